Background: an optimization exercise with open tools, aiming at small area and a short achievable clock period. Do not read the settings as production practice. Where RTL was checked, it was by simulation tests only, not by an equivalence proof against the original. The runs stand in the order in which they began. Some may have run side by side, so a run need not build on the results above it, and the first need not be the original design. Not every run is shown, and edits may drop behaviour that the tests do not exercise. Only the layout flow was run in run 11; the RTL was not checked for function there. No activity file was given, so power comes from the tool's default toggle rates.

## flow/constraint.sdc

```tcl
create_clock -name core_clock -period 13.0 [get_ports {clk}]
set_input_delay 2.6000 -clock core_clock [delete_from_list [all_inputs] [get_ports {clk}]]
set_output_delay 2.6000 -clock core_clock [all_outputs]
set_load 0.01 [all_outputs]
```

## flow/design.v

```verilog
`timescale 1ns / 1ps
module MUX2T1_32(input[31:0]I0,
				 input[31:0]I1,
				 input s,
				 output[31:0]o
    );
    assign o = s ? I1 : I0;
endmodule
`timescale 1ns / 1ps
module MUX4T1_32(
    input [1:0]s,
    input [31:0]I0, I1, I2, I3,
    output [31:0]o
    );
    wire s0 = s == 2'b00;
    wire s1 = s == 2'b01;
    wire s2 = s == 2'b10;
    wire s3 = s == 2'b11;
    assign o =  {32{s0}} & I0 |
                {32{s1}} & I1 |
                {32{s2}} & I2 |
                {32{s3}} & I3 ;
endmodule
`timescale 1ns / 1ps
module REG32(
                    input clk,
					input rst,
					input CE,
					input [31:0]D,
					output reg[31:0]Q
					);
	always @(posedge clk or posedge rst)
		if (rst)  Q <= 32'h00000000;
		else if (CE) Q <= D;
endmodule
`timescale 1ns / 1ps
module add_32(    input [31:0] a,
				  input [31:0] b,
				  output [31:0]c
    );
    assign c=a+b;
endmodule
`timescale 1ns / 1ps
module cmp_32(  input [31:0] a,
                input [31:0] b,
                input [2:0] ctrl,
                output c
    );
    parameter cmp_EQ  = 3'b001;
    parameter cmp_NE  = 3'b010;
    parameter cmp_LT  = 3'b011;
    parameter cmp_LTU = 3'b100;
    parameter cmp_GE  = 3'b101;
    parameter cmp_GEU = 3'b110;
    wire res_EQ  = a == b;
    wire res_NE  = ~res_EQ;
    wire res_LT  = (a[31] & ~b[31]) || (~(a[31] ^ b[31]) && a < b);
    wire res_LTU = a < b;
    wire res_GE  = ~res_LT;
    wire res_GEU = ~res_LTU;
    wire EQ  = ctrl == cmp_EQ ;
    wire NE  = ctrl == cmp_NE ;
    wire LT  = ctrl == cmp_LT ;
    wire LTU = ctrl == cmp_LTU;
    wire GE  = ctrl == cmp_GE ;
    wire GEU = ctrl == cmp_GEU;
    assign c = (EQ & res_EQ) |
                (NE & res_NE) |
                (LT & res_LT) |
                (LTU & res_LTU)|
                (GE & res_GE) |
                (GEU & res_GEU);
endmodule
`timescale 1ns / 1ps
module ALU(
    input[31:0] A, B,
    input[3:0] Control,
    output[31:0] res,
    output zero, overflow
);
    parameter ALU_ADD  = 4'b0001;
    parameter ALU_SUB  = 4'b0010;
    parameter ALU_AND  = 4'b0011;
    parameter ALU_OR   = 4'b0100;
    parameter ALU_XOR  = 4'b0101;
    parameter ALU_SLL  = 4'b0110;
    parameter ALU_SRL  = 4'b0111;
    parameter ALU_SLT  = 4'b1000;
    parameter ALU_SLTU = 4'b1001;
    parameter ALU_SRA  = 4'b1010;
    parameter ALU_Ap4  = 4'b1011;
    parameter ALU_Bout = 4'b1100;
    wire[4:0] shamt = B[4:0];
    wire[32:0] res_subu = {1'b0,A} - {1'b0,B};
    wire[31:0] res_ADD  = A + B;
    wire[31:0] res_SUB  = A - B;
    wire[31:0] res_AND  = A & B;
    wire[31:0] res_OR   = A | B;
    wire[31:0] res_XOR  = A ^ B;
    wire[31:0] res_SLL  = A << shamt;
    wire[31:0] res_SRL  = A >> shamt;
    wire add_of = A[31] & B[31] & ~res_ADD[31] |  
                  ~A[31] & ~B[31] & res_ADD[31];  
    wire sub_of = ~A[31] & B[31] & res_SUB[31] |  
                  A[31] & ~B[31] & ~res_SUB[31];  
    wire[31:0] res_SLT  = {31'b0, res_SUB[31] ^ sub_of};
    wire[31:0] res_SLTU = {31'b0, res_subu[32]};
    wire[31:0] res_SRA  = {{32{A[31]}}, A} >> shamt;
    wire[31:0] res_Ap4  = A + 4;
    wire[31:0] res_Bout = B;
    wire ADD  = Control == ALU_ADD ;
    wire SUB  = Control == ALU_SUB ;
    wire AND  = Control == ALU_AND ;
    wire OR   = Control == ALU_OR  ;
    wire XOR  = Control == ALU_XOR ;
    wire SLL  = Control == ALU_SLL ;
    wire SRL  = Control == ALU_SRL ;
    wire SLT  = Control == ALU_SLT ;
    wire SLTU = Control == ALU_SLTU;
    wire SRA  = Control == ALU_SRA ;
    wire Ap4  = Control == ALU_Ap4 ;
    wire Bout = Control == ALU_Bout;
    assign zero = ~|res;
    assign overflow = (Control == ALU_ADD && add_of) |
                    (Control == ALU_SUB && sub_of);
    assign res = {32{ADD }} & res_ADD  |
                 {32{SUB }} & res_SUB  |
                 {32{AND }} & res_AND  |
                 {32{OR  }} & res_OR   |
                 {32{XOR }} & res_XOR  |
                 {32{SLL }} & res_SLL  |
                 {32{SRL }} & res_SRL  |
                 {32{SLT }} & res_SLT  |
                 {32{SLTU}} & res_SLTU |
                 {32{SRA }} & res_SRA  |
                 {32{Ap4 }} & res_Ap4  |
                 {32{Bout}} & res_Bout ;
endmodule
`timescale 1ns / 1ps
module CtrlUnit(
    input[31:0] inst,
    input cmp_res,
    output Branch, ALUSrc_A, ALUSrc_B, DatatoReg, RegWrite, mem_w,
        MIO, rs1use, rs2use,
    output [1:0] hazard_optype,
    output [2:0] ImmSel, cmp_ctrl,
    output [3:0] ALUControl,
    output JALR
);
    wire[6:0] funct7   = inst[31:25];
    wire[2:0] funct3   = inst[14:12];
    wire[6:0] opcode   = inst[6:0];
    wire Rop = opcode == 7'b0110011;
    wire Iop = opcode == 7'b0010011;   
    wire Bop = opcode == 7'b1100011;   
    wire Lop = opcode == 7'b0000011;   
    wire Sop = opcode == 7'b0100011;   
    wire funct7_0  = funct7 == 7'h0;
    wire funct7_32 = funct7 == 7'h20;
    wire funct3_0 = funct3 == 3'h0;
    wire funct3_1 = funct3 == 3'h1;
    wire funct3_2 = funct3 == 3'h2;
    wire funct3_3 = funct3 == 3'h3;
    wire funct3_4 = funct3 == 3'h4;
    wire funct3_5 = funct3 == 3'h5;
    wire funct3_6 = funct3 == 3'h6;
    wire funct3_7 = funct3 == 3'h7;
    wire ADD  = Rop & funct3_0 & funct7_0;
    wire SUB  = Rop & funct3_0 & funct7_32;
    wire SLL  = Rop & funct3_1 & funct7_0;
    wire SLT  = Rop & funct3_2 & funct7_0;
    wire SLTU = Rop & funct3_3 & funct7_0;
    wire XOR  = Rop & funct3_4 & funct7_0;
    wire SRL  = Rop & funct3_5 & funct7_0;
    wire SRA  = Rop & funct3_5 & funct7_32;
    wire OR   = Rop & funct3_6 & funct7_0; 
    wire AND  = Rop & funct3_7 & funct7_0;
    wire ADDI  = Iop & funct3_0;
    wire SLTI  = Iop & funct3_2;
    wire SLTIU = Iop & funct3_3;
    wire XORI  = Iop & funct3_4;
    wire ORI   = Iop & funct3_6;
    wire ANDI  = Iop & funct3_7;
    wire SLLI  = Iop & funct3_1 & funct7_0;
    wire SRLI  = Iop & funct3_5 & funct7_0;
    wire SRAI  = Iop & funct3_5 & funct7_32;
    wire BEQ = Bop & funct3_0;
    wire BNE = Bop & funct3_1;
    wire BLT = Bop & funct3_4;
    wire BGE = Bop & funct3_5;
    wire BLTU = Bop & funct3_6;
    wire BGEU = Bop & funct3_7;
    wire LB =  Lop & funct3_0;
    wire LH =  Lop & funct3_1;
    wire LW =  Lop & funct3_2;
    wire LBU = Lop & funct3_4;
    wire LHU = Lop & funct3_5;
    wire SB = Sop & funct3_0;
    wire SH = Sop & funct3_1;
    wire SW = Sop & funct3_2;
    wire LUI   = opcode == 7'b0110111;
    wire AUIPC = opcode == 7'b0010111;
    wire JAL  = opcode == 7'b1101111;
    assign JALR = opcode == 7'b1100111 & funct3_0;
    wire R_valid = AND | OR | ADD | XOR | SLL | SRL | SRA | SUB | SLT | SLTU;
    wire I_valid = ANDI | ORI | ADDI | XORI | SLLI | SRLI | SRAI | SLTI | SLTIU;
    wire B_valid = BEQ | BNE | BLT | BGE | BLTU | BGEU;
    wire L_valid = LW | LH | LB | LHU | LBU;
    wire S_valid = SW | SH | SB;
    assign Branch = (B_valid & cmp_res) | JAL | JALR;
    parameter Imm_type_I = 3'b001;
    parameter Imm_type_B = 3'b010;
    parameter Imm_type_J = 3'b011;  
    parameter Imm_type_S = 3'b100;
    parameter Imm_type_U = 3'b101;
    assign ImmSel = {3{I_valid | JALR | L_valid}} & Imm_type_I |
                    {3{B_valid}}                  & Imm_type_B |
                    {3{JAL}}                      & Imm_type_J |
                    {3{S_valid}}                  & Imm_type_S |
                    {3{LUI | AUIPC}}              & Imm_type_U ;
    parameter cmp_EQ  = 3'b001;
    parameter cmp_NE  = 3'b010;
    parameter cmp_LT  = 3'b011;
    parameter cmp_LTU = 3'b100;
    parameter cmp_GE  = 3'b101;
    parameter cmp_GEU = 3'b110;
    assign cmp_ctrl = {3{BEQ}} & cmp_EQ  |
                     {3{BNE}} & cmp_NE  |
                     {3{BLT}} & cmp_LT  |
                     {3{BLTU}} & cmp_LTU |
                     {3{BGE}} & cmp_GE  |
                     {3{BGEU}} & cmp_GEU ;
    assign ALUSrc_A = JALR | JAL | AUIPC;   
    assign ALUSrc_B = I_valid | L_valid | S_valid | LUI | AUIPC;  
    parameter ALU_ADD  = 4'b0001;
    parameter ALU_SUB  = 4'b0010;
    parameter ALU_AND  = 4'b0011;
    parameter ALU_OR   = 4'b0100;
    parameter ALU_XOR  = 4'b0101;
    parameter ALU_SLL  = 4'b0110;
    parameter ALU_SRL  = 4'b0111;
    parameter ALU_SLT  = 4'b1000;
    parameter ALU_SLTU = 4'b1001;
    parameter ALU_SRA  = 4'b1010;
    parameter ALU_Ap4  = 4'b1011;
    parameter ALU_Bout = 4'b1100;
    assign ALUControl = {4{ADD | ADDI | L_valid | S_valid | AUIPC}} & ALU_ADD  |
                        {4{SUB}}                                    & ALU_SUB  |
                        {4{AND | ANDI}}                             & ALU_AND  |
                        {4{OR | ORI}}                               & ALU_OR   |
                        {4{XOR | XORI}}                             & ALU_XOR  |
                        {4{SLL | SLLI}}                             & ALU_SLL  |
                        {4{SRL | SRLI}}                             & ALU_SRL  |
                        {4{SLT | SLTI}}                             & ALU_SLT  |
                        {4{SLTU | SLTIU}}                           & ALU_SLTU |
                        {4{SRA | SRAI}}                             & ALU_SRA  |
                        {4{JAL | JALR}}                             & ALU_Ap4  |  
                        {4{LUI}}                                    & ALU_Bout ;
    assign DatatoReg = L_valid;
    assign RegWrite = R_valid | I_valid | JAL | JALR | L_valid | LUI | AUIPC;
    assign mem_w = S_valid;
    assign MIO = L_valid | S_valid;
    assign rs1use =  R_valid | I_valid | B_valid | L_valid | S_valid | JALR;  
    assign rs2use = R_valid | S_valid | B_valid;
    parameter HAZARD_NO  = 2'b00 ;
    parameter HAZARD_EX  = 2'b01 ;
    parameter HAZARD_MEM = 2'b10 ;
    parameter HAZARD_ST  = 2'b11 ;
    assign hazard_optype = {2{R_valid | I_valid | JAL | JALR | LUI | AUIPC}}& HAZARD_EX  |
                           {2{L_valid}}                                     & HAZARD_MEM |
                           {2{S_valid}}                                     & HAZARD_ST  ;
endmodule
`timescale 1ps/1ps
module HazardDetectionUnit(
    input clk,
    input Branch_ID, rs1use_ID, rs2use_ID,
    input[1:0] hazard_optype_ID,
    input[4:0] rd_EXE, rd_MEM, rs1_ID, rs2_ID, rs2_EXE,
    output PC_EN_IF, reg_FD_EN, reg_FD_stall, reg_FD_flush,
        reg_DE_EN, reg_DE_flush, reg_EM_EN, reg_EM_flush, reg_MW_EN,
    output forward_ctrl_ls,
    output[1:0] forward_ctrl_A, forward_ctrl_B
);
    parameter HAZARD_NO  = 2'b00 ;
    parameter HAZARD_EX  = 2'b01 ;
    parameter HAZARD_MEM = 2'b10 ;
    parameter HAZARD_ST  = 2'b11 ;
    reg [1:0] hazard_optype_EX, hazard_optype_MEM;
    always @(posedge clk) begin
        hazard_optype_MEM <= hazard_optype_EX;
        hazard_optype_EX <= hazard_optype_ID & {2{~reg_DE_flush}};
    end
    wire A_EX_Forward,B_EX_Forward;
    wire A_MEM_Forward,B_MEM_Forward;
    assign A_EX_Forward = rs1use_ID &   
                        (rs1_ID == rd_EXE) &   
                        (|rs1_ID) &   
                        (hazard_optype_EX == HAZARD_EX);  
    assign B_EX_Forward = rs2use_ID &
                        (rs2_ID == rd_EXE) &
                        (|rs2_ID) &
                        (hazard_optype_EX == HAZARD_EX);
    assign A_MEM_Forward = ~(A_EX_Forward) &  
                        rs1use_ID &   
                        (rs1_ID == rd_MEM) &   
                        (|rs1_ID) &  
                        (hazard_optype_MEM == HAZARD_EX | hazard_optype_MEM == HAZARD_MEM);  
    assign B_MEM_Forward = ~(B_EX_Forward) &
                        rs2use_ID &
                        (rs2_ID == rd_MEM) &
                        (|rs2_ID) &
                        (hazard_optype_MEM == HAZARD_EX | hazard_optype_MEM == HAZARD_MEM);
    assign forward_ctrl_A   = {2{A_EX_Forward}} & 2'b01|
                              {2{A_MEM_Forward&(hazard_optype_MEM==HAZARD_EX)}} & 2'b10 |
                              {2{A_MEM_Forward&(hazard_optype_MEM==HAZARD_MEM)}}& 2'b11 ;  
    assign forward_ctrl_B   = {2{B_EX_Forward}} & 2'b01|
                              {2{B_MEM_Forward&(hazard_optype_MEM==HAZARD_EX)}} & 2'b10 |
                              {2{B_MEM_Forward&(hazard_optype_MEM==HAZARD_MEM)}}& 2'b11 ;
    wire ST_Forward;   
    assign ST_Forward = (hazard_optype_EX==HAZARD_ST) &
                        (hazard_optype_MEM==HAZARD_MEM)&
                        (rs2_EXE == rd_MEM) &
                        (|rs2_EXE);  
    assign forward_ctrl_ls = ST_Forward;
    assign reg_FD_EN = 1'b1;
    assign reg_DE_EN = 1'b1;
    assign reg_EM_EN = 1'b1;
    assign reg_EM_flush = 1'b0;
    assign reg_MW_EN = 1'b1;
    wire reg_FD_stall_rs1 = rs1use_ID & (rs1_ID == rd_EXE) & (|rs1_ID) & (hazard_optype_EX == HAZARD_MEM);
    wire reg_FD_stall_rs2 = rs2use_ID & (rs2_ID == rd_EXE) & (|rs2_ID) & (hazard_optype_EX == HAZARD_MEM) & (hazard_optype_ID != HAZARD_ST);
    assign reg_FD_stall = reg_FD_stall_rs1 | reg_FD_stall_rs2;
    assign reg_DE_flush = reg_FD_stall;
    assign PC_EN_IF = ~reg_FD_stall;  
    assign reg_FD_flush = Branch_ID;
endmodule
`timescale 1ns / 1ps
module ImmGen(
            input  wire [2:0] ImmSel,
            input  wire [31:0] inst_field,
            output[31:0] Imm_out
    );
    parameter Imm_type_I = 3'b001;
    parameter Imm_type_B = 3'b010;
    parameter Imm_type_J = 3'b011;
    parameter Imm_type_S = 3'b100;
    parameter Imm_type_U = 3'b101;
    wire I = ImmSel == Imm_type_I;
    wire B = ImmSel == Imm_type_B;
    wire J = ImmSel == Imm_type_J;
    wire S = ImmSel == Imm_type_S;
    wire U = ImmSel == Imm_type_U;
    wire[31:0] Imm_I = {{20{inst_field[31]}}, inst_field[31:20]};
    wire[31:0] Imm_B = {{20{inst_field[31]}}, inst_field[7], inst_field[30:25], inst_field[11:8], 1'b0};
    wire[31:0] Imm_J = {{12{inst_field[31]}}, inst_field[19:12], inst_field[20], inst_field[30:21],1'b0};
    wire[31:0] Imm_S = {{20{inst_field[31]}}, inst_field[31:25], inst_field[11:7]};
    wire[31:0] Imm_U = {inst_field[31:12], 12'b0};
    assign Imm_out = {32{I}} & Imm_I |
                     {32{B}} & Imm_B |
                     {32{J}} & Imm_J |
                     {32{S}} & Imm_S |
                     {32{U}} & Imm_U ;
endmodule
`timescale 1ns / 1ps
module    REG_IF_ID(input clk,                                       
                    input rst,
                    input EN,
                    input Data_stall,
                    input flush,
                    input [31:0] PCOUT,
                    input [31:0] IR,
                    output reg[31:0] IR_ID,
                    output reg[31:0] PCurrent_ID
                );
    always @(posedge clk or posedge rst) begin
        if(rst) begin            
            IR_ID                  <= 32'h00000000;
            PCurrent_ID            <= 32'h00000000;
        end
        else if(EN)begin
            if(Data_stall)begin  
                IR_ID               <= IR_ID;
                PCurrent_ID         <= PCurrent_ID;
            end
            else if(flush)begin  
                IR_ID               <= 32'h00000033;  
                PCurrent_ID         <= PCurrent_ID;
            end
            else begin           
                IR_ID               <= IR;
                PCurrent_ID         <= PCOUT;
            end
        end
        else begin
            IR_ID                   <= IR_ID;
            PCurrent_ID             <= PCurrent_ID;
        end
    end
endmodule
`timescale 1ns / 1ps
module    REG_ID_EX(input clk,
                    input rst,
                    input EN,
                    input flush,
                    input [31:0] IR_ID,
                    input [31:0] PCurrent_ID,
                    input [4:0] rs1_addr,
                    input [4:0] rs2_addr,
                    input [31:0] rs1_data,
                    input [31:0] rs2_data,
                    input [31:0] Imm32,
                    input [4:0]  rd_addr,
                    input ALUSrc_A,
                    input ALUSrc_B,
                    input [3:0]  ALUC,
                    input DatatoReg,
                    input RegWrite,
                    input WR,
                    input [2:0] u_b_h_w,
                    input MIO,
                    output reg[31:0] PCurrent_EX,
                    output reg[31:0] IR_EX,
                    output reg[4:0]  rs1_EX,
                    output reg[4:0]  rs2_EX,
                    output reg[31:0] A_EX,
                    output reg[31:0] B_EX,
                    output reg[31:0] Imm32_EX,
                    output reg[4:0]  rd_EX,
                    output reg       ALUSrc_A_EX,
                    output reg       ALUSrc_B_EX,
                    output reg[3:0]  ALUC_EX,
                    output reg       DatatoReg_EX,
                    output reg       RegWrite_EX,
                    output reg       WR_EX,
                    output reg[2:0]  u_b_h_w_EX,
                    output reg       MIO_EX
                );
    always @(posedge clk or posedge rst) begin
    if(rst) begin
        rd_EX        <= 0;
        RegWrite_EX  <= 0;
        WR_EX        <= 0;
        IR_EX        <= 32'h00000000;
        PCurrent_EX  <= 32'h00000000 ;
        rs1_EX       <= 0;
        rs2_EX       <= 0;
        MIO_EX       <= 0;
    end
    else if(EN)begin
            if(flush)begin
                PCurrent_EX <= PCurrent_ID;
                IR_EX <= 32'h00000000;
                rd_EX <= 0;
                RegWrite_EX <= 0;
                WR_EX <= 0;
                MIO_EX <= 0;
            end
            else begin
                PCurrent_EX <= PCurrent_ID;
                IR_EX       <= IR_ID;
                A_EX        <= rs1_data;
                B_EX        <= rs2_data;
                Imm32_EX    <= Imm32;
                rd_EX       <= rd_addr;
                rs1_EX      <= rs1_addr;
                rs2_EX      <= rs2_addr;
                ALUSrc_A_EX <= ALUSrc_A;
                ALUSrc_B_EX <= ALUSrc_B;
                ALUC_EX     <= ALUC;
                DatatoReg_EX<= DatatoReg;
                RegWrite_EX <= RegWrite;
                WR_EX       <= WR;
                u_b_h_w_EX  <= u_b_h_w;
                MIO_EX      <= MIO;
                end
        end
    end
endmodule
`timescale 1ns / 1ps
module   REG_EX_MEM(input clk,
                    input rst,
                    input EN,
                    input flush,
                    input [31:0] IR_EX,
                    input [31:0] PCurrent_EX,
                    input [31:0] ALUO_EX,
                    input [31:0] B_EX,
                    input [4:0]  rd_EX,
                    input DatatoReg_EX,
                    input RegWrite_EX,
                    input WR_EX,
                    input[2:0] u_b_h_w_EX,
                    input MIO_EX,
                    output reg[31:0] PCurrent_MEM,
                    output reg[31:0] IR_MEM,
                    output reg[31:0] ALUO_MEM,
                    output reg[31:0] Datao_MEM,
                    output reg[4:0]  rd_MEM,
                    output reg       DatatoReg_MEM,
                    output reg       RegWrite_MEM,
                    output reg       WR_MEM,
                    output reg[2:0]  u_b_h_w_MEM,
                    output reg       MIO_MEM
                );
    always @(posedge clk or posedge rst) begin
        if(rst) begin
            IR_MEM       <= 0;
            PCurrent_MEM <= 0;
            rd_MEM       <= 0;
            RegWrite_MEM <= 0;
            WR_MEM       <= 0;
            MIO_MEM      <= 0;
        end
        else if(EN) begin
                IR_MEM       <= IR_EX;
                PCurrent_MEM <= PCurrent_EX;
                ALUO_MEM     <= ALUO_EX;
                Datao_MEM    <= B_EX;
                DatatoReg_MEM <= DatatoReg_EX;
                RegWrite_MEM  <= RegWrite_EX;
                WR_MEM        <= WR_EX;
                rd_MEM        <= rd_EX;
                u_b_h_w_MEM   <= u_b_h_w_EX;
                MIO_MEM       <= MIO_EX;
        end
    end
endmodule
`timescale 1ns / 1ps
module   REG_MEM_WB(input clk,
                    input rst,
                    input EN,
                    input [31:0] IR_MEM,
                    input [31:0] PCurrent_MEM,
                    input [31:0] ALUO_MEM,
                    input [31:0] Datai,
                    input [4:0]  rd_MEM,
                    input DatatoReg_MEM,
                    input RegWrite_MEM,
                    output reg[31:0] PCurrent_WB,
                    output reg[31:0] IR_WB,
                    output reg[31:0] ALUO_WB,
                    output reg[31:0] MDR_WB,
                    output reg[4:0]  rd_WB,
                    output reg       DatatoReg_WB,
                    output reg       RegWrite_WB
                );
    always @(posedge clk or posedge rst) begin
        if(rst) begin
            rd_WB       <= 0;
            RegWrite_WB <= 0;
            IR_WB       <= 0;
            PCurrent_WB <= 0;
        end
        else if(EN)begin
                IR_WB       <= IR_MEM;
                PCurrent_WB <= PCurrent_MEM;
                ALUO_WB     <= ALUO_MEM;
                MDR_WB      <= Datai;
                rd_WB       <= rd_MEM;
                RegWrite_WB <= RegWrite_MEM;
                DatatoReg_WB <= DatatoReg_MEM;
            end
    end
endmodule
`timescale 1ns / 1ps
module     Regs(input clk,
				input rst,
				input [4:0] R_addr_A,
				input [4:0] R_addr_B,
				input [4:0] Wt_addr,
				input [31:0]Wt_data,
				input L_S,
				output [31:0] rdata_A,
				output [31:0] rdata_B,
				input [4:0] Debug_addr,
				output[31:0] Debug_regs
			  );
reg [31:0] register [0:31]; 				 
integer i;
	assign rdata_A = (R_addr_A == 0)? 0 : register[R_addr_A]; 	  
	assign rdata_B = (R_addr_B == 0)? 0 : register[R_addr_B];     
	always @(negedge clk or posedge rst)
      begin
		if (rst) 	 begin 			 
		    for (i=0; i<32; i=i+1)
		    register[i] <= 0;	 
		end
		else begin
		     if ((Wt_addr != 0) && (L_S == 1)) 	 
		     register[Wt_addr] <= Wt_data;
		end
	end
    assign Debug_regs = (Debug_addr == 0) ? 0 : register[Debug_addr];                
endmodule
`timescale 1ns / 1ps
module  RV32core(
        input clk,   
        input rst,   
        input [4:0] debug_addr,   
        output[31:0] debug_data,   
        output[31:0] imem_addr,   
        input [31:0] imem_data,   
        output[31:0] dmem_addr,   
        output[31:0] dmem_wdata,   
        output dmem_we,   
        output dmem_re,   
        output[2:0] dmem_width,   
        input [31:0] dmem_rdata   
    );
    wire debug_clk;
    assign debug_clk = clk;
    wire Branch_ctrl, JALR, RegWrite_ctrl, mem_w_ctrl, MIO_ctrl,
        ALUSrc_A_ctrl, ALUSrc_B_ctrl, DatatoReg_ctrl, rs1use_ctrl, rs2use_ctrl;
    wire[1:0] hazard_optype_ctrl;
    wire[2:0] ImmSel_ctrl, cmp_ctrl;
    wire[3:0] ALUControl_ctrl;
    wire forward_ctrl_ls;
    wire[1:0] forward_ctrl_A, forward_ctrl_B;
    wire PC_EN_IF;
    wire [31:0] PC_IF, next_PC_IF, PC_4_IF, inst_IF;
    wire reg_FD_EN,reg_FD_stall,reg_FD_flush, cmp_res_ID;
    wire [31:0] jump_PC_ID, PC_ID, inst_ID, Debug_regs, rs1_data_reg, rs2_data_reg,
        Imm_out_ID, rs1_data_ID, rs2_data_ID, addA_ID;
    wire reg_DE_EN, reg_DE_flush, RegWrite_EXE, mem_w_EXE, MIO_EXE,
        ALUSrc_A_EXE, ALUSrc_B_EXE, ALUzero_EXE, ALUoverflow_EXE, DatatoReg_EXE;
    wire[2:0] u_b_h_w_EXE;
    wire[3:0] ALUControl_EXE;
    wire[4:0] rs1_EXE, rs2_EXE, rd_EXE;
    wire[31:0] ALUout_EXE, PC_EXE, inst_EXE, rs1_data_EXE, rs2_data_EXE, Imm_EXE,
        ALUA_EXE, ALUB_EXE, Dataout_EXE;
    wire reg_EM_EN, reg_EM_flush, RegWrite_MEM, DatatoReg_MEM, mem_w_MEM, MIO_MEM;
    wire[2:0] u_b_h_w_MEM;
    wire[4:0] rd_MEM;
    wire[31:0] ALUout_MEM, PC_MEM, inst_MEM, Dataout_MEM, Datain_MEM;
    wire reg_MW_EN, RegWrite_WB, DatatoReg_WB;
    wire[4:0] rd_WB;
    wire [31:0] wt_data_WB, PC_WB, inst_WB, ALUout_WB, Datain_WB;
    REG32 REG_PC(.clk(debug_clk),.rst(rst),.CE(PC_EN_IF),.D(next_PC_IF),.Q(PC_IF));
    add_32 add_IF(.a(PC_IF),.b(32'd4),.c(PC_4_IF));
    MUX2T1_32 mux_IF(.I0(PC_4_IF),.I1(jump_PC_ID),.s(Branch_ctrl),.o(next_PC_IF));
    assign imem_addr = PC_IF;
    assign inst_IF = imem_data;
    REG_IF_ID reg_IF_ID(.clk(debug_clk),.rst(rst),.EN(reg_FD_EN),.Data_stall(reg_FD_stall),
        .flush(reg_FD_flush),.PCOUT(PC_IF),.IR(inst_IF),
        .IR_ID(inst_ID),.PCurrent_ID(PC_ID));
    CtrlUnit ctrl(.inst(inst_ID),.cmp_res(cmp_res_ID),.Branch(Branch_ctrl),.ALUSrc_A(ALUSrc_A_ctrl),
        .ALUSrc_B(ALUSrc_B_ctrl),.DatatoReg(DatatoReg_ctrl),.RegWrite(RegWrite_ctrl),
        .mem_w(mem_w_ctrl),.MIO(MIO_ctrl),.rs1use(rs1use_ctrl),.rs2use(rs2use_ctrl),
        .hazard_optype(hazard_optype_ctrl),.ImmSel(ImmSel_ctrl),.cmp_ctrl(cmp_ctrl),
        .ALUControl(ALUControl_ctrl),.JALR(JALR));
    Regs register(.clk(debug_clk),.rst(rst),.L_S(RegWrite_WB),.R_addr_A(inst_ID[19:15]),
        .R_addr_B(inst_ID[24:20]),.rdata_A(rs1_data_reg),.rdata_B(rs2_data_reg),
        .Wt_addr(rd_WB),.Wt_data(wt_data_WB),
        .Debug_addr(debug_addr[4:0]),.Debug_regs(Debug_regs));
    ImmGen imm_gen(.ImmSel(ImmSel_ctrl),.inst_field(inst_ID),.Imm_out(Imm_out_ID));
    MUX4T1_32 mux_forward_A(.I0(rs1_data_reg),.I1(ALUout_EXE),.I2(ALUout_MEM),.I3(Datain_MEM),
        .s(forward_ctrl_A),.o(rs1_data_ID));
    MUX4T1_32 mux_forward_B(.I0(rs2_data_reg),.I1(ALUout_EXE),.I2(ALUout_MEM),.I3(Datain_MEM),
        .s(forward_ctrl_B),.o(rs2_data_ID));
    MUX2T1_32 mux_branch_ID(.I0(PC_ID),.I1(rs1_data_ID),.s(JALR),.o(addA_ID));
    add_32 add_branch_ID(.a(addA_ID),.b(Imm_out_ID),.c(jump_PC_ID));
    cmp_32 cmp_ID(.a(rs1_data_ID),.b(rs2_data_ID),.ctrl(cmp_ctrl),.c(cmp_res_ID));
    HazardDetectionUnit hazard_unit(.clk(debug_clk),.Branch_ID(Branch_ctrl),.rs1use_ID(rs1use_ctrl),
        .rs2use_ID(rs2use_ctrl),.hazard_optype_ID(hazard_optype_ctrl),.rd_EXE(rd_EXE),
        .rd_MEM(rd_MEM),.rs1_ID(inst_ID[19:15]),.rs2_ID(inst_ID[24:20]),.rs2_EXE(rs2_EXE),
        .PC_EN_IF(PC_EN_IF),.reg_FD_EN(reg_FD_EN),.reg_FD_stall(reg_FD_stall),
        .reg_FD_flush(reg_FD_flush),.reg_DE_EN(reg_DE_EN),.reg_DE_flush(reg_DE_flush),
       .reg_EM_EN(reg_EM_EN),.reg_EM_flush(reg_EM_flush),.reg_MW_EN(reg_MW_EN),
        .forward_ctrl_ls(forward_ctrl_ls),.forward_ctrl_A(forward_ctrl_A),
        .forward_ctrl_B(forward_ctrl_B));
    REG_ID_EX reg_ID_EX(.clk(debug_clk),.rst(rst),.EN(reg_DE_EN),.flush(reg_DE_flush),.IR_ID(inst_ID),
        .PCurrent_ID(PC_ID),.rs1_addr(inst_ID[19:15]),.rs2_addr(inst_ID[24:20]),.rs1_data(rs1_data_ID),
        .rs2_data(rs2_data_ID),.Imm32(Imm_out_ID),.rd_addr(inst_ID[11:7]),.ALUSrc_A(ALUSrc_A_ctrl),
        .ALUSrc_B(ALUSrc_B_ctrl),.ALUC(ALUControl_ctrl),.DatatoReg(DatatoReg_ctrl),
        .RegWrite(RegWrite_ctrl),.WR(mem_w_ctrl),.u_b_h_w(inst_ID[14:12]),.MIO(MIO_ctrl),
        .PCurrent_EX(PC_EXE),.IR_EX(inst_EXE),.rs1_EX(rs1_EXE),.rs2_EX(rs2_EXE),
        .A_EX(rs1_data_EXE),.B_EX(rs2_data_EXE),.Imm32_EX(Imm_EXE),.rd_EX(rd_EXE),
        .ALUSrc_A_EX(ALUSrc_A_EXE),.ALUSrc_B_EX(ALUSrc_B_EXE),.ALUC_EX(ALUControl_EXE),
        .DatatoReg_EX(DatatoReg_EXE),.RegWrite_EX(RegWrite_EXE),.WR_EX(mem_w_EXE),
        .u_b_h_w_EX(u_b_h_w_EXE),.MIO_EX(MIO_EXE));
    MUX2T1_32 mux_A_EXE(.I0(rs1_data_EXE),.I1(PC_EXE),.s(ALUSrc_A_EXE),.o(ALUA_EXE));
    MUX2T1_32 mux_B_EXE(.I0(rs2_data_EXE),.I1(Imm_EXE),.s(ALUSrc_B_EXE),.o(ALUB_EXE));
    ALU alu(.A(ALUA_EXE),.B(ALUB_EXE),.Control(ALUControl_EXE),
        .res(ALUout_EXE),.zero(ALUzero_EXE),.overflow(ALUoverflow_EXE));
    MUX2T1_32 mux_forward_EXE(.I0(rs2_data_EXE),.I1(Datain_MEM),.s(forward_ctrl_ls),.o(Dataout_EXE));
    REG_EX_MEM reg_EXE_MEM(.clk(debug_clk),.rst(rst),.EN(reg_EM_EN),.flush(reg_EM_flush),
        .IR_EX(inst_EXE),.PCurrent_EX(PC_EXE),.ALUO_EX(ALUout_EXE),.B_EX(Dataout_EXE),
        .rd_EX(rd_EXE),.DatatoReg_EX(DatatoReg_EXE),.RegWrite_EX(RegWrite_EXE),
        .WR_EX(mem_w_EXE),.u_b_h_w_EX(u_b_h_w_EXE),.MIO_EX(MIO_EXE),
        .PCurrent_MEM(PC_MEM),.IR_MEM(inst_MEM),.ALUO_MEM(ALUout_MEM),.Datao_MEM(Dataout_MEM),
        .rd_MEM(rd_MEM),.DatatoReg_MEM(DatatoReg_MEM),.RegWrite_MEM(RegWrite_MEM),
        .WR_MEM(mem_w_MEM),.u_b_h_w_MEM(u_b_h_w_MEM),.MIO_MEM(MIO_MEM));
    assign dmem_addr = ALUout_MEM;
    assign dmem_wdata = Dataout_MEM;
    assign dmem_we = mem_w_MEM;
    assign dmem_re = MIO_MEM & ~mem_w_MEM;
    assign dmem_width = u_b_h_w_MEM;
    assign Datain_MEM = dmem_rdata;
    REG_MEM_WB reg_MEM_WB(.clk(debug_clk),.rst(rst),.EN(reg_MW_EN),.IR_MEM(inst_MEM),
        .PCurrent_MEM(PC_MEM),.ALUO_MEM(ALUout_MEM),.Datai(Datain_MEM),.rd_MEM(rd_MEM),
        .DatatoReg_MEM(DatatoReg_MEM),.RegWrite_MEM(RegWrite_MEM),
        .PCurrent_WB(PC_WB),.IR_WB(inst_WB),.ALUO_WB(ALUout_WB),.MDR_WB(Datain_WB),
        .rd_WB(rd_WB),.DatatoReg_WB(DatatoReg_WB),.RegWrite_WB(RegWrite_WB));
    MUX2T1_32 mux_WB(.I0(ALUout_WB),.I1(Datain_WB),.s(DatatoReg_WB),.o(wt_data_WB));
    assign debug_data = Debug_regs;
endmodule
```

## flow/run.sh

```bash
#!/bin/bash
# synth_recipe.tcl (not shown) runs the flow's synth.tcl, then flattens the netlist and writes it again
# the make line also repeats each setting of config.mk as NAME=value (left out here)
make -C /OpenROAD-flow-scripts/flow DESIGN_CONFIG=/design/flow/config.mk WORK_HOME=/design/flow/orfs CLKGATE_MAP_FILE= SYNTH_SCRIPT=/design/flow/synth_recipe.tcl finish
```

## flow/config.mk

```make
export PLATFORM = sky130hd
export DESIGN_NAME = RV32core
export DESIGN_NICKNAME = RV32core
export VERILOG_FILES = /design/flow/design.v
export SDC_FILE = /design/flow/constraint.sdc
export NUM_CORES = 8
export LEC_CHECK = 0
export CAP_MARGIN = 20
export CORE_MARGIN = 2
export CORE_UTILIZATION = 25
export PLACE_DENSITY = 0.45
export SLEW_MARGIN = 20
```

==> summary.txt, run 1 <==
outcome: timing/DRC/antenna clean
post-CTS setup buffer count: 0
Setup Skew: 76.74 ps
combined area of the multi-input logic cells: 0.04304 mm2
share of flip-flops with an asynchronous set or reset: 82.52%
element type at the critical path end: output port
power density over the cells: 129.7 mW/mm2
full die area: 0.3300 mm2
remaining global-route overflow: 0
overall track demand over capacity in global routing: 32.83%
final-report hold violation count: 0
Storage cell area: 0.03596 mm2
final wirelength: 565700 um
static power due to leakage: 39.07 nW
number of max-cap violations: 0
largest driver fanout on the critical path: 4
via count: 91.32k
routability congestion estimate: 1.004
Slew @ Worst Pin: 1350 ps
starting DRC count in detailed routing: 19.64k
average wire length per cell after detail routing: 41.71 um
global-route wire length before repair: 750400 um
end of the critical path: debug_data[10]
largest voltage drop on the vdd net: 0.1012 mV
number of cells on the worst reg-to-reg path: 19
number of input and output port buffers inserted: 203
initial antenna violation count: 53
routed vias/inst: 6.733
Final Net Count: 9264
Hold/Removal Path Class: flip-flop to flip-flop
post-placement setup slack: 742.2 ps
largest net degree at the start of global routing: 112
via count of the first global-routing pass: 82.93k
first drt pass iteration count: 22
Starting Density: 25.11%
Final Slew Violations: 0
smallest setup slack after layout: 276.0 ps
slack of the worst reg-to-reg path: 400 ps
placed wire-length estimate after detailed placement: 356500 um
area added between synthesis and finish: 18.44%
fill count: 33.85k
Gate Count Post-Synth: 9061
Slew Limit Headroom: 9.340%
synthesized area per cell: 8.979 um2
prevailing post-synth register cell: sky130_fd_sc_hd__dfrtn_1
start point of the critical path: register.register[2][10]$_DFFE_NP0P_
Finished Core Util: 29.74%
unrepaired setup endpoints after global routing: false
number of nets with antenna violations after detailed routing: 0
deepest level of the CTS H-tree: 4
y dimension of the die: 574.5 um
setup violators final: 0
TritonCTS sink count: 1390
buffer cell driving the clock tree root: sky130_fd_sc_hd__clkbuf_16
source of the worst register-to-register timing path: register.register[21][13]$_DFFE_NP0P_
post-cts sizing count: 0
setup_tns: 0 ps
type of the worst setup path: flip-flop to output port
count of hold-fix buffers inserted at cts: 0
Yosys warnings: 8
Req. time, crit path: 10400 ps
clock latency at the later pin of the worst-skew pair: 890 ps
CTS tree: done
number of rows created at floorplan: 209
EDFF count, synth: 239
type of origin of the critical path: flip-flop
Max Root-Sink Buffers: 4
clock edge transition at the registers on the reported setup and hold paths: 60 ps
worst hold margin: 361.4 ps
fraction of the yosys area taken by sequential cells: 44.20%
Yosys reg bits: 1390
TritonCTS buffer count: 174
Placeable Area: 0.3240 mm2
endpoint of the lowest-slack register-to-register path: REG_PC.Q[7]$_DFFE_PP0N_
boundary pin count: 204
post-synthesis instance area: 0.08135 mm2
Yosys cell types: 95
die width: 574.5 um
arrival time at the worst endpoint: 10120 ps
Total Power Consumption: 12.50 mW
layout cells sized above 1: 11.42%
post-route DRC violation count: 0
-- stage by stage --
| stage | cells | area (um2) |
|---|---|---|
| floorplan | 9061 | 81360 |
| CTS | 13470 | 96030 |
| global route | 13480 | 96150 |
| finish | 13560 | 96360 |
| global placement | 13160 | 90280 |
| detailed placement | 13170 | 90430 |
-- logic make-up (layout without fill, tap and decap cells) --
family                   after synthesis  after routing  synth area share [%]
flip-flops                          1390           1390                 44.20
adder cells (fa/ha/maj)              168            168                 2.611
AO/OA/AOI/OAI                       3489           3489                 28.87
buffers and inverters                963           1051                 4.522
AND/OR/NAND/NOR                     2646           2646                 14.58
XOR/XNOR                              82             82                0.8828
multiplexers                         323            323                 4.340
other                                  0             88                     0
-- layer usage --
metal / track usage (%) / share of wire, % / routed length (um)
met1: 41.39 / 38 / 214800
met2: 44.54 / 39 / 220600
met3: 14.47 / 14 / 80720
met4: 22.16 / 8.7 / 49080
met5: 1.664 / 0.092 / 520
-- Yosys cell counts (20+ instances only) --
cell	number	share of area [%]
sky130_fd_sc_hd__a21oi_1	1085	6.7
sky130_fd_sc_hd__dfrtn_1	992	31
sky130_fd_sc_hd__nor2_1	991	4.6
sky130_fd_sc_hd__nand2_1	763	3.5
sky130_fd_sc_hd__clkbuf_1	723	3.3
sky130_fd_sc_hd__a22oi_1	582	5.4
sky130_fd_sc_hd__o21ai_0	540	3.3
sky130_fd_sc_hd__a221oi_1	408	4.4
sky130_fd_sc_hd__a22o_1	361	3.9
sky130_fd_sc_hd__edfxtp_1	239	8.8
sky130_fd_sc_hd__nand4_1	233	1.8
sky130_fd_sc_hd__nand3_1	198	1.2
sky130_fd_sc_hd__mux2i_1	186	2.3
sky130_fd_sc_hd__nor3_1	176	1.1
sky130_fd_sc_hd__ha_1	165	2.5
sky130_fd_sc_hd__dfrtp_1	155	4.8
sky130_fd_sc_hd__inv_1	134	0.62
sky130_fd_sc_hd__mux2_2	125	1.7
sky130_fd_sc_hd__a222oi_1	95	1.2
sky130_fd_sc_hd__a21o_1	79	0.73
sky130_fd_sc_hd__buf_1	64	0.30
sky130_fd_sc_hd__xnor2_1	59	0.64
sky130_fd_sc_hd__o211ai_1	44	0.41
sky130_fd_sc_hd__a211oi_1	42	0.39
sky130_fd_sc_hd__nor2b_1	39	0.30
sky130_fd_sc_hd__and3_1	36	0.28
sky130_fd_sc_hd__nand2b_1	36	0.28
sky130_fd_sc_hd__nor4_1	34	0.26
sky130_fd_sc_hd__a31oi_1	33	0.25
sky130_fd_sc_hd__buf_2	30	0.18
sky130_fd_sc_hd__and2_1	29	0.22
sky130_fd_sc_hd__o22ai_1	28	0.22
sky130_fd_sc_hd__nand3b_1	25	0.23
sky130_fd_sc_hd__o31ai_1	23	0.21
sky130_fd_sc_hd__xor2_1	23	0.25
sky130_fd_sc_hd__a221o_1	20	0.25
sky130_fd_sc_hd__o221ai_1	20	0.22
-- sequential cells by signal, indices dropped and copies added, names as in the netlist, 2 cells and up --
| register | flops |
|---|---|
| hazard_unit.hazard_optype_MEM | 2 |
| REG_PC.Q | 32 |
| reg_ID_EX.ALUC_EX | 4 |
| reg_ID_EX.A_EX | 32 |
| reg_MEM_WB.MDR_WB | 32 |
| reg_ID_EX.Imm32_EX | 32 |
| register.register | 992 |
| hazard_unit.hazard_optype_EX | 2 |
| reg_ID_EX.rd_EX | 5 |
| reg_IF_ID.IR_ID | 32 |
| reg_ID_EX.PCurrent_EX | 32 |
| reg_MEM_WB.rd_WB | 5 |
| reg_EXE_MEM.u_b_h_w_MEM | 3 |
| reg_IF_ID.PCurrent_ID | 32 |
| reg_EXE_MEM.rd_MEM | 5 |
| reg_ID_EX.rs2_EX | 5 |
| reg_MEM_WB.ALUO_WB | 32 |
| reg_ID_EX.u_b_h_w_EX | 3 |
| reg_ID_EX.B_EX | 32 |
| reg_EXE_MEM.ALUO_MEM | 32 |
| reg_EXE_MEM.Datao_MEM | 32 |
-- power by group --
group	internal [mW]	switching, mW
clock network	2.89	2.10
registers	4.78	0.449
logic	0.699	1.58
total	8.37	4.12
-- cell usage in the layout, fill, tap and decap left out, types with 35 or more instances in the layout --
master	count
sky130_fd_sc_hd__and3_1	35
sky130_fd_sc_hd__a221oi_1	408
sky130_fd_sc_hd__mux2i_1	142
sky130_fd_sc_hd__inv_1	133
sky130_fd_sc_hd__edfxtp_1	239
sky130_fd_sc_hd__dfrtn_1	992
sky130_fd_sc_hd__clkbuf_16	179
sky130_fd_sc_hd__a22oi_1	582
sky130_fd_sc_hd__nand2_1	758
sky130_fd_sc_hd__nand3_1	195
sky130_fd_sc_hd__a211oi_1	41
sky130_fd_sc_hd__nand4_1	233
sky130_fd_sc_hd__buf_4	364
sky130_fd_sc_hd__o21ai_0	540
sky130_fd_sc_hd__ha_1	165
sky130_fd_sc_hd__a22o_1	361
sky130_fd_sc_hd__clkbuf_1	41
sky130_fd_sc_hd__nor2_4	109
sky130_fd_sc_hd__clkdlybuf4s50_1	202
sky130_fd_sc_hd__nor3_1	166
sky130_fd_sc_hd__a21o_1	79
sky130_fd_sc_hd__mux2_2	125
sky130_fd_sc_hd__xnor2_1	59
sky130_fd_sc_hd__a222oi_1	95
sky130_fd_sc_hd__diode_2	88
sky130_fd_sc_hd__a21oi_1	1083
sky130_fd_sc_hd__nand2b_1	35
sky130_fd_sc_hd__nor2_1	882
sky130_fd_sc_hd__nor2b_1	37
sky130_fd_sc_hd__dfrtp_1	153
sky130_fd_sc_hd__o211ai_1	44
-- worst max-delay path, stage by stage, from the launching register on --
cell and delay, ps:
sky130_fd_sc_hd__dfrtn_1 390, sky130_fd_sc_hd__a22o_1 220, sky130_fd_sc_hd__a221oi_1 410, sky130_fd_sc_hd__nand4_1 170, sky130_fd_sc_hd__nor3_1 650, sky130_fd_sc_hd__a21oi_1 350
sky130_fd_sc_hd__clkdlybuf4s50_1 590
-- worst min-delay path by stage --
stage | startpoint | to | slack, ps | cells after the start
3_5_place_dp | reg_ID_EX.RegWrite_EX$_DFF_PP0_ | reg_EXE_MEM.RegWrite_MEM$_DFF_PP0_ | 340 | 0
4_1_cts | reg_ID_EX.RegWrite_EX$_DFF_PP0_ | reg_EXE_MEM.RegWrite_MEM$_DFF_PP0_ | 360 | 0
3_3_place_gp | reg_EXE_MEM.RegWrite_MEM$_DFF_PP0_ | reg_MEM_WB.RegWrite_WB$_DFF_PP0_ | 340 | 0
6_report | reg_ID_EX.RegWrite_EX$_DFF_PP0_ | reg_EXE_MEM.RegWrite_MEM$_DFF_PP0_ | 360 | 0
5_1_grt | reg_ID_EX.RegWrite_EX$_DFF_PP0_ | reg_EXE_MEM.RegWrite_MEM$_DFF_PP0_ | 380 | 0
2_1_floorplan | reg_ID_EX.MIO_EX$_DFF_PP0_ | reg_EXE_MEM.MIO_MEM$_DFF_PP0_ | 330 | 0
-- cell type report --
type	instances	area share [%]
Inverter	142	0.5571
Clock buffer	248	5.202
Multi-Input combinational cell	6708	44.67
Tap cell	4325	5.616
Antenna cell	88	0.2285
Clock inverter	52	0.6116
Timing Repair Buffer	609	5.794
Sequential cell	1390	37.32
==> run 2, diff against run 1 <==
==> flow/design.v (replaced) <==
`timescale 1ns / 1ps
module inc30(input [29:0] a, output [29:0] y);
    wire [4:0] blk;                  
    wire [4:0] cin;                  
    genvar k, j;
    generate
        for (k = 0; k < 5; k = k + 1) begin : b
            assign blk[k] = &a[6*k +: 6];
        end
    endgenerate
    assign cin[0] = 1'b1;
    assign cin[1] = blk[0];
    assign cin[2] = blk[0] & blk[1];
    assign cin[3] = blk[0] & blk[1] & blk[2];
    assign cin[4] = blk[0] & blk[1] & blk[2] & blk[3];
    generate
        for (k = 0; k < 5; k = k + 1) begin : r
            wire [6:0] c;
            assign c[0] = cin[k];
            for (j = 0; j < 6; j = j + 1) begin : h
                ha u(.a(a[6*k+j]), .b(c[j]), .s(y[6*k+j]), .co(c[j+1]));
            end
        end
    endgenerate
endmodule
module dec30(input [29:0] a, output [29:0] y);
    assign y = a - 30'd1;
endmodule
module ha(input a, input b, output s, output co);
    assign s = a ^ b;
    assign co = a & b;
endmodule
`timescale 1ns / 1ps
module bk32(input [31:0] a, input [31:0] b, input ci, output [31:0] s, output co,
    output [31:0] p0, output [31:0] g0);
    assign p0 = a ^ b;
    assign g0 = a & b;
    wire G0; gc u0g(.gh(g0[0]), .ph(p0[0]), .gl(ci), .g(G0));
    wire G1; gc u1g(.gh(g0[2]), .ph(p0[2]), .gl(g0[1]), .g(G1));
    wire P1 = p0[2] & p0[1];
    wire G2; gc u2g(.gh(g0[4]), .ph(p0[4]), .gl(g0[3]), .g(G2));
    wire P2 = p0[4] & p0[3];
    wire G3; gc u3g(.gh(g0[6]), .ph(p0[6]), .gl(g0[5]), .g(G3));
    wire P3 = p0[6] & p0[5];
    wire G4; gc u4g(.gh(g0[8]), .ph(p0[8]), .gl(g0[7]), .g(G4));
    wire P4 = p0[8] & p0[7];
    wire G5; gc u5g(.gh(g0[10]), .ph(p0[10]), .gl(g0[9]), .g(G5));
    wire P5 = p0[10] & p0[9];
    wire G6; gc u6g(.gh(g0[12]), .ph(p0[12]), .gl(g0[11]), .g(G6));
    wire P6 = p0[12] & p0[11];
    wire G7; gc u7g(.gh(g0[14]), .ph(p0[14]), .gl(g0[13]), .g(G7));
    wire P7 = p0[14] & p0[13];
    wire G8; gc u8g(.gh(g0[16]), .ph(p0[16]), .gl(g0[15]), .g(G8));
    wire P8 = p0[16] & p0[15];
    wire G9; gc u9g(.gh(g0[18]), .ph(p0[18]), .gl(g0[17]), .g(G9));
    wire P9 = p0[18] & p0[17];
    wire G10; gc u10g(.gh(g0[20]), .ph(p0[20]), .gl(g0[19]), .g(G10));
    wire P10 = p0[20] & p0[19];
    wire G11; gc u11g(.gh(g0[22]), .ph(p0[22]), .gl(g0[21]), .g(G11));
    wire P11 = p0[22] & p0[21];
    wire G12; gc u12g(.gh(g0[24]), .ph(p0[24]), .gl(g0[23]), .g(G12));
    wire P12 = p0[24] & p0[23];
    wire G13; gc u13g(.gh(g0[26]), .ph(p0[26]), .gl(g0[25]), .g(G13));
    wire P13 = p0[26] & p0[25];
    wire G14; gc u14g(.gh(g0[28]), .ph(p0[28]), .gl(g0[27]), .g(G14));
    wire P14 = p0[28] & p0[27];
    wire G15; gc u15g(.gh(g0[30]), .ph(p0[30]), .gl(g0[29]), .g(G15));
    wire P15 = p0[30] & p0[29];
    wire G16; gc u16g(.gh(G1), .ph(P1), .gl(G0), .g(G16));
    wire G17; gc u17g(.gh(G3), .ph(P3), .gl(G2), .g(G17));
    wire P17 = P3 & P2;
    wire G18; gc u18g(.gh(G5), .ph(P5), .gl(G4), .g(G18));
    wire P18 = P5 & P4;
    wire G19; gc u19g(.gh(G7), .ph(P7), .gl(G6), .g(G19));
    wire P19 = P7 & P6;
    wire G20; gc u20g(.gh(G9), .ph(P9), .gl(G8), .g(G20));
    wire P20 = P9 & P8;
    wire G21; gc u21g(.gh(G11), .ph(P11), .gl(G10), .g(G21));
    wire P21 = P11 & P10;
    wire G22; gc u22g(.gh(G13), .ph(P13), .gl(G12), .g(G22));
    wire P22 = P13 & P12;
    wire G23; gc u23g(.gh(G15), .ph(P15), .gl(G14), .g(G23));
    wire P23 = P15 & P14;
    wire G24; gc u24g(.gh(G17), .ph(P17), .gl(G16), .g(G24));
    wire G25; gc u25g(.gh(G19), .ph(P19), .gl(G18), .g(G25));
    wire P25 = P19 & P18;
    wire G26; gc u26g(.gh(G21), .ph(P21), .gl(G20), .g(G26));
    wire P26 = P21 & P20;
    wire G27; gc u27g(.gh(G23), .ph(P23), .gl(G22), .g(G27));
    wire P27 = P23 & P22;
    wire G28; gc u28g(.gh(G25), .ph(P25), .gl(G24), .g(G28));
    wire G29; gc u29g(.gh(G27), .ph(P27), .gl(G26), .g(G29));
    wire P29 = P27 & P26;
    wire G30; gc u30g(.gh(G29), .ph(P29), .gl(G28), .g(G30));
    wire G31; gc u31g(.gh(G26), .ph(P26), .gl(G28), .g(G31));
    wire G32; gc u32g(.gh(G18), .ph(P18), .gl(G24), .g(G32));
    wire G33; gc u33g(.gh(G20), .ph(P20), .gl(G28), .g(G33));
    wire G34; gc u34g(.gh(G22), .ph(P22), .gl(G31), .g(G34));
    wire G35; gc u35g(.gh(G2), .ph(P2), .gl(G16), .g(G35));
    wire G36; gc u36g(.gh(G4), .ph(P4), .gl(G24), .g(G36));
    wire G37; gc u37g(.gh(G6), .ph(P6), .gl(G32), .g(G37));
    wire G38; gc u38g(.gh(G8), .ph(P8), .gl(G28), .g(G38));
    wire G39; gc u39g(.gh(G10), .ph(P10), .gl(G33), .g(G39));
    wire G40; gc u40g(.gh(G12), .ph(P12), .gl(G31), .g(G40));
    wire G41; gc u41g(.gh(G14), .ph(P14), .gl(G34), .g(G41));
    wire G42; gc u42g(.gh(g0[1]), .ph(p0[1]), .gl(G0), .g(G42));
    wire G43; gc u43g(.gh(g0[3]), .ph(p0[3]), .gl(G16), .g(G43));
    wire G44; gc u44g(.gh(g0[5]), .ph(p0[5]), .gl(G35), .g(G44));
    wire G45; gc u45g(.gh(g0[7]), .ph(p0[7]), .gl(G24), .g(G45));
    wire G46; gc u46g(.gh(g0[9]), .ph(p0[9]), .gl(G36), .g(G46));
    wire G47; gc u47g(.gh(g0[11]), .ph(p0[11]), .gl(G32), .g(G47));
    wire G48; gc u48g(.gh(g0[13]), .ph(p0[13]), .gl(G37), .g(G48));
    wire G49; gc u49g(.gh(g0[15]), .ph(p0[15]), .gl(G28), .g(G49));
    wire G50; gc u50g(.gh(g0[17]), .ph(p0[17]), .gl(G38), .g(G50));
    wire G51; gc u51g(.gh(g0[19]), .ph(p0[19]), .gl(G33), .g(G51));
    wire G52; gc u52g(.gh(g0[21]), .ph(p0[21]), .gl(G39), .g(G52));
    wire G53; gc u53g(.gh(g0[23]), .ph(p0[23]), .gl(G31), .g(G53));
    wire G54; gc u54g(.gh(g0[25]), .ph(p0[25]), .gl(G40), .g(G54));
    wire G55; gc u55g(.gh(g0[27]), .ph(p0[27]), .gl(G34), .g(G55));
    wire G56; gc u56g(.gh(g0[29]), .ph(p0[29]), .gl(G41), .g(G56));
    wire G57; gc u57g(.gh(g0[31]), .ph(p0[31]), .gl(G30), .g(G57));
    wire [32:0] c;
    assign c[0] = ci;
    assign c[1] = G0;
    assign c[2] = G42;
    assign c[3] = G16;
    assign c[4] = G43;
    assign c[5] = G35;
    assign c[6] = G44;
    assign c[7] = G24;
    assign c[8] = G45;
    assign c[9] = G36;
    assign c[10] = G46;
    assign c[11] = G32;
    assign c[12] = G47;
    assign c[13] = G37;
    assign c[14] = G48;
    assign c[15] = G28;
    assign c[16] = G49;
    assign c[17] = G38;
    assign c[18] = G50;
    assign c[19] = G33;
    assign c[20] = G51;
    assign c[21] = G39;
    assign c[22] = G52;
    assign c[23] = G31;
    assign c[24] = G53;
    assign c[25] = G40;
    assign c[26] = G54;
    assign c[27] = G34;
    assign c[28] = G55;
    assign c[29] = G41;
    assign c[30] = G56;
    assign c[31] = G30;
    assign c[32] = G57;
    assign s = p0 ^ c[31:0];
    assign co = c[32];
endmodule
module gc(input gh, input ph, input gl, output g);
    assign g = gh | ph & gl;
endmodule
`timescale 1ns / 1ps
module cmp_32(input [31:0] a, input [31:0] b, input [2:0] f3, output c);
    wire eq  = a == b;
    wire ltu = a < b;
    wire lt  = (a[31] ^ b[31]) ? a[31] : ltu;
    assign c = (f3[2] ? (f3[1] ? ltu : lt) : eq) ^ f3[0];
endmodule
`timescale 1ns / 1ps
module ALU(
    input  [31:0] A,
    input  [31:0] B,
    input  sub,               
    input  sa,                
    input  o_add, o_slt, o_sltu, o_xor, o_or, o_and, o_sll, o_srl,
    output [31:0] res
);
    wire [31:0] sum, p, g;
    wire co;
    bk32 add(.a(A), .b(B), .ci(sub), .s(sum), .co(co), .p0(p), .g0(g));
    wire s_ltu = ~co;
    wire s_lt  = (A[31] ^ B[31]) ? sum[31] : A[31];
    wire slt   = o_slt & s_lt | o_sltu & s_ltu;
    wire [31:0] shn;          
    shr32n sh(.a(A), .s(B[4:0]), .fill(sa & A[31]), .yn(shn));
    wire s_p = o_xor | o_or;
    wire s_g = o_and | o_or;
    wire n_srl = ~o_srl;
    wire n_sll = ~o_sll;
    wire [31:0] r;
    genvar k;
    generate for (k = 0; k < 32; k = k + 1) begin : rb
        alu_bit m(.o_add(o_add), .sum(sum[k]), .s_p(s_p), .p(p[k]), .s_g(s_g), .g(g[k]),
                  .n_srl(n_srl), .shr_n(shn[k]), .n_sll(n_sll), .shl_n(shn[31-k]), .y(r[k]));
    end endgenerate
    assign res = {r[31:1], r[0] | slt};
endmodule
module alu_bit(
    input o_add, sum, s_p, p, s_g, g, n_srl, shr_n, n_sll, shl_n,
    output y
);
    wire n1, n2;
    aoi222 a(.a1(o_add), .a2(sum), .b1(s_p), .b2(p), .c1(s_g), .c2(g), .y(n1));
    assign n2 = (shr_n | n_srl) & (shl_n | n_sll);
    assign y = ~(n1 & n2);
endmodule
module shr32n(
    input  [31:0] a,
    input  [4:0] s,
    input  fill,
    output [31:0] yn
);
    wire [31:0] l1n, l2, l3n, l4, l5n;
    genvar i;
    generate for (i = 0; i < 32; i = i + 1) begin : lv
        mx2i m0(.a(a[i]),   .b(i + 1  < 32 ? a[(i+1)   % 32] : fill),  .s(s[0]), .y(l1n[i]));
        mx2i m1(.a(l1n[i]), .b(i + 2  < 32 ? l1n[(i+2) % 32] : ~fill), .s(s[1]), .y(l2[i]));
        mx2i m2(.a(l2[i]),  .b(i + 4  < 32 ? l2[(i+4)  % 32] : fill),  .s(s[2]), .y(l3n[i]));
        mx2i m3(.a(l3n[i]), .b(i + 8  < 32 ? l3n[(i+8) % 32] : ~fill), .s(s[3]), .y(l4[i]));
        mx2i m4(.a(l4[i]),  .b(i + 16 < 32 ? l4[(i+16) % 32] : fill),  .s(s[4]), .y(l5n[i]));
    end endgenerate
    assign yn = l5n;
endmodule
module mx2i(input a, input b, input s, output y);
    assign y = ~(s ? b : a);
endmodule
`timescale 1ns / 1ps
module Regs(
    input  [31*32-1:0] rf,        
    input  [31:1] vld,
    input  [4:0] R_addr_A,
    input  [4:0] R_addr_B,
    input  [4:0] Debug_addr,
    output [31:0] rdata_A,
    output [31:0] rdata_B,
    output [31:0] Debug_regs
);
    rf_port pa(.rf(rf), .vld(vld), .a(R_addr_A),   .d(rdata_A));
    rf_port pb(.rf(rf), .vld(vld), .a(R_addr_B),   .d(rdata_B));
    rf_port pd(.rf(rf), .vld(vld), .a(Debug_addr), .d(Debug_regs));
endmodule
module rf_port(
    input  [31*32-1:0] rf,
    input  [31:1] vld,
    input  [4:0] a,
    output [31:0] d
);
    wire [31:1] sel;
    genvar i, b;
    generate
        for (i = 1; i < 32; i = i + 1) begin : s
            assign sel[i] = vld[i] & (a == i);
        end
        for (b = 0; b < 32; b = b + 1) begin : bs
            wire [30:0] col;
            for (i = 0; i < 31; i = i + 1) begin : c
                assign col[i] = rf[32*i + b];
            end
            rf_bit m(.s(sel), .d(col), .y(d[b]));
        end
    endgenerate
endmodule
module rf_bit(
    input  [30:0] s,
    input  [30:0] d,
    output y
);
    wire [10:0] t;
    genvar i;
    generate
        for (i = 0; i < 10; i = i + 1) begin : g
            aoi222 u(.a1(s[3*i]), .a2(d[3*i]), .b1(s[3*i+1]), .b2(d[3*i+1]),
                     .c1(s[3*i+2]), .c2(d[3*i+2]), .y(t[i]));
        end
    endgenerate
    assign t[10] = ~(s[30] & d[30]);
    nand11 n(.t(t), .y(y));
endmodule
module aoi222(input a1, a2, b1, b2, c1, c2, output y);
    assign y = ~(a1 & a2 | b1 & b2 | c1 & c2);
endmodule
module nand11(input [10:0] t, output y);
    assign y = ~&t;
endmodule
`timescale 1ns / 1ps
module  RV32core(
        input clk,   
        input rst,   
        input [4:0] debug_addr,   
        output[31:0] debug_data,   
        output[31:0] imem_addr,   
        input [31:0] imem_data,   
        output[31:0] dmem_addr,   
        output[31:0] dmem_wdata,   
        output dmem_we,   
        output dmem_re,   
        output[2:0] dmem_width,   
        input [31:0] dmem_rdata   
    );
    reg  [31:0] PC;           
    reg  [31:0] IR;           
    reg         v_ID;         
    reg  [31:0] A_EX, B_EX, S_EX;    
    reg  [4:0]  rd_EX;
    reg  [2:0]  f3_EX;
    reg         wa_EX, ld_EX, st_EX;  
    reg         stf_EX;               
    reg         sub_EX, sa_EX;
    reg         o_add, o_slt, o_sltu, o_xor, o_or, o_and, o_sll, o_srl;
    reg  [31:0] Y_MEM, S_MEM;
    reg  [4:0]  rd_MEM;
    reg  [2:0]  f3_MEM;
    reg         wa_MEM, ld_MEM, st_MEM;
    wire [6:0] opcode = IR[6:0];
    wire [2:0] f3 = IR[14:12];
    wire [6:0] f7 = IR[31:25];
    wire [4:0] rs1 = IR[19:15];
    wire [4:0] rs2 = IR[24:20];
    wire [4:0] rd  = IR[11:7];
    wire f7_0  = f7 == 7'h00;
    wire f7_32 = f7 == 7'h20;
    wire Rop   = v_ID & (opcode == 7'b0110011);
    wire Iop   = v_ID & (opcode == 7'b0010011);
    wire Bop   = v_ID & (opcode == 7'b1100011);
    wire Lop   = v_ID & (opcode == 7'b0000011);
    wire Sop   = v_ID & (opcode == 7'b0100011);
    wire LUI   = v_ID & (opcode == 7'b0110111);
    wire AUIPC = v_ID & (opcode == 7'b0010111);
    wire JAL   = v_ID & (opcode == 7'b1101111);
    wire JALR  = v_ID & (opcode == 7'b1100111) & (f3 == 3'd0);
    wire R_valid = Rop & (f7_0 | f7_32 & (f3 == 3'd0 | f3 == 3'd5));
    wire I_valid = Iop & (f3 == 3'd1 ? f7_0 : f3 == 3'd5 ? (f7_0 | f7_32) : 1'b1);
    wire B_valid = Bop & (f3[2] | ~f3[1]);
    wire L_valid = Lop & (f3 == 3'd0 | f3 == 3'd1 | f3 == 3'd2 | f3 == 3'd4 | f3 == 3'd5);
    wire S_valid = Sop & (f3 == 3'd0 | f3 == 3'd1 | f3 == 3'd2);
    wire wa_ID  = R_valid | I_valid | JAL | JALR | LUI | AUIPC;    
    wire rs1use = R_valid | I_valid | B_valid | L_valid | S_valid | JALR;
    wire rs2use = R_valid | S_valid | B_valid;
    wire [31:0] Imm_I = {{20{IR[31]}}, IR[31:20]};
    wire [31:0] Imm_B = {{20{IR[31]}}, IR[7], IR[30:25], IR[11:8], 1'b0};
    wire [31:0] Imm_J = {{12{IR[31]}}, IR[19:12], IR[20], IR[30:21], 1'b0};
    wire [31:0] Imm_S = {{20{IR[31]}}, IR[31:25], IR[11:7]};
    wire [31:0] Imm_U = {IR[31:12], 12'b0};
    wire [31:0] rf_a, rf_b;
    wire        rf_we = (wa_MEM | ld_MEM);
    wire [31:0] wd_MEM = ld_MEM ? dmem_rdata : Y_MEM;
    reg [31*32-1:0] rf;
    reg [31:1] vld;
    wire [31:1] rf_wen;
    genvar g;
    generate
        for (g = 1; g < 32; g = g + 1) begin : w
            assign rf_wen[g] = rf_we & (rd_MEM == g);
            always @(posedge clk)
                if (rf_wen[g]) rf[32*(g-1) +: 32] <= wd_MEM;
        end
    endgenerate
    always @(posedge clk or posedge rst)
        if (rst) vld <= 31'b0;
        else     vld <= vld | rf_wen;
    Regs register(.rf(rf), .vld(vld), .R_addr_A(rs1), .R_addr_B(rs2),
        .Debug_addr(debug_addr), .rdata_A(rf_a), .rdata_B(rf_b), .Debug_regs(debug_data));
    wire [31:0] Y_EX;
    wire fa_ex  = wa_EX & (rs1 == rd_EX) & (|rs1);
    wire fb_ex  = wa_EX & (rs2 == rd_EX) & (|rs2);
    wire fa_mem = (wa_MEM | ld_MEM) & (rs1 == rd_MEM) & (|rs1);
    wire fb_mem = (wa_MEM | ld_MEM) & (rs2 == rd_MEM) & (|rs2);
    wire [31:0] a_ID = fa_ex ? Y_EX : fa_mem ? wd_MEM : rf_a;
    wire [31:0] b_ID = fb_ex ? Y_EX : fb_mem ? wd_MEM : rf_b;
    wire stall = ld_EX & ((rs1use & (rs1 == rd_EX) & (|rs1)) |
                          ((R_valid | B_valid) & (rs2 == rd_EX) & (|rs2)));
    wire cmp;
    cmp_32 cmp_ID(.a(a_ID), .b(b_ID), .f3(f3), .c(cmp));
    wire taken = (B_valid & cmp) | JAL | JALR;
    wire [29:0] PC_ID_hi, PC_4_hi;
    dec30 dec_pc(.a(PC[31:2]), .y(PC_ID_hi));
    inc30 inc_pc(.a(PC[31:2]), .y(PC_4_hi));
    wire [31:0] PC_ID = {PC_ID_hi, PC[1:0]};
    wire [31:0] PC_4 = {PC_4_hi, PC[1:0]};
    wire [31:0] t_imm = JALR ? Imm_I : JAL ? Imm_J : Imm_B;
    wire [31:0] target;
    wire t_co;
    wire [31:0] t_p, t_g;
    bk32 add_target(.a(JALR ? a_ID : PC_ID), .b(t_imm), .ci(1'b0), .s(target), .co(t_co),
                    .p0(t_p), .g0(t_g));
    always @(posedge clk or posedge rst)
        if (rst) PC <= 32'b0;
        else if (!stall) PC <= taken ? target : PC_4;
    always @(posedge clk or posedge rst)
        if (rst) v_ID <= 1'b0;
        else if (!stall) v_ID <= ~taken;
    always @(posedge clk)
        if (!stall) IR <= imem_data;
    assign imem_addr = PC;
    wire sll_ID = (R_valid | I_valid) & (f3 == 3'd1);
    wire [31:0] a_rev;
    genvar k;
    generate for (k = 0; k < 32; k = k + 1) begin : rev
        assign a_rev[k] = a_ID[31-k];
    end endgenerate
    wire isR = R_valid, isI = I_valid;
    wire alu_ri = isR | isI;
    wire useImm = I_valid | L_valid | S_valid | LUI | AUIPC;
    wire [31:0] A_ID = (JAL | JALR) ? PC : AUIPC ? PC_ID : LUI ? 32'b0 : sll_ID ? a_rev : a_ID;
    wire sub_ID = alu_ri & (f3 == 3'd2 | f3 == 3'd3) | isR & (f3 == 3'd0) & f7[5];
    wire [31:0] B_ID = {32{sub_ID}} ^ (useImm ? (S_valid ? Imm_S : (LUI | AUIPC) ? Imm_U : Imm_I) :
                       (JAL | JALR) ? 32'b0 : b_ID);
    always @(posedge clk) begin
        A_EX   <= A_ID;
        B_EX   <= B_ID;
        S_EX   <= b_ID;
        rd_EX  <= rd;
        f3_EX  <= f3;
        stf_EX <= ld_EX & (rs2 == rd_EX) & (|rs2);
        sub_EX <= sub_ID;
        sa_EX  <= f7[5];
        o_add  <= ~alu_ri | (f3 == 3'd0);
        o_slt  <= alu_ri & (f3 == 3'd2);
        o_sltu <= alu_ri & (f3 == 3'd3);
        o_xor  <= alu_ri & (f3 == 3'd4);
        o_or   <= alu_ri & (f3 == 3'd6);
        o_and  <= alu_ri & (f3 == 3'd7);
        o_sll  <= alu_ri & (f3 == 3'd1);
        o_srl  <= alu_ri & (f3 == 3'd5);
    end
    always @(posedge clk or posedge rst)
        if (rst) begin
            wa_EX <= 1'b0; ld_EX <= 1'b0; st_EX <= 1'b0;
        end else begin
            wa_EX <= wa_ID & ~stall;
            ld_EX <= L_valid & ~stall;
            st_EX <= S_valid & ~stall;
        end
    ALU alu(.A(A_EX), .B(B_EX), .sub(sub_EX), .sa(sa_EX), .o_add(o_add), .o_slt(o_slt),
        .o_sltu(o_sltu), .o_xor(o_xor), .o_or(o_or), .o_and(o_and), .o_sll(o_sll), .o_srl(o_srl),
        .res(Y_EX));
    always @(posedge clk) begin
        Y_MEM  <= Y_EX;
        S_MEM  <= stf_EX ? dmem_rdata : S_EX;
        rd_MEM <= rd_EX;
        f3_MEM <= f3_EX;
    end
    always @(posedge clk or posedge rst)
        if (rst) begin
            wa_MEM <= 1'b0; ld_MEM <= 1'b0; st_MEM <= 1'b0;
        end else begin
            wa_MEM <= wa_EX;
            ld_MEM <= ld_EX;
            st_MEM <= st_EX;
        end
    assign dmem_addr  = Y_MEM;
    assign dmem_wdata = S_MEM;
    assign dmem_we    = st_MEM;
    assign dmem_re    = ld_MEM;
    assign dmem_width = f3_MEM;
endmodule
==> flow/flow/run.sh (new file) <==
#!/bin/bash
set -euo pipefail
W=$(pwd)
{ echo "include $W/config.mk"; cat "$W/flow/extra.mk"; } > "$W/own_config.mk"
sed "s#DESIGN_CONFIG=[^ ]*#DESIGN_CONFIG=$W/own_config.mk#" "$W/standard.sh" > "$W/own_standard.sh"
bash "$W/own_standard.sh" > "$W/own_flow.log" 2>&1
==> flow/flow/extra.mk (new file) <==
export BUFFER_PORTS_ARGS = -buffer_cell sky130_fd_sc_hd__buf_2
export CTS_ARGS = -sink_clustering_enable -repair_clock_nets -dont_use_dummy_load -buf_list "sky130_fd_sc_hd__clkbuf_8" -sink_clustering_size 24 -sink_clustering_max_diameter 60
export SETUP_SLACK_MARGIN = 6.5
==> flow/standard.sh (new file) <==
#!/bin/bash
# synth_recipe.tcl (not shown) runs the flow's synth.tcl, then flattens the netlist and writes it again
# the make line also repeats each setting of config.mk as NAME=value (left out here)
make -C /OpenROAD-flow-scripts/flow DESIGN_CONFIG=/design/flow/config.mk WORK_HOME=/design/flow/orfs CLKGATE_MAP_FILE= SYNTH_SCRIPT=/design/flow/synth_recipe.tcl "${@:-finish}"
--- a/flow/config.mk
+++ b/flow/config.mk
@@ -7,6 +7,8 @@
 export LEC_CHECK = 0
 export CAP_MARGIN = 20
 export CORE_MARGIN = 2
-export CORE_UTILIZATION = 25
-export PLACE_DENSITY = 0.45
+export CORE_UTILIZATION = 35
+export MIN_ROUTING_LAYER = met2
+export PLACE_DENSITY = 0.5
 export SLEW_MARGIN = 20
+export SYNTH_HIERARCHICAL = 1
removed: flow/run.sh
==> run 2 against run 1 <==
Compared with the run above: the run now fails in global routing (5_1_grt); synthesized area fell by 23%; synthesized cell count down 49%.
==> summary.txt, run 2 <==
boundary pin count: 204
overall track demand over capacity in global routing: 62.09%
number of input and output port buffers inserted: 203
First Error: [ERROR GRT-0232] Routing congestion too high. Check the congestion heatmap in the GUI.
die width: 427.7 um
Max Root-Sink Buffers: 3
TritonCTS sink count: 1281
synthesized area per cell: 13.68 um2
buffer cell driving the clock tree root: sky130_fd_sc_hd__clkbuf_8
area post-placement: 0.06818 mm2
TritonCTS buffer count: 135
remaining global-route overflow: 2
number of rows created at floorplan: 155
Gate Count Post-Synth: 4593
Yosys warnings: 7
largest net degree at the start of global routing: 69
cell count after placement: 7219
last stage reached: global routing (5_1_grt)
outcome: aborted with a tool error
post-synthesis instance area: 0.06282 mm2
Starting Density: 35.21%
deepest level of the CTS H-tree: 4
routability congestion estimate: 1.190
y dimension of the die: 427.7 um
placed wire-length estimate after detailed placement: 204800 um
==> run 2: what timing repair did <==
action,4_1_cts
resized for setup,186
cloned,47
setup endpoints to repair,65
setup buffers,79
hold buffers,0
pin swaps,142
==> run 2: worst max-delay path by stage <==
| stage | from | to | cells past startpoint |
|---|---|---|---|
| CTS | debug_addr[2] | debug_data[11] | 9 |
| detailed placement | debug_addr[0] | debug_data[10] | 7 |
| floorplan | debug_addr[1] | debug_data[0] | 5 |
| global placement | debug_addr[3] | debug_data[30] | 8 |
==> run 2: per-stage QoR <==
step | setup WS (ps) | hold WS [ps] | total power [mW]
2_1_floorplan | 6501 | 309.6 | 5.603
3_3_place_gp | 5376 | 312.2 | 6.197
4_1_cts | 5599 | 347.0 | 8.574
3_5_place_dp | 5358 | 312.1 | 6.212
==> run 2: routing by layer <==
metal,GRT overflow,track usage (%)
met4,1,47.81
met2,1,65.41
met3,0,68.65
met5,0,45.42
met1,-,-
==> run 2: power by group through the flow <==
stage	sequential (mW)	combinational, mW	clock (mW)
floorplan	4.80	0.802	0
global placement	4.86	1.34	0
detailed placement	4.86	1.35	0
CTS	4.77	1.43	2.38
==> run 3, diff against run 2 <==
==> flow/run.sh (new file) <==
#!/bin/bash
# synth_recipe.tcl (not shown) runs the flow's synth.tcl, then flattens the netlist and writes it again
# the make line also repeats each setting of config.mk as NAME=value (left out here)
make -C /OpenROAD-flow-scripts/flow DESIGN_CONFIG=/design/flow/config.mk WORK_HOME=/design/flow/orfs CLKGATE_MAP_FILE= SYNTH_SCRIPT=/design/flow/synth_recipe.tcl finish
--- a/flow/config.mk
+++ b/flow/config.mk
@@ -8,7 +8,7 @@
 export CAP_MARGIN = 20
 export CORE_MARGIN = 2
 export CORE_UTILIZATION = 35
-export MIN_ROUTING_LAYER = met2
 export PLACE_DENSITY = 0.5
+export SETUP_SLACK_MARGIN = 5
 export SLEW_MARGIN = 20
 export SYNTH_HIERARCHICAL = 1
removed: flow/flow/run.sh
removed: flow/flow/extra.mk
removed: flow/standard.sh
==> run 3 against run 2 <==
Compared with the run above: now clean on timing, DRC and antenna; synthesized cell count did not move; synthesized area unchanged.
==> summary.txt, run 3 <==
register with the highest flop count: rf
static power due to leakage: 26.70 nW
TritonCTS sink count: 1281
final wirelength: 313600 um
number of rows created at floorplan: 155
y dimension of the die: 427.7 um
buffer cell driving the clock tree root: sky130_fd_sc_hd__clkbuf_16
Slew @ Worst Pin: 1151 ps
Slew Limit Headroom: 21.06%
layout cells sized above 1: 15.79%
metal3 WL: 47500 um
post-layout min period: 8130 ps
overall track demand over capacity in global routing: 32.91%
Final Net Count: 5221
routed vias/inst: 7.332
placed wire-length estimate after detailed placement: 196300 um
met1 routed wirelength after detailed routing: 109400 um
Gate Count Post-Synth: 4593
via count: 55.07k
deepest level of the CTS H-tree: 4
full die area: 0.1829 mm2
clock latency at the later pin of the worst-skew pair: 820 ps
most common cell after layout, fill and taps aside: sky130_fd_sc_hd__edfxtp_1
largest driver fanout on the critical path: 32
number of nets with antenna violations after detailed routing: 0
unrepaired setup endpoints after global routing: true
via count of the first global-routing pass: 51.23k
setup_tns: 0 ps
starting DRC count in detailed routing: 15.62k
global-route wire length before repair: 420900 um
Placeable Area: 0.1784 mm2
Setup Skew: 60.19 ps
combined area of the multi-input logic cells: 0.02626 mm2
count of hold-fix buffers inserted at cts: 0
Routed met2 length: 135800 um
CTS tree: done
remaining global-route overflow: 0
average wire length per cell after detail routing: 41.75 um
type of the worst setup path: input pin to output port
power density over the cells: 140.6 mW/mm2
post-synthesis instance area: 0.06282 mm2
Req. time, crit path: 10400 ps
TritonCTS buffer count: 146
initial antenna violation count: 33
post-route DRC violation count: 0
Starting Density: 35.21%
Hold/Removal Path Class: flip-flop to flip-flop
outcome: timing/DRC/antenna clean
Max Root-Sink Buffers: 3
element type at the critical path end: output port
die width: 427.7 um
first drt pass iteration count: 17
highest-count cells in the layout ignoring fill and taps: sky130_fd_sc_hd__edfxtp_1 (1024), sky130_fd_sc_hd__a222oi_1 (994), sky130_fd_sc_hd__nand2_1 (277)
Finished Core Util: 41.68%
final-report hold violation count: 0
ratio of final minimum period to clock period: 62.54%
max FFs per register: 992
number of input and output port buffers inserted: 203
arrival time at the worst endpoint: 5530 ps
Yosys warnings: 7
Total Power Consumption: 10.46 mW
Storage cell area: 0.03627 mm2
synthesized area per cell: 13.68 um2
largest net degree at the start of global routing: 52
setup violators final: 0
clock edge transition at the registers on the reported setup and hold paths: 60 ps
uppermost layer routed: met5
routability congestion estimate: 0.9572
fill count: 16.53k
number of max-cap violations: 0
Final Slew Violations: 0
largest voltage drop on the vdd net: 0.1200 mV
Peak Freq: 123.0 MHz
area added between synthesis and finish: 18.37%
boundary pin count: 204
type of origin of the critical path: input pin
==> run 3: final cells by class <==
type	instances	share of cell area, %
Sequential cell	1281	48.77
Timing Repair Buffer	396	4.969
Clock inverter	82	1.193
Multi-Input combinational cell	3129	35.31
Inverter	69	0.3500
Antenna cell	15	0.05048
Tap cell	2355	3.963
Clock buffer	184	5.394
==> run 3: critical path, stage by stage <==
cell	delay, ps
sky130_fd_sc_hd__clkdlybuf4s15_2	260
sky130_fd_sc_hd__and3_2	280
sky130_fd_sc_hd__and3_2	230
sky130_fd_sc_hd__buf_8	190
sky130_fd_sc_hd__a222oi_1	460
sky130_fd_sc_hd__nand4_1	420
sky130_fd_sc_hd__or3_4	540
sky130_fd_sc_hd__clkdlybuf4s50_1	500
==> run 3: routing by layer <==
metal	GRT usage, %	vias up
met1	40.28	27080
met2	49.69	5096
met3	13.00	1110
met4	17.64	26
met5	0.6771	-
li1	-	21770
==> run 3: power by group <==
part           internal (mW)  switching (mW)
registers               4.57           0.218
logic                  0.569           0.838
clock network           2.43            1.83
==> run 3: through the flow <==
stage | setup WS [ps] | instances | hold slack (ps) | cell area, um2
6_report | 4870 | 7511 | 325.3 | 74360
5_1_grt | 4922 | 7504 | 336.8 | 74340
4_1_cts | 4993 | 7493 | 328.5 | 74180
3_5_place_dp | 4253 | 7227 | 315.3 | 69010
3_3_place_gp | 4323 | 7226 | 315.0 | 68980
2_1_floorplan | 6243 | 4594 | 309.6 | 62830
==> run 3: timing repair <==
action,CTS,global route
buffers inserted,0,0
resized for setup,84,26
endpoints found under the setup margin,32,55
hold endpoints to repair,0,0
pin swaps,30,43
==> run 3: worst paths after layout <==
check	startpoint	cells after the start	slack (ps)	endpoint
max	debug_addr[2]	8	4870	debug_data[21]
min	f3_EX[0]$_DFF_P_	0	330	f3_MEM[0]$_DFF_P_
max reg2reg	B_EX[0]$_DFF_P_	25	5380	PC[0]$_DFFE_PP0P_
min reg2reg	f3_EX[0]$_DFF_P_	0	330	f3_MEM[0]$_DFF_P_
max in group asynchronous	rst	3	9620	vld[13]$_DFF_PP0_
min in group asynchronous	rst	2	2240	st_EX$_DFF_PP0_
==> run 4, diff against run 3 <==
--- a/flow/design.v
+++ b/flow/design.v
@@ -237,7 +237,7 @@
 );
     rf_port pa(.rf(rf), .vld(vld), .a(R_addr_A),   .d(rdata_A));
     rf_port pb(.rf(rf), .vld(vld), .a(R_addr_B),   .d(rdata_B));
-    rf_port pd(.rf(rf), .vld(vld), .a(Debug_addr), .d(Debug_regs));
+    dbg_port pd(.rf(rf), .vld(vld), .a(Debug_addr), .d(Debug_regs));
 endmodule
 module rf_port(
     input  [31*32-1:0] rf,
@@ -282,6 +282,67 @@
 module nand11(input [10:0] t, output y);
     assign y = ~&t;
 endmodule
+module dbg_port(
+    input  [31*32-1:0] rf,
+    input  [31:1] vld,
+    input  [4:0] a,
+    output [31:0] d
+);
+    wire [3:0] lo;
+    wire [7:0] hi;
+    pre2 p2(.a(a[1:0]), .y(lo));
+    pre3 p3(.a(a[4:2]), .y(hi));
+    wire [31:1] sel;
+    genvar i, b;
+    generate
+        for (i = 1; i < 32; i = i + 1) begin : s
+            an3 u(.a(lo[i % 4]), .b(hi[i / 4]), .c(vld[i]), .y(sel[i]));
+        end
+        for (b = 0; b < 32; b = b + 1) begin : bs
+            wire [30:0] col;
+            for (i = 0; i < 31; i = i + 1) begin : c
+                assign col[i] = rf[32*i + b];
+            end
+            dbg_bit m(.s(sel), .d(col), .y(d[b]));
+        end
+    endgenerate
+endmodule
+module pre2(input [1:0] a, output [3:0] y);
+    assign y = 4'b1 << a;
+endmodule
+module pre3(input [2:0] a, output [7:0] y);
+    assign y = 8'b1 << a;
+endmodule
+module an3(input a, b, c, output y);
+    assign y = a & b & c;
+endmodule
+module dbg_bit(
+    input  [30:0] s,
+    input  [30:0] d,
+    output y
+);
+    wire [10:0] t;
+    genvar i;
+    generate
+        for (i = 0; i < 10; i = i + 1) begin : g
+            aoi222 u(.a1(s[3*i]), .a2(d[3*i]), .b1(s[3*i+1]), .b2(d[3*i+1]),
+                     .c1(s[3*i+2]), .c2(d[3*i+2]), .y(t[i]));
+        end
+    endgenerate
+    nd2 u10(.a(s[30]), .b(d[30]), .y(t[10]));
+    wire [2:0] u;
+    nd4 n0(.a(t[0]), .b(t[1]), .c(t[2]),  .d(t[3]), .y(u[0]));
+    nd4 n1(.a(t[4]), .b(t[5]), .c(t[6]),  .d(t[7]), .y(u[1]));
+    nd3 n2(.a(t[8]), .b(t[9]), .c(t[10]),           .y(u[2]));
+    wire yn;
+    nr3 o(.a(u[0]), .b(u[1]), .c(u[2]), .y(yn));
+    iv  v(.a(yn), .y(y));
+endmodule
+module nd2(input a, b, output y); assign y = ~(a & b); endmodule
+module nd3(input a, b, c, output y); assign y = ~(a & b & c); endmodule
+module nd4(input a, b, c, d, output y); assign y = ~(a & b & c & d); endmodule
+module nr3(input a, b, c, output y); assign y = ~(a | b | c); endmodule
+module iv(input a, output y); assign y = ~a; endmodule
 `timescale 1ns / 1ps
 module  RV32core(
         input clk,   
==> flow/flow/run.sh (new file) <==
#!/bin/bash
set -euo pipefail
W=$(pwd)
{ echo "include $W/config.mk"; cat "$W/flow/extra.mk"; } > "$W/own_config.mk"
sed "s#DESIGN_CONFIG=[^ ]*#DESIGN_CONFIG=$W/own_config.mk#" "$W/standard.sh" > "$W/own_standard.sh"
bash "$W/own_standard.sh" > "$W/own_flow.log" 2>&1
==> flow/flow/extra.mk (new file) <==
export BUFFER_PORTS_ARGS = -buffer_cell sky130_fd_sc_hd__buf_2
export CTS_ARGS = -sink_clustering_enable -repair_clock_nets -dont_use_dummy_load -buf_list "sky130_fd_sc_hd__clkbuf_16" -sink_clustering_size 24 -sink_clustering_max_diameter 50
export SETUP_SLACK_MARGIN = 6.5
export POST_GLOBAL_ROUTE_TCL = $(WORK_HOME)/../flow/grt_post.tcl
==> flow/flow/grt_post.tcl (new file) <==
# Extra antenna margin after global routing, so that detailed routing leaves
# no antenna violation to repair (each post-route repair re-runs the router).
repair_antennas -iterations 3 -ratio_margin 25
check_placement -verbose
==> flow/standard.sh (new file) <==
#!/bin/bash
# synth_recipe.tcl (not shown) runs the flow's synth.tcl, then flattens the netlist and writes it again
# the make line also repeats each setting of config.mk as NAME=value (left out here)
make -C /OpenROAD-flow-scripts/flow DESIGN_CONFIG=/design/flow/config.mk WORK_HOME=/design/flow/orfs CLKGATE_MAP_FILE= SYNTH_SCRIPT=/design/flow/synth_recipe.tcl "${@:-finish}"
--- a/flow/config.mk
+++ b/flow/config.mk
@@ -9,6 +9,5 @@
 export CORE_MARGIN = 2
 export CORE_UTILIZATION = 35
 export PLACE_DENSITY = 0.5
-export SETUP_SLACK_MARGIN = 5
 export SLEW_MARGIN = 20
 export SYNTH_HIERARCHICAL = 1
removed: flow/run.sh
==> run 4 against run 3 <==
Compared with the run above: routed wire length rose by 13%; global-route usage rose by 3.5 points; sequential cell count did not move; die area rose by 0.33%; fmax rose by 9.4%; clock-buffer cell count fell by 30; sequential power barely moved; synthesized area rose by 0.33%; combinational power fell by 6%; utilization barely moved; register-to-register slack improved by 1000 ps; critical path depth rose by 1.
==> summary.txt, run 4 <==
post-cts sizing count: 175
cell count after placement: 7244
proportion of power drawn by the clock network: 37.6%
count of hold-fix buffers inserted at cts: 0
arrival time at the worst endpoint: 4830 ps
internal power consumption: 7.136 mW
overall track demand over capacity in global routing: 36.45%
metal3 WL: 58880 um
type of the worst setup path: input pin to output port
Largest stage delay, worst path: 490 ps
boundary pin count: 204
cell-by-cell listing of the critical path: buf_12 -> and2b_4 -> and3_4 -> buf_12 -> a222oi_1 -> nand4_1 -> nor3_4 -> inv_1 -> buf_2
deepest level of the CTS H-tree: 4
CTS tree: done
initial antenna violation count: 18
register with the highest flop count: rf
clock edge transition at the registers on the reported setup and hold paths: 70 ps
Max Root-Sink Buffers: 3
largest voltage drop on the vdd net: 0.1026 mV
via count: 58.41k
combined area of the multi-input logic cells: 0.02658 mm2
remaining global-route overflow: 0
outcome: timing/DRC/antenna clean
synthesized area per cell: 13.64 um2
largest driver fanout on the critical path: 7
TritonCTS sink count: 1281
y dimension of the die: 428.4 um
full die area: 0.1835 mm2
Yosys warnings: 7
Peak Freq: 134.6 MHz
final wirelength: 355400 um
setup_tns: 0 ps
first drt pass iteration count: 22
highest-count cells in the layout ignoring fill and taps: sky130_fd_sc_hd__edfxtp_1 (1024), sky130_fd_sc_hd__a222oi_1 (994), sky130_fd_sc_hd__nand2_1 (275)
worst-path cell with the longest stage delay: sky130_fd_sc_hd__a222oi_1
sequential share of power: 48.9%
post-layout min period: 7430 ps
number of max-cap violations: 0
buffer cell driving the clock tree root: sky130_fd_sc_hd__clkbuf_16
Hold/Removal Path Class: flip-flop to flip-flop
final-report hold violation count: 0
post-CTS setup buffer count: 55
Final Slew Violations: 0
Storage cell area: 0.03626 mm2
number of input and output port buffers inserted: 203
die width: 428.4 um
Slew Limit Headroom: 11.71%
Gate Count Post-Synth: 4621
starting DRC count in detailed routing: 17.32k
cell type with the highest occurrence count on the critical path: sky130_fd_sc_hd__buf_12
post-synthesis instance area: 0.06303 mm2
smallest setup slack after layout: 5570 ps
average wire length per cell after detail routing: 47.24 um
family with the most delay on the worst path: simple AND/OR/NAND/NOR gates
uppermost layer routed: met5
layout cells sized above 1: 20.80%
type of origin of the critical path: input pin
largest net degree at the start of global routing: 71
Req. time, crit path: 10400 ps
Starting Density: 35.29%
clock latency at the later pin of the worst-skew pair: 850 ps
routability congestion estimate: 0.9478
Routed met2 length: 148200 um
placed wire-length estimate after detailed placement: 196600 um
setup violators final: 0
switching part of the total: 27.08%
ratio of final minimum period to clock period: 57.16%
number of nets with antenna violations after detailed routing: 0
via count of the first global-routing pass: 53.96k
count of buffer and inverter cells on the critical path: 4
Switching Power: 2.650 mW
routed vias/inst: 7.764
static power due to leakage: 27.38 nW
met1 routed wirelength after detailed routing: 115900 um
fill count: 16.53k
post-placement setup slack: 5233 ps
combinational share of power: 13.5%
global-route wire length before repair: 458700 um
worst hold margin: 296.2 ps
most common cell after layout, fill and taps aside: sky130_fd_sc_hd__edfxtp_1
number of rows created at floorplan: 155
Placeable Area: 0.1786 mm2
Post-Layout Cell Count: 7523
element type at the critical path end: output port
power density over the cells: 131.5 mW/mm2
TritonCTS buffer count: 154
Slew @ Worst Pin: 1287 ps
area added between synthesis and finish: 18.04%
max FFs per register: 992
Setup Skew: 118.7 ps
Final Net Count: 5349
post-route DRC violation count: 0
==> run 4: final timing paths <==
path                                  start                 end  slack, ps  cells after the start
min                        f3_EX[1]$_DFF_P_   f3_MEM[1]$_DFF_P_        300                      0
max in group asynchronous               rst    ld_MEM$_DFF_PP0_      10420                      3
min reg2reg                f3_EX[1]$_DFF_P_   f3_MEM[1]$_DFF_P_        300                      0
min in group asynchronous               rst     ld_EX$_DFF_PP0_       2010                      3
max reg2reg                IR[17]$_DFFE_PN_  PC[30]$_DFFE_PP0N_       6400                     22
max                           debug_addr[0]      debug_data[30]       5570                      9
==> run 4: through the flow <==
| stage | cell area (um2) | utilization (%) | power, mW |
|---|---|---|---|
| after CTS | 73750 | 41.29 | 9.758 |
| final | 74400 | 41.65 | 9.786 |
| after floorplan | 63080 | - | 5.601 |
| after global placement | 68110 | 38.13 | 6.126 |
| after detailed placement | 68130 | 38.15 | 6.131 |
==> run 4: layer usage <==
layer,global-route usage [%],vias up
li1,-,21930
met1,41.84,28600
met2,53.39,6170
met3,17.08,1701
met4,25.84,6
met5,0.3123,-
==> run 4: power groups by stage <==
stage	Sequential (mW)	Combinational, mW	Clock [mW]
after global placement	4.87	1.25	0
after detailed placement	4.87	1.26	0
after CTS	4.79	1.29	3.68
final	4.79	1.32	3.68
after floorplan	4.80	0.800	0
==> run 4: cell type report <==
| cell class | count | area share, % |
|---|---|---|
| timing repair buffer | 482 | 5.822 |
| clock buffer | 154 | 5.180 |
| multi-input combinational | 3131 | 35.73 |
| tap | 2355 | 3.960 |
| sequential | 1281 | 48.74 |
| antenna | 19 | 0.06390 |
| inverter | 101 | 0.5096 |
==> run 5, diff against run 4 <==
--- a/flow/design.v
+++ b/flow/design.v
@@ -321,23 +321,23 @@
     input  [30:0] d,
     output y
 );
-    wire [10:0] t;
-    genvar i;
-    generate
-        for (i = 0; i < 10; i = i + 1) begin : g
-            aoi222 u(.a1(s[3*i]), .a2(d[3*i]), .b1(s[3*i+1]), .b2(d[3*i+1]),
-                     .c1(s[3*i+2]), .c2(d[3*i+2]), .y(t[i]));
-        end
-    endgenerate
-    nd2 u10(.a(s[30]), .b(d[30]), .y(t[10]));
-    wire [2:0] u;
-    nd4 n0(.a(t[0]), .b(t[1]), .c(t[2]),  .d(t[3]), .y(u[0]));
-    nd4 n1(.a(t[4]), .b(t[5]), .c(t[6]),  .d(t[7]), .y(u[1]));
-    nd3 n2(.a(t[8]), .b(t[9]), .c(t[10]),           .y(u[2]));
-    wire yn;
-    nr3 o(.a(u[0]), .b(u[1]), .c(u[2]), .y(yn));
-    iv  v(.a(yn), .y(y));
+    wire [3:0] u;                
+    ao8 g0(.s(s[7:0]),   .d(d[7:0]),   .y(u[0]));
+    ao8 g1(.s(s[15:8]),  .d(d[15:8]),  .y(u[1]));
+    ao8 g2(.s(s[23:16]), .d(d[23:16]), .y(u[2]));
+    ao7 g3(.s(s[30:24]), .d(d[30:24]), .y(u[3]));
+    wire v0, v1;
+    nr2 n0(.a(u[0]), .b(u[1]), .y(v0));
+    nr2 n1(.a(u[2]), .b(u[3]), .y(v1));
+    nd2 n2(.a(v0), .b(v1), .y(y));
 endmodule
+module ao8(input [7:0] s, input [7:0] d, output y);
+    assign y = |(s & d);
+endmodule
+module ao7(input [6:0] s, input [6:0] d, output y);
+    assign y = |(s & d);
+endmodule
+module nr2(input a, b, output y); assign y = ~(a | b); endmodule
 module nd2(input a, b, output y); assign y = ~(a & b); endmodule
 module nd3(input a, b, c, output y); assign y = ~(a & b & c); endmodule
 module nd4(input a, b, c, d, output y); assign y = ~(a & b & c & d); endmodule
==> run 5 against run 4 <==
Compared with the run above: sequential cell count unchanged; register-to-register slack about the same; first-iteration DRC count decreased by 6.2%; synthesized area increased by 0.76%; clock skew decreased by 1.9 ps; synthesized cell count increased by 4.2%; clock-buffer cell count decreased by 6; routed wire length increased by 0.78%; power decreased by 1.1%.
==> summary.txt, run 5 <==
cell-by-cell listing of the critical path: buf_6 -> and3b_2 -> and3_2 -> buf_12 -> a22oi_1 -> nand4_1 -> nor2_1 -> nand2_4 -> buf_6
via count of the first global-routing pass: 55.35k
Gate Count Post-Synth: 4813
Slew Limit Headroom: 14.08%
Setup Skew: 116.8 ps
Switching Power: 2.619 mW
combinational share of power: 13.5%
final wirelength: 358200 um
worst-path cell with the longest stage delay: sky130_fd_sc_hd__a22oi_1
clock edge transition at the registers on the reported setup and hold paths: 70 ps
Final Net Count: 5507
Req. time, crit path: 10400 ps
type of the worst setup path: input pin to output port
Slew @ Worst Pin: 1253 ps
count of hold-fix buffers inserted at cts: 0
Placeable Area: 0.1805 mm2
setup violators final: 0
switching part of the total: 27.07%
register with the highest flop count: rf
final-report hold violation count: 0
overall track demand over capacity in global routing: 36.78%
Max Root-Sink Buffers: 3
routability congestion estimate: 0.9870
number of input and output port buffers inserted: 203
first drt pass iteration count: 23
initial antenna violation count: 22
number of rows created at floorplan: 156
boundary pin count: 204
y dimension of the die: 430.0 um
full die area: 0.1849 mm2
TritonCTS buffer count: 148
proportion of power drawn by the clock network: 37.0%
via count: 59.24k
max FFs per register: 992
static power due to leakage: 26.92 nW
most common cell after layout, fill and taps aside: sky130_fd_sc_hd__edfxtp_1
layout cells sized above 1: 19.31%
CTS tree: done
Yosys warnings: 7
post-layout min period: 7066 ps
cell count after placement: 7456
buffer cell driving the clock tree root: sky130_fd_sc_hd__clkbuf_16
starting DRC count in detailed routing: 16.24k
power density over the cells: 130.3 mW/mm2
die width: 430.0 um
ratio of final minimum period to clock period: 54.35%
synthesized area per cell: 13.20 um2
Hold/Removal Path Class: flip-flop to flip-flop
post-synthesis instance area: 0.06351 mm2
highest-count cells in the layout ignoring fill and taps: sky130_fd_sc_hd__edfxtp_1 (1024), sky130_fd_sc_hd__a222oi_1 (706), sky130_fd_sc_hd__a22oi_1 (439)
type of origin of the critical path: input pin
deepest level of the CTS H-tree: 4
Post-Layout Cell Count: 7706
arrival time at the worst endpoint: 4470 ps
TritonCTS sink count: 1281
sequential share of power: 49.4%
number of nets with antenna violations after detailed routing: 0
largest driver fanout on the critical path: 32
global-route wire length before repair: 466600 um
fill count: 16.71k
post-route DRC violation count: 0
largest voltage drop on the vdd net: 0.08436 mV
cell type with the highest occurrence count on the critical path: sky130_fd_sc_hd__buf_6
largest net degree at the start of global routing: 71
post-cts sizing count: 173
internal power consumption: 7.056 mW
routed vias/inst: 7.688
post-CTS setup buffer count: 42
clock latency at the later pin of the worst-skew pair: 840 ps
remaining global-route overflow: 0
Final Slew Violations: 0
area added between synthesis and finish: 16.92%
Largest stage delay, worst path: 290 ps
outcome: timing/DRC/antenna clean
element type at the critical path end: output port
Starting Density: 35.18%
placed wire-length estimate after detailed placement: 206500 um
Peak Freq: 141.5 MHz
setup_tns: 0 ps
average wire length per cell after detail routing: 46.48 um
number of max-cap violations: 0
-- run 5: stage by stage --
step           power, mW  instance area (um2)  setup WS (ps)  utilization, %  hold slack (ps)
4_1_cts            9.647                73670           6011           40.80            328.9
3_3_place_gp       6.108                68650           5095           38.02            311.6
2_1_floorplan      5.599                63550           6506               -            309.6
6_report           9.674                74260           5934           41.13            329.8
3_5_place_dp       6.113                68660           5077           38.03            312.1
-- run 5: cell type report --
cell class	count	area [um2]	area share (%)
Antenna cell	29	72.57	0.09772
Clock buffer	148	3704	4.987
Inverter	69	259.0	0.3488
Multi-Input combinational cell	3349	27160	36.58
Sequential cell	1281	36270	48.84
Tap cell	2370	2965	3.993
Timing Repair Buffer	460	3831	5.159
-- run 5: per-layer routing --
| layer | GRT usage (%) | part of all wire [%] | up-vias |
|---|---|---|---|
| met5 | 1.015 | 0.13 | - |
| met4 | 27.38 | 9.9 | 29 |
| met3 | 17.54 | 16 | 1917 |
| met2 | 53.44 | 41 | 6338 |
| met1 | 41.83 | 33 | 28750 |
| li1 | - | - | 22210 |
-- run 5: worst paths after layout --
| kind | start | to | slack (ps) | cells after the start |
|---|---|---|---|---|
| max in group asynchronous | rst | PC[18]$_DFFE_PP0N_ | 10470 | 3 |
| setup / recovery | debug_addr[3] | debug_data[4] | 5930 | 9 |
| setup reg to reg | IR[15]$_DFFE_PN_ | PC[1]$_DFFE_PP0P_ | 6400 | 20 |
| hold / removal | f3_EX[2]$_DFF_P_ | f3_MEM[2]$_DFF_P_ | 330 | 0 |
| min in group asynchronous | rst | st_MEM$_DFF_PP0_ | 1980 | 3 |
| hold reg to reg | f3_EX[2]$_DFF_P_ | f3_MEM[2]$_DFF_P_ | 330 | 0 |
-- run 5: power groups by stage --
stage                     registers (mW)  logic (mW)  clock network [mW]
final                               4.78        1.31                3.58
after floorplan                     4.80       0.798                   0
after global placement              4.88        1.23                   0
after detailed placement            4.88        1.24                   0
after CTS                           4.78        1.27                3.59
-- run 5: critical path: cells and delay by family --
family | cells | cell delay [ps]
and+or+nand+nor | 5 | 980
buffers and inverters | 3 | 450
AOI/OAI and AO/OA | 1 | 290
==> run 6, diff against run 5 <==
==> flow/flow/extra.mk (replaced) <==
export BUFFER_PORTS_ARGS = -buffer_cell sky130_fd_sc_hd__buf_1
export CTS_ARGS = -sink_clustering_enable -repair_clock_nets -dont_use_dummy_load -buf_list "sky130_fd_sc_hd__clkbuf_16" -sink_clustering_size 30 -sink_clustering_max_diameter 80
export SETUP_SLACK_MARGIN = 6.2
export POST_GLOBAL_ROUTE_TCL = $(WORK_HOME)/../flow/grt_post.tcl
--- a/flow/config.mk
+++ b/flow/config.mk
@@ -7,7 +7,7 @@
 export LEC_CHECK = 0
 export CAP_MARGIN = 20
 export CORE_MARGIN = 2
-export CORE_UTILIZATION = 35
-export PLACE_DENSITY = 0.5
+export CORE_UTILIZATION = 38
+export PLACE_DENSITY = 0.52
 export SLEW_MARGIN = 20
 export SYNTH_HIERARCHICAL = 1
==> run 6 against run 5 <==
Compared with the run above: fmax is 1.4% lower; first-iteration DRC count is 4.1% higher; sequential share of layout area is 1.4 points higher; cell count is 3.4% lower; largest power group unchanged.
==> summary.txt, run 6 <==
most common cell after layout, fill and taps aside: sky130_fd_sc_hd__edfxtp_1
placed wire-length estimate after detailed placement: 198100 um
post-CTS setup buffer count: 30
largest net degree at the start of global routing: 71
Hold/Removal Path Class: flip-flop to flip-flop
ratio of final minimum period to clock period: 55.14%
setup violators final: 0
cell type with the highest occurrence count on the critical path: sky130_fd_sc_hd__buf_12
Req. time, crit path: 10400 ps
count of hold-fix buffers inserted at cts: 0
remaining global-route overflow: 0
start point of the critical path: debug_addr[4]
post-cts sizing count: 176
Final Net Count: 5425
Yosys warnings: 7
TritonCTS buffer count: 88
largest voltage drop on the vdd net: 0.1245 mV
arrival time at the worst endpoint: 4570 ps
power density over the cells: 120.1 mW/mm2
area added between synthesis and finish: 13.57%
element type at the critical path end: output port
post-route DRC violation count: 0
CTS tree: done
post-synthesis instance area: 0.06351 mm2
post-layout min period: 7168 ps
number of rows created at floorplan: 150
number of input and output port buffers inserted: 203
TritonCTS sink count: 1281
layout cells sized above 1: 14.72%
synthesized area per cell: 13.20 um2
type of origin of the critical path: input pin
static power due to leakage: 25.49 nW
final wirelength: 344300 um
first drt pass iteration count: 17
Slew @ Worst Pin: 1281 ps
initial antenna violation count: 24
via count of the first global-routing pass: 54.14k
Final Slew Violations: 0
Peak Freq: 139.5 MHz
slack of the worst reg-to-reg path: 6190 ps
outcome: timing/DRC/antenna clean
Largest stage delay, worst path: 270 ps
worst-path cell with the longest stage delay: sky130_fd_sc_hd__a22oi_1
Slew Limit Headroom: 14.37%
Starting Density: 38.11%
end of the critical path: debug_data[27]
number of max-cap violations: 0
number of nets with antenna violations after detailed routing: 0
max FFs per register: 992
clock edge transition at the registers on the reported setup and hold paths: 50 ps
via count: 58.56k
Max Root-Sink Buffers: 3
number of cells on the worst reg-to-reg path: 21
overall track demand over capacity in global routing: 38.40%
Setup Skew: 114.5 ps
routed vias/inst: 7.864
final-report hold violation count: 0
starting DRC count in detailed routing: 16.89k
routability congestion estimate: 0.9990
buffer cell driving the clock tree root: sky130_fd_sc_hd__clkbuf_16
type of the worst setup path: input pin to output port
cell-by-cell listing of the critical path: buf_12 -> buf_4 -> and3b_2 -> and3_2 -> buf_12 -> a22oi_1 -> nand4_1 -> nor2_1 -> nand2_1 -> buf_1
full die area: 0.1704 mm2
endpoint of the lowest-slack register-to-register path: PC[30]$_DFFE_PP0N_
die width: 412.8 um
global-route wire length before repair: 452300 um
Finished Core Util: 43.28%
largest driver fanout on the critical path: 32
highest-count cells in the layout ignoring fill and taps: sky130_fd_sc_hd__edfxtp_1 (1024), sky130_fd_sc_hd__a222oi_1 (706), sky130_fd_sc_hd__a22oi_1 (436)
Gate Count Post-Synth: 4813
clock latency at the later pin of the worst-skew pair: 780 ps
register with the highest flop count: rf
deepest level of the CTS H-tree: 3
post-placement setup slack: 5159 ps
Placeable Area: 0.1667 mm2
average wire length per cell after detail routing: 46.24 um
boundary pin count: 204
setup_tns: 0 ps
source of the worst register-to-register timing path: IR[17]$_DFFE_PN_
smallest setup slack after layout: 5832 ps
y dimension of the die: 412.8 um
==> run 6: report_power, final <==
part           internal, mW  leakage (nW)  switching [mW]  total [mW]
Combinational         0.480          12.5           0.781        1.26
Sequential             4.57          11.9           0.219        4.78
Clock                  1.19          1.08            1.43        2.62
Total                  6.24          25.5            2.43        8.67
==> run 6: how the worst min path moves through the flow <==
stage | slack (ps) | from | depth (start not counted) | endpoint
global placement | 310 | f3_EX[0]$_DFF_P_ | 0 | f3_MEM[0]$_DFF_P_
detailed placement | 310 | f3_EX[1]$_DFF_P_ | 0 | f3_MEM[1]$_DFF_P_
finish | 320 | f3_EX[0]$_DFF_P_ | 0 | f3_MEM[0]$_DFF_P_
floorplan | 310 | f3_EX[0]$_DFF_P_ | 0 | f3_MEM[0]$_DFF_P_
CTS | 320 | f3_EX[1]$_DFF_P_ | 0 | f3_MEM[1]$_DFF_P_
==> run 6: stage by stage <==
| stage | instance area [um2] | power, mW | instances | hold WS (ps) |
|---|---|---|---|---|
| 2_1_floorplan | 63510 | 5.600 | 4814 | 309.6 |
| 6_report | 72130 | 8.666 | 7446 | 324.4 |
| 3_3_place_gp | 68080 | 6.072 | 7274 | 312.4 |
| 4_1_cts | 71460 | 8.624 | 7400 | 324.4 |
| 3_5_place_dp | 68120 | 6.083 | 7276 | 312.8 |
==> run 6: layer usage <==
metal / wire, um / vias to the layer above / global-route usage [%] / share of wire (%)
li1: - / 22020 / - / -
met2: 142400 / 6336 / 56.40 / 41
met3: 55840 / 1753 / 16.63 / 16
met1: 114100 / 28430 / 45.66 / 33
met4: 31520 / 20 / 24.90 / 9.2
met5: 428 / - / 1.441 / 0.12
==> run 6: layout make-up <==
class	count	area, um2
inverters	69	259.0
well taps	2204	2758
flip-flops and latches	1281	36260
multi-input cells	3349	27080
repair buffers	438	3526
clock buffers	88	2202
fillers	15310	94530
diodes	17	42.54
==> run 6: critical path: cells and delay by family <==
kind            cells  cell delay [ps]
simple gates        5              910
buf+inv             4              610
compound gates      1              270
==> run 7, diff against run 6 <==
==> flow/flow/extra.mk (replaced) <==
export BUFFER_PORTS_ARGS = -buffer_cell sky130_fd_sc_hd__buf_2
export CTS_ARGS = -sink_clustering_enable -repair_clock_nets -dont_use_dummy_load -buf_list "sky130_fd_sc_hd__clkbuf_8" -sink_clustering_size 16 -sink_clustering_max_diameter 50
export SETUP_SLACK_MARGIN = 6.5
export POST_GLOBAL_ROUTE_TCL = $(WORK_HOME)/../flow/grt_post.tcl
--- a/flow/config.mk
+++ b/flow/config.mk
@@ -7,7 +7,7 @@
 export LEC_CHECK = 0
 export CAP_MARGIN = 20
 export CORE_MARGIN = 2
-export CORE_UTILIZATION = 38
-export PLACE_DENSITY = 0.52
+export CORE_UTILIZATION = 35
+export PLACE_DENSITY = 0.5
 export SLEW_MARGIN = 20
 export SYNTH_HIERARCHICAL = 1
==> run 7 against run 6 <==
Compared with the run above: first-iteration DRC count down 1.3%; critical path depth decreased by 1; clock-buffer cell count up 62; combinational power rose by 4%; cell area up 0.89%; sequential cell count did not move; largest power group unchanged.
==> summary.txt, run 7 <==
routed vias/inst: 7.663
boundary pin count: 204
Post-Layout Cell Count: 7715
cell count after placement: 7456
final wirelength: 358700 um
number of rows created at floorplan: 156
type of the worst setup path: input pin to output port
post-synthesis instance area: 0.06351 mm2
clock edge transition at the registers on the reported setup and hold paths: 100 ps
area post-placement: 0.06866 mm2
Total Power Consumption: 8.579 mW
combined area of the multi-input logic cells: 0.02723 mm2
initial antenna violation count: 18
type of origin of the critical path: input pin
largest driver fanout on the critical path: 32
largest voltage drop on the vdd net: 0.07233 mV
Gate Count Post-Synth: 4813
post-CTS setup buffer count: 43
static power due to leakage: 26.19 nW
Switching Power: 2.488 mW
area added between synthesis and finish: 14.58%
met1 routed wirelength after detailed routing: 118400 um
Routed met2 length: 148500 um
layout cells sized above 1: 19.50%
deepest level of the CTS H-tree: 4
final-report hold violation count: 0
y dimension of the die: 430.0 um
Storage cell area: 0.03627 mm2
Setup Skew: 112.3 ps
via count of the first global-routing pass: 55.31k
placed wire-length estimate after detailed placement: 206500 um
die width: 430.0 um
sequential share of power: 55.7%
Final Net Count: 5507
full die area: 0.1849 mm2
highest-count cells in the layout ignoring fill and taps: sky130_fd_sc_hd__edfxtp_1 (1024), sky130_fd_sc_hd__a222oi_1 (706), sky130_fd_sc_hd__a22oi_1 (438)
setup_tns: 0 ps
average wire length per cell after detail routing: 46.50 um
most common cell after layout, fill and taps aside: sky130_fd_sc_hd__edfxtp_1
smallest setup slack after layout: 5925 ps
Slew @ Worst Pin: 1244 ps
worst hold margin: 336.6 ps
TritonCTS buffer count: 150
cell-by-cell listing of the critical path: buf_4 -> and2_4 -> and3_2 -> buf_8 -> a22oi_1 -> nand4_1 -> nor2_1 -> nand2_4 -> buf_6
register with the highest flop count: rf
largest net degree at the start of global routing: 71
Placeable Area: 0.1805 mm2
clock latency at the later pin of the worst-skew pair: 1030 ps
number of max-cap violations: 0
metal3 WL: 56110 um
max FFs per register: 992
Finished Core Util: 40.31%
starting DRC count in detailed routing: 16.67k
uppermost layer routed: met5
synthesized area per cell: 13.20 um2
remaining global-route overflow: 0
post-layout min period: 7075 ps
Hold/Removal Path Class: flip-flop to flip-flop
routability congestion estimate: 0.9870
CTS tree: done
Req. time, crit path: 10400 ps
Largest stage delay, worst path: 270 ps
Starting Density: 35.18%
via count: 59.12k
proportion of power drawn by the clock network: 29.0%
ratio of final minimum period to clock period: 54.42%
power density over the cells: 117.9 mW/mm2
worst-path cell with the longest stage delay: sky130_fd_sc_hd__a22oi_1
fill count: 16.86k
Yosys warnings: 7
Max Root-Sink Buffers: 3
arrival time at the worst endpoint: 4470 ps
TritonCTS sink count: 1281
buffer cell driving the clock tree root: sky130_fd_sc_hd__clkbuf_8
number of nets with antenna violations after detailed routing: 0
internal power consumption: 6.091 mW
number of input and output port buffers inserted: 203
overall track demand over capacity in global routing: 36.74%
element type at the critical path end: output port
setup violators final: 0
post-cts sizing count: 180
combinational share of power: 15.3%
outcome: timing/DRC/antenna clean
switching part of the total: 29.00%
Slew Limit Headroom: 14.73%
post-route standard cell area excluding fillers: 0.07277 mm2
count of hold-fix buffers inserted at cts: 0
post-route DRC violation count: 0
post-placement setup slack: 5077 ps
global-route wire length before repair: 465700 um
Peak Freq: 141.3 MHz
Final Slew Violations: 0
first drt pass iteration count: 17
[run 7: cell types whose count changed in the layout (fill, tap and decap cells not counted), sizes merged]
cell / previous run / this run
buf: 425 / 451
diode: 17 / 38
inv: 68 / 67
clkbuf: 100 / 156
clkinv: 1 / 2
[run 7: layer usage]
layer,vias up,global-route usage [%]
met3,1869,17.43
met4,22,28.73
met2,6221,52.99
li1,22190,-
met1,28820,41.68
met5,-,0.3643
[run 7: worst paths after layout]
| kind | endpoint | from | slack [ps] | cells past startpoint |
|---|---|---|---|---|
| max | debug_data[4] | debug_addr[0] | 5930 | 9 |
| min | f3_MEM[2]$_DFF_P_ | f3_EX[2]$_DFF_P_ | 340 | 0 |
| max reg2reg | PC[30]$_DFFE_PP0N_ | IR[19]$_DFFE_PN_ | 6480 | 22 |
| min reg2reg | f3_MEM[2]$_DFF_P_ | f3_EX[2]$_DFF_P_ | 340 | 0 |
| max in group asynchronous | vld[16]$_DFF_PP0_ | rst | 10650 | 4 |
| min in group asynchronous | st_MEM$_DFF_PP0_ | rst | 1670 | 3 |
[run 7: critical path, delay by kind of cell]
kind                   cells  cell delay (ps)
and+or+nand+nor            5              940
AOI/OAI and AO/OA          1              270
buffers and inverters      3              480
[run 7: power by group through the flow]
stage                     logic [mW]  registers (mW)  clock network (mW)
after floorplan                0.798            4.80                   0
after global placement          1.23            4.88                   0
after detailed placement        1.24            4.88                   0
after CTS                       1.28            4.77                2.49
final                           1.31            4.78                2.49
[run 7: final cells by class]
type	instances	area share, %
Timing Repair Buffer	458	5.342
Clock buffer	150	2.837
Sequential cell	1281	49.84
Tap cell	2370	4.075
Inverter	69	0.3559
Antenna cell	38	0.1307
Multi-Input combinational cell	3349	37.42
==> run 8, diff against run 7 <==
==> flow/flow/extra.mk (replaced) <==
export BUFFER_PORTS_ARGS = -buffer_cell sky130_fd_sc_hd__buf_1
export CTS_ARGS = -sink_clustering_enable -repair_clock_nets -dont_use_dummy_load -buf_list "sky130_fd_sc_hd__clkbuf_8" -sink_clustering_size 16 -sink_clustering_max_diameter 50
export SETUP_SLACK_MARGIN = 6.2
export POST_GLOBAL_ROUTE_TCL = $(WORK_HOME)/../flow/grt_post.tcl
--- a/flow/config.mk
+++ b/flow/config.mk
@@ -7,7 +7,7 @@
 export LEC_CHECK = 0
 export CAP_MARGIN = 20
 export CORE_MARGIN = 2
-export CORE_UTILIZATION = 35
-export PLACE_DENSITY = 0.5
+export CORE_UTILIZATION = 38
+export PLACE_DENSITY = 0.52
 export SLEW_MARGIN = 20
 export SYNTH_HIERARCHICAL = 1
==> run 8 against run 7 <==
Compared with the run above: still clean; clock power barely moved; sequential cell count did not move; fmax fell by 1.5%.
==> summary.txt, run 8 <==
fill count: 15.37k
post-synthesis instance area: 0.06351 mm2
outcome: timing/DRC/antenna clean
TritonCTS buffer count: 149
first drt pass iteration count: 17
starting DRC count in detailed routing: 17.18k
initial antenna violation count: 29
final-report hold violation count: 0
Final Slew Violations: 0
power density over the cells: 118.3 mW/mm2
Final Net Count: 5485
post-route DRC violation count: 0
number of input and output port buffers inserted: 203
Setup Skew: 136.7 ps
TritonCTS sink count: 1281
CTS tree: done
full die area: 0.1704 mm2
synthesized area per cell: 13.20 um2
routability congestion estimate: 0.9990
type of origin of the critical path: input pin
static power due to leakage: 25.47 nW
Req. time, crit path: 10400 ps
endpoint of the lowest-slack register-to-register path: PC[30]$_DFFE_PP0N_
max FFs per register: 992
average wire length per cell after detail routing: 46.05 um
worst-path cell with the longest stage delay: sky130_fd_sc_hd__nor3b_2
Yosys warnings: 7
largest net degree at the start of global routing: 71
clock latency at the later pin of the worst-skew pair: 1020 ps
Storage cell area: 0.03626 mm2
number of cells on the worst reg-to-reg path: 22
slack of the worst reg-to-reg path: 6180 ps
Placeable Area: 0.1667 mm2
largest voltage drop on the vdd net: 0.1289 mV
number of max-cap violations: 0
Gate Count Post-Synth: 4813
type of the worst setup path: input pin to output port
source of the worst register-to-register timing path: IR[17]$_DFFE_PN_
boundary pin count: 204
Hold/Removal Path Class: flip-flop to flip-flop
post-layout min period: 7184 ps
global-route wire length before repair: 455500 um
highest-count cells in the layout ignoring fill and taps: sky130_fd_sc_hd__edfxtp_1 (1024), sky130_fd_sc_hd__a222oi_1 (706), sky130_fd_sc_hd__a22oi_1 (440)
post-cts sizing count: 176
count of buffer and inverter cells on the critical path: 3
start point of the critical path: debug_addr[3]
overall track demand over capacity in global routing: 38.88%
clock edge transition at the registers on the reported setup and hold paths: 60 ps
most common cell after layout, fill and taps aside: sky130_fd_sc_hd__edfxtp_1
Slew @ Worst Pin: 1261 ps
arrival time at the worst endpoint: 4580 ps
setup_tns: 0 ps
routed vias/inst: 7.854
element type at the critical path end: output port
area added between synthesis and finish: 13.38%
cell-by-cell listing of the critical path: buf_6 -> nor3b_2 -> and3_2 -> buf_12 -> a22oi_1 -> nand4_1 -> nor2_1 -> nand2_1 -> buf_1
die width: 412.8 um
register with the highest flop count: rf
via count of the first global-routing pass: 54.63k
y dimension of the die: 412.8 um
area post-placement: 0.06812 mm2
combined area of the multi-input logic cells: 0.02706 mm2
buffer cell driving the clock tree root: sky130_fd_sc_hd__clkbuf_8
Max Root-Sink Buffers: 3
remaining global-route overflow: 0
Largest stage delay, worst path: 370 ps
largest driver fanout on the critical path: 32
family with the most delay on the worst path: simple AND/OR/NAND/NOR gates
number of rows created at floorplan: 150
final wirelength: 346300 um
end of the critical path: debug_data[27]
number of gates on the worst path with buffers counted: 9
Slew Limit Headroom: 15.91%
deepest level of the CTS H-tree: 4
Starting Density: 38.11%
setup violators final: 0
post-CTS setup buffer count: 29
ratio of final minimum period to clock period: 55.26%
post-route standard cell area excluding fillers: 0.07201 mm2
number of nets with antenna violations after detailed routing: 0
count of hold-fix buffers inserted at cts: 0
via count: 59.06k
layout cells sized above 1: 15.59%
placed wire-length estimate after detailed placement: 198100 um
Peak Freq: 139.2 MHz
[run 8: final cells by class]
cell class | instances | area share [%]
well taps | 2204 | 3.830
clock buffers | 149 | 2.848
diodes | 31 | 0.1077
inverters | 69 | 0.3597
flip-flops and latches | 1281 | 50.36
repair buffers | 437 | 4.917
multi-input cells | 3349 | 37.58
[run 8: how the worst min path moves through the flow]
stage	from	end	slack, ps	cells after the start
after global placement	f3_EX[0]$_DFF_P_	f3_MEM[0]$_DFF_P_	310	0
after floorplan	f3_EX[0]$_DFF_P_	f3_MEM[0]$_DFF_P_	310	0
after CTS	f3_EX[1]$_DFF_P_	f3_MEM[1]$_DFF_P_	330	0
after detailed placement	f3_EX[1]$_DFF_P_	f3_MEM[1]$_DFF_P_	310	0
final	f3_EX[1]$_DFF_P_	f3_MEM[1]$_DFF_P_	330	0
[run 8: metrics by stage]
stage	worst slack (ps)	power, mW	hold slack [ps]	util [%]	std cells
after CTS	6005	8.478	327.1	42.79	7460
after floorplan	6243	5.600	309.6	-	4814
final	5816	8.522	327.1	43.21	7520
after global placement	5200	6.072	312.4	40.85	7274
after detailed placement	5159	6.083	312.8	40.87	7276
[run 8: worst reg2reg max path, cell delays in order, from the launching register on]
cell and delay, ps:
sky130_fd_sc_hd__edfxtp_1 320, sky130_fd_sc_hd__buf_4 360, sky130_fd_sc_hd__nor3b_2 430, sky130_fd_sc_hd__and3_2 830, sky130_fd_sc_hd__buf_4 630, sky130_fd_sc_hd__a222oi_1 240, sky130_fd_sc_hd__nand4_1 190, sky130_fd_sc_hd__or3_1 140
sky130_fd_sc_hd__o21ai_0 100, sky130_fd_sc_hd__o21ai_1 910, sky130_fd_sc_hd__mux2_2 350, sky130_fd_sc_hd__ha_1 280, sky130_fd_sc_hd__a21o_1 220, sky130_fd_sc_hd__a21o_1 160, sky130_fd_sc_hd__a21o_1 140, sky130_fd_sc_hd__a21o_1 250
sky130_fd_sc_hd__a21o_1 250, sky130_fd_sc_hd__a21o_1 220, sky130_fd_sc_hd__a21o_1 190, sky130_fd_sc_hd__a21o_1 170, sky130_fd_sc_hd__xor2_1 140, sky130_fd_sc_hd__mux2i_1 110, sky130_fd_sc_hd__o21ai_0 90
[run 8: per-layer routing]
| layer | track usage (%) | vias to the layer above | part of all wire [%] |
|---|---|---|---|
| met5 | 0.8479 | - | 0.097 |
| met4 | 26.27 | 20 | 8.9 |
| met3 | 18.30 | 1840 | 16 |
| met2 | 56.30 | 6440 | 41 |
| met1 | 45.62 | 28640 | 34 |
| li1 | - | 22120 | - |
[run 8: power breakdown]
group | internal [mW] | switching, mW | leakage [nW]
sequential | 4.57 | 0.220 | 11.9
combinational | 0.481 | 0.783 | 12.5
clock | 1.01 | 1.46 | 1.07
total | 6.06 | 2.46 | 25.5
==> run 9, diff against run 8 <==
==> flow/flow/extra.mk (replaced) <==
export BUFFER_PORTS_ARGS = -buffer_cell sky130_fd_sc_hd__buf_2
export CTS_ARGS = -sink_clustering_enable -repair_clock_nets -dont_use_dummy_load -buf_list "sky130_fd_sc_hd__clkbuf_8" -sink_clustering_size 16 -sink_clustering_max_diameter 50
export SETUP_SLACK_MARGIN = 7.0
export POST_GLOBAL_ROUTE_TCL = $(WORK_HOME)/../flow/grt_post.tcl
--- a/flow/config.mk
+++ b/flow/config.mk
@@ -7,7 +7,7 @@
 export LEC_CHECK = 0
 export CAP_MARGIN = 20
 export CORE_MARGIN = 2
-export CORE_UTILIZATION = 38
-export PLACE_DENSITY = 0.52
+export CORE_UTILIZATION = 35
+export PLACE_DENSITY = 0.5
 export SLEW_MARGIN = 20
 export SYNTH_HIERARCHICAL = 1
==> run 9 against run 8 <==
Compared with the run above: still clean; sequential power is essentially flat; power rose by 2.2%; worst setup slack improved by 61 ps; synthesized area is the same; global-route usage increased by 1.2 points; utilization fell by 0.40 points; routed wire length increased by 12%; sequential share of layout area is 3.4 points lower; sequential cell count did not move; largest power group unchanged.
==> summary.txt, run 9 <==
sequential share of power: 55.2%
number of max-cap violations: 0
Slew Limit Headroom: 13.89%
post-route DRC violation count: 0
clock latency at the later pin of the worst-skew pair: 1020 ps
post-layout min period: 7124 ps
most common cell after layout, fill and taps aside: sky130_fd_sc_hd__edfxtp_1
combined area of the multi-input logic cells: 0.02849 mm2
Storage cell area: 0.03630 mm2
arrival time at the worst endpoint: 4520 ps
largest driver fanout on the critical path: 5
largest net degree at the start of global routing: 65
Starting Density: 35.18%
Finished Core Util: 42.80%
slack of the worst reg-to-reg path: 6800 ps
starting DRC count in detailed routing: 19.30k
Placeable Area: 0.1805 mm2
Hold/Removal Path Class: flip-flop to flip-flop
register with the highest flop count: rf
via count of the first global-routing pass: 56.63k
Peak Freq: 140.4 MHz
TritonCTS buffer count: 150
Max Root-Sink Buffers: 3
hold-critical path depth: 0
static power due to leakage: 27.76 nW
Final Net Count: 5742
largest voltage drop on the vdd net: 0.07879 mV
full die area: 0.1849 mm2
global-route wire length before repair: 499000 um
setup_tns: 0 ps
deepest level of the CTS H-tree: 4
layout cells sized above 1: 25.91%
Slew @ Worst Pin: 1267 ps
HP Start: f3_EX[0]$_DFF_P_
Req. time, crit path: 10400 ps
clock edge transition at the registers on the reported setup and hold paths: 30 ps
area added between synthesis and finish: 21.68%
type of origin of the critical path: input pin
post-route standard cell area excluding fillers: 0.07728 mm2
initial antenna violation count: 29
post-synthesis instance area: 0.06351 mm2
endpoint of the lowest-slack register-to-register path: PC[0]$_DFFE_PP0P_
type of the worst setup path: input pin to output port
number of cells on the worst reg-to-reg path: 21
post-cts sizing count: 261
switching part of the total: 29.41%
overall track demand over capacity in global routing: 40.08%
outcome: timing/DRC/antenna clean
number of input and output port buffers inserted: 203
final wirelength: 386300 um
placed wire-length estimate after detailed placement: 204000 um
number of rows created at floorplan: 156
count of hold-fix buffers inserted at cts: 0
die width: 430.0 um
buffer cell driving the clock tree root: sky130_fd_sc_hd__clkbuf_8
Hold Path End: f3_MEM[0]$_DFF_P_
combinational share of power: 16.2%
highest-count cells in the layout ignoring fill and taps: sky130_fd_sc_hd__edfxtp_1 (1024), sky130_fd_sc_hd__a222oi_1 (706), sky130_fd_sc_hd__a22oi_1 (378)
via count: 62.19k
number of nets with antenna violations after detailed routing: 0
source of the worst register-to-register timing path: IR[22]$_DFFE_PN_
power density over the cells: 112.7 mW/mm2
routed vias/inst: 7.803
area post-placement: 0.06864 mm2
ratio of final minimum period to clock period: 54.80%
Switching Power: 2.561 mW
element type at the critical path end: output port
post-CTS setup buffer count: 213
synthesized area per cell: 13.20 um2
Final Slew Violations: 0
remaining global-route overflow: 0
boundary pin count: 204
max FFs per register: 992
TritonCTS sink count: 1281
y dimension of the die: 430.0 um
setup violators final: 0
Yosys warnings: 7
proportion of power drawn by the clock network: 28.6%
fill count: 16.30k
internal power consumption: 6.147 mW
Gate Count Post-Synth: 4813
final-report hold violation count: 0
routability congestion estimate: 0.9747
first drt pass iteration count: 19
Setup Skew: 121.2 ps
CTS tree: done
average wire length per cell after detail routing: 48.46 um
-- run 9: power by group through the flow --
stage / combinational, mW / sequential (mW) / clock [mW]
final: 1.41 / 4.80 / 2.49
after detailed placement: 1.22 / 4.89 / 0
after CTS: 1.32 / 4.79 / 2.48
after global placement: 1.21 / 4.89 / 0
after floorplan: 0.798 / 4.80 / 0
-- run 9: worst max-delay path by stage --
stage,from,to,slack (ps),cells past startpoint
detailed placement,debug_addr[1],debug_data[9],5410,8
floorplan,debug_addr[1],debug_data[10],6740,6
global placement,debug_addr[1],debug_data[15],5420,8
CTS,debug_addr[2],debug_data[30],5810,13
finish,debug_addr[2],debug_data[30],5880,13
-- run 9: routing by layer --
metal	track usage, %	vias up	wire length (um)
met4	33.66	53	43430
li1	-	22720	-
met5	7.598	-	1781
met3	22.53	2369	65640
met1	43.58	29970	121400
met2	55.57	7072	154100
-- run 9: through the flow --
stage          hold WS [ps]  worst slack, ps  total power [mW]  std cells
4_1_cts               319.4             5815             8.590       7834
6_report              318.8             5876             8.707       7970
2_1_floorplan         309.6             6736             5.599       4814
3_5_place_dp          312.1             5412             6.109       7437
3_3_place_gp          312.9             5415             6.098       7436
-- run 9: critical path: stages --
cell and delay (ps):
sky130_fd_sc_hd__buf_12 110, sky130_fd_sc_hd__nor3b_4 150, sky130_fd_sc_hd__buf_12 120, sky130_fd_sc_hd__buf_6 110, sky130_fd_sc_hd__buf_8 110, sky130_fd_sc_hd__and3_4 190
sky130_fd_sc_hd__buf_16 170, sky130_fd_sc_hd__buf_12 150, sky130_fd_sc_hd__a22oi_2 160, sky130_fd_sc_hd__nand4_1 150, sky130_fd_sc_hd__nor2_2 190, sky130_fd_sc_hd__nand2_2 140
sky130_fd_sc_hd__buf_6 150
-- run 9: area by class of cell --
| type | instances | area share (%) |
|---|---|---|
| antenna | 58 | 0.1878 |
| clock buffer | 150 | 2.671 |
| inverter | 69 | 0.3367 |
| multi-input combinational | 3375 | 36.86 |
| sequential | 1281 | 46.98 |
| tap | 2370 | 3.837 |
| timing repair buffer | 667 | 9.131 |
==> run 10, diff against run 9 <==
==> flow/flow/extra.mk (replaced) <==
export BUFFER_PORTS_ARGS = -buffer_cell sky130_fd_sc_hd__buf_1
export CTS_ARGS = -sink_clustering_enable -repair_clock_nets -dont_use_dummy_load -buf_list "sky130_fd_sc_hd__clkbuf_8" -sink_clustering_size 16 -sink_clustering_max_diameter 50
export SETUP_SLACK_MARGIN = 6.5
export POST_GLOBAL_ROUTE_TCL = $(WORK_HOME)/../flow/grt_post.tcl
==> run 10 against run 9 <==
Compared with the run above: hold slack got worse by 27 ps; clock-buffer cell count down 2; critical path depth shrank 3; critical endpoint is now debug_data[4]; largest cell class unchanged.
==> summary.txt, run 10 <==
first drt pass iteration count: 17
deepest level of the CTS H-tree: 4
Yosys warnings: 7
power density over the cells: 116.4 mW/mm2
cell count after placement: 7450
TritonCTS buffer count: 148
Post-Layout Cell Count: 7731
number of rows created at floorplan: 156
type of the worst setup path: input pin to output port
routability congestion estimate: 0.9600
post-layout min period: 7138 ps
Peak Freq: 140.1 MHz
largest net degree at the start of global routing: 71
Setup Skew: 133.3 ps
type of origin of the critical path: input pin
setup violators final: 0
ratio of final minimum period to clock period: 54.91%
Slew @ Worst Pin: 1308 ps
Slew Limit Headroom: 10.31%
arrival time at the worst endpoint: 4540 ps
count of hold-fix buffers inserted at cts: 0
area post-placement: 0.06836 mm2
outcome: timing/DRC/antenna clean
worst hold margin: 292.1 ps
max FFs per register: 992
clock edge transition at the registers on the reported setup and hold paths: 90 ps
post-route standard cell area excluding fillers: 0.07342 mm2
largest driver fanout on the critical path: 16
die width: 430.0 um
clock latency at the later pin of the worst-skew pair: 1020 ps
TritonCTS sink count: 1281
Placeable Area: 0.1805 mm2
via count of the first global-routing pass: 55.23k
buffer cell driving the clock tree root: sky130_fd_sc_hd__clkbuf_8
boundary pin count: 204
global-route wire length before repair: 469400 um
Final Net Count: 5538
placed wire-length estimate after detailed placement: 202200 um
Starting Density: 35.18%
average wire length per cell after detail routing: 46.46 um
starting DRC count in detailed routing: 16.37k
final-report hold violation count: 0
Gate Count Post-Synth: 4813
post-synthesis instance area: 0.06351 mm2
post-cts sizing count: 244
Final Slew Violations: 0
synthesized area per cell: 13.20 um2
CTS tree: done
via count: 59.04k
setup_tns: 0 ps
area added between synthesis and finish: 15.59%
post-CTS setup buffer count: 61
full die area: 0.1849 mm2
most common cell after layout, fill and taps aside: sky130_fd_sc_hd__edfxtp_1
Finished Core Util: 40.66%
final wirelength: 359200 um
y dimension of the die: 430.0 um
element type at the critical path end: output port
highest-count cells in the layout ignoring fill and taps: sky130_fd_sc_hd__edfxtp_1 (1024), sky130_fd_sc_hd__a222oi_1 (706), sky130_fd_sc_hd__a22oi_1 (396)
static power due to leakage: 25.92 nW
Max Root-Sink Buffers: 3
largest voltage drop on the vdd net: 0.08280 mV
initial antenna violation count: 23
layout cells sized above 1: 17.65%
remaining global-route overflow: 0
number of nets with antenna violations after detailed routing: 0
routed vias/inst: 7.637
register with the highest flop count: rf
overall track demand over capacity in global routing: 37.08%
number of max-cap violations: 0
post-route DRC violation count: 0
number of input and output port buffers inserted: 203
Req. time, crit path: 10400 ps
fill count: 16.75k
Hold/Removal Path Class: flip-flop to flip-flop
run 10: cell types whose count changed in the layout (fill, tap and decap cells not counted), sizes merged:
cell	change
and3	-24
buf	-181
clkbuf	+1
clkinv	-1
diode	-35
inv	+1
run 10: per-layer routing:
layer | wire, um | track usage, % | vias up
met3 | 57370 | 17.76 | 1853
met2 | 148400 | 53.45 | 6141
li1 | - | - | 22260
met4 | 34940 | 28.32 | 26
met1 | 118000 | 42.19 | 28760
met5 | 446 | 1.067 | -
run 10: path summary, 6_finish.rpt:
path	from	end	slack (ps)	cells past startpoint
max in group asynchronous	rst	PC[18]$_DFFE_PP0N_	10590	3
max	debug_addr[4]	debug_data[4]	5860	10
min	f3_EX[1]$_DFF_P_	f3_MEM[1]$_DFF_P_	290	0
min in group asynchronous	rst	vld[29]$_DFF_PP0_	1830	3
min reg2reg	f3_EX[1]$_DFF_P_	f3_MEM[1]$_DFF_P_	290	0
max reg2reg	IR[15]$_DFFE_PN_	PC[1]$_DFFE_PP0P_	6510	19
run 10: layout make-up:
| type | instances | area [um2] | share of cell area (%) |
|---|---|---|---|
| Multi-Input combinational cell | 3351 | 27420 | 37.35 |
| Sequential cell | 1281 | 36270 | 49.40 |
| Inverter | 69 | 259.0 | 0.3528 |
| Clock buffer | 148 | 2037 | 2.775 |
| Tap cell | 2370 | 2965 | 4.039 |
| Antenna cell | 23 | 57.56 | 0.07840 |
| Timing Repair Buffer | 489 | 4409 | 6.006 |
run 10: metrics by stage:
stage / power, mW / setup WS, ps
after floorplan: 5.599 / 6506
after global placement: 6.085 / 5143
after detailed placement: 6.094 / 5068
after CTS: 8.508 / 5910
final: 8.544 / 5862
run 10: power by group:
part / leakage, nW / internal, mW / switching (mW)
clock network: 1.06 / 1.01 / 1.47
logic: 13.0 / 0.485 / 0.814
registers: 11.9 / 4.57 / 0.205
total: 25.9 / 6.06 / 2.48
run 10: worst max-delay path, cell delays in order:
cell,delay (ps)
sky130_fd_sc_hd__buf_12,110
sky130_fd_sc_hd__buf_4,130
sky130_fd_sc_hd__nor3b_4,280
sky130_fd_sc_hd__and3_4,390
sky130_fd_sc_hd__buf_12,290
sky130_fd_sc_hd__a22oi_1,130
sky130_fd_sc_hd__nand4_1,130
sky130_fd_sc_hd__nor2_1,70
sky130_fd_sc_hd__nand2_2,200
sky130_fd_sc_hd__clkbuf_2,180
==> run 11, diff against run 10 <==
--- a/flow/design.v
+++ b/flow/design.v
@@ -321,15 +321,27 @@
     input  [30:0] d,
     output y
 );
-    wire [3:0] u;                
-    ao8 g0(.s(s[7:0]),   .d(d[7:0]),   .y(u[0]));
-    ao8 g1(.s(s[15:8]),  .d(d[15:8]),  .y(u[1]));
-    ao8 g2(.s(s[23:16]), .d(d[23:16]), .y(u[2]));
-    ao7 g3(.s(s[30:24]), .d(d[30:24]), .y(u[3]));
-    wire v0, v1;
-    nr2 n0(.a(u[0]), .b(u[1]), .y(v0));
-    nr2 n1(.a(u[2]), .b(u[3]), .y(v1));
-    nd2 n2(.a(v0), .b(v1), .y(y));
+    wire [31:0] t;               
+    genvar i;
+    generate
+        for (i = 0; i < 31; i = i + 1) begin : g
+            nd2 u(.a(s[i]), .b(d[i]), .y(t[i]));
+        end
+    endgenerate
+    wire [7:0] u;                
+    generate
+        for (i = 0; i < 7; i = i + 1) begin : h
+            nd4 n(.a(t[4*i]), .b(t[4*i+1]), .c(t[4*i+2]), .d(t[4*i+3]), .y(u[i]));
+        end
+    endgenerate
+    nd3 n7(.a(t[28]), .b(t[29]), .c(t[30]), .y(u[7]));
+    wire [3:0] v;
+    generate
+        for (i = 0; i < 4; i = i + 1) begin : o
+            nr2 r(.a(u[2*i]), .b(u[2*i+1]), .y(v[i]));
+        end
+    endgenerate
+    nd4 f(.a(v[0]), .b(v[1]), .c(v[2]), .d(v[3]), .y(y));
 endmodule
 module ao8(input [7:0] s, input [7:0] d, output y);
     assign y = |(s & d);
==> flow/flow/extra.mk (replaced) <==
export BUFFER_PORTS_ARGS = -buffer_cell sky130_fd_sc_hd__buf_2
export CTS_ARGS = -sink_clustering_enable -repair_clock_nets -dont_use_dummy_load -buf_list "sky130_fd_sc_hd__clkbuf_8" -sink_clustering_size 16 -sink_clustering_max_diameter 50
export SETUP_SLACK_MARGIN = 6.5
export POST_GLOBAL_ROUTE_TCL = $(WORK_HOME)/../flow/grt_post.tcl
==> run 11 against run 10 <==
Compared with the run above: synthesized cell count up 15%; power up 0.77%; cell area up 2.5%; routed wire length up 1.4%; clock power up 2%; register-to-register slack worse by 60 ps; synthesized area up 1.8%; sequential power about the same; sequential share of layout area down 1.2 points; first-iteration DRC count up 0.68%; global-route usage down 0.92 points.
==> summary.txt, run 11 <==
first drt pass iteration count: 20
global-route wire length before repair: 466100 um
static power due to leakage: 27.66 nW
average wire length per cell after detail routing: 42.46 um
TritonCTS buffer count: 151
boundary pin count: 204
clock edge transition at the registers on the reported setup and hold paths: 90 ps
largest voltage drop on the vdd net: 0.08792 mV
buffer cell driving the clock tree root: sky130_fd_sc_hd__clkbuf_8
deepest level of the CTS H-tree: 4
area post-placement: 0.07000 mm2
Total Power Consumption: 8.609 mW
y dimension of the die: 433.9 um
number of max-cap violations: 0
CTS tree: done
setup_tns: 0 ps
TritonCTS sink count: 1281
Req. time, crit path: 10400 ps
number of nets with antenna violations after detailed routing: 0
highest-count cells in the layout ignoring fill and taps: sky130_fd_sc_hd__nand2_1 (1203), sky130_fd_sc_hd__edfxtp_1 (1024), sky130_fd_sc_hd__a222oi_1 (674)
number of input and output port buffers inserted: 203
count of hold-fix buffers inserted at cts: 0
Slew @ Worst Pin: 1213 ps
Gate Count Post-Synth: 5517
element type at the critical path end: output port
outcome: timing/DRC/antenna clean
post-route standard cell area excluding fillers: 0.07522 mm2
largest net degree at the start of global routing: 71
overall track demand over capacity in global routing: 36.16%
Final Net Count: 6285
synthesized area per cell: 11.72 um2
type of origin of the critical path: input pin
final wirelength: 364100 um
remaining global-route overflow: 0
post-CTS setup buffer count: 43
Final Slew Violations: 0
starting DRC count in detailed routing: 16.48k
layout cells sized above 1: 18.83%
power density over the cells: 114.5 mW/mm2
Peak Freq: 139.2 MHz
final-report hold violation count: 0
Placeable Area: 0.1833 mm2
largest driver fanout on the critical path: 16
routability congestion estimate: 0.9763
die width: 433.9 um
max FFs per register: 992
Yosys warnings: 7
Setup Skew: 124.6 ps
full die area: 0.1882 mm2
Max Root-Sink Buffers: 3
area added between synthesis and finish: 16.31%
post-layout min period: 7185 ps
setup violators final: 0
arrival time at the worst endpoint: 4580 ps
via count of the first global-routing pass: 55.99k
routed vias/inst: 7.114
placed wire-length estimate after detailed placement: 211100 um
post-cts sizing count: 157
ratio of final minimum period to clock period: 55.27%
type of the worst setup path: input pin to output port
initial antenna violation count: 21
via count: 61.01k
number of rows created at floorplan: 157
clock latency at the later pin of the worst-skew pair: 1020 ps
fill count: 17.37k
post-synthesis instance area: 0.06467 mm2
Slew Limit Headroom: 16.81%
register with the highest flop count: rf
post-route DRC violation count: 0
most common cell after layout, fill and taps aside: sky130_fd_sc_hd__nand2_1
Hold/Removal Path Class: flip-flop to flip-flop
Starting Density: 35.29%
==> run 11: worst paths after layout <==
kind                                  startpoint  slack (ps)                 to  depth (start not counted)
worst max register to register  IR[22]$_DFFE_PN_        6450  PC[0]$_DFFE_PP0P_                         24
min in group asynchronous                    rst        1850   v_ID$_DFFE_PP0N_                          3
worst min register to register  f3_EX[2]$_DFF_P_         340  f3_MEM[2]$_DFF_P_                          0
worst min-delay path            f3_EX[2]$_DFF_P_         340  f3_MEM[2]$_DFF_P_                          0
worst max-delay path               debug_addr[0]        5820     debug_data[12]                          9
max in group asynchronous                    rst       10580   ld_MEM$_DFF_PP0_                          3
==> run 11: layout make-up <==
class | count | area [um2] | area share, %
sequential | 1281 | 36270 | 48.22
multi-input combinational | 4053 | 28540 | 37.94
timing repair buffer | 531 | 4926 | 6.549
tap | 2464 | 3083 | 4.099
clock buffer | 151 | 2078 | 2.763
inverter | 69 | 259.0 | 0.3443
antenna | 26 | 65.06 | 0.08650
==> run 11: worst max-delay path: stages <==
cell	delay, ps
sky130_fd_sc_hd__buf_4	140
sky130_fd_sc_hd__and2b_4	220
sky130_fd_sc_hd__and3_4	270
sky130_fd_sc_hd__buf_12	200
sky130_fd_sc_hd__nand2_1	110
sky130_fd_sc_hd__nand4_1	100
sky130_fd_sc_hd__nor2_2	130
sky130_fd_sc_hd__nand4_1	430
sky130_fd_sc_hd__buf_2	320
==> run 11: report_power, final <==
part | leakage (nW) | total (mW) | internal [mW] | switching, mW
sequential | 11.9 | 4.78 | 4.57 | 0.213
combinational | 14.7 | 1.32 | 0.513 | 0.808
clock | 1.09 | 2.51 | 1.03 | 1.48
==> run 11: layer usage <==
metal  GRT usage, %  part of all wire [%]  up-vias
met5         0.1301                 0.079        -
met4          26.58                   9.4       22
met3          15.41                    15     1665
met2          53.98                    42     5972
met1          41.23                    33    29600
li1               -                     -    23740
==> run 11: metrics by stage <==
stage               std cells  setup WS [ps]  utilization (%)  hold WS, ps
CTS                      8465           5929            40.06        340.5
floorplan                5518           6503                -        309.6
finish                   8575           5815            41.04        337.9
detailed placement       8261           5325            38.19        313.9
global placement         8260           5297            38.19        314.9
==> run 12, diff against run 11 <==
--- a/flow/design.v
+++ b/flow/design.v
@@ -321,27 +321,15 @@
     input  [30:0] d,
     output y
 );
-    wire [31:0] t;               
-    genvar i;
-    generate
-        for (i = 0; i < 31; i = i + 1) begin : g
-            nd2 u(.a(s[i]), .b(d[i]), .y(t[i]));
-        end
-    endgenerate
-    wire [7:0] u;                
-    generate
-        for (i = 0; i < 7; i = i + 1) begin : h
-            nd4 n(.a(t[4*i]), .b(t[4*i+1]), .c(t[4*i+2]), .d(t[4*i+3]), .y(u[i]));
-        end
-    endgenerate
-    nd3 n7(.a(t[28]), .b(t[29]), .c(t[30]), .y(u[7]));
-    wire [3:0] v;
-    generate
-        for (i = 0; i < 4; i = i + 1) begin : o
-            nr2 r(.a(u[2*i]), .b(u[2*i+1]), .y(v[i]));
-        end
-    endgenerate
-    nd4 f(.a(v[0]), .b(v[1]), .c(v[2]), .d(v[3]), .y(y));
+    wire [3:0] u;                
+    ao8 g0(.s(s[7:0]),   .d(d[7:0]),   .y(u[0]));
+    ao8 g1(.s(s[15:8]),  .d(d[15:8]),  .y(u[1]));
+    ao8 g2(.s(s[23:16]), .d(d[23:16]), .y(u[2]));
+    ao7 g3(.s(s[30:24]), .d(d[30:24]), .y(u[3]));
+    wire v0, v1;
+    nr2 n0(.a(u[0]), .b(u[1]), .y(v0));
+    nr2 n1(.a(u[2]), .b(u[3]), .y(v1));
+    nd2 n2(.a(v0), .b(v1), .y(y));
 endmodule
 module ao8(input [7:0] s, input [7:0] d, output y);
     assign y = |(s & d);
--- a/flow/config.mk
+++ b/flow/config.mk
@@ -7,7 +7,7 @@
 export LEC_CHECK = 0
 export CAP_MARGIN = 20
 export CORE_MARGIN = 2
-export CORE_UTILIZATION = 35
-export PLACE_DENSITY = 0.5
+export CORE_UTILIZATION = 32
+export PLACE_DENSITY = 0.48
 export SLEW_MARGIN = 20
 export SYNTH_HIERARCHICAL = 1
==> run 12 against run 11 <==
Compared with the run above: synthesized cell count fell by 13%; sequential share of layout area up 1.5 points; clock skew up 46 ps; cell area down 3.0%; cell count decreased by 7.0%; hold slack got worse by 6.7 ps; via count fell by 3.6%; fmax up 0.51%; first-iteration DRC count grew 0.12%; global-route usage decreased by 2.0 points; still clean.
==> summary.txt, run 12 <==
outcome: timing/DRC/antenna clean
global-route wire length before repair: 474900 um
synthesized area per cell: 13.20 um2
Post-Layout Cell Count: 7971
Starting Density: 32.20%
placed wire-length estimate after detailed placement: 209100 um
arrival time at the worst endpoint: 4550 ps
first drt pass iteration count: 23
layout cells sized above 1: 19.49%
deepest level of the CTS H-tree: 4
post-layout min period: 7148 ps
Final Net Count: 5496
via count: 58.79k
Slew @ Worst Pin: 1212 ps
Gate Count Post-Synth: 4813
Peak Freq: 139.9 MHz
buffer cell driving the clock tree root: sky130_fd_sc_hd__clkbuf_8
highest-count cells in the layout ignoring fill and taps: sky130_fd_sc_hd__edfxtp_1 (1024), sky130_fd_sc_hd__a222oi_1 (706), sky130_fd_sc_hd__a22oi_1 (445)
Slew Limit Headroom: 16.88%
area post-placement: 0.06893 mm2
routed vias/inst: 7.376
most common cell after layout, fill and taps aside: sky130_fd_sc_hd__edfxtp_1
die width: 449.5 um
Setup Skew: 170.7 ps
number of max-cap violations: 0
setup_tns: 0 ps
number of rows created at floorplan: 163
remaining global-route overflow: 0
static power due to leakage: 26.12 nW
via count of the first global-routing pass: 55.22k
largest net degree at the start of global routing: 65
post-synthesis instance area: 0.06351 mm2
Placeable Area: 0.1972 mm2
type of origin of the critical path: input pin
largest driver fanout on the critical path: 19
element type at the critical path end: output port
clock edge transition at the registers on the reported setup and hold paths: 90 ps
final-report hold violation count: 0
overall track demand over capacity in global routing: 34.18%
cell count after placement: 7716
average wire length per cell after detail routing: 45.56 um
post-route standard cell area excluding fillers: 0.07297 mm2
y dimension of the die: 449.5 um
Req. time, crit path: 10400 ps
TritonCTS sink count: 1281
Final Slew Violations: 0
largest voltage drop on the vdd net: 0.1222 mV
post-route DRC violation count: 0
Yosys warnings: 7
number of nets with antenna violations after detailed routing: 0
area added between synthesis and finish: 14.90%
full die area: 0.2021 mm2
ratio of final minimum period to clock period: 54.99%
post-CTS setup buffer count: 39
clock latency at the later pin of the worst-skew pair: 1030 ps
initial antenna violation count: 29
routability congestion estimate: 0.9696
post-cts sizing count: 182
CTS tree: done
Max Root-Sink Buffers: 3
register with the highest flop count: rf
Hold/Removal Path Class: flip-flop to flip-flop
setup violators final: 0
starting DRC count in detailed routing: 16.50k
fill count: 19.06k
final wirelength: 363100 um
power density over the cells: 118.5 mW/mm2
type of the worst setup path: input pin to output port
max FFs per register: 992
count of hold-fix buffers inserted at cts: 0
TritonCTS buffer count: 158
number of input and output port buffers inserted: 203
boundary pin count: 204
[run 12: metal layers]
metal / share of wire (%) / vias to the layer above / global-route usage [%] / wire length [um]
li1: - / 22190 / - / -
met1: 33 / 28610 / 38.47 / 120100
met2: 42 / 6166 / 50.19 / 152100
met3: 15 / 1791 / 15.66 / 56120
met4: 9.4 / 34 / 26.30 / 34300
met5: 0.13 / - / 0.4735 / 479
[run 12: critical path, stage by stage]
cell,delay [ps]
sky130_fd_sc_hd__buf_12,110
sky130_fd_sc_hd__and3b_2,240
sky130_fd_sc_hd__and3_4,200
sky130_fd_sc_hd__buf_12,170
sky130_fd_sc_hd__a222oi_1,430
sky130_fd_sc_hd__nand3_2,250
sky130_fd_sc_hd__nor2_2,180
sky130_fd_sc_hd__nand2_2,140
sky130_fd_sc_hd__buf_6,160
[run 12: final cells by class]
cell class                 instances  area, um2  share of cell area (%)
inverter                          69      259.0                  0.3549
clock buffer                     158       2175                   2.980
sequential                      1281      36270                   49.70
multi-input combinational       3349      27260                   37.36
antenna                           35      87.58                  0.1200
tap                             2640       3303                   4.527
timing repair buffer             439       3618                   4.959
[run 12: worst paths after layout]
path                       slack, ps              from                  to  depth (start not counted)
setup / recovery                5850     debug_addr[4]      debug_data[29]                          9
hold / removal                   330  rd_EX[4]$_DFF_P_   rd_MEM[4]$_DFF_P_                          0
setup reg to reg                6520  IR[20]$_DFFE_PN_   PC[1]$_DFFE_PP0P_                         22
hold reg to reg                  330  rd_EX[4]$_DFF_P_   rd_MEM[4]$_DFF_P_                          0
max in group asynchronous      10030               rst  PC[15]$_DFFE_PP0N_                          3
min in group asynchronous       1850               rst   vld[11]$_DFF_PP0_                          2
[run 12: power breakdown]
| part | leakage, nW | switching (mW) | internal, mW |
|---|---|---|---|
| registers | 11.9 | 0.219 | 4.57 |
| logic | 13.1 | 0.798 | 0.505 |
| clock network | 1.14 | 1.49 | 1.07 |
[run 12: per-stage QoR]
step                      hold slack (ps)  utilization [%]  power (mW)  setup slack, ps
after floorplan                     309.6                -       5.599             6506
after global placement              314.2            34.95       6.100             4890
after detailed placement            315.7            34.95       6.113             4930
after CTS                           336.8            36.66       8.624             6004
final                               331.2            37.00       8.650             5852

## re-timing with driven ports
How much do the figures lean on ideal ports? The routed layouts below were timed once more, with nothing changed but the port constraints. Step 1 sets driving cells, clkbuf_16 on the clock port and buf_2 on the other inputs (assumed; they add their load-dependent delay and slew). Step 2, shift: input delay + t, output delay - t, t = (earliest + latest rising clock arrival at the registers) / 2. This alone moves slack from input paths to output paths. Slacks: ideal / step 1 / step 2; pairs: ideal / step 1.
run	shift t [ns]	setup WS [ns]	slew at the worst register clock pin (ns)
run 3	0.873	4.870 / 4.753 / 4.708	0.07 / 0.07
run 4	0.877	5.570 / 5.490 / 5.490	0.08 / 0.08
run 5	0.870	5.934 / 5.869 / 5.869	0.08 / 0.08
run 6	0.798	5.832 / 5.755 / 5.711	0.11 / 0.11
run 7	1.046	5.925 / 5.885 / 5.873	0.11 / 0.11
run 8	1.040	5.816 / 5.745 / 5.745	0.11 / 0.11
run 9	1.048	5.876 / 5.823 / 5.823	0.11 / 0.11
run 10	1.026	5.862 / 5.806 / 5.806	0.11 / 0.11
run 11	1.034	5.815 / 5.741 / 5.741	0.11 / 0.11
run 12	1.030	5.852 / 5.794 / 5.794	0.10 / 0.10
After both steps setup and hold are still met in every run listed. The setup slack of run 3, which loses most, moves by -0.117 ns with the drivers and by -0.162 ns with both steps.
